What follows belongs to an exercise in optimizing a design on an open flow for small area; a production flow would make more cautious choices.
Function was checked by simulation only, so behaviour that the tests miss may differ from the original.
Runs are listed by start time; runs that overlapped did not see each other's results, and the first one shown may already differ from the original design.
Not every run is shown, and edits may drop behaviour that the tests do not exercise.
Power figures rest on the tool's default switching activity, not on a simulated workload.

$ cat flow/design.v
module oled_fsm(
    input        clk_50m,
    input        rst_n,
    input        init_finish,
    input        clear_finish,
    output       init_req,
    output       clear_req,
    output       is_run
);
    localparam S_INIT  = 2'd0;
    localparam S_CLEAR = 2'd1;
    localparam S_RUN   = 2'd2;
    reg [1:0] state, next_state;
    always @(posedge clk_50m or negedge rst_n)
        if(!rst_n) state <= S_INIT;
        else       state <= next_state;
    always @(*) begin
        case(state)
            S_INIT : next_state = init_finish  ? S_CLEAR : S_INIT;
            S_CLEAR: next_state = clear_finish ? S_RUN   : S_CLEAR;
            S_RUN  : next_state = S_RUN;
            default: next_state = S_INIT;
        endcase
    end
    assign init_req  = (state == S_INIT);
    assign clear_req = (state == S_CLEAR);
    assign is_run    = (state == S_RUN);
endmodule
module oled_draw_engine_3fx3dy(
    input         clk_50m,
    input         rst_n,
    input         is_run,
    input  [63:0] fixed_char0,
    input  [6:0]  fixed_x0,
    input  [5:0]  fixed_y0,
    input  [63:0] fixed_char1,
    input  [6:0]  fixed_x1,
    input  [5:0]  fixed_y1,
    input  [63:0] fixed_char2,
    input  [6:0]  fixed_x2,
    input  [5:0]  fixed_y2,
    input  [15:0] dy_value0,
    input  [6:0]  dy_x0,
    input  [5:0]  dy_y0,
    input  [15:0] dy_value1,
    input  [6:0]  dy_x1,
    input  [5:0]  dy_y1,
    input  [15:0] dy_value2,
    input  [6:0]  dy_x2,
    input  [5:0]  dy_y2,
    output reg        start,
    output reg [7:0]  ascii,
    output reg [6:0]  x,
    output reg [3:0]  y,
    input             char_busy,
    input             char_done,
    output reg        engine_busy
);
    localparam ST_IDLE      = 3'd0;
    localparam ST_PREP_CHAR = 3'd1;
    localparam ST_SEND_CHAR = 3'd2;
    localparam ST_WAIT_DONE = 3'd3;
    reg [2:0] state;
    reg [2:0] cur_group;
    reg       cur_is_dynamic;       
    reg [3:0] cur_char_total;       
    reg [3:0] char_index;           
    reg [63:0] cur_word;            
    reg [6:0]  base_x;
    reg [3:0]  base_y;
    reg [3:0] digit3;   
    reg [3:0] digit2;   
    reg [3:0] digit1;   
    reg [3:0] digit0;   
    reg fix_pending0, fix_pending1, fix_pending2;
    reg dy_pending0,  dy_pending1,  dy_pending2;
    reg [63:0] prev_fixed_char0, prev_fixed_char1, prev_fixed_char2;
    reg [6:0]  prev_fixed_x0,    prev_fixed_x1,    prev_fixed_x2;
    reg [5:0]  prev_fixed_y0,    prev_fixed_y1,    prev_fixed_y2;
    reg [15:0] prev_dy_value0, prev_dy_value1, prev_dy_value2;
    reg [6:0]  prev_dy_x0,     prev_dy_x1,     prev_dy_x2;
    reg [5:0]  prev_dy_y0,     prev_dy_y1,     prev_dy_y2;
    always @(posedge clk_50m or negedge rst_n) begin
        if(!rst_n) begin
            state         <= ST_IDLE;
            cur_group     <= 3'd0;
            cur_is_dynamic<= 1'b0;
            cur_char_total<= 4'd0;
            char_index    <= 4'd0;
            cur_word      <= 64'd0;
            base_x        <= 7'd0;
            base_y        <= 4'd0;
            digit3        <= 4'd0;
            digit2        <= 4'd0;
            digit1        <= 4'd0;
            digit0        <= 4'd0;
            ascii         <= 8'd0;
            x             <= 7'd0;
            y             <= 4'd0;
            start         <= 1'b0;
            engine_busy   <= 1'b0;
            fix_pending0 <= 1'b1;
            fix_pending1 <= 1'b1;
            fix_pending2 <= 1'b1;
            dy_pending0  <= 1'b1;
            dy_pending1  <= 1'b1;
            dy_pending2  <= 1'b1;
            prev_fixed_char0 <= 64'd0;
            prev_fixed_char1 <= 64'd0;
            prev_fixed_char2 <= 64'd0;
            prev_fixed_x0    <= 7'd0;
            prev_fixed_x1    <= 7'd0;
            prev_fixed_x2    <= 7'd0;
            prev_fixed_y0    <= 6'd0;
            prev_fixed_y1    <= 6'd0;
            prev_fixed_y2    <= 6'd0;
            prev_dy_value0 <= 16'd0;
            prev_dy_value1 <= 16'd0;
            prev_dy_value2 <= 16'd0;
            prev_dy_x0     <= 7'd0;
            prev_dy_x1     <= 7'd0;
            prev_dy_x2     <= 7'd0;
            prev_dy_y0     <= 6'd0;
            prev_dy_y1     <= 6'd0;
            prev_dy_y2     <= 6'd0;
        end else begin
            start <= 1'b0;
            case(state)
                ST_IDLE: begin
                    char_index <= 4'd0;
                    if(is_run) begin
                        if(fix_pending0) begin
                            cur_group      <= 3'd0;
                            cur_is_dynamic <= 1'b0;
                            cur_char_total <= 4'd8;
                            cur_word       <= fixed_char0;
                            base_x         <= fixed_x0;
                            base_y         <= fixed_y0[3:0];
                            engine_busy    <= 1'b1;
                            state          <= ST_PREP_CHAR;
                        end else if(fix_pending1) begin
                            cur_group      <= 3'd1;
                            cur_is_dynamic <= 1'b0;
                            cur_char_total <= 4'd8;
                            cur_word       <= fixed_char1;
                            base_x         <= fixed_x1;
                            base_y         <= fixed_y1[3:0];
                            engine_busy    <= 1'b1;
                            state          <= ST_PREP_CHAR;
                        end else if(fix_pending2) begin
                            cur_group      <= 3'd2;
                            cur_is_dynamic <= 1'b0;
                            cur_char_total <= 4'd8;
                            cur_word       <= fixed_char2;
                            base_x         <= fixed_x2;
                            base_y         <= fixed_y2[3:0];
                            engine_busy    <= 1'b1;
                            state          <= ST_PREP_CHAR;
                        end else if(dy_pending0) begin
                            cur_group      <= 3'd3;
                            cur_is_dynamic <= 1'b1;
                            cur_char_total <= 4'd4;
                            base_x         <= dy_x0;
                            base_y         <= dy_y0[3:0];
                            digit3         <= (dy_value0 / 1000) % 10;
                            digit2         <= (dy_value0 / 100)  % 10;
                            digit1         <= (dy_value0 / 10)   % 10;
                            digit0         <=  dy_value0 % 10;
                            engine_busy    <= 1'b1;
                            state          <= ST_PREP_CHAR;
                        end else if(dy_pending1) begin
                            cur_group      <= 3'd4;
                            cur_is_dynamic <= 1'b1;
                            cur_char_total <= 4'd4;
                            base_x         <= dy_x1;
                            base_y         <= dy_y1[3:0];
                            digit3         <= (dy_value1 / 1000) % 10;
                            digit2         <= (dy_value1 / 100)  % 10;
                            digit1         <= (dy_value1 / 10)   % 10;
                            digit0         <=  dy_value1 % 10;
                            engine_busy    <= 1'b1;
                            state          <= ST_PREP_CHAR;
                        end else if(dy_pending2) begin
                            cur_group      <= 3'd5;
                            cur_is_dynamic <= 1'b1;
                            cur_char_total <= 4'd4;
                            base_x         <= dy_x2;
                            base_y         <= dy_y2[3:0];
                            digit3         <= (dy_value2 / 1000) % 10;
                            digit2         <= (dy_value2 / 100)  % 10;
                            digit1         <= (dy_value2 / 10)   % 10;
                            digit0         <=  dy_value2 % 10;
                            engine_busy    <= 1'b1;
                            state          <= ST_PREP_CHAR;
                        end else begin
                            engine_busy <= 1'b0;
                        end
                    end else begin
                        engine_busy <= 1'b0;
                    end
                end
                ST_PREP_CHAR: begin
                    if(!cur_is_dynamic) begin
                        case(char_index)
                            4'd0: ascii <= cur_word[63:56];
                            4'd1: ascii <= cur_word[55:48];
                            4'd2: ascii <= cur_word[47:40];
                            4'd3: ascii <= cur_word[39:32];
                            4'd4: ascii <= cur_word[31:24];
                            4'd5: ascii <= cur_word[23:16];
                            4'd6: ascii <= cur_word[15:8];
                            4'd7: ascii <= cur_word[7:0];
                            default: ascii <= 8'h20;
                        endcase
                    end else begin
                        case(char_index)
                            4'd0: ascii <= 8'd48 + digit3;
                            4'd1: ascii <= 8'd48 + digit2;
                            4'd2: ascii <= 8'd48 + digit1;
                            4'd3: ascii <= 8'd48 + digit0;
                            default: ascii <= 8'h20;
                        endcase
                    end
                    x <= base_x + (char_index << 3);
                    y <= base_y;
                    state <= ST_SEND_CHAR;
                end
                ST_SEND_CHAR: begin
                    if(!char_busy) begin
                        start <= 1'b1;
                        state <= ST_WAIT_DONE;
                    end
                end
                ST_WAIT_DONE: begin
                    if(char_done) begin
                        if(char_index == (cur_char_total - 1)) begin
                            case(cur_group)
                                3'd0: fix_pending0 <= 1'b0;
                                3'd1: fix_pending1 <= 1'b0;
                                3'd2: fix_pending2 <= 1'b0;
                                3'd3: dy_pending0  <= 1'b0;
                                3'd4: dy_pending1  <= 1'b0;
                                3'd5: dy_pending2  <= 1'b0;
                                default: ;
                            endcase
                            state <= ST_IDLE;
                        end else begin
                            char_index <= char_index + 1'b1;
                            state      <= ST_PREP_CHAR;
                        end
                    end
                end
                default: begin
                    state <= ST_IDLE;
                end
            endcase
            if( (fixed_char0 != prev_fixed_char0) ||
                (fixed_x0    != prev_fixed_x0)    ||
                (fixed_y0    != prev_fixed_y0) ) begin
                prev_fixed_char0 <= fixed_char0;
                prev_fixed_x0    <= fixed_x0;
                prev_fixed_y0    <= fixed_y0;
                fix_pending0     <= 1'b1;
            end
            if( (fixed_char1 != prev_fixed_char1) ||
                (fixed_x1    != prev_fixed_x1)    ||
                (fixed_y1    != prev_fixed_y1) ) begin
                prev_fixed_char1 <= fixed_char1;
                prev_fixed_x1    <= fixed_x1;
                prev_fixed_y1    <= fixed_y1;
                fix_pending1     <= 1'b1;
            end
            if( (fixed_char2 != prev_fixed_char2) ||
                (fixed_x2    != prev_fixed_x2)    ||
                (fixed_y2    != prev_fixed_y2) ) begin
                prev_fixed_char2 <= fixed_char2;
                prev_fixed_x2    <= fixed_x2;
                prev_fixed_y2    <= fixed_y2;
                fix_pending2     <= 1'b1;
            end
            if( (dy_value0 != prev_dy_value0) ||
                (dy_x0     != prev_dy_x0)     ||
                (dy_y0     != prev_dy_y0) ) begin
                prev_dy_value0 <= dy_value0;
                prev_dy_x0     <= dy_x0;
                prev_dy_y0     <= dy_y0;
                dy_pending0    <= 1'b1;
            end
            if( (dy_value1 != prev_dy_value1) ||
                (dy_x1     != prev_dy_x1)     ||
                (dy_y1     != prev_dy_y1) ) begin
                prev_dy_value1 <= dy_value1;
                prev_dy_x1     <= dy_x1;
                prev_dy_y1     <= dy_y1;
                dy_pending1    <= 1'b1;
            end
            if( (dy_value2 != prev_dy_value2) ||
                (dy_x2     != prev_dy_x2)     ||
                (dy_y2     != prev_dy_y2) ) begin
                prev_dy_value2 <= dy_value2;
                prev_dy_x2     <= dy_x2;
                prev_dy_y2     <= dy_y2;
                dy_pending2    <= 1'b1;
            end
        end
    end
endmodule
module font_data(
    input           clk_50m,
    input           rst_n,
    input           font_row,
    input [7:0]     ascii,
    input [4:0]     index, 
    output reg [7:0] data             
);
wire [4:0] rom_addr = index + (font_row ? 5'd8 : 5'd0);
reg  [3:0] rom_char;
reg        rom_hit;
reg  [7:0] rom_q;
always @(*) begin
    rom_hit  = 1'b1;
    rom_char = 4'd0;
    if      (ascii == "0") rom_char = 4'd0;
    else if (ascii == "1") rom_char = 4'd1;
    else if (ascii == "2") rom_char = 4'd2;
    else if (ascii == "3") rom_char = 4'd3;
    else if (ascii == "4") rom_char = 4'd4;
    else if (ascii == "5") rom_char = 4'd5;
    else if (ascii == "6") rom_char = 4'd6;
    else if (ascii == "7") rom_char = 4'd7;
    else if (ascii == "8") rom_char = 4'd8;
    else if (ascii == "9") rom_char = 4'd9;
    else                   rom_hit  = 1'b0;
end
always @(*) begin
    rom_q = 8'h00;
    if (!rom_addr[4]) begin
        case ({rom_char, rom_addr[3:0]})
            8'h00: rom_q = 8'h00;
            8'h01: rom_q = 8'hE0;
            8'h02: rom_q = 8'h10;
            8'h03: rom_q = 8'h08;
            8'h04: rom_q = 8'h08;
            8'h05: rom_q = 8'h10;
            8'h06: rom_q = 8'hE0;
            8'h07: rom_q = 8'h00;
            8'h08: rom_q = 8'h00;
            8'h09: rom_q = 8'h0F;
            8'h0A: rom_q = 8'h10;
            8'h0B: rom_q = 8'h20;
            8'h0C: rom_q = 8'h20;
            8'h0D: rom_q = 8'h10;
            8'h0E: rom_q = 8'h0F;
            8'h0F: rom_q = 8'h00;
            8'h10: rom_q = 8'h00;
            8'h11: rom_q = 8'h00;
            8'h12: rom_q = 8'h10;
            8'h13: rom_q = 8'h10;
            8'h14: rom_q = 8'hF8;
            8'h15: rom_q = 8'h00;
            8'h16: rom_q = 8'h00;
            8'h17: rom_q = 8'h00;
            8'h18: rom_q = 8'h00;
            8'h19: rom_q = 8'h00;
            8'h1A: rom_q = 8'h20;
            8'h1B: rom_q = 8'h20;
            8'h1C: rom_q = 8'h3F;
            8'h1D: rom_q = 8'h20;
            8'h1E: rom_q = 8'h20;
            8'h1F: rom_q = 8'h00;
            8'h20: rom_q = 8'h00;
            8'h21: rom_q = 8'h70;
            8'h22: rom_q = 8'h08;
            8'h23: rom_q = 8'h08;
            8'h24: rom_q = 8'h08;
            8'h25: rom_q = 8'h08;
            8'h26: rom_q = 8'hF0;
            8'h27: rom_q = 8'h00;
            8'h28: rom_q = 8'h00;
            8'h29: rom_q = 8'h30;
            8'h2A: rom_q = 8'h28;
            8'h2B: rom_q = 8'h24;
            8'h2C: rom_q = 8'h22;
            8'h2D: rom_q = 8'h21;
            8'h2E: rom_q = 8'h30;
            8'h2F: rom_q = 8'h00;
            8'h30: rom_q = 8'h00;
            8'h31: rom_q = 8'h30;
            8'h32: rom_q = 8'h08;
            8'h33: rom_q = 8'h08;
            8'h34: rom_q = 8'h08;
            8'h35: rom_q = 8'h88;
            8'h36: rom_q = 8'h70;
            8'h37: rom_q = 8'h00;
            8'h38: rom_q = 8'h00;
            8'h39: rom_q = 8'h18;
            8'h3A: rom_q = 8'h20;
            8'h3B: rom_q = 8'h21;
            8'h3C: rom_q = 8'h21;
            8'h3D: rom_q = 8'h22;
            8'h3E: rom_q = 8'h1C;
            8'h3F: rom_q = 8'h00;
            8'h40: rom_q = 8'h00;
            8'h41: rom_q = 8'h00;
            8'h42: rom_q = 8'h80;
            8'h43: rom_q = 8'h40;
            8'h44: rom_q = 8'h30;
            8'h45: rom_q = 8'hF8;
            8'h46: rom_q = 8'h00;
            8'h47: rom_q = 8'h00;
            8'h48: rom_q = 8'h00;
            8'h49: rom_q = 8'h06;
            8'h4A: rom_q = 8'h05;
            8'h4B: rom_q = 8'h24;
            8'h4C: rom_q = 8'h24;
            8'h4D: rom_q = 8'h3F;
            8'h4E: rom_q = 8'h24;
            8'h4F: rom_q = 8'h24;
            8'h50: rom_q = 8'h00;
            8'h51: rom_q = 8'hF8;
            8'h52: rom_q = 8'h88;
            8'h53: rom_q = 8'h88;
            8'h54: rom_q = 8'h88;
            8'h55: rom_q = 8'h08;
            8'h56: rom_q = 8'h08;
            8'h57: rom_q = 8'h00;
            8'h58: rom_q = 8'h00;
            8'h59: rom_q = 8'h19;
            8'h5A: rom_q = 8'h20;
            8'h5B: rom_q = 8'h20;
            8'h5C: rom_q = 8'h20;
            8'h5D: rom_q = 8'h11;
            8'h5E: rom_q = 8'h0E;
            8'h5F: rom_q = 8'h00;
            8'h60: rom_q = 8'h00;
            8'h61: rom_q = 8'hE0;
            8'h62: rom_q = 8'h10;
            8'h63: rom_q = 8'h88;
            8'h64: rom_q = 8'h88;
            8'h65: rom_q = 8'h90;
            8'h66: rom_q = 8'h00;
            8'h67: rom_q = 8'h00;
            8'h68: rom_q = 8'h00;
            8'h69: rom_q = 8'h0F;
            8'h6A: rom_q = 8'h11;
            8'h6B: rom_q = 8'h20;
            8'h6C: rom_q = 8'h20;
            8'h6D: rom_q = 8'h20;
            8'h6E: rom_q = 8'h1F;
            8'h6F: rom_q = 8'h00;
            8'h70: rom_q = 8'h00;
            8'h71: rom_q = 8'h18;
            8'h72: rom_q = 8'h08;
            8'h73: rom_q = 8'h08;
            8'h74: rom_q = 8'h88;
            8'h75: rom_q = 8'h68;
            8'h76: rom_q = 8'h18;
            8'h77: rom_q = 8'h00;
            8'h78: rom_q = 8'h00;
            8'h79: rom_q = 8'h00;
            8'h7A: rom_q = 8'h00;
            8'h7B: rom_q = 8'h3E;
            8'h7C: rom_q = 8'h01;
            8'h7D: rom_q = 8'h00;
            8'h7E: rom_q = 8'h00;
            8'h7F: rom_q = 8'h00;
            8'h80: rom_q = 8'h00;
            8'h81: rom_q = 8'h70;
            8'h82: rom_q = 8'h88;
            8'h83: rom_q = 8'h08;
            8'h84: rom_q = 8'h08;
            8'h85: rom_q = 8'h88;
            8'h86: rom_q = 8'h70;
            8'h87: rom_q = 8'h00;
            8'h88: rom_q = 8'h00;
            8'h89: rom_q = 8'h1C;
            8'h8A: rom_q = 8'h22;
            8'h8B: rom_q = 8'h21;
            8'h8C: rom_q = 8'h21;
            8'h8D: rom_q = 8'h22;
            8'h8E: rom_q = 8'h1C;
            8'h8F: rom_q = 8'h00;
            8'h90: rom_q = 8'h00;
            8'h91: rom_q = 8'hF0;
            8'h92: rom_q = 8'h08;
            8'h93: rom_q = 8'h08;
            8'h94: rom_q = 8'h08;
            8'h95: rom_q = 8'h10;
            8'h96: rom_q = 8'hE0;
            8'h97: rom_q = 8'h00;
            8'h98: rom_q = 8'h00;
            8'h99: rom_q = 8'h01;
            8'h9A: rom_q = 8'h12;
            8'h9B: rom_q = 8'h22;
            8'h9C: rom_q = 8'h22;
            8'h9D: rom_q = 8'h11;
            8'h9E: rom_q = 8'h0F;
            8'h9F: rom_q = 8'h00;
            default: rom_q = 8'h00;
        endcase
    end
end
always @(posedge clk_50m or negedge rst_n) begin
    if(!rst_n)
        data <= 8'h00;
    else if (rom_hit)
        data <= rom_q;
    else
        data <= 8'h00;    
end
endmodule
module oled_char_gen(
    input           clk_50m,       
    input           rst_n,         
    input           start,         
    input  [7:0]    ascii,         
    input  [6:0]    x,             
    input  [3:0]    y,             
    output reg      busy,          
    output reg      done,          
    output          iic_wr_req,    
    output [23:0]   iic_wr_data,   
    input           iic_wr_done    
);
    reg [4:0] font_index;          
    reg       font_row;            
    reg [3:0] digit;
    reg [7:0] show_x;              
    reg [3:0] show_y;              
    wire [7:0] fontdata;           
    font_data u_font (
        .clk_50m   (clk_50m),
        .rst_n     (rst_n),
        .font_row  (font_row),             
        .ascii     (ascii_latched),        
        .index     (font_index - 5'd3),    
        .data      (fontdata)
    );
    localparam IDLE   = 2'd0;      
    localparam RUN    = 2'd1;      
    localparam FINISH = 2'd2;      
    reg [1:0] state, next_state;
    always @(posedge clk_50m or negedge rst_n) begin
        if(!rst_n)
            state <= IDLE;
        else
            state <= next_state;
    end
    wire onefont_finish =
            (font_row   == 1'b1)  &&      
            (font_index == 5'd10) &&
            (iic_wr_done == 1'b1);
    always @(*) begin
        case(state)
            IDLE:   next_state = start ? RUN : IDLE;
            RUN:    next_state = onefont_finish ? FINISH : RUN;
            FINISH: next_state = IDLE;
            default:next_state = IDLE;
        endcase
    end
    always @(posedge clk_50m or negedge rst_n) begin
        if(!rst_n) begin
            busy <= 1'b0;
            done <= 1'b0;
        end else begin
            case(state)
                IDLE:   begin busy <= 1'b0; done <= 1'b0; end
                RUN:    begin busy <= 1'b1; done <= 1'b0; end
                FINISH: begin busy <= 1'b0; done <= 1'b1; end
            endcase
        end
    end
    reg [7:0] ascii_latched;
    always @(posedge clk_50m or negedge rst_n) begin
        if(!rst_n) begin
            ascii_latched <= 8'd0;
            show_x <= 8'd0;
            show_y <= 4'd0;
        end
        else if(state == IDLE && start) begin
            ascii_latched <= ascii;        
            show_x <= {1'b0, x};           
            show_y <= y;                   
        end
    end
    always @(posedge clk_50m or negedge rst_n) begin
        if(!rst_n)
            font_index <= 5'd0;
        else if(state == IDLE)
            font_index <= 5'd0;
        else if(state == RUN && iic_wr_done) begin
            if(font_index == 5'd10)
                font_index <= 5'd0;             
            else
                font_index <= font_index + 1'b1;
        end
    end
    always @(posedge clk_50m or negedge rst_n) begin
        if(!rst_n)
            font_row <= 1'b0;
        else if(state == IDLE)
            font_row <= 1'b0;                  
        else if(state == RUN && onefont_finish)
            font_row <= 1'b0;                  
        else if(state == RUN && iic_wr_done && font_index == 5'd10)
            font_row <= 1'b1;                  
    end
    reg [23:0] reg_data;
    always @(*) begin
        case(font_index)
            5'd0:
                reg_data = {8'h78, 8'h00, 8'hB0 + show_y + font_row};
            5'd1:
                reg_data = {8'h78, 8'h00, 8'h00 + show_x[3:0]};
            5'd2:
                reg_data = {8'h78, 8'h00, 8'h10 + show_x[7:4]};
            default:
                reg_data = {8'h78, 8'h40, fontdata};
        endcase
    end
    assign iic_wr_data = reg_data;
    assign iic_wr_req = (state == RUN);
endmodule  
module oled_init(
    input               clk_50m,
    input               rst_n,
    input               i_req,
    input               i_write_done,
    output              o_init_done,
    output [23:0]       o_data
);
    reg [4:0]   r_idx;
    reg [23:0]  r_data;
    assign o_data      = r_data;
    assign o_init_done = (r_idx == 5'd26 && i_write_done);
    always @(posedge clk_50m or negedge rst_n) begin
        if (!rst_n)
            r_idx <= 5'd0;
        else if (o_init_done)
            r_idx <= 5'd0;
        else if (i_write_done && i_req)
            r_idx <= r_idx + 1'b1;
    end
    always @(*) begin
        case (r_idx)
            5'd0 :  r_data = {8'h78, 8'h00, 8'hAE};
            5'd1 :  r_data = {8'h78, 8'h00, 8'h00};
            5'd2 :  r_data = {8'h78, 8'h00, 8'h10};
            5'd3 :  r_data = {8'h78, 8'h00, 8'h40};
            5'd4 :  r_data = {8'h78, 8'h00, 8'hB0};
            5'd5 :  r_data = {8'h78, 8'h00, 8'h81};
            5'd6 :  r_data = {8'h78, 8'h00, 8'hFF};
            5'd7 :  r_data = {8'h78, 8'h00, 8'hA1};
            5'd8 :  r_data = {8'h78, 8'h00, 8'hA6};
            5'd9 :  r_data = {8'h78, 8'h00, 8'hA8};
            5'd10:  r_data = {8'h78, 8'h00, 8'h3F};
            5'd11:  r_data = {8'h78, 8'h00, 8'hC8};
            5'd12:  r_data = {8'h78, 8'h00, 8'hD3};
            5'd13:  r_data = {8'h78, 8'h00, 8'h00};
            5'd14:  r_data = {8'h78, 8'h00, 8'hD5};
            5'd15:  r_data = {8'h78, 8'h00, 8'h80};
            5'd16:  r_data = {8'h78, 8'h00, 8'hD8};
            5'd17:  r_data = {8'h78, 8'h00, 8'h05};
            5'd18:  r_data = {8'h78, 8'h00, 8'hD9};
            5'd19:  r_data = {8'h78, 8'h00, 8'hF1};
            5'd20:  r_data = {8'h78, 8'h00, 8'hDA};
            5'd21:  r_data = {8'h78, 8'h00, 8'h12};
            5'd22:  r_data = {8'h78, 8'h00, 8'hDB};
            5'd23:  r_data = {8'h78, 8'h00, 8'h30};
            5'd24:  r_data = {8'h78, 8'h00, 8'h8D};
            5'd25:  r_data = {8'h78, 8'h00, 8'h14};
            5'd26:  r_data = {8'h78, 8'h00, 8'hAF};
            default:
                r_data = {8'h78, 8'h00, 8'hAE};
        endcase
    end
endmodule
module oled_clear(
    input               clk_50m,          
    input               rst_n,            
    input               refresh_req,      
    input               write_done,       
    output              refresh_finish,   
    output [23:0]       refresh_data      
);
reg [23:00]            refresh_data_reg;  
reg [10:0]             refresh_index;     
reg [2:0]              page;              
assign refresh_data = refresh_data_reg;
assign refresh_finish =
    (page == 'd7 && refresh_index == 'd130 && write_done == 1'b1) ? 1'b1 : 1'b0;
always @(posedge clk_50m or negedge rst_n) begin
    if (!rst_n)
        refresh_index <= 'd0;
    else if (refresh_index == 'd130 && write_done == 1'b1)
        refresh_index <= 'd0;               
    else if (write_done == 1'b1)
        refresh_index <= refresh_index + 1'b1;  
    else
        refresh_index <= refresh_index;
end
always @(posedge clk_50m or negedge rst_n) begin
    if (!rst_n)
        page <= 'd0;
    else if (refresh_index == 'd130 && write_done == 1'b1)
        page <= page + 1'b1;                
    else
        page <= page;
end
always @(*) begin
    case (refresh_index)
        'd0:
            refresh_data_reg <= {8'h78, 8'h00, 8'hB0 + page};
        'd1:
            refresh_data_reg <= {8'h78, 8'h00, 8'h00};
        'd2:
            refresh_data_reg <= {8'h78, 8'h00, 8'h10};
        default:
            refresh_data_reg <= {8'h78, 8'h40, 8'h00};
    endcase
end
endmodule
module oled_sel(
    input               clk_50m,
    input               rst_n,
    input               i_init_req,
    input   [23:0]      i_init_data,
    input               i_clear_req,
    input   [23:0]      i_clear_data,
    input               i_char_req,
    input   [23:0]      i_char_data,
    output              o_iic_req,
    output  [23:0]      o_iic_data
);
    reg         r_req;
    reg [23:0]  r_data;
    always @(*) begin
        r_req  = 1'b0;        
        r_data = 24'd0;       
        if (i_init_req) begin
            r_req  = 1'b1;
            r_data = i_init_data;
        end
        else if (i_clear_req) begin
            r_req  = 1'b1;
            r_data = i_clear_data;
        end
        else if (i_char_req) begin
            r_req  = 1'b1;
            r_data = i_char_data;
        end
    end
    assign o_iic_req  = r_req;
    assign o_iic_data = r_data;
endmodule
module oled_iic_driver(
    input           clk_50m,             
    input           rst_n,               
    output          iic_scl,             
    output          iic_sda,             
    output          iic_sda_oe,          
    input           iic_sda_i,           
    input  [15:0]   iic_slave,           
    input           iic_wr_req,          
    output          iic_wr_done,         
    input  [7:0]    iic_wr_data,         
    input           iic_rd_req,          
    output          iic_rd_done,         
    output [7:0]    iic_rd_data          
);
    localparam IDLE   = 6'b000_001;      
    localparam START  = 6'b000_010;      
    localparam WRDATA = 6'b000_100;      
    localparam RDDATA = 6'b001_000;      
    localparam ACK    = 6'b010_000;      
    localparam DONE   = 6'b100_000;      
    localparam WAIT_TIME = 'd100;        
    reg [5:0]   state, next_state;       
    reg [21:0]  iic_cnt;                 
    reg [3:0]   iic_bit_cnt;             
    reg [1:0]   iic_ack_done_cnt;        
    reg [2:0]   iic_send_bytes;          
    reg [15:0]  r_iic_slave;             
    reg [7:0]   r_iic_rd_data;           
    reg         r_iic_wr_req;            
    reg         iic_tx;                  
    reg         iic_clk;                 
    assign iic_sda    = iic_tx;
    assign iic_sda_oe = (state == RDDATA || (state == ACK)) ? 1'b0 : 1'b1;
    assign iic_scl = iic_clk;
    assign iic_rd_data = r_iic_rd_data;
    assign iic_rd_done = (state != next_state && state == DONE) ? 1'b1 : 1'b0;
    assign iic_wr_done = (state != next_state && state == DONE) ? 1'b1 : 1'b0;
    always @(posedge clk_50m or negedge rst_n) begin
        if (!rst_n)
            r_iic_wr_req <= 1'b0;
        else if (iic_wr_done)
            r_iic_wr_req <= 1'b0;
        else if (iic_wr_req)
            r_iic_wr_req <= 1'b1;         
        else
            r_iic_wr_req <= r_iic_wr_req;
    end
    always @(posedge clk_50m or negedge rst_n) begin
        if (!rst_n)
            state <= IDLE;
        else
            state <= next_state;
    end
    always @(*) begin
        case (state)
            IDLE:
                if (iic_wr_req || iic_rd_req)
                    next_state <= START;      
                else
                    next_state <= IDLE;
            START:
                if (iic_cnt == (WAIT_TIME * 2))
                    next_state <= WRDATA;     
                else
                    next_state <= START;
            WRDATA:
                if (iic_bit_cnt == 8 && iic_clk == 1'b0)
                    next_state <= ACK;        
                else
                    next_state <= WRDATA;
            RDDATA:
                if (iic_bit_cnt == 8 && iic_cnt == WAIT_TIME/4 && iic_clk == 1'b0)
                    next_state <= ACK;
                else
                    next_state <= RDDATA;
            ACK:
                if (iic_ack_done_cnt == 1 && iic_clk == 1'b0) begin
                    if (iic_send_bytes == 2) begin
                        if (r_iic_wr_req)
                            next_state <= DONE;      
                        else
                            next_state <= RDDATA;    
                    end
                    else if (iic_send_bytes == 2 && iic_rd_req)
                        next_state <= START;         
                    else if (iic_send_bytes == 4)
                        next_state <= DONE;          
                    else
                        next_state <= WRDATA;        
                end
                else
                    next_state <= ACK;
            DONE:
                if (iic_ack_done_cnt == 1 && iic_cnt == WAIT_TIME/4 && iic_clk == 1'b1)
                    next_state <= IDLE;              
                else
                    next_state <= DONE;
            default:
                next_state <= IDLE;
        endcase
    end
    always @(posedge clk_50m or negedge rst_n) begin
        if (!rst_n)
            iic_send_bytes <= 0;
        else if (state == IDLE)
            iic_send_bytes <= 0;
        else if (state == ACK && next_state != state)
            iic_send_bytes <= iic_send_bytes + 1'b1;
    end
    always @(posedge clk_50m or negedge rst_n) begin
        if (!rst_n)
            iic_cnt <= 0;
        else if ((iic_cnt == WAIT_TIME) && state != START)
            iic_cnt <= 0;
        else if ((iic_cnt == WAIT_TIME * 2) && state != START)
            iic_cnt <= 0;
        else if (state != next_state)
            iic_cnt <= 0;
        else
            iic_cnt <= iic_cnt + 1'b1;
    end
    always @(posedge clk_50m or negedge rst_n) begin
        if (!rst_n)
            iic_bit_cnt <= 0;
        else if (state == IDLE || state == ACK)
            iic_bit_cnt <= 0;
        else if (state == WRDATA && iic_cnt == WAIT_TIME/2 && iic_clk == 1'b1)
            iic_bit_cnt <= iic_bit_cnt + 1'b1;
        else if (state == RDDATA && iic_cnt == WAIT_TIME/2 && iic_clk == 1'b1)
            iic_bit_cnt <= iic_bit_cnt + 1'b1;
    end
    always @(posedge clk_50m or negedge rst_n) begin
        if (!rst_n)
            iic_ack_done_cnt <= 0;
        else if (state != next_state)
            iic_ack_done_cnt <= 0;
        else if ((state == ACK || state == DONE) && iic_cnt == WAIT_TIME/2 && iic_clk == 1'b1)
            iic_ack_done_cnt <= iic_ack_done_cnt + 1'b1;
    end
    always @(posedge clk_50m or negedge rst_n) begin
        if (!rst_n)
            r_iic_slave <= 0;
        else if ((iic_wr_req || iic_rd_req) && state == IDLE)
            r_iic_slave <= iic_slave;                    
        else if (state == ACK && state != next_state) begin
            if (iic_send_bytes == 2)
                r_iic_slave <= {r_iic_slave[7:0], r_iic_slave[15:8]} + 1'b1;
            else
                r_iic_slave <= {r_iic_slave[7:0], r_iic_slave[15:8]};
        end
    end
    always @(posedge clk_50m or negedge rst_n) begin
        if (!rst_n)
            iic_clk <= 1'b1;
        else if (state == START && iic_cnt == WAIT_TIME*2)
            iic_clk <= 1'b0;
        else if (state == START && iic_cnt > WAIT_TIME)
            iic_clk <= 1'b1;
        else if (state == WRDATA && iic_cnt == WAIT_TIME)
            iic_clk <= ~iic_clk;
        else if (state == RDDATA && iic_cnt == WAIT_TIME)
            iic_clk <= ~iic_clk;
        else if (state == ACK && iic_cnt == WAIT_TIME)
            iic_clk <= ~iic_clk;
        else if (state == DONE && iic_cnt == WAIT_TIME)
            iic_clk <= 1'b1;
    end
    always @(posedge clk_50m or negedge rst_n) begin
        if (!rst_n)
            iic_tx <= 1'b1;
        else if (state == START && iic_cnt == WAIT_TIME/2)
            iic_tx <= 1'b0;
        else if (state == START && iic_cnt == WAIT_TIME/4)
            iic_tx <= 1'b1;
        else if (state == WRDATA && iic_cnt == WAIT_TIME/2) begin
            if (iic_clk == 1'b0 && iic_send_bytes == 2 && (iic_wr_req || r_iic_wr_req))
                iic_tx <= iic_wr_data[7 - iic_bit_cnt];
            else if (iic_clk == 1'b0)
                iic_tx <= r_iic_slave[7 - iic_bit_cnt];
        end
        else if (state == ACK)
            iic_tx <= 1'b0;
        else if (state == DONE && iic_cnt == WAIT_TIME && iic_clk == 1'b1)
            iic_tx <= 1'b1;
        else if (state == IDLE)
            iic_tx <= 1'b1;
    end
    always @(posedge clk_50m or negedge rst_n) begin
        if (!rst_n)
            r_iic_rd_data <= 0;
        else if (state == RDDATA && iic_cnt == WAIT_TIME/2 && iic_clk == 1'b1)
            r_iic_rd_data <= {r_iic_rd_data[6:0], iic_sda_i};
    end
endmodule
module top_oled_driver(
    input           clk_50m,
    input           rst_n,
    input  [63:0]   fixed_char,
    input  [6:0]    fixed_x,
    input  [5:0]    fixed_y,
    input  [63:0]   fixed_char1,
    input  [6:0]    fixed_x1,
    input  [5:0]    fixed_y1,
    input  [63:0]   fixed_char2,
    input  [6:0]    fixed_x2,
    input  [5:0]    fixed_y2,
    input  [15:0]   dy_value,
    input  [6:0]    dy_x,
    input  [5:0]    dy_y,
    input  [15:0]   dy_value1,
    input  [6:0]    dy_x1,
    input  [5:0]    dy_y1,
    input  [15:0]   dy_value2,
    input  [6:0]    dy_x2,
    input  [5:0]    dy_y2,
    output          busy,
    output          iic_scl,
    output          iic_sda,       
    output          iic_sda_oe     
);
    wire init_finish;
    wire clear_finish;
    wire init_req;
    wire clear_req;
    wire is_run;
    oled_fsm u_oled_fsm(
        .clk_50m      (clk_50m),
        .rst_n        (rst_n),
        .init_finish  (init_finish),
        .clear_finish (clear_finish),
        .init_req     (init_req),
        .clear_req    (clear_req),
        .is_run       (is_run)
    );
    wire        draw_start;
    wire [7:0]  draw_ascii;
    wire [6:0]  draw_x;
    wire [3:0]  draw_y;
    wire        draw_busy;
    wire        draw_done;
    wire        engine_busy;
    oled_draw_engine_3fx3dy u_draw_engine(
        .clk_50m   (clk_50m),
        .rst_n     (rst_n),
        .is_run    (is_run),
        .fixed_char0 (fixed_char),
        .fixed_x0    (fixed_x),
        .fixed_y0    (fixed_y[3:0]),    
        .fixed_char1 (fixed_char1),
        .fixed_x1    (fixed_x1),
        .fixed_y1    (fixed_y1[3:0]),
        .fixed_char2 (fixed_char2),
        .fixed_x2    (fixed_x2),
        .fixed_y2    (fixed_y2[3:0]),
        .dy_value0   (dy_value),
        .dy_x0       (dy_x),
        .dy_y0       (dy_y[3:0]),
        .dy_value1   (dy_value1),
        .dy_x1       (dy_x1),
        .dy_y1       (dy_y1[3:0]),
        .dy_value2   (dy_value2),
        .dy_x2       (dy_x2),
        .dy_y2       (dy_y2[3:0]),
        .start       (draw_start),
        .ascii       (draw_ascii),
        .x           (draw_x),
        .y           (draw_y),
        .char_busy   (draw_busy),
        .char_done   (draw_done),
        .engine_busy (engine_busy)
    );
    wire [23:0] IICWriteData_char;
    wire        IICWriteReq_char;
    wire        IICWriteDone;
    oled_char_gen u_char_gen(
        .clk_50m     (clk_50m),
        .rst_n       (rst_n),
        .start       (draw_start),
        .ascii       (draw_ascii),
        .x           (draw_x),
        .y           (draw_y),
        .busy        (draw_busy),
        .done        (draw_done),
        .iic_wr_req  (IICWriteReq_char),
        .iic_wr_data (IICWriteData_char),
        .iic_wr_done (IICWriteDone)
    );
    wire [23:0] Init_data;
    wire [23:0] clear_data;
    wire        IICWriteReq;
    wire [23:0] IICWriteData;
    oled_init u_init(
        .clk_50m      (clk_50m),
        .rst_n        (rst_n),
        .i_req        (init_req),
        .i_write_done (IICWriteDone),
        .o_init_done  (init_finish),
        .o_data       (Init_data)
    );
    oled_clear u_clear(
        .clk_50m        (clk_50m),
        .rst_n          (rst_n),
        .refresh_req    (1'b0),
        .write_done     (IICWriteDone),
        .refresh_finish (clear_finish),
        .refresh_data   (clear_data)
    );
    oled_sel u_sel(
        .clk_50m      (clk_50m),
        .rst_n        (rst_n),
        .i_init_req   (init_req),
        .i_init_data  (Init_data),
        .i_clear_req  (clear_req),
        .i_clear_data (clear_data),
        .i_char_req   (IICWriteReq_char),
        .i_char_data  (IICWriteData_char),
        .o_iic_req    (IICWriteReq),
        .o_iic_data   (IICWriteData)
    );
    oled_iic_driver u_iic(
        .clk_50m      (clk_50m),
        .rst_n        (rst_n),
        .iic_scl      (iic_scl),
        .iic_sda      (iic_sda),
        .iic_sda_oe   (iic_sda_oe),
        .iic_sda_i    (1'b1),
        .iic_slave    ({IICWriteData[15:8], IICWriteData[23:16]}),
        .iic_wr_req   (IICWriteReq),
        .iic_wr_done  (IICWriteDone),
        .iic_wr_data  (IICWriteData[7:0]),
        .iic_rd_req   (1'b0)
    );
    assign busy = !is_run || engine_busy;
endmodule
$ cat flow/run.sh
#!/bin/bash
# synth_recipe.tcl (not shown) runs the flow's synth.tcl, then flattens the netlist and writes it again
# the make line also repeats each setting of config.mk as NAME=value (left out here)
make -C /OpenROAD-flow-scripts/flow DESIGN_CONFIG=/design/flow/config.mk WORK_HOME=/design/flow/orfs CLKGATE_MAP_FILE= SYNTH_SCRIPT=/design/flow/synth_recipe.tcl finish
$ cat flow/config.mk
export PLATFORM = sky130hd
export DESIGN_NAME = top_oled_driver
export DESIGN_NICKNAME = top_oled_driver
export VERILOG_FILES = /design/flow/design.v
export SDC_FILE = /design/flow/constraint.sdc
export NUM_CORES = 4
export LEC_CHECK = 0
export CAP_MARGIN = 20
export CORE_MARGIN = 2
export CORE_UTILIZATION = 40
export SLEW_MARGIN = 20
$ cat flow/constraint.sdc
create_clock -name core_clock -period 20.0 [get_ports {clk_50m}]
set_input_delay 4.0000 -clock core_clock [delete_from_list [all_inputs] [get_ports {clk_50m}]]
set_output_delay 4.0000 -clock core_clock [all_outputs]
set_load 0.01 [all_outputs]
==> impl_metrics.csv, run 1 <==
group,metric,value,unit
global_route,grt_pass1_wl,207.4,mm
worst_setup_path,critPathLaunch,"dy_value1[15]",
timing,rsz0062_at_grt,"false",
worst_setup_path,worstPathArrival,17.54,ns
power_and_ir_drop,design_power_total,4.066,mW
flow_run,drv_cap,0,
timing,fin_crit_sh,0.8520,
global_route,grt_pass1_vias,33910,
synth,synthAdderAreaFrac,0.02669,
detailed_routing,drt_first_pass_iters,5,
floorplan,die_h,318.3,um
global_route,grt_use_total,0.2600,
clock_tree,htreeDepth,2,
worst_setup_path,worstSetupStartpointType,"input port",
detailed_routing,ant_nets,0,
timing,max_freq,58.69,MHz
synth,synthMuxAreaShare,0.04892,
synth,synth_area,0.03952,mm^2
timing,worst_slew_pin_slew,1.141,ns
timing,setup_viol,0,
clock_tree,clk_pin_slew_worst_paths,0.06,ns
clock_tree,cts_resized,0,
detailed_routing,vias,35900,
power_and_ir_drop,powerDensity,90.90,mW/mm^2
cells_and_area,fin_nets,5050,
timing,slew_viol_final,0,
clock_tree,holdBufCountCts,0,
worst_setup_path,critPathMaxStageDelay,0.81,ns
synth,yosys.area_share.simple,0.1869,
synth,ys_seq_elements,549,
global_route,grt_start_max_net_pins,131,
cells_and_area,register_area,0.01376,mm^2
clock_tree,clock-sinks,549,
clock_tree,post_cts_buffers,0,
clock_tree,cts_root_buf,"clkbuf_16",
global_route,antenna_found_initial,24,
floorplan,fp.coreArea,0.09813,mm^2
synth,synth-compound-area-share,0.2262,
worst_setup_path,critical_path_class,"input port to flop",
synth,synthXorXnorAreaFrac,0.09973,
clock_tree,cts_tree,"built",
worst_setup_path,critPathMaxFanout,29,
detailed_routing,viasPerCell,5.973,
timing,finalCriticalPeriod,17.04,ns
power_and_ir_drop,ir_drop,0.00006849,V
timing,finalHoldViolCount,0,
floorplan,die_w,318.3,um
floorplan,start_util,0.4027,
power_and_ir_drop,leakage,18.15,nW
placement,port_buffers,311,
floorplan,fp.dieArea,0.1013,mm^2
cells_and_area,fillCellCount,9619,
detailed_routing,drc,0,
detailed_routing,drt-total-wl,135.6,mm
worst_setup_path,worstSetupEndpointType,"flop",
timing,relSlewSlack,0.2293,
cells_and_area,mostFrequentLayoutCells,"dfrtp_1, nor2_1, nand2_1",
synth,syn_avg_cell_area,8.249,um^2
synth,syn-num-nets,5177,
placement,hpwl,104.2,mm
cells_and_area,area_delta_synth_final,13.18,%
worst_setup_path,r2r-start,"u_draw_engine.dy_pending1$_DFFE_PN1P_",
worst_hold_path,hold_path_class,"flop to flop",
timing,setup_tns,0,ns
synth,synth_edf_count,0,
worst_setup_path,worstPathRequired,20.50,ns
worst_setup_path,cp_slowest_cell,"nor2_1",
status,status,"timing/DRC/antenna clean",
cells_and_area,layout_commonest_cell,"dfrtp_1",
synth,synth_flop_cell,"dfrtp_1",
cells_and_area,layout-drive-gt1-share,0.06872,
detailed_routing,drt_first_iter_violations,3482,
placement,gp_congestion,0.9436,
synth,synthArstFlopShare,1.000,
floorplan,io_pins,324,
clock_tree,clock_path_buffers,3,
synth,netlist_instances,4791,
worst_hold_path,holdCritStartpoint,"u_char_gen.busy$_DFFE_PN0P_",
detailed_routing,routedWlPerCell,22.56,um
synth,yosysSeqAreaShare,0.3479,
clock_tree,cts_buffers,61,
synth,synth_cell_types,125,
worst_setup_path,r2r_slack,5.95,ns
synth,yosys_warnings,14,
synth,synth_top_family_by_area,"compound AO/OA/AOI/OAI gates",
timing,finClkSkew,0.05193,ns
clock_tree,insertion_delay,0.66,ns
cells_and_area,multiInputGateArea,0.02331,mm^2
global_route,grt-ovfl-total,0,
floorplan,rows,115,
-- sequential cells by signal, summed over array words and instances (netlist names), 11 cells and up --
| name | count |
|---|---|
| u_draw_engine.prev_dy_value2 | 16 |
| u_draw_engine.prev_fixed_char1 | 64 |
| u_iic.iic_cnt | 22 |
| u_draw_engine.prev_fixed_char0 | 64 |
| u_clear.refresh_index | 11 |
| u_iic.r_iic_slave | 16 |
| u_draw_engine.prev_fixed_char2 | 64 |
| u_draw_engine.prev_dy_value0 | 16 |
| u_draw_engine.prev_dy_value1 | 16 |
| u_draw_engine.cur_word | 64 |
-- cells in the mapped netlist (13+ instances only) --
cell type | count | area share
a221oi_1 | 30 | 0.0066
xnor2_1 | 274 | 0.061
ha_1 | 65 | 0.021
o21ai_1 | 33 | 0.0042
nor2_1 | 435 | 0.041
nand4_1 | 95 | 0.015
a221o_1 | 13 | 0.0033
and3_1 | 39 | 0.0062
o211ai_1 | 66 | 0.013
nand2_1 | 418 | 0.040
o21ai_0 | 275 | 0.035
o41ai_1 | 17 | 0.0038
buf_1 | 22 | 0.0021
o2111ai_1 | 14 | 0.0031
xor2_1 | 176 | 0.039
nand3_1 | 142 | 0.018
a22oi_1 | 34 | 0.0065
maj3_1 | 21 | 0.0053
a21boi_0 | 14 | 0.0027
o31ai_1 | 31 | 0.0059
nor3_1 | 129 | 0.016
o221ai_1 | 21 | 0.0047
o211a_1 | 14 | 0.0035
and2_1 | 33 | 0.0052
a21o_1 | 26 | 0.0049
dfrtp_1 | 540 | 0.34
inv_1 | 88 | 0.0084
nor4_1 | 86 | 0.014
nand2b_1 | 31 | 0.0049
clkbuf_1 | 491 | 0.047
a31oi_1 | 73 | 0.012
or2_2 | 16 | 0.0025
or3_1 | 27 | 0.0043
buf_2 | 42 | 0.0053
a211o_1 | 21 | 0.0047
o21a_1 | 37 | 0.0070
mux2i_1 | 126 | 0.032
nor2b_1 | 21 | 0.0033
o22ai_1 | 39 | 0.0062
o31a_1 | 13 | 0.0029
a21oi_1 | 313 | 0.040
a32oi_1 | 13 | 0.0029
a211oi_1 | 59 | 0.011
mux2_2 | 48 | 0.014
a2111oi_0 | 15 | 0.0033
-- stage by stage --
| step | hold slack [ns] | cells | util | setup slack [ns] | area [um^2] |
|---|---|---|---|---|---|
| finish | 0.4719 | 6010 | 0.4558 | 2.960 | 44730 |
| global route | 0.4836 | 6007 | 0.4557 | 2.000 | 44720 |
| CTS | 0.4767 | 6001 | 0.4553 | 3.269 | 44680 |
| detailed placement | 0.4574 | 5887 | 0.4338 | 2.648 | 42570 |
| global placement | 0.4384 | 5887 | 0.4338 | 2.827 | 42570 |
| floorplan | 0.4253 | 4791 | - | 6.429 | 39520 |
-- per-layer routing --
metal  wire length [um]  part of all wire  GRT usage
met5                187            0.0014          0
met4               3400             0.025    0.06772
met3               9225             0.068    0.04903
met2              63520              0.47     0.4242
met1              59260              0.44     0.3535
-- power breakdown --
| part | leakage [nW] | internal, mW | switching (mW) |
|---|---|---|---|
| clock network | 1.03 | 0.682 | 0.491 |
| registers | 6.42 | 1.14 | 0.0158 |
| logic | 10.7 | 0.636 | 1.10 |
| total | 18.1 | 2.46 | 1.60 |
-- critical path, delay by kind of cell --
kind,cells,cell delay [ns]
simple gates,13,6.13
compound gates,16,4.48
buf+inv,4,1.44
fa+ha+maj,2,0.95
mux,2,0.47
-- final timing paths --
path | to | cells after the start
setup / recovery | u_draw_engine.digit1[2]$_DFFE_PN0P_ | 37
hold / removal | u_draw_engine.start$_DFF_PN0_ | 1
setup reg to reg | u_draw_engine.digit1[2]$_DFFE_PN0P_ | 36
hold reg to reg | u_draw_engine.start$_DFF_PN0_ | 1
max in group asynchronous | u_draw_engine.prev_fixed_char1[8]$_DFFE_PN0P_ | 4
min in group asynchronous | u_iic.iic_cnt[20]$_DFF_PN0_ | 1
-- kinds of logic (layout without fill, tap and decap cells) --
logic type | after synthesis | count (layout)
compound gates | 1327 | 1327
xor+xnor | 450 | 450
fa+ha+maj | 88 | 88
buf+inv | 652 | 576
flops | 549 | 549
mux | 181 | 181
other cells | 0 | 8
simple gates | 1544 | 1544
-- cell type report --
type                       instances  share of cell area
multi-input combinational       3590              0.5211
sequential                       549              0.3076
timing repair buffer             370             0.07997
tap                             1287             0.03600
clock inverter                    31            0.008056
clock buffer                      83             0.03913
inverter                          92            0.007720
antenna                            8           0.0004476
==> run 2: changes to the inputs <==
==> flow/design.v (replaced) <==
module top_oled_driver(
    input           clk_50m,
    input           rst_n,
    input  [63:0]   fixed_char,
    input  [6:0]    fixed_x,
    input  [5:0]    fixed_y,
    input  [63:0]   fixed_char1,
    input  [6:0]    fixed_x1,
    input  [5:0]    fixed_y1,
    input  [63:0]   fixed_char2,
    input  [6:0]    fixed_x2,
    input  [5:0]    fixed_y2,
    input  [15:0]   dy_value,
    input  [6:0]    dy_x,
    input  [5:0]    dy_y,
    input  [15:0]   dy_value1,
    input  [6:0]    dy_x1,
    input  [5:0]    dy_y1,
    input  [15:0]   dy_value2,
    input  [6:0]    dy_x2,
    input  [5:0]    dy_y2,
    output          busy,
    output          iic_scl,
    output          iic_sda,
    output          iic_sda_oe
);
    localparam P_INIT = 2'd0, P_CLEAR = 2'd1, P_RUN = 2'd2;
    reg [1:0] phase;
    wire is_init  = (phase == P_INIT);
    wire is_clear = (phase == P_CLEAR);
    wire is_run   = (phase == P_RUN);
    localparam E_IDLE0 = 3'd0,   
               E_IDLE1 = 3'd1,   
               E_PREP  = 3'd2,
               E_SEND  = 3'd3,
               E_W1    = 3'd4,   
               E_RUN   = 3'd5,   
               E_FIN   = 3'd6,
               E_DN    = 3'd7;   
    reg [2:0] es;
    wire wr_done;
    reg [7:0] wc;
    reg [2:0] pg;
    wire ch_active = (es == E_RUN) || (es == E_FIN);
    wire wc_wrap   = is_run ? (wc[3:0] == 4'd15) : (wc == 8'd130);
    always @(posedge clk_50m or negedge rst_n) begin
        if (!rst_n) begin
            wc <= 8'd0;
            pg <= 3'd0;
        end else if (is_run && !ch_active) begin
            wc <= 8'd5;
            pg <= 3'd0;
        end else if (wr_done) begin
            if (wc_wrap) begin
                wc <= is_run ? 8'd5 : 8'd0;
                pg <= pg + 1'b1;
            end else
                wc <= wc + 1'b1;
        end
    end
    wire init_done  = (wc == 8'd26) && wr_done;
    wire clear_done = (pg == 3'd7) && (wc == 8'd130) && wr_done;
    always @(posedge clk_50m or negedge rst_n) begin
        if (!rst_n)
            phase <= P_INIT;
        else if (is_init && init_done)
            phase <= P_CLEAR;
        else if (is_clear && clear_done)
            phase <= P_RUN;
    end
    reg [74:0] pf0, pf1, pf2;
    reg [26:0] pd0, pd1, pd2;
    wire [74:0] nf0 = {fixed_char,  fixed_x,  fixed_y[3:0]};
    wire [74:0] nf1 = {fixed_char1, fixed_x1, fixed_y1[3:0]};
    wire [74:0] nf2 = {fixed_char2, fixed_x2, fixed_y2[3:0]};
    wire [26:0] nd0 = {dy_value,  dy_x,  dy_y[3:0]};
    wire [26:0] nd1 = {dy_value1, dy_x1, dy_y1[3:0]};
    wire [26:0] nd2 = {dy_value2, dy_x2, dy_y2[3:0]};
    always @(posedge clk_50m) begin
        pf0 <= nf0; pf1 <= nf1; pf2 <= nf2;
        pd0 <= nd0; pd1 <= nd1; pd2 <= nd2;
    end
    wire [5:0] chg = { |(nd2 ^ pd2), |(nd1 ^ pd1), |(nd0 ^ pd0),
                       |(nf2 ^ pf2), |(nf1 ^ pf1), |(nf0 ^ pf0) };
    reg  [5:0] pend;
    reg  [2:0] cg;       
    reg  [2:0] ci;       
    reg  [31:0] R;       
    reg  [6:0] cx;       
    reg  [3:0] cy;       
    wire pick = (es == E_IDLE0 || es == E_IDLE1) && is_run && (|pend);
    wire last = (ci[1:0] == 2'd3) && (cg[2] || ci[2]);
    wire [2:0] sel = pend[0] ? 3'd0 : pend[1] ? 3'd1 : pend[2] ? 3'd2 :
                     pend[3] ? 3'd4 : pend[4] ? 3'd5 : 3'd6;
    always @(posedge clk_50m or negedge rst_n) begin
        if (!rst_n)
            pend <= 6'b111111;
        else begin
            if (es == E_DN && last) begin
                case (cg)
                    3'd0: pend[0] <= 1'b0;
                    3'd1: pend[1] <= 1'b0;
                    3'd2: pend[2] <= 1'b0;
                    3'd4: pend[3] <= 1'b0;
                    3'd5: pend[4] <= 1'b0;
                    default: pend[5] <= 1'b0;
                endcase
            end
            if (chg[0]) pend[0] <= 1'b1;
            if (chg[1]) pend[1] <= 1'b1;
            if (chg[2]) pend[2] <= 1'b1;
            if (chg[3]) pend[3] <= 1'b1;
            if (chg[4]) pend[4] <= 1'b1;
            if (chg[5]) pend[5] <= 1'b1;
        end
    end
    always @(posedge clk_50m or negedge rst_n) begin
        if (!rst_n)
            es <= E_IDLE0;
        else case (es)
            E_IDLE0, E_IDLE1: es <= pick ? E_PREP : E_IDLE0;
            E_PREP:  es <= E_SEND;
            E_SEND:  es <= E_W1;
            E_W1:    es <= E_RUN;
            E_RUN:   es <= (pg[0] && wc[3:0] == 4'd15 && wr_done) ? E_FIN : E_RUN;
            E_FIN:   es <= E_DN;
            default: es <= last ? E_IDLE1 : E_PREP;
        endcase
    end
    function [3:0] cc;
        input [7:0] a;
        cc = (a[7:4] == 4'h3 && a[3:0] <= 4'd9) ? a[3:0] : 4'hF;
    endfunction
    reg [63:0] ltxt;
    reg [15:0] lval;
    reg [6:0]  lx;
    reg [3:0]  ly;
    always @(*) begin
        case (sel)
            3'd0: begin ltxt = fixed_char;  lx = fixed_x;  ly = fixed_y[3:0];  end
            3'd1: begin ltxt = fixed_char1; lx = fixed_x1; ly = fixed_y1[3:0]; end
            3'd2: begin ltxt = fixed_char2; lx = fixed_x2; ly = fixed_y2[3:0]; end
            3'd4: begin ltxt = fixed_char2; lx = dy_x;     ly = dy_y[3:0];     end
            3'd5: begin ltxt = fixed_char2; lx = dy_x1;    ly = dy_y1[3:0];    end
            default: begin ltxt = fixed_char2; lx = dy_x2; ly = dy_y2[3:0];    end
        endcase
        case (sel)
            3'd4: lval = dy_value;
            3'd5: lval = dy_value1;
            default: lval = dy_value2;
        endcase
    end
    wire [31:0] ltxt_c = {cc(ltxt[63:56]), cc(ltxt[55:48]), cc(ltxt[47:40]), cc(ltxt[39:32]),
                          cc(ltxt[31:24]), cc(ltxt[23:16]), cc(ltxt[15:8]),  cc(ltxt[7:0])};
    wire [31:0] lval_c = {15'd0, lval, 1'b1};
    function [3:0] ad3;
        input [3:0] d;
        ad3 = (d >= 4'd5) ? d + 4'd3 : d;
    endfunction
    wire [15:0] bcd_adj = {ad3(R[31:28]), ad3(R[27:24]), ad3(R[23:20]), ad3(R[19:16])};
    wire dd_step = cg[2] && (|R[14:0]);
    always @(posedge clk_50m) begin
        if (pick) begin
            cg <= sel;
            ci <= 3'd0;
            R  <= sel[2] ? lval_c : ltxt_c;
            cx <= lx;
            cy <= ly;
        end else if (es == E_DN && !last) begin
            ci <= ci + 1'b1;
            R  <= {R[27:0], 4'd0};
            cx[6:3] <= cx[6:3] + 1'b1;
        end else if (dd_step) begin
            R <= {bcd_adj[14:0], R[15:0], 1'b0};
        end
    end
    wire [7:0] rom_key = {R[31:28], pg[0], wc[2:0]};
    reg  [7:0] rom_q;
    always @(*) begin
        case (rom_key)
            8'h00: rom_q = 8'h00;
            8'h01: rom_q = 8'hE0;
            8'h02: rom_q = 8'h10;
            8'h03: rom_q = 8'h08;
            8'h04: rom_q = 8'h08;
            8'h05: rom_q = 8'h10;
            8'h06: rom_q = 8'hE0;
            8'h07: rom_q = 8'h00;
            8'h08: rom_q = 8'h00;
            8'h09: rom_q = 8'h0F;
            8'h0A: rom_q = 8'h10;
            8'h0B: rom_q = 8'h20;
            8'h0C: rom_q = 8'h20;
            8'h0D: rom_q = 8'h10;
            8'h0E: rom_q = 8'h0F;
            8'h0F: rom_q = 8'h00;
            8'h10: rom_q = 8'h00;
            8'h11: rom_q = 8'h00;
            8'h12: rom_q = 8'h10;
            8'h13: rom_q = 8'h10;
            8'h14: rom_q = 8'hF8;
            8'h15: rom_q = 8'h00;
            8'h16: rom_q = 8'h00;
            8'h17: rom_q = 8'h00;
            8'h18: rom_q = 8'h00;
            8'h19: rom_q = 8'h00;
            8'h1A: rom_q = 8'h20;
            8'h1B: rom_q = 8'h20;
            8'h1C: rom_q = 8'h3F;
            8'h1D: rom_q = 8'h20;
            8'h1E: rom_q = 8'h20;
            8'h1F: rom_q = 8'h00;
            8'h20: rom_q = 8'h00;
            8'h21: rom_q = 8'h70;
            8'h22: rom_q = 8'h08;
            8'h23: rom_q = 8'h08;
            8'h24: rom_q = 8'h08;
            8'h25: rom_q = 8'h08;
            8'h26: rom_q = 8'hF0;
            8'h27: rom_q = 8'h00;
            8'h28: rom_q = 8'h00;
            8'h29: rom_q = 8'h30;
            8'h2A: rom_q = 8'h28;
            8'h2B: rom_q = 8'h24;
            8'h2C: rom_q = 8'h22;
            8'h2D: rom_q = 8'h21;
            8'h2E: rom_q = 8'h30;
            8'h2F: rom_q = 8'h00;
            8'h30: rom_q = 8'h00;
            8'h31: rom_q = 8'h30;
            8'h32: rom_q = 8'h08;
            8'h33: rom_q = 8'h08;
            8'h34: rom_q = 8'h08;
            8'h35: rom_q = 8'h88;
            8'h36: rom_q = 8'h70;
            8'h37: rom_q = 8'h00;
            8'h38: rom_q = 8'h00;
            8'h39: rom_q = 8'h18;
            8'h3A: rom_q = 8'h20;
            8'h3B: rom_q = 8'h21;
            8'h3C: rom_q = 8'h21;
            8'h3D: rom_q = 8'h22;
            8'h3E: rom_q = 8'h1C;
            8'h3F: rom_q = 8'h00;
            8'h40: rom_q = 8'h00;
            8'h41: rom_q = 8'h00;
            8'h42: rom_q = 8'h80;
            8'h43: rom_q = 8'h40;
            8'h44: rom_q = 8'h30;
            8'h45: rom_q = 8'hF8;
            8'h46: rom_q = 8'h00;
            8'h47: rom_q = 8'h00;
            8'h48: rom_q = 8'h00;
            8'h49: rom_q = 8'h06;
            8'h4A: rom_q = 8'h05;
            8'h4B: rom_q = 8'h24;
            8'h4C: rom_q = 8'h24;
            8'h4D: rom_q = 8'h3F;
            8'h4E: rom_q = 8'h24;
            8'h4F: rom_q = 8'h24;
            8'h50: rom_q = 8'h00;
            8'h51: rom_q = 8'hF8;
            8'h52: rom_q = 8'h88;
            8'h53: rom_q = 8'h88;
            8'h54: rom_q = 8'h88;
            8'h55: rom_q = 8'h08;
            8'h56: rom_q = 8'h08;
            8'h57: rom_q = 8'h00;
            8'h58: rom_q = 8'h00;
            8'h59: rom_q = 8'h19;
            8'h5A: rom_q = 8'h20;
            8'h5B: rom_q = 8'h20;
            8'h5C: rom_q = 8'h20;
            8'h5D: rom_q = 8'h11;
            8'h5E: rom_q = 8'h0E;
            8'h5F: rom_q = 8'h00;
            8'h60: rom_q = 8'h00;
            8'h61: rom_q = 8'hE0;
            8'h62: rom_q = 8'h10;
            8'h63: rom_q = 8'h88;
            8'h64: rom_q = 8'h88;
            8'h65: rom_q = 8'h90;
            8'h66: rom_q = 8'h00;
            8'h67: rom_q = 8'h00;
            8'h68: rom_q = 8'h00;
            8'h69: rom_q = 8'h0F;
            8'h6A: rom_q = 8'h11;
            8'h6B: rom_q = 8'h20;
            8'h6C: rom_q = 8'h20;
            8'h6D: rom_q = 8'h20;
            8'h6E: rom_q = 8'h1F;
            8'h6F: rom_q = 8'h00;
            8'h70: rom_q = 8'h00;
            8'h71: rom_q = 8'h18;
            8'h72: rom_q = 8'h08;
            8'h73: rom_q = 8'h08;
            8'h74: rom_q = 8'h88;
            8'h75: rom_q = 8'h68;
            8'h76: rom_q = 8'h18;
            8'h77: rom_q = 8'h00;
            8'h78: rom_q = 8'h00;
            8'h79: rom_q = 8'h00;
            8'h7A: rom_q = 8'h00;
            8'h7B: rom_q = 8'h3E;
            8'h7C: rom_q = 8'h01;
            8'h7D: rom_q = 8'h00;
            8'h7E: rom_q = 8'h00;
            8'h7F: rom_q = 8'h00;
            8'h80: rom_q = 8'h00;
            8'h81: rom_q = 8'h70;
            8'h82: rom_q = 8'h88;
            8'h83: rom_q = 8'h08;
            8'h84: rom_q = 8'h08;
            8'h85: rom_q = 8'h88;
            8'h86: rom_q = 8'h70;
            8'h87: rom_q = 8'h00;
            8'h88: rom_q = 8'h00;
            8'h89: rom_q = 8'h1C;
            8'h8A: rom_q = 8'h22;
            8'h8B: rom_q = 8'h21;
            8'h8C: rom_q = 8'h21;
            8'h8D: rom_q = 8'h22;
            8'h8E: rom_q = 8'h1C;
            8'h8F: rom_q = 8'h00;
            8'h90: rom_q = 8'h00;
            8'h91: rom_q = 8'hF0;
            8'h92: rom_q = 8'h08;
            8'h93: rom_q = 8'h08;
            8'h94: rom_q = 8'h08;
            8'h95: rom_q = 8'h10;
            8'h96: rom_q = 8'hE0;
            8'h97: rom_q = 8'h00;
            8'h98: rom_q = 8'h00;
            8'h99: rom_q = 8'h01;
            8'h9A: rom_q = 8'h12;
            8'h9B: rom_q = 8'h22;
            8'h9C: rom_q = 8'h22;
            8'h9D: rom_q = 8'h11;
            8'h9E: rom_q = 8'h0F;
            8'h9F: rom_q = 8'h00;
            default: rom_q = 8'h00;
        endcase
    end
    reg [7:0] init_b;
    always @(*) begin
        case (wc[4:0])
            5'd0 :  init_b = 8'hAE;
            5'd1 :  init_b = 8'h00;
            5'd2 :  init_b = 8'h10;
            5'd3 :  init_b = 8'h40;
            5'd4 :  init_b = 8'hB0;
            5'd5 :  init_b = 8'h81;
            5'd6 :  init_b = 8'hFF;
            5'd7 :  init_b = 8'hA1;
            5'd8 :  init_b = 8'hA6;
            5'd9 :  init_b = 8'hA8;
            5'd10:  init_b = 8'h3F;
            5'd11:  init_b = 8'hC8;
            5'd12:  init_b = 8'hD3;
            5'd13:  init_b = 8'h00;
            5'd14:  init_b = 8'hD5;
            5'd15:  init_b = 8'h80;
            5'd16:  init_b = 8'hD8;
            5'd17:  init_b = 8'h05;
            5'd18:  init_b = 8'hD9;
            5'd19:  init_b = 8'hF1;
            5'd20:  init_b = 8'hDA;
            5'd21:  init_b = 8'h12;
            5'd22:  init_b = 8'hDB;
            5'd23:  init_b = 8'h30;
            5'd24:  init_b = 8'h8D;
            5'd25:  init_b = 8'h14;
            5'd26:  init_b = 8'hAF;
            default: init_b = 8'hAE;
        endcase
    end
    reg [7:0] data_b;
    reg       is_data;
    always @(*) begin
        if (is_init) begin
            data_b  = init_b;
            is_data = 1'b0;
        end else if (is_clear) begin
            is_data = (wc >= 8'd3);
            case (wc)
                8'd0:    data_b = 8'hB0 + pg;
                8'd2:    data_b = 8'h10;
                default: data_b = 8'h00;
            endcase
        end else begin
            is_data = wc[3];
            case (wc[3:0])
                4'd5:    data_b = 8'hB0 + cy + pg[0];
                4'd6:    data_b = {4'h0, cx[3:0]};
                4'd7:    data_b = {5'h02, cx[6:4]};
                default: data_b = rom_q;
            endcase
        end
    end
    wire wr_req = !is_run || (es == E_RUN);
    localparam S_IDLE = 3'd0, S_START = 3'd1, S_WR = 3'd2, S_ACK = 3'd3, S_DONE = 3'd4;
    reg [2:0] st, st_n;
    reg [7:0] cnt;
    reg [3:0] bitc;
    reg       ackc;
    reg [1:0] nbytes;
    reg       scl_r, sda_r;
    always @(*) begin
        case (st)
            S_IDLE:  st_n = wr_req ? S_START : S_IDLE;
            S_START: st_n = (cnt == 8'd200) ? S_WR : S_START;
            S_WR:    st_n = (bitc == 4'd8 && !scl_r) ? S_ACK : S_WR;
            S_ACK:   st_n = (ackc && !scl_r) ? ((nbytes == 2'd2) ? S_DONE : S_WR) : S_ACK;
            S_DONE:  st_n = (ackc && cnt == 8'd25 && scl_r) ? S_IDLE : S_DONE;
            default: st_n = S_IDLE;
        endcase
    end
    wire st_chg = (st != st_n);
    assign wr_done = (st == S_DONE) && st_chg;
    always @(posedge clk_50m or negedge rst_n) begin
        if (!rst_n)
            st <= S_IDLE;
        else
            st <= st_n;
    end
    always @(posedge clk_50m or negedge rst_n) begin
        if (!rst_n)
            cnt <= 8'd0;
        else if (st_chg || (cnt == 8'd100 && st != S_START))
            cnt <= 8'd0;
        else
            cnt <= cnt + 1'b1;
    end
    wire mid_hi = (cnt == 8'd50) && scl_r;
    always @(posedge clk_50m or negedge rst_n) begin
        if (!rst_n)
            nbytes <= 2'd0;
        else if (st == S_IDLE)
            nbytes <= 2'd0;
        else if (st == S_ACK && st_chg)
            nbytes <= nbytes + 1'b1;
    end
    always @(posedge clk_50m or negedge rst_n) begin
        if (!rst_n)
            bitc <= 4'd0;
        else if (st == S_IDLE || st == S_ACK)
            bitc <= 4'd0;
        else if (st == S_WR && mid_hi)
            bitc <= bitc + 1'b1;
    end
    always @(posedge clk_50m or negedge rst_n) begin
        if (!rst_n)
            ackc <= 1'b0;
        else if (st_chg)
            ackc <= 1'b0;
        else if ((st == S_ACK || st == S_DONE) && mid_hi)
            ackc <= 1'b1;
    end
    always @(posedge clk_50m or negedge rst_n) begin
        if (!rst_n)
            scl_r <= 1'b1;
        else if (st == S_START && cnt == 8'd200)
            scl_r <= 1'b0;
        else if ((st == S_WR || st == S_ACK) && cnt == 8'd100)
            scl_r <= ~scl_r;
        else if (st == S_DONE && cnt == 8'd100)
            scl_r <= 1'b1;
    end
    reg [7:0] tx_byte;
    always @(*) begin
        case (nbytes)
            2'd0:    tx_byte = 8'h78;
            2'd1:    tx_byte = {1'b0, is_data, 6'd0};
            default: tx_byte = data_b;
        endcase
    end
    always @(posedge clk_50m or negedge rst_n) begin
        if (!rst_n)
            sda_r <= 1'b1;
        else if (st == S_START && cnt == 8'd50)
            sda_r <= 1'b0;
        else if (st == S_WR && cnt == 8'd50) begin
            if (!scl_r)
                sda_r <= tx_byte[~bitc[2:0]];
        end
        else if (st == S_ACK)
            sda_r <= 1'b0;
        else if (st == S_DONE && cnt == 8'd100 && scl_r)
            sda_r <= 1'b1;
        else if (st == S_IDLE)
            sda_r <= 1'b1;
    end
    assign iic_scl    = scl_r;
    assign iic_sda    = sda_r;
    assign iic_sda_oe = (st != S_ACK);
    assign busy       = !is_run || (es != E_IDLE0);
endmodule
==> run 2 against run 1 <==
Net effect: still clean; sequential cell count fell by 152; register-to-register slack improved by 9.2 ns; first-iteration DRC count fell by 59%; largest power group is now sequential cells.
==> impl_metrics.csv, run 2 <==
group,metric,value,unit
synth,synth_flop_cell,"dfxtp_1",
clock_tree,clock-sinks,397,
synth,syn-num-nets,2285,
status,status,"timing/DRC/antenna clean",
timing,fin_crit_sh,0.3343,
clock_tree,post_cts_buffers,0,
synth,synthTopCellsByCount,"dfxtp_1, xnor2_1, nor2_1, xor2_1, nand2_1",
clock_tree,insertion_delay,0.58,ns
worst_setup_path,worstSetupStartpointType,"flop",
synth,ys_seq_elements,397,
cells_and_area,layout_commonest_cell,"clkdlybuf4s50_1",
worst_hold_path,holdCritStartpoint,"ci[1]$_SDFFE_PP0P_",
floorplan,rows,78,
detailed_routing,drt_first_pass_iters,5,
worst_setup_path,worstSetupEndpointType,"output pin",
synth,yosys_warnings,1,
floorplan,die_w,219.3,um
clock_tree,cts_resized,0,
clock_tree,clk_pin_slew_worst_paths,0.06,ns
placement,hpwl,51.93,mm
synth,synth_cell_types,76,
detailed_routing,viasPerCell,5.533,
floorplan,die_h,219.3,um
cells_and_area,fin_nets,2562,
cells_and_area,layout-drive-gt1-share,0.05226,
global_route,grt_start_max_net_pins,71,
clock_tree,cts_tree,"built",
clock_tree,clock_path_buffers,3,
cells_and_area,area_delta_synth_final,27.25,%
timing,max_freq,149.6,MHz
worst_hold_path,hold_path_class,"flop to flop",
global_route,grt-ovfl-total,0,
synth,syn_avg_cell_area,9.620,um^2
synth,synth.most_common_cell,"dfxtp_1",
timing,finClkSkew,0.02824,ns
floorplan,fp.coreArea,0.04558,mm^2
synth,netlist_instances,1928,
detailed_routing,drt-total-wl,65.82,mm
cells_and_area,largestRegisters,"pf0 x75, pf1 x75, pf2 x75",
timing,slew_viol_final,0,
synth,synth-compound-area-share,0.1344,
synth,synth_top_family_by_area,"XOR/XNOR gates",
placement,port_buffers,311,
detailed_routing,routedWlPerCell,23.07,um
detailed_routing,ant_nets,0,
worst_setup_path,r2r-start,"pend[1]$_DFFE_PN1P_",
cells_and_area,mostFrequentLayoutCells,"clkdlybuf4s50_1, dfxtp_1, xnor2_1",
detailed_routing,drt_first_iter_violations,1421,
timing,worst_slew_pin_slew,1.049,ns
flow_run,drv_cap,0,
synth,yosysSeqAreaShare,0.4652,
timing,setup_viol,0,
synth,yosys.area_share.simple,0.1501,
synth,synth_area,0.01855,mm^2
floorplan,start_util,0.4070,
placement,dp_cells,2761,
detailed_routing,vias,15790,
synth,synthAdderAreaFrac,0.02496,
global_route,grt_use_total,0.2717,
synth,synthXorXnorAreaFrac,0.1544,
worst_setup_path,worstPathArrival,2.69,ns
timing,relSlewSlack,0.2945,
worst_setup_path,worstPathRequired,16.00,ns
worst_setup_path,r2r_slack,15.14,ns
worst_setup_path,critPathLaunch,"phase[1]$_DFFE_PN0P_",
worst_setup_path,critPathMaxFanout,12,
clock_tree,htreeDepth,2,
power_and_ir_drop,powerDensity,77.01,mW/mm^2
worst_setup_path,critical_path_class,"flop to output pin",
worst_setup_path,timing.rr.end,"es[1]$_DFF_PN0_",
synth,synthArstFlopShare,0.1058,
worst_setup_path,r2r.worst_path.cells,8,
floorplan,io_pins,324,
clock_tree,cts_root_buf,"clkbuf_16",
synth,synth_edf_count,46,
global_route,antenna_found_initial,21,
synth,synth_top_area_frac,0.3335,
power_and_ir_drop,leakage,9.009,nW
detailed_routing,drc,0,
timing,rsz0062_at_grt,"false",
global_route,grt_pass1_vias,15580,
timing,finalCriticalPeriod,6.685,ns
global_route,grt_pass1_wl,96.76,mm
timing,holdWs,0.4674,ns
clock_tree,holdBufCountCts,0,
timing,setup_tns,0,ns
floorplan,fp.dieArea,0.04811,mm^2
synth,synth.largest_area_cell,"dfxtp_1",
cells_and_area,layoutNonFillerInstCount,2853,
synth,synthTopCellsByArea,"dfxtp_1, xnor2_1, xor2_1",
worst_hold_path,hold_depth,2,
worst_hold_path,hold-path-endpoint,"ci[1]$_SDFFE_PP0P_",
power_and_ir_drop,design_power_total,1.818,mW
placement,gp_congestion,0.9083,
power_and_ir_drop,ir_drop,0.00006025,V
cells_and_area,fin_util,0.5178,
clock_tree,cts_buffers,42,
timing,finalHoldViolCount,0,
synth,synthMuxAreaShare,0.04115,
[run 2: changes by cell type in the layout (fill, tap and decap cells not counted), moves of 198 or more]
cell	before	now
nor2_1	435	158
a21oi_1	312	114
dfrtp_1	540	34
dfxtp_1	0	309
nand2_1	418	126
o21ai_0	274	67
[run 2: report_power, final]
part	switching (mW)	internal [mW]	total, mW
clock	0.330	0.459	0.789
sequential	0.0135	0.839	0.852
combinational	0.0801	0.0961	0.176
total	0.424	1.39	1.82
[run 2: cell families (layout without fill, tap and decap cells)]
family / Yosys count / after routing
and+or+nand+nor: 575 / 575
DFF: 397 / 397
AOI/OAI and AO/OA: 380 / 380
xor gates and xnor gates: 327 / 327
buffers and inverters: 138 / 449
muxes: 74 / 74
adders and majority gates: 37 / 37
other: 0 / 14
[run 2: metrics by stage]
stage | setup slack (ns) | area [um^2]
after floorplan | 14.44 | 18550
after detailed placement | 12.86 | 22150
final | 13.31 | 23600
after CTS | 13.30 | 23570
after global routing | 13.15 | 23600
after global placement | 12.83 | 22150
[run 2: worst max path at each step]
stage,to,slack (ns),depth (start not counted)
final,busy,13.31,4
after global routing,busy,13.15,4
after CTS,busy,13.30,4
after detailed placement,R[13]$_DFFE_PP_,12.86,7
after global placement,R[13]$_DFFE_PP_,12.83,7
after floorplan,R[10]$_DFFE_PP_,14.44,8
[run 2: critical path, cell delays in order (launching register included)]
cell and delay, ns:
dfrtp_1 0.58, nand2b_1 0.21, nor3_1 0.63, nand2b_1 0.20
clkdlybuf4s50_1 0.52
[run 2: metal layers]
layer | vias to the layer above | share of wire | track usage
li1 | 7502 | - | -
met1 | 7534 | 0.44 | 0.3662
met2 | 617 | 0.44 | 0.4181
met3 | 122 | 0.081 | 0.07013
met4 | 10 | 0.034 | 0.1005
met5 | - | 0.00087 | 0
[run 2: area by class of cell]
cell class / count / area, um^2
diodes: 14 / 35.03
clock buffers: 63 / 1284
clock inverters: 15 / 128.9
fillers: 4169 / 21970
inverters: 45 / 168.9
multi-input cells: 1393 / 9382
flip-flops and latches: 397 / 8632
well taps: 600 / 750.7
repair buffers: 326 / 3221
==> run 3: changes to the inputs <==
--- a/flow/design.v
+++ b/flow/design.v
@@ -131,3 +131,7 @@
         input [7:0] a;
-        cc = (a[7:4] == 4'h3 && a[3:0] <= 4'd9) ? a[3:0] : 4'hF;
+        reg nh;
+        begin
+            nh = (a[7:4] != 4'h3);
+            cc = {a[3] | nh, a[2], a[1] | nh, a[0]};
+        end
     endfunction
@@ -160,3 +164,6 @@
     wire [15:0] bcd_adj = {ad3(R[31:28]), ad3(R[27:24]), ad3(R[23:20]), ad3(R[19:16])};
-    wire dd_step = cg[2] && (|R[14:0]);
+    wire dd_act  = cg[2] && (|R[14:0]);
+    wire adv     = (es == E_FIN) || (es == E_DN) ||
+                   ((es == E_PREP || es == E_SEND) && (ci != 3'd0));
+    wire [15:0] rtop = dd_act ? bcd_adj : R[31:16];
     always @(posedge clk_50m) begin
@@ -168,8 +175,9 @@
             cy <= ly;
-        end else if (es == E_DN && !last) begin
-            ci <= ci + 1'b1;
-            R  <= {R[27:0], 4'd0};
-            cx[6:3] <= cx[6:3] + 1'b1;
-        end else if (dd_step) begin
-            R <= {bcd_adj[14:0], R[15:0], 1'b0};
+        end else begin
+            if (es == E_DN && !last) begin
+                ci <= ci + 1'b1;
+                cx[6:3] <= cx[6:3] + 1'b1;
+            end
+            if (dd_act || adv)
+                R <= {rtop[14:0], R[15:0], 1'b0};
         end
@@ -402,5 +410,5 @@
     reg [2:0] st, st_n;
-    reg [7:0] cnt;
-    reg [3:0] bitc;
-    reg       ackc;
+    reg [7:0] cnt;       
+    localparam [7:0] T25 = 8'hAF, T50 = 8'hAC, T100 = 8'hA2, T200 = 8'h41;
+    reg [3:0] bitc;      
     reg [1:0] nbytes;
@@ -410,6 +418,6 @@
             S_IDLE:  st_n = wr_req ? S_START : S_IDLE;
-            S_START: st_n = (cnt == 8'd200) ? S_WR : S_START;
+            S_START: st_n = (cnt == T200) ? S_WR : S_START;
             S_WR:    st_n = (bitc == 4'd8 && !scl_r) ? S_ACK : S_WR;
-            S_ACK:   st_n = (ackc && !scl_r) ? ((nbytes == 2'd2) ? S_DONE : S_WR) : S_ACK;
-            S_DONE:  st_n = (ackc && cnt == 8'd25 && scl_r) ? S_IDLE : S_DONE;
+            S_ACK:   st_n = (bitc[0] && !scl_r) ? ((nbytes == 2'd2) ? S_DONE : S_WR) : S_ACK;
+            S_DONE:  st_n = (bitc[0] && cnt == T25 && scl_r) ? S_IDLE : S_DONE;
             default: st_n = S_IDLE;
@@ -425,15 +433,11 @@
     end
-    always @(posedge clk_50m or negedge rst_n) begin
-        if (!rst_n)
-            cnt <= 8'd0;
-        else if (st_chg || (cnt == 8'd100 && st != S_START))
+    always @(posedge clk_50m) begin
+        if (st_chg || (cnt == T100 && st != S_START))
             cnt <= 8'd0;
         else
-            cnt <= cnt + 1'b1;
+            cnt <= {cnt[6:0], ~(cnt[7] ^ cnt[2])};
     end
-    wire mid_hi = (cnt == 8'd50) && scl_r;
-    always @(posedge clk_50m or negedge rst_n) begin
-        if (!rst_n)
-            nbytes <= 2'd0;
-        else if (st == S_IDLE)
+    wire mid_hi = (cnt == T50) && scl_r;
+    always @(posedge clk_50m) begin
+        if (st == S_IDLE)
             nbytes <= 2'd0;
@@ -442,8 +446,6 @@
     end
-    always @(posedge clk_50m or negedge rst_n) begin
-        if (!rst_n)
-            bitc <= 4'd0;
-        else if (st == S_IDLE || st == S_ACK)
+    always @(posedge clk_50m) begin
+        if (st == S_IDLE || st_chg)
             bitc <= 4'd0;
-        else if (st == S_WR && mid_hi)
+        else if (st != S_START && mid_hi)
             bitc <= bitc + 1'b1;
@@ -452,16 +454,8 @@
         if (!rst_n)
-            ackc <= 1'b0;
-        else if (st_chg)
-            ackc <= 1'b0;
-        else if ((st == S_ACK || st == S_DONE) && mid_hi)
-            ackc <= 1'b1;
-    end
-    always @(posedge clk_50m or negedge rst_n) begin
-        if (!rst_n)
             scl_r <= 1'b1;
-        else if (st == S_START && cnt == 8'd200)
+        else if (st == S_START && cnt == T200)
             scl_r <= 1'b0;
-        else if ((st == S_WR || st == S_ACK) && cnt == 8'd100)
+        else if ((st == S_WR || st == S_ACK) && cnt == T100)
             scl_r <= ~scl_r;
-        else if (st == S_DONE && cnt == 8'd100)
+        else if (st == S_DONE && cnt == T100)
             scl_r <= 1'b1;
@@ -479,5 +473,5 @@
             sda_r <= 1'b1;
-        else if (st == S_START && cnt == 8'd50)
+        else if (st == S_START && cnt == T50)
             sda_r <= 1'b0;
-        else if (st == S_WR && cnt == 8'd50) begin
+        else if (st == S_WR && cnt == T50) begin
             if (!scl_r)
@@ -487,3 +481,3 @@
             sda_r <= 1'b0;
-        else if (st == S_DONE && cnt == 8'd100 && scl_r)
+        else if (st == S_DONE && cnt == T100 && scl_r)
             sda_r <= 1'b1;
==> flow/flow/run.sh (new file) <==
#!/bin/bash
set -euo pipefail
cat >> config.mk <<'EOC'
export BUFFER_PORTS_ARGS = -buffer_cell sky130_fd_sc_hd__buf_1
export CTS_ARGS = -sink_clustering_enable -repair_clock_nets -buf_list {sky130_fd_sc_hd__clkbuf_16} -sink_clustering_size 24 -sink_clustering_max_diameter 100 -dont_use_dummy_load
EOC

# 1. standard synthesis
bash standard.sh synth > synth.log 2>&1
RES=orfs/results/${FLOW_PLATFORM}/top_oled_driver/base
LOGD=orfs/logs/${FLOW_PLATFORM}/top_oled_driver/base
cp $RES/1_2_yosys.v $RES/1_2_yosys_std.v

# re-map combinational logic
YOSYS=yosys
if [ -x "$FLOW_HOME/../tools/install/yosys/bin/yosys" ]; then YOSYS="$FLOW_HOME/../tools/install/yosys/bin/yosys"; fi
export REMAP_LIB="$FLOW_HOME/platforms/sky130hd/lib/sky130_fd_sc_hd__tt_025C_1v80.lib"
export REMAP_IN="$RES/1_2_yosys_std.v"
export REMAP_OUT="$RES/1_2_yosys_remap.v"
export REMAP_ABC="$PWD/flow/remap.abc"
export REMAP_TOP="$FLOW_TOP"
export REMAP_DONT_USE="$(grep -o -- '-dont_use [^ ]*' $LOGD/1_2_yosys.log | sort -u | awk '{print $2}' | tr '\n' ' ')"
$YOSYS -c flow/remap.tcl > remap.log 2>&1
cp $REMAP_OUT $RES/1_2_yosys.v
rm -f $RES/1_synth.odb
bash standard.sh synth > synth_odb.log 2>&1

# 2./3. rest of the standard flow
bash standard.sh > standard.log 2>&1
==> flow/flow/remap.abc (new file) <==
strash
dch
map -a
topo
dnsize
==> flow/flow/remap.tcl (new file) <==
# Re-map the combinational logic of the standard synthesis netlist for area.
# Registers (and every other sequential cell) are kept as they are: same
# instances, names, cell types and connections.
set lib $::env(REMAP_LIB)
set in  $::env(REMAP_IN)
set out $::env(REMAP_OUT)
set abc_script $::env(REMAP_ABC)
set dont_use $::env(REMAP_DONT_USE)

yosys read_liberty -ignore_miss_func $lib
yosys blackbox sky130_fd_sc_hd__df* sky130_fd_sc_hd__edf* sky130_fd_sc_hd__sdf* sky130_fd_sc_hd__sedf* sky130_fd_sc_hd__dl*
yosys read_verilog $in
yosys hierarchy -top $::env(REMAP_TOP)
yosys tee -o remap_before.txt stat -liberty $lib
yosys flatten
# define every library cell again (as blackboxes) so the new cells have port directions
yosys read_liberty -lib -overwrite $lib
yosys opt -purge
yosys setundef -zero
set du {}
foreach c $dont_use { lappend du -dont_use $c }
yosys abc -script $abc_script -liberty $lib {*}$du
yosys splitnets
yosys opt_clean -purge
yosys hilomap -singleton -hicell sky130_fd_sc_hd__conb_1 HI -locell sky130_fd_sc_hd__conb_1 LO
yosys insbuf -buf sky130_fd_sc_hd__buf_4 A X
yosys check -assert -mapped
yosys tee -o remap_after.txt stat -liberty $lib
yosys write_verilog -noattr -nohex -nodec $out
==> flow/standard.sh (new file) <==
#!/bin/bash
# synth_recipe.tcl (not shown) runs the flow's synth.tcl, then flattens the netlist and writes it again
# the make line also repeats each setting of config.mk as NAME=value (left out here)
make -C /OpenROAD-flow-scripts/flow DESIGN_CONFIG=/design/flow/config.mk WORK_HOME=/design/flow/orfs CLKGATE_MAP_FILE= SYNTH_SCRIPT=/design/flow/synth_recipe.tcl "${@:-finish}"
--- a/flow/config.mk
+++ b/flow/config.mk
@@ -7,5 +7,8 @@
 export LEC_CHECK = 0
+export ABC_AREA = 1
 export CAP_MARGIN = 20
 export CORE_MARGIN = 2
-export CORE_UTILIZATION = 40
+export CORE_UTILIZATION = 60
 export SLEW_MARGIN = 20
+export BUFFER_PORTS_ARGS = -buffer_cell sky130_fd_sc_hd__buf_1
+export CTS_ARGS = -sink_clustering_enable -repair_clock_nets -buf_list {sky130_fd_sc_hd__clkbuf_16} -sink_clustering_size 24 -sink_clustering_max_diameter 100 -dont_use_dummy_load
removed: flow/run.sh
==> run 3 against run 2 <==
Net effect: still clean; sequential power is essentially flat; clock skew increased by 0.017 ns; count of clock-buffer cells in the layout fell by 43; hold slack got worse by 0.022 ns; largest cell class is now sequential cells; cell area is 20% lower; die area decreased by 40%; non-clock buffer count is 2 lower.
==> impl_metrics.csv, run 3 <==
group,metric,value,unit
timing,finalHoldViolCount,0,
worst_setup_path,timing.rr.end,"R[16]$_DFFE_PP_",
placement,hpwl,39.83,mm
worst_hold_path,hold-path-endpoint,"cnt[7]$_SDFF_PP0_",
worst_hold_path,hold_depth,2,
detailed_routing,drt_first_pass_iters,6,
worst_setup_path,worstSetupStartpointType,"input port",
clock_tree,post_cts_buffers,0,
floorplan,rows,60,
synth,synth_area,0.01659,mm^2
timing,worst_slew_pin_slew,1.037,ns
clock_tree,cts_root_buf,"clkbuf_16",
cells_and_area,layout-drive-gt1-share,0.02658,
worst_setup_path,worstPathRequired,20.44,ns
global_route,grt-ovfl-total,0,
synth,syn-num-nets,2083,
cells_and_area,final_area,0.01882,mm^2
clock_tree,insertion_delay,0.54,ns
floorplan,die_h,170.3,um
detailed_routing,viasPerCell,5.965,
cells_and_area,area_delta_synth_final,13.43,%
placement,place_area,0.01831,mm^2
placement,dp_slack,13.41,ns
worst_setup_path,worstSetupEndpointType,"flop",
global_route,grt_pass1_vias,14180,
flow_run,drv_cap,0,
floorplan,io_pins,324,
timing,rsz0062_at_grt,"false",
power_and_ir_drop,powerDensity,74.32,mW/mm^2
global_route,use_met3,0.06977,
timing,setup_tns,0,ns
worst_setup_path,r2r_slack,15.21,ns
detailed_routing,drc,0,
placement,port_buffers,311,
clock_tree,clk_pin_slew_worst_paths,0.09,ns
floorplan,die_w,170.3,um
worst_setup_path,r2r-start,"pend[1]$_DFFE_PN1P_",
global_route,grt_start_max_net_pins,44,
global_route,met2_usage,0.5840,
timing,fin_crit_sh,0.3067,
synth,syn_avg_cell_area,9.410,um^2
detailed_routing,ant_nets,0,
power_and_ir_drop,leakage,6.519,nW
clock_tree,clock-sinks,396,
worst_setup_path,path_delay_family,"simple AND/OR/NAND/NOR gates",
worst_setup_path,cp_slowest_cell,"nor4_1",
detailed_routing,routedWlPerCell,20.72,um
cells_and_area,layout_commonest_cell,"dfxtp_1",
clock_tree,cts_buffers,20,
clock_tree,holdBufCountCts,0,
power_and_ir_drop,ir_drop,0.00008471,V
global_route,use_met1,0.4338,
timing,setup_ws,13.87,ns
worst_hold_path,hold_path_class,"flop to flop",
worst_hold_path,holdCritStartpoint,"cnt[6]$_SDFF_PP0_",
worst_setup_path,cp_num_buf_inv,1,
global_route,grt_pass1_wl,77.20,mm
cells_and_area,mostFrequentLayoutCells,"dfxtp_1, buf_1, xnor2_1",
timing,finClkSkew,0.04545,ns
floorplan,start_util,0.6138,
worst_setup_path,crit_chain,"buf_1, xnor2_1, nand4_1, nor4_1, nand4_1, nor4_1, o21ai_0",
worst_setup_path,critPathMaxFanout,3,
timing,relSlewSlack,0.3061,
clock_tree,htreeDepth,1,
synth,netlist_instances,1763,
cells_and_area,largestRegisters,"pf0 x75, pf1 x75, pf2 x75",
global_route,top_usage_layer,"met2",
timing,max_freq,163.0,MHz
worst_setup_path,critical_path_class,"input port to flop",
worst_setup_path,critPathMaxStageDelay,0.82,ns
worst_setup_path,worstPathArrival,6.57,ns
floorplan,fp.dieArea,0.02900,mm^2
timing,setup_viol,0,
synth,yosys_warnings,1,
clock_tree,clock_path_buffers,3,
detailed_routing,drt-total-wl,50.83,mm
worst_setup_path,r2r.worst_path.cells,13,
floorplan,fp.coreArea,0.02703,mm^2
global_route,antenna_found_initial,7,
placement,gp_congestion,0.9614,
global_route,grt_use_total,0.3451,
timing,finalCriticalPeriod,6.134,ns
detailed_routing,vias,14630,
cells_and_area,fin_nets,2429,
clock_tree,cts_tree,"built",
timing,slew_viol_final,0,
status,status,"timing/DRC/antenna clean",
cells_and_area,fin_util,0.6963,
clock_tree,cts_resized,0,
detailed_routing,drt_first_iter_violations,1370,
==> run 3: cell types whose count changed in the layout (fill, tap and decap cells not counted), moves of 37 or more <==
cell             change
buf_1              +310
xnor2_1             +38
xor2_1              -64
a21oi_1             -37
mux2i_1             -65
nand2_1             +38
inv_1               -40
clkinv_1           +145
ha_1                -37
clkdlybuf4s50_1    -310
==> run 3: how the worst max path moves through the flow <==
| stage | slack (ns) | cells after the start | start | to |
|---|---|---|---|---|
| 2_1_floorplan | 14.42 | 12 | pend[0]$_DFFE_PN1P_ | es[1]$_DFF_PN0_ |
| 3_3_place_gp | 13.44 | 7 | fixed_y1[3] | pend[1]$_DFFE_PN1P_ |
| 3_5_place_dp | 13.41 | 7 | fixed_char1[4] | pend[1]$_DFFE_PN1P_ |
| 4_1_cts | 13.94 | 7 | fixed_char1[4] | pend[1]$_DFFE_PN1P_ |
| 5_1_grt | 13.81 | 4 | phase[1]$_DFFE_PN0P_ | busy |
| 6_report | 13.87 | 7 | fixed_char1[4] | pend[1]$_DFFE_PN1P_ |
==> run 3: worst reg2reg max path, stage by stage, from the launching register on <==
cell and delay, ns:
dfstp_2 0.43, nor2_4 0.08, buf_4 0.42, clkinv_1 0.48
nor2_1 0.53, clkinv_1 0.48, nor2_1 0.27, clkinv_1 0.24
nor2_1 0.66, buf_4 0.36, a22oi_1 0.14, nand3_1 0.21
o211ai_1 0.14, a21oi_1 0.18
==> run 3: through the flow <==
stage	std cells	total power, mW	hold slack (ns)
2_1_floorplan	1763	0.9264	0.4163
3_3_place_gp	2428	0.9818	0.4261
3_5_place_dp	2428	0.9872	0.4333
4_1_cts	2448	1.399	0.4492
5_1_grt	2451	1.441	0.4783
6_report	2453	1.399	0.4459
==> run 3: metal layers <==
layer	vias up	wire (um)
met4	2	2025
li1	6877	-
met3	119	4602
met5	-	11
met1	6911	19940
met2	723	24250
==> run 3: cell type report <==
| type | instances | area [um^2] |
|---|---|---|
| fill | 2214 | 8208 |
| sequential | 396 | 8533 |
| clock buffer | 20 | 500.5 |
| timing repair buffer | 324 | 1266 |
| tap | 341 | 426.7 |
| multi-input combinational | 1217 | 7516 |
| inverter | 150 | 563.0 |
| antenna | 5 | 12.51 |
==> run 3: where the power goes <==
part / switching [mW] / internal (mW) / leakage (nW) / total, mW
Combinational: 0.0658 / 0.0560 / 2.79 / 0.122
Sequential: 0.0141 / 0.835 / 3.48 / 0.849
Clock: 0.248 / 0.180 / 0.246 / 0.428
Total: 0.328 / 1.07 / 6.52 / 1.40
==> run 4: changes to the inputs <==
--- a/flow/flow/run.sh
+++ b/flow/flow/run.sh
@@ -4,3 +4,3 @@
 export BUFFER_PORTS_ARGS = -buffer_cell sky130_fd_sc_hd__buf_1
-export CTS_ARGS = -sink_clustering_enable -repair_clock_nets -buf_list {sky130_fd_sc_hd__clkbuf_16} -sink_clustering_size 24 -sink_clustering_max_diameter 100 -dont_use_dummy_load
+export CTS_ARGS = -sink_clustering_enable -repair_clock_nets -buf_list {sky130_fd_sc_hd__clkbuf_16} -sink_clustering_size 28 -sink_clustering_max_diameter 100 -dont_use_dummy_load
 EOC
==> flow/flow/remap.abc (replaced) <==
strash
&get -n
&dch -f
&nf -R 1000
&put
--- a/flow/config.mk
+++ b/flow/config.mk
@@ -10,5 +10,5 @@
 export CORE_MARGIN = 2
-export CORE_UTILIZATION = 60
+export CORE_UTILIZATION = 55
 export SLEW_MARGIN = 20
 export BUFFER_PORTS_ARGS = -buffer_cell sky130_fd_sc_hd__buf_1
-export CTS_ARGS = -sink_clustering_enable -repair_clock_nets -buf_list {sky130_fd_sc_hd__clkbuf_16} -sink_clustering_size 24 -sink_clustering_max_diameter 100 -dont_use_dummy_load
+export CTS_ARGS = -sink_clustering_enable -repair_clock_nets -buf_list {sky130_fd_sc_hd__clkbuf_16} -sink_clustering_size 28 -sink_clustering_max_diameter 100 -dont_use_dummy_load
==> run 4 against run 3 <==
Net effect: still clean on timing, DRC and antenna; register-to-register slack gained 0.38 ns; die area up 7.5%; non-clock buffer count is 2 higher; wire length is 2.8% lower; hold slack improved by 0.041 ns; critical endpoint is now busy.
==> impl_metrics.csv, run 4 <==
group,metric,value,unit
status,status,"timing/DRC/antenna clean",
cells_and_area,register_area,0.008533,mm^2
timing,finalCriticalPeriod,6.058,ns
timing,relSlewSlack,0.3741,
power_and_ir_drop,ir_drop,0.00007541,V
worst_hold_path,hold_path_class,"flop to flop",
placement,port_buffers,311,
power_and_ir_drop,power.internal,1.054,mW
cells_and_area,largestRegisters,"pf0 x75, pf1 x75, pf2 x75",
clock_tree,htreeDepth,1,
detailed_routing,drt-total-wl,49.41,mm
detailed_routing,vias,13720,
power_and_ir_drop,p_sw_frac,0.2341,
synth,syn-num-nets,1932,
synth,yosys_warnings,1,
placement,hpwl,38.31,mm
timing,fin_crit_sh,0.3029,
timing,max_freq,165.1,MHz
floorplan,die_h,176.5,um
detailed_routing,drt_first_iter_violations,1098,
worst_setup_path,timing.rr.end,"sda_r$_DFFE_PN1P_",
timing,setup_tns,0,ns
power_and_ir_drop,p_clk_frac,0.295,
worst_setup_path,worstPathArrival,2.06,ns
worst_setup_path,critPathMaxFanout,10,
floorplan,fp.dieArea,0.03116,mm^2
floorplan,fp.coreArea,0.02948,mm^2
power_and_ir_drop,powerDensity,73.85,mW/mm^2
timing,slew_viol_final,0,
clock_tree,clk_pin_slew_worst_paths,0.10,ns
cells_and_area,mostFrequentLayoutCells,"dfxtp_1, buf_1, xnor2_1",
detailed_routing,viasPerCell,5.835,
global_route,grt_use_total,0.3134,
global_route,grt_start_max_net_pins,46,
worst_hold_path,holdCritStartpoint,"cnt[0]$_SDFF_PP0_",
worst_setup_path,r2r-start,"wc[1]$_DFFE_PN0P_",
floorplan,rows,63,
global_route,grt_pass1_vias,13250,
global_route,antenna_found_initial,5,
power_and_ir_drop,p_switching,0.3223,mW
timing,finalHoldViolCount,0,
timing,setup_ws,13.94,ns
worst_setup_path,worstSetupEndpointType,"output pin",
placement,dp_slack,13.61,ns
cells_and_area,multiInputGateArea,0.007779,mm^2
worst_setup_path,r2r.worst_path.cells,17,
floorplan,start_util,0.5553,
detailed_routing,routedWlPerCell,21.02,um
detailed_routing,ant_nets,0,
worst_setup_path,r2r_slack,15.59,ns
synth,syn_avg_cell_area,10.16,um^2
timing,finClkSkew,0.08733,ns
cells_and_area,fin_nets,2278,
worst_hold_path,hold_depth,1,
worst_hold_path,hold-path-endpoint,"cnt[1]$_SDFF_PP0_",
cells_and_area,area_delta_synth_final,13.85,%
timing,rsz0062_at_grt,"false",
global_route,grt_pass1_wl,75.17,mm
clock_tree,insertion_delay,0.55,ns
synth,synth_area,0.01637,mm^2
placement,gp_congestion,0.9211,
clock_tree,cts_resized,0,
cells_and_area,layout_commonest_cell,"dfxtp_1",
detailed_routing,drc,0,
clock_tree,holdBufCountCts,0,
worst_setup_path,critical_path_class,"flop to output pin",
worst_setup_path,worstPathRequired,16.00,ns
floorplan,die_w,176.5,um
clock_tree,cts_buffers,18,
floorplan,io_pins,324,
cells_and_area,fillCellCount,2603,
power_and_ir_drop,pwr-share-seq,0.617,
clock_tree,clock-sinks,396,
global_route,grt-ovfl-total,0,
clock_tree,post_cts_buffers,0,
clock_tree,cts_root_buf,"clkbuf_16",
detailed_routing,drt_first_pass_iters,6,
clock_tree,cts_tree,"built",
flow_run,drv_cap,0,
power_and_ir_drop,leakage,6.567,nW
synth,netlist_instances,1612,
worst_setup_path,worstSetupStartpointType,"flop",
timing,setup_viol,0,
cells_and_area,layout-drive-gt1-share,0.02505,
clock_tree,clock_path_buffers,3,
power_and_ir_drop,pwr-share-comb,0.088,
timing,worst_slew_pin_slew,0.9366,ns
[run 4: layer usage]
metal  vias up  GRT usage  share of wire  routed length, um
li1       6590          -              -                  -
met1      6545     0.4386           0.44              21940
met2       518     0.5049           0.46              22500
met3        63    0.05814          0.077               3800
met4         2    0.07266          0.023               1156
met5         -          0        0.00028                 14
[run 4: metrics by stage]
step	instances	total power, mW	util	area [um^2]	hold WS, ns
finish	2351	1.376	0.6322	18640	0.4867
global route	2348	1.420	0.6320	18630	0.4976
CTS	2346	1.382	0.6316	18620	0.4745
detailed placement	2328	0.9871	0.6163	18170	0.4702
global placement	2328	0.9835	0.6163	18170	0.4676
floorplan	1612	0.9255	-	16370	0.4540
[run 4: worst max-delay path, stage by stage, from the launching register on]
cell and delay [ns]:
dfrtp_1 0.56, nand2b_1 0.18, nor3_1 0.48, nand2b_1 0.17, buf_1 0.16
[run 4: worst max-delay path by stage]
stage / start / to / slack [ns] / depth (start not counted)
floorplan: pend[0]$_DFFE_PN1P_ / es[1]$_DFF_PN0_ / 14.59 / 7
global placement: fixed_char[4] / pend[0]$_DFFE_PN1P_ / 13.63 / 7
detailed placement: fixed_char[4] / pend[0]$_DFFE_PN1P_ / 13.61 / 7
CTS: phase[1]$_DFFE_PN0P_ / busy / 13.89 / 4
global route: phase[1]$_DFFE_PN0P_ / busy / 13.78 / 4
finish: phase[1]$_DFFE_PN0P_ / busy / 13.94 / 4
[run 4: final cells by class]
cell class	instances	area share
inverters	25	0.005035
clock buffers	18	0.02417
diodes	5	0.0006713
multi-input cells	1191	0.4174
well taps	390	0.02618
repair buffers	326	0.06874
flip-flops and latches	396	0.4578
[run 4: power by group through the flow]
stage / clock network [mW] / registers [mW] / logic (mW)
after floorplan: 0 / 0.865 / 0.0604
after CTS: 0.412 / 0.849 / 0.121
after global routing: 0.434 / 0.852 / 0.133
final: 0.406 / 0.849 / 0.122
after detailed placement: 0 / 0.867 / 0.120
after global placement: 0 / 0.866 / 0.118
==> run 5: changes to the inputs <==
--- a/flow/design.v
+++ b/flow/design.v
@@ -1 +1,408 @@
+module font_rom_bit(code, row, col, b, o);
+  input [3:0] code;
+  wire [3:0] code;
+  input row;
+  wire row;
+  input [2:0] col;
+  wire [2:0] col;
+  input [2:0] b;
+  wire [2:0] b;
+  output o;
+  wire o;
+  wire _000_;
+  wire _001_;
+  wire _002_;
+  wire _003_;
+  wire _004_;
+  wire _005_;
+  wire _006_;
+  wire _007_;
+  wire _008_;
+  wire _009_;
+  wire _010_;
+  wire _011_;
+  wire _012_;
+  wire _013_;
+  wire _014_;
+  wire _015_;
+  wire _016_;
+  wire _017_;
+  wire _018_;
+  wire _019_;
+  wire _020_;
+  wire _021_;
+  wire _022_;
+  wire _023_;
+  wire _024_;
+  wire _025_;
+  wire _026_;
+  wire _027_;
+  wire _028_;
+  wire _029_;
+  wire _030_;
+  wire _031_;
+  wire _032_;
+  wire _033_;
+  wire _034_;
+  wire _035_;
+  wire _036_;
+  wire _037_;
+  wire _038_;
+  wire _039_;
+  wire _040_;
+  wire _041_;
+  wire _042_;
+  wire _043_;
+  wire _044_;
+  wire _045_;
+  wire _046_;
+  wire _047_;
+  wire _048_;
+  wire _049_;
+  wire _050_;
+  wire _051_;
+  wire _052_;
+  wire _053_;
+  wire _054_;
+  wire _055_;
+  wire _056_;
+  wire _057_;
+  wire _058_;
+  wire _059_;
+  wire _060_;
+  wire _061_;
+  wire _062_;
+  wire _063_;
+  wire _064_;
+  wire _065_;
+  wire _066_;
+  wire _067_;
+  wire _068_;
+  wire _069_;
+  wire _070_;
+  wire _071_;
+  wire _072_;
+  wire _073_;
+  wire _074_;
+  wire _075_;
+  wire _076_;
+  wire _077_;
+  wire _078_;
+  wire _079_;
+  wire _080_;
+  wire _081_;
+  wire _082_;
+  wire _083_;
+  wire _084_;
+  wire _085_;
+  wire _086_;
+  wire _087_;
+  wire _088_;
+  wire _089_;
+  wire _090_;
+  wire _091_;
+  wire _092_;
+  wire _093_;
+  wire _094_;
+  wire _095_;
+  wire _096_;
+  wire _097_;
+  wire _098_;
+  wire _099_;
+  wire _100_;
+  wire _101_;
+  wire _102_;
+  wire _103_;
+  wire _104_;
+  wire _105_;
+  wire _106_;
+  wire _107_;
+  wire _108_;
+  wire _109_;
+  wire _110_;
+  wire _111_;
+  wire _112_;
+  wire _113_;
+  wire _114_;
+  wire _115_;
+  wire _116_;
+  wire _117_;
+  wire _118_;
+  wire _119_;
+  wire _120_;
+  wire _121_;
+  wire _122_;
+  wire _123_;
+  wire _124_;
+  wire _125_;
+  wire _126_;
+  wire _127_;
+  wire _128_;
+  wire _129_;
+  wire _130_;
+  wire _131_;
+  wire _132_;
+  wire _133_;
+  wire _134_;
+  wire _135_;
+  wire _136_;
+  wire _137_;
+  wire _138_;
+  wire _139_;
+  wire _140_;
+  wire _141_;
+  wire _142_;
+  wire _143_;
+  wire _144_;
+  wire _145_;
+  wire _146_;
+  wire _147_;
+  wire _148_;
+  wire _149_;
+  wire _150_;
+  wire _151_;
+  wire _152_;
+  wire _153_;
+  wire _154_;
+  wire _155_;
+  wire _156_;
+  wire _157_;
+  wire _158_;
+  wire _159_;
+  wire _160_;
+  wire _161_;
+  wire _162_;
+  wire _163_;
+  wire _164_;
+  wire _165_;
+  wire _166_;
+  wire _167_;
+  wire _168_;
+  wire _169_;
+  wire _170_;
+  wire _171_;
+  wire _172_;
+  wire _173_;
+  wire _174_;
+  wire _175_;
+  wire _176_;
+  wire _177_;
+  wire _178_;
+  wire _179_;
+  wire _180_;
+  wire _181_;
+  wire _182_;
+  wire _183_;
+  wire _184_;
+  wire _185_;
+  wire _186_;
+  wire _187_;
+  wire _188_;
+  wire _189_;
+  wire _190_;
+  wire _191_;
+  wire _192_;
+  wire _193_;
+  wire _194_;
+  wire _195_;
+  wire _196_;
+  assign _030_ = 4'h2 >> { code[1], col[2] };
+  assign _041_ = 4'h2 >> { col[1], col[2] };
+  assign _052_ = 4'h4 >> { _041_, col[0] };
+  assign _063_ = 4'h8 >> { _052_, code[0] };
+  assign _074_ = 4'h2 >> { col[0], col[1] };
+  assign _085_ = 4'h4 >> { _074_, code[0] };
+  assign _096_ = 4'h1 >> { _085_, _063_ };
+  assign _107_ = 4'h1 >> { _096_, _030_ };
+  assign _118_ = 4'h4 >> { col[0], col[1] };
+  assign _119_ = 4'h8 >> { _118_, code[0] };
+  assign _120_ = 4'h4 >> { _119_, code[1] };
+  assign _121_ = 4'h1 >> { _120_, _107_ };
+  assign _122_ = 4'h2 >> { _121_, b[0] };
+  assign _123_ = 4'h4 >> { code[1], col[2] };
+  assign _124_ = 4'h1 >> { _123_, _030_ };
+  assign _125_ = 4'h2 >> { _124_, _119_ };
+  assign _126_ = 4'h4 >> code[1:0];
+  assign _127_ = 4'h2 >> { _126_, _118_ };
+  assign _128_ = 4'h4 >> { col[0], col[2] };
+  assign _129_ = 4'h4 >> { _128_, code[0] };
+  assign _130_ = 4'h8 >> { code[1], col[1] };
+  assign _131_ = 4'h2 >> { _130_, _129_ };
+  assign _132_ = 4'h2 >> { _131_, _127_ };
+  assign _133_ = 4'h4 >> { _131_, _127_ };
+  assign _134_ = 4'h2 >> { _133_, code[2] };
+  assign _135_ = 4'h4 >> { _134_, _132_ };
+  assign _136_ = 4'h1 >> { _135_, _125_ };
+  assign _137_ = 4'h2 >> { _136_, b[0] };
+  assign _138_ = 4'h1 >> { _119_, _085_ };
+  assign _139_ = 4'h1 >> { _138_, col[2] };
+  assign _140_ = 4'h4 >> { col[1], col[2] };
+  assign _141_ = 4'h4 >> { col[0], code[0] };
+  assign _142_ = 4'h2 >> { _141_, _140_ };
+  assign _143_ = 4'h1 >> { _142_, code[1] };
+  assign _144_ = 4'h4 >> { _143_, _139_ };
+  assign _145_ = 4'h2 >> { _129_, code[1] };
+  assign _146_ = 4'h4 >> { _145_, _052_ };
+  assign _147_ = 4'h1 >> { _146_, _144_ };
+  assign _148_ = 4'h1 >> { _118_, _074_ };
+  assign _149_ = 4'h1 >> { _140_, _041_ };
+  assign _150_ = 4'h1 >> { _149_, code[0] };
+  assign _151_ = 4'h8 >> { _150_, _148_ };
+  assign _152_ = 4'h1 >> { _151_, _119_ };
+  assign _153_ = 4'h8 >> { _152_, _041_ };
+  assign _154_ = 4'h2 >> { _153_, code[2] };
+  assign _155_ = 4'h4 >> { _154_, _147_ };
+  assign _156_ = 4'h1 >> { _155_, _134_ };
+  assign _157_ = 4'h4 >> { _149_, _148_ };
+  assign _158_ = 4'h4 >> { _157_, code[0] };
+  assign _159_ = 4'h8 >> { _130_, _128_ };
+  assign _160_ = 4'h1 >> { _159_, _158_ };
+  assign _161_ = 4'h2 >> { _160_, _145_ };
+  assign _162_ = 4'h2 >> { _148_, _138_ };
+  assign _163_ = 4'h8 >> { _162_, _143_ };
+  assign _164_ = 4'h1 >> { _163_, _161_ };
+  assign _165_ = 4'h4 >> { _164_, _156_ };
+  assign _166_ = 4'h1 >> { _165_, _137_ };
+  assign _167_ = 4'h1 >> { _166_, _122_ };
+  assign _168_ = 4'h1 >> { _167_, code[3] };
+  assign _169_ = 4'h1 >> { _149_, b[0] };
+  assign _170_ = 4'h8 >> { _169_, _152_ };
+  assign _171_ = 4'h8 >> { col[2], code[0] };
+  assign _172_ = 4'h8 >> { _171_, _074_ };
+  assign _173_ = 4'h2 >> { _152_, b[0] };
+  assign _174_ = 4'h1 >> { _173_, _172_ };
+  assign _175_ = 4'h4 >> { _174_, _170_ };
+  assign _176_ = 4'h1 >> { _175_, code[2] };
+  assign _177_ = 4'h1 >> { _176_, _168_ };
+  assign _178_ = 4'h2 >> code[2:1];
+  assign _179_ = 4'h1 >> { _149_, _074_ };
+  assign _180_ = 4'h8 >> { _179_, _175_ };
+  assign _181_ = 4'h2 >> { _180_, _178_ };
+  assign _182_ = 4'h1 >> code[2:1];
+  assign _183_ = 4'h4 >> { _182_, _063_ };
+  assign _184_ = 4'h4 >> { _183_, _158_ };
+  assign _185_ = 4'h4 >> { _184_, code[3] };
+  assign _186_ = 4'h8 >> { _141_, _130_ };
+  assign _187_ = 4'h8 >> { b[1], row };
+  assign _188_ = 4'h4 >> { _187_, _186_ };
+  assign _189_ = 4'h4 >> { _188_, _185_ };
+  assign _190_ = 4'h4 >> { _189_, _181_ };
+  assign _191_ = 4'h4 >> { _190_, _177_ };
+  assign _192_ = 4'h1 >> code[1:0];
+  assign _193_ = 4'h1 >> { col[1], col[2] };
+  assign _194_ = 4'h2 >> { _193_, _192_ };
+  assign _195_ = 4'h2 >> { _194_, _165_ };
+  assign _196_ = 4'h2 >> { _158_, _149_ };
+  assign _000_ = 4'h4 >> { _196_, _163_ };
+  assign _001_ = 4'h2 >> { _192_, row };
+  assign _002_ = 4'h4 >> { _001_, _000_ };
+  assign _003_ = 4'h8 >> { _002_, code[3] };
+  assign _004_ = 4'h4 >> { _178_, _172_ };
+  assign _005_ = 4'h8 >> { _129_, col[1] };
+  assign _006_ = 4'h2 >> { _005_, _004_ };
+  assign _007_ = 4'h8 >> { b[0], row };
+  assign _008_ = 4'h4 >> { _007_, _006_ };
+  assign _009_ = 4'h4 >> { _008_, _184_ };
+  assign _010_ = 4'h1 >> { _009_, _003_ };
+  assign _011_ = 4'h1 >> { _010_, _195_ };
+  assign _012_ = 4'h1 >> { _171_, row };
+  assign _013_ = 4'h8 >> { _121_, row };
+  assign _014_ = 4'h2 >> { _194_, _149_ };
+  assign _015_ = 4'h2 >> { _014_, _013_ };
+  assign _016_ = 4'h8 >> { _192_, _041_ };
+  assign _017_ = 4'h2 >> { _016_, code[2] };
+  assign _018_ = 4'h4 >> { _017_, _015_ };
+  assign _019_ = 4'h2 >> { row, col[2] };
+  assign _020_ = 4'h2 >> { _019_, _119_ };
+  assign _021_ = 4'h8 >> { _074_, code[1] };
+  assign _022_ = 4'h4 >> { _021_, _012_ };
+  assign _023_ = 4'h1 >> { _022_, _020_ };
+  assign _024_ = 4'h4 >> { _150_, _148_ };
+  assign _025_ = 4'h8 >> { _024_, code[1] };
+  assign _026_ = 4'h2 >> { _025_, _023_ };
+  assign _027_ = 4'h8 >> { _026_, _018_ };
+  assign _028_ = 4'h2 >> { _148_, code[3] };
+  assign _029_ = 4'h2 >> { _002_, _142_ };
+  assign _031_ = 4'h4 >> { _182_, _153_ };
+  assign _032_ = 4'h4 >> { _031_, _029_ };
+  assign _033_ = 4'h4 >> { _032_, _028_ };
+  assign _034_ = 4'h2 >> { _032_, code[3] };
+  assign _035_ = 4'h1 >> { _034_, _033_ };
+  assign _036_ = 4'h4 >> { _035_, _027_ };
+  assign _037_ = 4'h2 >> { _036_, _012_ };
+  assign _038_ = 4'h8 >> { _004_, row };
+  assign _039_ = 4'h4 >> { _038_, _139_ };
+  assign _040_ = 4'h1 >> { _039_, _184_ };
+  assign _042_ = 4'h1 >> { _040_, _037_ };
+  assign _043_ = 4'h2 >> { _023_, code[2] };
+  assign _044_ = 4'h1 >> { _043_, _018_ };
+  assign _045_ = 4'h8 >> { code[1], row };
+  assign _046_ = 4'h1 >> { _045_, _044_ };
+  assign _047_ = 4'h2 >> { _046_, _165_ };
+  assign _048_ = 4'h1 >> { _119_, _052_ };
+  assign _049_ = 4'h1 >> { _048_, row };
+  assign _050_ = 4'h1 >> { _128_, _074_ };
+  assign _051_ = 4'h2 >> { _050_, code[0] };
+  assign _053_ = 4'h1 >> { _051_, _159_ };
+  assign _054_ = 4'h4 >> { _053_, _049_ };
+  assign _055_ = 4'h8 >> { _054_, _046_ };
+  assign _056_ = 4'h1 >> { _055_, b[0] };
+  assign _057_ = 4'h4 >> { _056_, _047_ };
+  assign _058_ = 4'h4 >> { _057_, _042_ };
+  assign _059_ = 4'h1 >> { _058_, _011_ };
+  assign _060_ = 4'h2 >> { _149_, row };
+  assign _061_ = 4'h2 >> { _060_, _182_ };
+  assign _062_ = 4'h2 >> { _061_, code[3] };
+  assign _064_ = 4'h1 >> { code[2], row };
+  assign _065_ = 4'h8 >> { _064_, _149_ };
+  assign _066_ = 4'h1 >> { _065_, b[1] };
+  assign _067_ = 4'h4 >> { _066_, _062_ };
+  assign _068_ = 4'h4 >> { _067_, _059_ };
+  assign _069_ = 4'h1 >> { _068_, _191_ };
+  assign _070_ = 4'h2 >> { _069_, b[2] };
+  assign _071_ = 4'h4 >> { _178_, _157_ };
+  assign _072_ = 4'h2 >> { code[2], row };
+  assign _073_ = 4'h1 >> { _072_, _071_ };
+  assign _075_ = 4'h4 >> { _073_, _184_ };
+  assign _076_ = 4'h1 >> { _075_, _002_ };
+  assign _077_ = 4'h1 >> { _076_, code[3] };
+  assign _078_ = 4'h8 >> { _065_, _028_ };
+  assign _079_ = 4'h8 >> { _078_, _061_ };
+  assign _080_ = 4'h1 >> { _079_, _077_ };
+  assign _081_ = 4'h1 >> { row, col[1] };
+  assign _082_ = 4'h8 >> { _081_, _136_ };
+  assign _083_ = 4'h1 >> { _082_, _044_ };
+  assign _084_ = 4'h1 >> { _083_, _080_ };
+  assign _086_ = 4'h8 >> { code[3], code[0] };
+  assign _087_ = 4'h4 >> { _086_, _081_ };
+  assign _088_ = 4'h8 >> { _087_, _149_ };
+  assign _089_ = 4'h8 >> { _013_, _165_ };
+  assign _090_ = 4'h1 >> { _089_, _088_ };
+  assign _091_ = 4'h8 >> { _090_, _036_ };
+  assign _092_ = 4'h8 >> { _060_, _182_ };
+  assign _093_ = 4'h4 >> { _092_, _091_ };
+  assign _094_ = 4'h1 >> { _093_, _084_ };
+  assign _095_ = 4'h1 >> { _094_, b[0] };
+  assign _097_ = 4'h2 >> { _071_, b[0] };
+  assign _098_ = 4'h8 >> { _097_, _091_ };
+  assign _099_ = 4'h2 >> { _098_, b[1] };
+  assign _100_ = 4'h4 >> { _099_, _095_ };
+  assign _101_ = 4'h8 >> { _136_, b[0] };
+  assign _102_ = 4'h2 >> { _101_, _040_ };
+  assign _103_ = 4'h1 >> { _102_, _080_ };
+  assign _104_ = 4'h4 >> { _024_, code[2] };
+  assign _105_ = 4'h2 >> { _104_, code[3] };
+  assign _106_ = 4'h2 >> { _138_, col[2] };
+  assign _108_ = 4'h2 >> { _106_, _178_ };
+  assign _109_ = 4'h1 >> { _108_, b[0] };
+  assign _110_ = 4'h4 >> { _109_, _185_ };
+  assign _111_ = 4'h4 >> { _110_, _105_ };
+  assign _112_ = 4'h4 >> { _111_, _155_ };
+  assign _113_ = 4'h1 >> { _112_, _103_ };
+  assign _114_ = 4'h1 >> { _113_, row };
+  assign _115_ = 4'h1 >> { _114_, b[1] };
+  assign _116_ = 4'h1 >> { _115_, b[2] };
+  assign _117_ = 4'h4 >> { _116_, _100_ };
+  assign o = 4'he >> { _117_, _070_ };
+endmodule
 module top_oled_driver(
@@ -184,169 +591,10 @@
     end
-    wire [7:0] rom_key = {R[31:28], pg[0], wc[2:0]};
-    reg  [7:0] rom_q;
-    always @(*) begin
-        case (rom_key)
-            8'h00: rom_q = 8'h00;
-            8'h01: rom_q = 8'hE0;
-            8'h02: rom_q = 8'h10;
-            8'h03: rom_q = 8'h08;
-            8'h04: rom_q = 8'h08;
-            8'h05: rom_q = 8'h10;
-            8'h06: rom_q = 8'hE0;
-            8'h07: rom_q = 8'h00;
-            8'h08: rom_q = 8'h00;
-            8'h09: rom_q = 8'h0F;
-            8'h0A: rom_q = 8'h10;
-            8'h0B: rom_q = 8'h20;
-            8'h0C: rom_q = 8'h20;
-            8'h0D: rom_q = 8'h10;
-            8'h0E: rom_q = 8'h0F;
-            8'h0F: rom_q = 8'h00;
-            8'h10: rom_q = 8'h00;
-            8'h11: rom_q = 8'h00;
-            8'h12: rom_q = 8'h10;
-            8'h13: rom_q = 8'h10;
-            8'h14: rom_q = 8'hF8;
-            8'h15: rom_q = 8'h00;
-            8'h16: rom_q = 8'h00;
-            8'h17: rom_q = 8'h00;
-            8'h18: rom_q = 8'h00;
-            8'h19: rom_q = 8'h00;
-            8'h1A: rom_q = 8'h20;
-            8'h1B: rom_q = 8'h20;
-            8'h1C: rom_q = 8'h3F;
-            8'h1D: rom_q = 8'h20;
-            8'h1E: rom_q = 8'h20;
-            8'h1F: rom_q = 8'h00;
-            8'h20: rom_q = 8'h00;
-            8'h21: rom_q = 8'h70;
-            8'h22: rom_q = 8'h08;
-            8'h23: rom_q = 8'h08;
-            8'h24: rom_q = 8'h08;
-            8'h25: rom_q = 8'h08;
-            8'h26: rom_q = 8'hF0;
-            8'h27: rom_q = 8'h00;
-            8'h28: rom_q = 8'h00;
-            8'h29: rom_q = 8'h30;
-            8'h2A: rom_q = 8'h28;
-            8'h2B: rom_q = 8'h24;
-            8'h2C: rom_q = 8'h22;
-            8'h2D: rom_q = 8'h21;
-            8'h2E: rom_q = 8'h30;
-            8'h2F: rom_q = 8'h00;
-            8'h30: rom_q = 8'h00;
-            8'h31: rom_q = 8'h30;
-            8'h32: rom_q = 8'h08;
-            8'h33: rom_q = 8'h08;
-            8'h34: rom_q = 8'h08;
-            8'h35: rom_q = 8'h88;
-            8'h36: rom_q = 8'h70;
-            8'h37: rom_q = 8'h00;
-            8'h38: rom_q = 8'h00;
-            8'h39: rom_q = 8'h18;
-            8'h3A: rom_q = 8'h20;
-            8'h3B: rom_q = 8'h21;
-            8'h3C: rom_q = 8'h21;
-            8'h3D: rom_q = 8'h22;
-            8'h3E: rom_q = 8'h1C;
-            8'h3F: rom_q = 8'h00;
-            8'h40: rom_q = 8'h00;
-            8'h41: rom_q = 8'h00;
-            8'h42: rom_q = 8'h80;
-            8'h43: rom_q = 8'h40;
-            8'h44: rom_q = 8'h30;
-            8'h45: rom_q = 8'hF8;
-            8'h46: rom_q = 8'h00;
-            8'h47: rom_q = 8'h00;
-            8'h48: rom_q = 8'h00;
-            8'h49: rom_q = 8'h06;
-            8'h4A: rom_q = 8'h05;
-            8'h4B: rom_q = 8'h24;
-            8'h4C: rom_q = 8'h24;
-            8'h4D: rom_q = 8'h3F;
-            8'h4E: rom_q = 8'h24;
-            8'h4F: rom_q = 8'h24;
-            8'h50: rom_q = 8'h00;
-            8'h51: rom_q = 8'hF8;
-            8'h52: rom_q = 8'h88;
-            8'h53: rom_q = 8'h88;
-            8'h54: rom_q = 8'h88;
-            8'h55: rom_q = 8'h08;
-            8'h56: rom_q = 8'h08;
-            8'h57: rom_q = 8'h00;
-            8'h58: rom_q = 8'h00;
-            8'h59: rom_q = 8'h19;
-            8'h5A: rom_q = 8'h20;
-            8'h5B: rom_q = 8'h20;
-            8'h5C: rom_q = 8'h20;
-            8'h5D: rom_q = 8'h11;
-            8'h5E: rom_q = 8'h0E;
-            8'h5F: rom_q = 8'h00;
-            8'h60: rom_q = 8'h00;
-            8'h61: rom_q = 8'hE0;
-            8'h62: rom_q = 8'h10;
-            8'h63: rom_q = 8'h88;
-            8'h64: rom_q = 8'h88;
-            8'h65: rom_q = 8'h90;
-            8'h66: rom_q = 8'h00;
-            8'h67: rom_q = 8'h00;
-            8'h68: rom_q = 8'h00;
-            8'h69: rom_q = 8'h0F;
-            8'h6A: rom_q = 8'h11;
-            8'h6B: rom_q = 8'h20;
-            8'h6C: rom_q = 8'h20;
-            8'h6D: rom_q = 8'h20;
-            8'h6E: rom_q = 8'h1F;
-            8'h6F: rom_q = 8'h00;
-            8'h70: rom_q = 8'h00;
-            8'h71: rom_q = 8'h18;
-            8'h72: rom_q = 8'h08;
-            8'h73: rom_q = 8'h08;
-            8'h74: rom_q = 8'h88;
-            8'h75: rom_q = 8'h68;
-            8'h76: rom_q = 8'h18;
-            8'h77: rom_q = 8'h00;
-            8'h78: rom_q = 8'h00;
-            8'h79: rom_q = 8'h00;
-            8'h7A: rom_q = 8'h00;
-            8'h7B: rom_q = 8'h3E;
-            8'h7C: rom_q = 8'h01;
-            8'h7D: rom_q = 8'h00;
-            8'h7E: rom_q = 8'h00;
-            8'h7F: rom_q = 8'h00;
-            8'h80: rom_q = 8'h00;
-            8'h81: rom_q = 8'h70;
-            8'h82: rom_q = 8'h88;
-            8'h83: rom_q = 8'h08;
-            8'h84: rom_q = 8'h08;
-            8'h85: rom_q = 8'h88;
-            8'h86: rom_q = 8'h70;
-            8'h87: rom_q = 8'h00;
-            8'h88: rom_q = 8'h00;
-            8'h89: rom_q = 8'h1C;
-            8'h8A: rom_q = 8'h22;
-            8'h8B: rom_q = 8'h21;
-            8'h8C: rom_q = 8'h21;
-            8'h8D: rom_q = 8'h22;
-            8'h8E: rom_q = 8'h1C;
-            8'h8F: rom_q = 8'h00;
-            8'h90: rom_q = 8'h00;
-            8'h91: rom_q = 8'hF0;
-            8'h92: rom_q = 8'h08;
-            8'h93: rom_q = 8'h08;
-            8'h94: rom_q = 8'h08;
-            8'h95: rom_q = 8'h10;
-            8'h96: rom_q = 8'hE0;
-            8'h97: rom_q = 8'h00;
-            8'h98: rom_q = 8'h00;
-            8'h99: rom_q = 8'h01;
-            8'h9A: rom_q = 8'h12;
-            8'h9B: rom_q = 8'h22;
-            8'h9C: rom_q = 8'h22;
-            8'h9D: rom_q = 8'h11;
-            8'h9E: rom_q = 8'h0F;
-            8'h9F: rom_q = 8'h00;
-            default: rom_q = 8'h00;
-        endcase
-    end
+    wire rom_bit;
+    font_rom_bit u_font (
+        .code (R[31:28]),
+        .row  (pg[0]),
+        .col  (wc[2:0]),
+        .b    (bitc[2:0]),
+        .o    (rom_bit)
+    );
     reg [7:0] init_b;
@@ -403,3 +651,3 @@
                 4'd7:    data_b = {5'h02, cx[6:4]};
-                default: data_b = rom_q;
+                default: data_b = 8'h00;
             endcase
@@ -470,2 +718,4 @@
     end
+    wire rom_sel = is_run && wc[3] && (nbytes == 2'd2);
+    wire tx_bit  = rom_sel ? rom_bit : tx_byte[~bitc[2:0]];
     always @(posedge clk_50m or negedge rst_n) begin
@@ -477,3 +727,3 @@
             if (!scl_r)
-                sda_r <= tx_byte[~bitc[2:0]];
+                sda_r <= tx_bit;
         end
==> run 5 against run 4 <==
Net effect: still clean on timing, DRC and antenna; sequential cell count stayed put; hold slack better by 0.0058 ns; die area is 1.4% lower; sequential share of layout area is 0.71 points higher; cell area is 1.5% lower; register-to-register slack worse by 0.44 ns; critical path type unchanged; highest routed layer unchanged.
==> impl_metrics.csv, run 5 <==
group,metric,value,unit
worst_setup_path,r2r.worst_path.cells,15,
worst_setup_path,worstSetupEndpointType,"output pin",
detailed_routing,drc,0,
clock_tree,clock-sinks,396,
timing,slew_viol_final,0,
clock_tree,clk_pin_slew_worst_paths,0.10,ns
clock_tree,cts_resized,0,
worst_setup_path,worstSetupStartpointType,"flop",
flow_run,drv_cap,0,
worst_setup_path,worstPathRequired,16.00,ns
synth,syn_avg_cell_area,10.39,um^2
clock_tree,post_cts_buffers,0,
detailed_routing,drt-total-wl,47.99,mm
global_route,grt_use_total,0.3080,
worst_setup_path,worstPathArrival,2.13,ns
synth,synth_area,0.01614,mm^2
synth,netlist_instances,1553,
worst_hold_path,hold_depth,2,
global_route,grt-ovfl-total,0,
cells_and_area,fin_util,0.6377,
cells_and_area,mostFrequentLayoutCells,"dfxtp_1, buf_1, xnor2_1",
worst_hold_path,hold-path-endpoint,"sda_r$_DFFE_PN1P_",
clock_tree,cts_root_buf,"clkbuf_16",
global_route,grt_start_max_net_pins,39,
power_and_ir_drop,leakage,6.588,nW
timing,relSlewSlack,0.3765,
detailed_routing,routedWlPerCell,21.05,um
cells_and_area,largestRegisters,"pf0 x75, pf1 x75, pf2 x75",
timing,finalHoldViolCount,0,
power_and_ir_drop,p_clk_frac,0.295,
power_and_ir_drop,p_sw_frac,0.2339,
cells_and_area,area_delta_synth_final,13.74,%
detailed_routing,drt_first_iter_violations,1296,
worst_setup_path,critical_path_class,"flop to output pin",
clock_tree,holdBufCountCts,0,
global_route,antenna_found_initial,3,
worst_setup_path,critPathMaxStageDelay,0.60,ns
global_route,grt_pass1_vias,12970,
detailed_routing,ant_nets,0,
timing,worst_slew_pin_slew,0.9352,ns
clock_tree,insertion_delay,0.53,ns
timing,setup_tns,0,ns
floorplan,rows,62,
power_and_ir_drop,pwr-share-comb,0.087,
power_and_ir_drop,p_switching,0.3213,mW
detailed_routing,vias,13440,
clock_tree,htreeDepth,1,
worst_hold_path,hold_path_class,"flop to flop",
status,status,"timing/DRC/antenna clean",
clock_tree,cts_tree,"built",
timing,max_freq,163.2,MHz
clock_tree,clock_path_buffers,3,
floorplan,io_pins,324,
detailed_routing,drt_first_pass_iters,6,
power_and_ir_drop,ir_drop,0.00007696,V
detailed_routing,viasPerCell,5.893,
floorplan,fp.coreArea,0.02878,mm^2
power_and_ir_drop,powerDensity,74.87,mW/mm^2
worst_setup_path,timing.rr.end,"sda_r$_DFFE_PN1P_",
power_and_ir_drop,design_power_total,1.374,mW
worst_setup_path,path_common_cell,"nand2b_1",
worst_setup_path,crit_chain,"nand2b_1, nor3_1, nand2b_1, buf_1",
timing,finalCriticalPeriod,6.128,ns
worst_setup_path,r2r-start,"wc[2]$_DFFE_PN0P_",
placement,place_area,0.01790,mm^2
timing,holdWs,0.4924,ns
cells_and_area,final_area,0.01835,mm^2
power_and_ir_drop,power.internal,1.053,mW
worst_setup_path,cp_slowest_cell,"dfrtp_1",
floorplan,die_h,175.3,um
timing,setup_viol,0,
power_and_ir_drop,pwr-share-seq,0.618,
timing,finClkSkew,0.03688,ns
timing,rsz0062_at_grt,"false",
synth,yosys_warnings,1,
worst_setup_path,critPathMaxFanout,12,
placement,hpwl,36.92,mm
clock_tree,cts_buffers,18,
synth,syn-num-nets,1873,
cells_and_area,layout-drive-gt1-share,0.02270,
placement,port_buffers,311,
placement,gp_congestion,0.8967,
cells_and_area,fin_nets,2216,
global_route,grt_pass1_wl,73.22,mm
timing,fin_crit_sh,0.3064,
floorplan,fp.dieArea,0.03072,mm^2
worst_setup_path,r2r_slack,15.15,ns
worst_hold_path,holdCritStartpoint,"sda_r$_DFFE_PN1P_",
floorplan,start_util,0.5606,
floorplan,die_w,175.3,um
cells_and_area,layout_commonest_cell,"dfxtp_1",
run 5: final cells by class:
cell class | count | area (um^2)
clock buffer | 18 | 450.4
inverter | 14 | 52.55
tap | 384 | 480.5
timing repair buffer | 323 | 1257
multi-input combinational | 1143 | 7574
sequential | 396 | 8533
antenna | 2 | 5.005
fill | 2494 | 10430
run 5: power groups by stage:
stage                     logic, mW  clock network [mW]  registers [mW]
final                         0.120               0.405           0.849
after global routing          0.132               0.437           0.852
after CTS                     0.120               0.410           0.849
after detailed placement      0.119                   0           0.867
after global placement        0.117                   0           0.866
after floorplan              0.0586                   0           0.865
run 5: routing by layer:
| metal | GRT usage | vias up | wire length [um] |
|---|---|---|---|
| met5 | 0 | - | 14 |
| met4 | 0.08993 | 2 | 1462 |
| met3 | 0.07944 | 85 | 4616 |
| met2 | 0.4806 | 621 | 21110 |
| met1 | 0.4235 | 6344 | 20790 |
| li1 | - | 6384 | - |
run 5: metrics by stage:
| stage | setup WS [ns] | std cells |
|---|---|---|
| floorplan | 14.53 | 1553 |
| global placement | 13.71 | 2260 |
| CTS | 13.90 | 2278 |
| global route | 13.80 | 2279 |
| finish | 13.87 | 2280 |
| detailed placement | 13.65 | 2260 |
run 5: worst max-delay path by stage:
stage / startpoint / to / cells after the start
6_report: phase[1]$_DFFE_PN0P_ / busy / 4
5_1_grt: phase[1]$_DFFE_PN0P_ / busy / 4
4_1_cts: phase[1]$_DFFE_PN0P_ / busy / 4
3_5_place_dp: fixed_x2[3] / pend[2]$_DFFE_PN1P_ / 7
3_3_place_gp: fixed_x2[3] / pend[2]$_DFFE_PN1P_ / 7
2_1_floorplan: fixed_char2[56] / pend[2]$_DFFE_PN1P_ / 7
run 5: critical path, delay by kind of cell, from the launching register on:
family | cells | cell delay (ns)
AND/OR/NAND/NOR | 3 | 0.81
flip-flops | 1 | 0.60
buffers and inverters | 1 | 0.19
==> run 6: changes to the inputs <==
--- a/flow/flow/run.sh
+++ b/flow/flow/run.sh
@@ -4,3 +4,3 @@
 export BUFFER_PORTS_ARGS = -buffer_cell sky130_fd_sc_hd__buf_1
-export CTS_ARGS = -sink_clustering_enable -repair_clock_nets -buf_list {sky130_fd_sc_hd__clkbuf_16} -sink_clustering_size 28 -sink_clustering_max_diameter 100 -dont_use_dummy_load
+export CTS_ARGS = -sink_clustering_enable -repair_clock_nets -buf_list {sky130_fd_sc_hd__clkbuf_16} -sink_clustering_size 34 -sink_clustering_max_diameter 70 -dont_use_dummy_load
 EOC
--- a/flow/config.mk
+++ b/flow/config.mk
@@ -13,2 +13,2 @@
 export BUFFER_PORTS_ARGS = -buffer_cell sky130_fd_sc_hd__buf_1
-export CTS_ARGS = -sink_clustering_enable -repair_clock_nets -buf_list {sky130_fd_sc_hd__clkbuf_16} -sink_clustering_size 28 -sink_clustering_max_diameter 100 -dont_use_dummy_load
+export CTS_ARGS = -sink_clustering_enable -repair_clock_nets -buf_list {sky130_fd_sc_hd__clkbuf_16} -sink_clustering_size 34 -sink_clustering_max_diameter 70 -dont_use_dummy_load
==> run 6 against run 5 <==
Net effect: still clean; synthesized cell count did not move; clock skew up 0.030 ns; core utilization rose by 0.52 points; sequential share of layout area is 0.38 points lower; setup slack better by 0.076 ns; total power is 4.1% higher; sequential cell count is the same; critical endpoint unchanged; largest cell class unchanged.
==> impl_metrics.csv, run 6 <==
group,metric,value,unit
floorplan,fp.coreArea,0.02878,mm^2
placement,dp_cells,2260,
worst_setup_path,critPathMaxStageDelay,0.57,ns
worst_setup_path,worstSetupEndpointType,"output pin",
global_route,grt_use_total,0.3097,
synth,synth_area,0.01614,mm^2
clock_tree,cts_tree,"built",
power_and_ir_drop,power.internal,1.102,mW
clock_tree,clock_path_buffers,3,
power_and_ir_drop,powerDensity,77.32,mW/mm^2
detailed_routing,drc,0,
cells_and_area,fin_nets,2222,
power_and_ir_drop,p_clk_frac,0.323,
clock_tree,post_cts_buffers,0,
worst_setup_path,critical_path_class,"flop to output pin",
worst_setup_path,path_depth,4,
worst_setup_path,cp_slowest_cell,"dfrtp_1",
worst_setup_path,r2r_slack,15.14,ns
timing,finalCriticalPeriod,6.052,ns
detailed_routing,routedWlPerCell,21.13,um
cells_and_area,area_delta_synth_final,14.67,%
cells_and_area,largestRegisters,"pf0 x75, pf1 x75, pf2 x75",
worst_setup_path,crit_chain,"nand2b_1, nor3_1, nand2b_1, buf_1",
timing,setup_ws,13.95,ns
cells_and_area,layout_commonest_cell,"dfxtp_1",
synth,syn_avg_cell_area,10.39,um^2
floorplan,die_w,175.3,um
clock_tree,cts_buffers,24,
worst_setup_path,r2r.worst_path.cells,15,
worst_setup_path,critPathMaxFanout,12,
detailed_routing,vias,13450,
flow_run,drv_cap,0,
global_route,grt_pass1_wl,73.67,mm
placement,gp_congestion,0.8967,
placement,hpwl,36.92,mm
cells_and_area,layout-drive-gt1-share,0.02579,
clock_tree,htreeDepth,1,
placement,dp_slack,13.65,ns
synth,yosys_warnings,1,
timing,fin_crit_sh,0.3026,
worst_setup_path,worstPathRequired,16.00,ns
floorplan,rows,62,
timing,worst_slew_pin_slew,0.9095,ns
power_and_ir_drop,p_sw_frac,0.2294,
timing,rsz0062_at_grt,"false",
worst_setup_path,timing.rr.end,"sda_r$_DFFE_PN1P_",
clock_tree,clk_pin_slew_worst_paths,0.06,ns
floorplan,fp.dieArea,0.03072,mm^2
detailed_routing,drt-total-wl,48.30,mm
detailed_routing,viasPerCell,5.885,
timing,setup_tns,0,ns
synth,syn-num-nets,1873,
worst_setup_path,cp_num_buf_inv,1,
timing,finClkSkew,0.06693,ns
worst_setup_path,worstPathArrival,2.05,ns
power_and_ir_drop,p_switching,0.3282,mW
power_and_ir_drop,ir_drop,0.00006870,V
global_route,grt-ovfl-total,0,
floorplan,start_util,0.5606,
detailed_routing,drt_first_pass_iters,7,
detailed_routing,ant_nets,0,
power_and_ir_drop,pwr-share-seq,0.593,
clock_tree,insertion_delay,0.57,ns
clock_tree,cts_resized,0,
worst_hold_path,holdCritStartpoint,"sda_r$_DFFE_PN1P_",
timing,slew_viol_final,0,
cells_and_area,layoutNonFillerInstCount,2286,
worst_setup_path,critPathLaunch,"phase[1]$_DFFE_PN0P_",
global_route,antenna_found_initial,4,
power_and_ir_drop,design_power_total,1.431,mW
power_and_ir_drop,leakage,6.662,nW
worst_hold_path,hold-path-endpoint,"sda_r$_DFFE_PN1P_",
worst_setup_path,r2r-start,"wc[2]$_DFFE_PN0P_",
worst_setup_path,path_delay_family,"simple AND/OR/NAND/NOR gates",
power_and_ir_drop,pwr-share-comb,0.084,
synth,netlist_instances,1553,
timing,setup_viol,0,
worst_setup_path,path_common_cell,"nand2b_1",
placement,port_buffers,311,
floorplan,die_h,175.3,um
cells_and_area,mostFrequentLayoutCells,"dfxtp_1, buf_1, xnor2_1",
worst_hold_path,hold_path_class,"flop to flop",
clock_tree,holdBufCountCts,0,
floorplan,io_pins,324,
detailed_routing,drt_first_iter_violations,1162,
worst_hold_path,hold_depth,2,
status,status,"timing/DRC/antenna clean",
global_route,grt_start_max_net_pins,39,
worst_setup_path,worstSetupStartpointType,"flop",
clock_tree,cts_root_buf,"clkbuf_16",
timing,max_freq,165.2,MHz
global_route,grt_pass1_vias,13090,
timing,finalHoldViolCount,0,
timing,relSlewSlack,0.3937,
clock_tree,clock-sinks,396,
-- run 6: layout make-up --
cell class                      instances  area [um^2]
Fill cell                            2472        10280
Sequential cell                       396         8533
Multi-Input combinational cell       1143         7574
Timing Repair Buffer                  323         1257
Clock buffer                           24        600.6
Tap cell                              384        480.5
Inverter                               14        52.55
Antenna cell                            2        5.005
-- run 6: worst max-delay path by stage --
| stage | end | slack (ns) |
|---|---|---|
| 2_1_floorplan | pend[2]$_DFFE_PN1P_ | 14.53 |
| 3_3_place_gp | pend[2]$_DFFE_PN1P_ | 13.71 |
| 3_5_place_dp | pend[2]$_DFFE_PN1P_ | 13.65 |
| 4_1_cts | busy | 13.94 |
| 5_1_grt | busy | 13.81 |
| 6_report | busy | 13.95 |
-- run 6: through the flow --
stage               hold WS, ns  cell area (um^2)    util
floorplan                0.4548             16140       -
global placement         0.4657             17900  0.6219
detailed placement       0.4810             17900  0.6219
CTS                      0.4917             18500  0.6427
global route             0.5098             18500  0.6428
finish                   0.4869             18500  0.6429
-- run 6: worst reg2reg max path, stage by stage, from the launching register on --
cell and delay, ns:
dfrtp_1 0.87, clkinv_1 0.56, nand2_1 0.35, nand2_1 0.28
o311a_1 0.48, o311ai_0 0.45, a221oi_1 0.23, nand2b_1 0.19
a211oi_1 0.24, nor2_1 0.11, a2111oi_0 0.37, o21ai_0 0.15
o311a_1 0.12, o21ai_0 0.17, nand3b_1 0.09, o21ai_0 0.08
-- run 6: metal layers --
layer  up-vias  wire, um  GRT usage
met1      6379     20600     0.4176
met4         4      1402    0.08924
li1       6396         -          -
met3        85      4767    0.08874
met2       590     21510     0.4869
met5         -        23          0
-- run 6: power by group through the flow --
stage	logic, mW	registers (mW)	clock network, mW
after floorplan	0.0586	0.865	0
after global placement	0.117	0.866	0
after detailed placement	0.119	0.867	0
after CTS	0.120	0.849	0.470
after global routing	0.132	0.852	0.497
final	0.120	0.849	0.462
==> run 7: changes to the inputs <==
--- a/flow/flow/run.sh
+++ b/flow/flow/run.sh
@@ -4,3 +4,3 @@
 export BUFFER_PORTS_ARGS = -buffer_cell sky130_fd_sc_hd__buf_1
-export CTS_ARGS = -sink_clustering_enable -repair_clock_nets -buf_list {sky130_fd_sc_hd__clkbuf_16} -sink_clustering_size 34 -sink_clustering_max_diameter 70 -dont_use_dummy_load
+export CTS_ARGS = -sink_clustering_enable -repair_clock_nets -buf_list {sky130_fd_sc_hd__clkbuf_16} -sink_clustering_size 28 -sink_clustering_max_diameter 100 -dont_use_dummy_load
 EOC
==> flow/config.mk (replaced) <==
export PLATFORM = sky130hd
export DESIGN_NAME = top_oled_driver
export DESIGN_NICKNAME = top_oled_driver
export VERILOG_FILES = /design/flow/design.v
export SDC_FILE = /design/flow/constraint.sdc
export NUM_CORES = 4
export LEC_CHECK = 0
export ABC_AREA = 1
export CAP_MARGIN = 5
export CORE_MARGIN = 2
export CORE_UTILIZATION = 55
export SLEW_MARGIN = 5
export BUFFER_PORTS_ARGS = -buffer_cell sky130_fd_sc_hd__buf_1
export CTS_ARGS = -sink_clustering_enable -repair_clock_nets -buf_list {sky130_fd_sc_hd__clkbuf_16} -sink_clustering_size 28 -sink_clustering_max_diameter 100 -dont_use_dummy_load
==> run 7 against run 6 <==
Net effect: sequential power barely moved; critical endpoint unchanged; core utilization fell by 0.52 points; cell area fell by 0.81%; area after synthesis did not move; via count fell by 0.13%; critical path type unchanged; hold slack improved by 0.0055 ns; fmax fell by 1.2%; setup slack got worse by 0.076 ns; non-clock buffer count did not move; clock skew fell by 0.030 ns; largest cell class unchanged.
==> impl_metrics.csv, run 7 <==
group,metric,value,unit
status,status,"timing/DRC/antenna clean",
clock_tree,cts_tree,"built",
detailed_routing,routed-wl-met3,4.616,mm
global_route,grt-ovfl-total,0,
clock_tree,clk_pin_slew_worst_paths,0.10,ns
timing,finalCriticalPeriod,6.128,ns
detailed_routing,drt_first_pass_iters,6,
timing,relSlewSlack,0.3765,
floorplan,fp.coreArea,0.02878,mm^2
cells_and_area,fin_util,0.6377,
timing,finClkSkew,0.03688,ns
floorplan,rows,62,
clock_tree,holdBufCountCts,0,
detailed_routing,top_layer_used,"met5",
cells_and_area,layout_commonest_cell,"dfxtp_1",
cells_and_area,largestRegisters,"pf0 x75, pf1 x75, pf2 x75",
synth,syn_avg_cell_area,10.39,um^2
cells_and_area,fin_nets,2216,
worst_setup_path,critPathMaxFanout,12,
clock_tree,htreeDepth,1,
timing,finalHoldViolCount,0,
power_and_ir_drop,leakage,6.588,nW
clock_tree,cts_buffers,18,
worst_hold_path,hold-path-endpoint,"sda_r$_DFFE_PN1P_",
clock_tree,post_cts_buffers,0,
detailed_routing,viasPerCell,5.893,
synth,yosys_warnings,1,
clock_tree,clock-sinks,396,
timing,max_freq,163.2,MHz
power_and_ir_drop,design_power_total,1.374,mW
worst_hold_path,holdCritStartpoint,"sda_r$_DFFE_PN1P_",
timing,fin_crit_sh,0.3064,
clock_tree,clock_path_buffers,3,
timing,worst_slew_pin_slew,0.9352,ns
worst_setup_path,cp_slowest_cell,"dfrtp_1",
global_route,grt_pass1_wl,73.22,mm
floorplan,die_h,175.3,um
placement,dp_cells,2260,
timing,slew_viol_final,0,
placement,dp_slack,13.65,ns
placement,port_buffers,311,
clock_tree,cts_resized,0,
worst_setup_path,timing.rr.end,"sda_r$_DFFE_PN1P_",
detailed_routing,met2_length,21.11,mm
timing,rsz0062_at_grt,"false",
worst_setup_path,crit_chain,"nand2b_1, nor3_1, nand2b_1, buf_1",
placement,gp_congestion,0.8967,
worst_setup_path,path_common_cell,"nand2b_1",
cells_and_area,layout-drive-gt1-share,0.02270,
detailed_routing,wl_met1,20.79,mm
placement,place_area,0.01790,mm^2
worst_hold_path,hold_path_class,"flop to flop",
clock_tree,cts_root_buf,"clkbuf_16",
timing,setup_tns,0,ns
worst_setup_path,worstSetupStartpointType,"flop",
global_route,antenna_found_initial,3,
cells_and_area,area_delta_synth_final,13.74,%
synth,synth_area,0.01614,mm^2
floorplan,io_pins,324,
worst_hold_path,hold_depth,2,
global_route,grt_start_max_net_pins,39,
worst_setup_path,cp_num_buf_inv,1,
worst_setup_path,r2r_slack,15.15,ns
worst_setup_path,path_delay_family,"simple AND/OR/NAND/NOR gates",
cells_and_area,mostFrequentLayoutCells,"dfxtp_1, buf_1, xnor2_1",
power_and_ir_drop,powerDensity,74.87,mW/mm^2
clock_tree,insertion_delay,0.53,ns
power_and_ir_drop,ir_drop,0.00007696,V
worst_setup_path,critical_path_class,"flop to output pin",
synth,syn-num-nets,1873,
detailed_routing,drc,0,
timing,setup_viol,0,
flow_run,drv_cap,0,
floorplan,fp.dieArea,0.03072,mm^2
detailed_routing,routedWlPerCell,21.05,um
worst_setup_path,worstSetupEndpointType,"output pin",
worst_setup_path,r2r.worst_path.cells,15,
worst_setup_path,worstPathArrival,2.13,ns
global_route,grt_pass1_vias,12970,
detailed_routing,drt_first_iter_violations,1296,
worst_setup_path,worstPathRequired,16.00,ns
cells_and_area,layoutNonFillerInstCount,2280,
placement,hpwl,36.92,mm
floorplan,die_w,175.3,um
floorplan,start_util,0.5606,
timing,setup_ws,13.87,ns
global_route,grt_use_total,0.3080,
synth,netlist_instances,1553,
cells_and_area,final_area,0.01835,mm^2
timing,holdWs,0.4924,ns
detailed_routing,ant_nets,0,
detailed_routing,vias,13440,
worst_setup_path,critPathMaxStageDelay,0.60,ns
detailed_routing,drt-total-wl,47.99,mm
worst_setup_path,r2r-start,"wc[2]$_DFFE_PN0P_",
==> run 7: per-layer routing <==
layer | vias up | track usage
li1 | 6384 | -
met1 | 6344 | 0.4235
met2 | 621 | 0.4806
met3 | 85 | 0.07944
met4 | 2 | 0.08993
met5 | - | 0
==> run 7: how the worst max path moves through the flow <==
stage | startpoint | endpoint | slack [ns] | cells past startpoint
floorplan | fixed_char2[56] | pend[2]$_DFFE_PN1P_ | 14.53 | 7
global placement | fixed_x2[3] | pend[2]$_DFFE_PN1P_ | 13.71 | 7
detailed placement | fixed_x2[3] | pend[2]$_DFFE_PN1P_ | 13.65 | 7
CTS | phase[1]$_DFFE_PN0P_ | busy | 13.90 | 4
global route | phase[1]$_DFFE_PN0P_ | busy | 13.80 | 4
finish | phase[1]$_DFFE_PN0P_ | busy | 13.87 | 4
==> run 7: worst reg2reg max path: stages, from the launching register on <==
cell and delay [ns]:
dfrtp_1 0.90, clkinv_1 0.58, nand2_1 0.35, nand2_1 0.28
o311a_1 0.48, o311ai_0 0.46, a221oi_1 0.22, nand2b_1 0.19
a211oi_1 0.25, nor2_1 0.12, a2111oi_0 0.38, o21ai_0 0.15
o311a_1 0.12, o21ai_0 0.17, nand3b_1 0.09, o21ai_0 0.08
==> run 7: layout make-up <==
type,instances,area [um^2]
antenna,2,5.005
clock buffer,18,450.4
fill,2494,10430
inverter,14,52.55
multi-input combinational,1143,7574
sequential,396,8533
tap,384,480.5
timing repair buffer,323,1257
==> run 7: report_power, final <==
part	switching, mW	leakage [nW]	internal, mW
Combinational	0.0654	2.82	0.0546
Clock	0.243	0.222	0.163
Sequential	0.0134	3.54	0.835
Total	0.321	6.59	1.05
==> run 8: changes to the inputs <==
--- a/flow/flow/run.sh
+++ b/flow/flow/run.sh
@@ -4,3 +4,3 @@
 export BUFFER_PORTS_ARGS = -buffer_cell sky130_fd_sc_hd__buf_1
-export CTS_ARGS = -sink_clustering_enable -repair_clock_nets -buf_list {sky130_fd_sc_hd__clkbuf_16} -sink_clustering_size 28 -sink_clustering_max_diameter 100 -dont_use_dummy_load
+export CTS_ARGS = -sink_clustering_enable -repair_clock_nets -buf_list {sky130_fd_sc_hd__clkbuf_16} -sink_clustering_size 30 -sink_clustering_max_diameter 120 -dont_use_dummy_load
 EOC
==> flow/config.mk (replaced) <==
export PLATFORM = sky130hd
export DESIGN_NAME = top_oled_driver
export DESIGN_NICKNAME = top_oled_driver
export VERILOG_FILES = /design/flow/design.v
export SDC_FILE = /design/flow/constraint.sdc
export NUM_CORES = 4
export LEC_CHECK = 0
export ABC_AREA = 1
export CAP_MARGIN = 20
export CORE_MARGIN = 2
export CORE_UTILIZATION = 55
export SLEW_MARGIN = 20
export BUFFER_PORTS_ARGS = -buffer_cell sky130_fd_sc_hd__buf_1
export CTS_ARGS = -sink_clustering_enable -repair_clock_nets -buf_list {sky130_fd_sc_hd__clkbuf_16} -sink_clustering_size 30 -sink_clustering_max_diameter 120 -dont_use_dummy_load
==> run 8 against run 7 <==
Net effect: final cell count about the same; still clean; largest cell class unchanged; die area stayed put; first-iteration DRC count is 5.4% lower; critical path depth stayed put; hold slack lost 0.0021 ns; total power fell by 0.86%; clock skew up 0.017 ns; sequential power barely moved.
==> impl_metrics.csv, run 8 <==
group,metric,value,unit
cells_and_area,largestRegisters,"pf0 x75, pf1 x75, pf2 x75",
timing,finalHoldViolCount,0,
power_and_ir_drop,p_sw_frac,0.2335,
placement,dp_slack,13.65,ns
cells_and_area,final_area,0.01833,mm^2
clock_tree,clk_pin_slew_worst_paths,0.11,ns
power_and_ir_drop,leakage,6.576,nW
cells_and_area,layout-drive-gt1-share,0.02219,
floorplan,start_util,0.5606,
clock_tree,cts_resized,0,
placement,port_buffers,311,
worst_setup_path,cp_slowest_cell,"dfrtp_1",
power_and_ir_drop,ir_drop,0.00006587,V
worst_setup_path,critPathMaxFanout,12,
global_route,grt-ovfl-total,0,
clock_tree,clock-sinks,396,
power_and_ir_drop,power.internal,1.044,mW
clock_tree,cts_buffers,17,
power_and_ir_drop,pwr-share-comb,0.088,
timing,setup_tns,0,ns
detailed_routing,vias,13400,
status,status,"timing/DRC/antenna clean",
placement,gp_congestion,0.8967,
cells_and_area,multiInputGateArea,0.007574,mm^2
timing,max_freq,163.7,MHz
timing,worst_slew_pin_slew,0.9383,ns
global_route,grt_pass1_wl,72.91,mm
worst_setup_path,path_common_cell,"nand2b_1",
power_and_ir_drop,powerDensity,74.33,mW/mm^2
floorplan,fp.dieArea,0.03072,mm^2
worst_setup_path,r2r-start,"wc[2]$_DFFE_PN0P_",
detailed_routing,drt_first_iter_violations,1226,
clock_tree,clock_path_buffers,3,
global_route,grt_pass1_vias,12960,
worst_setup_path,critical_path_class,"flop to output pin",
detailed_routing,drt-total-wl,48.00,mm
floorplan,rows,62,
floorplan,io_pins,324,
synth,yosys_warnings,1,
timing,finalCriticalPeriod,6.109,ns
cells_and_area,fillCellCount,2485,
global_route,grt_start_max_net_pins,39,
worst_setup_path,timing.rr.end,"sda_r$_DFFE_PN1P_",
synth,syn-num-nets,1873,
worst_setup_path,worstPathRequired,16.00,ns
cells_and_area,area_delta_synth_final,13.59,%
global_route,grt_use_total,0.3065,
timing,rsz0062_at_grt,"false",
worst_setup_path,r2r.worst_path.cells,15,
worst_hold_path,hold_path_class,"flop to flop",
timing,holdWs,0.4903,ns
worst_setup_path,crit_chain,"nand2b_1, nor3_1, nand2b_1, buf_1",
placement,dp_cells,2260,
placement,hpwl,36.92,mm
cells_and_area,fin_nets,2215,
floorplan,fp.coreArea,0.02878,mm^2
worst_setup_path,critPathLaunch,"phase[1]$_DFFE_PN0P_",
timing,slew_viol_final,0,
clock_tree,post_cts_buffers,0,
floorplan,die_h,175.3,um
clock_tree,cts_tree,"built",
worst_setup_path,worstSetupStartpointType,"flop",
clock_tree,holdBufCountCts,0,
worst_setup_path,critPathMaxStageDelay,0.59,ns
timing,setup_viol,0,
clock_tree,insertion_delay,0.54,ns
detailed_routing,routedWlPerCell,21.06,um
power_and_ir_drop,p_switching,0.3181,mW
power_and_ir_drop,design_power_total,1.362,mW
timing,relSlewSlack,0.3744,
cells_and_area,layoutNonFillerInstCount,2279,
timing,setup_ws,13.89,ns
clock_tree,htreeDepth,1,
floorplan,die_w,175.3,um
worst_setup_path,crit_path_end,"busy",
worst_setup_path,r2r_slack,15.19,ns
cells_and_area,register_area,0.008533,mm^2
detailed_routing,viasPerCell,5.881,
timing,finClkSkew,0.05387,ns
worst_setup_path,worstSetupEndpointType,"output pin",
global_route,antenna_found_initial,4,
detailed_routing,drc,0,
cells_and_area,mostFrequentLayoutCells,"dfxtp_1, buf_1, xnor2_1",
timing,fin_crit_sh,0.3055,
synth,synth_area,0.01614,mm^2
detailed_routing,ant_nets,0,
worst_setup_path,worstPathArrival,2.11,ns
detailed_routing,drt_first_pass_iters,8,
placement,place_area,0.01790,mm^2
power_and_ir_drop,pwr-share-seq,0.623,
synth,netlist_instances,1553,
synth,syn_avg_cell_area,10.39,um^2
power_and_ir_drop,p_clk_frac,0.289,
flow_run,drv_cap,0,
cells_and_area,fin_util,0.6368,
clock_tree,cts_root_buf,"clkbuf_16",
cells_and_area,layout_commonest_cell,"dfxtp_1",
==> run 8: cell count changes in the layout (fill, tap and decap cells not counted) <==
cell and change:
clkbuf_16 -1
==> run 8: worst min-delay path by stage <==
stage | cells after the start | startpoint | endpoint | slack (ns)
5_1_grt | 1 | cnt[5]$_SDFF_PP0_ | cnt[6]$_SDFF_PP0_ | 0.52
6_report | 2 | sda_r$_DFFE_PN1P_ | sda_r$_DFFE_PN1P_ | 0.49
2_1_floorplan | 1 | cnt[6]$_SDFF_PP0_ | cnt[7]$_SDFF_PP0_ | 0.45
3_3_place_gp | 1 | cnt[5]$_SDFF_PP0_ | cnt[6]$_SDFF_PP0_ | 0.47
4_1_cts | 2 | sda_r$_DFFE_PN1P_ | sda_r$_DFFE_PN1P_ | 0.50
3_5_place_dp | 2 | sda_r$_DFFE_PN1P_ | sda_r$_DFFE_PN1P_ | 0.48
==> run 8: critical path: cells and delay by family (launching register included) <==
family | cells | cell delay [ns]
buf+inv | 1 | 0.19
flops | 1 | 0.59
simple gates | 3 | 0.81
==> run 8: power by group through the flow <==
stage	combinational, mW	clock [mW]	sequential (mW)
after floorplan	0.0586	0	0.865
after global placement	0.117	0	0.866
after detailed placement	0.119	0	0.867
after CTS	0.120	0.399	0.849
after global routing	0.132	0.422	0.852
final	0.120	0.393	0.849
==> run 8: layer usage <==
layer,up-vias,share of wire,wire length (um),track usage
li1,6376,-,-,-
met3,85,0.098,4710,0.07987
met4,4,0.031,1502,0.09097
met1,6351,0.43,20510,0.4179
met2,587,0.44,21250,0.4811
met5,-,0.00050,24,0
==> run 8: layout make-up <==
cell class | instances | share of cell area
Clock buffer | 17 | 0.02321
Timing Repair Buffer | 323 | 0.06861
Sequential cell | 396 | 0.4656
Antenna cell | 2 | 0.0002731
Inverter | 14 | 0.002867
Tap cell | 384 | 0.02622
Multi-Input combinational cell | 1143 | 0.4132

afterwards: timing with drivers on the ports:
How much do the figures lean on ideal ports? The routed layouts below were timed once more, with nothing changed but the port constraints. Step 1 assumes that a clkbuf_16 drives the clock port and a buf_2 every other input. Step 2 moves the port delays by t, midway between the first and last clock arrival at a register: inputs arrive t later, outputs are due t later. That takes back most of the time a late clock gives input paths. Slacks: no drivers / after step 1 / after step 2; pairs: no drivers / after step 1.
run | t (ns) | setup slack, ns | worst setup path at the end | worst register clock-pin slew, ns | worst slew at a driven data input, ns
run 1 | 0.703 | 2.960 / 2.998 / 2.296 | input to register | 0.07 / 0.07 | 0.14
run 2 | 0.619 | 13.315 / 13.260 / 12.781 | input to register | 0.06 / 0.06 | 0.10
run 3 | 0.572 | 13.867 / 13.894 / 13.323 | input to register | 0.10 / 0.10 | 0.08
run 4 | 0.560 | 13.942 / 13.887 / 13.927 | input to register | 0.11 / 0.11 | 0.11
run 5 | 0.564 | 13.872 / 13.822 / 13.583 | input to register | 0.11 / 0.11 | 0.08
run 6 | 0.577 | 13.948 / 13.897 / 13.468 | input to register | 0.11 / 0.11 | 0.08
run 7 | 0.564 | 13.872 / 13.822 / 13.583 | input to register | 0.11 / 0.11 | 0.08
run 8 | 0.566 | 13.891 / 13.838 / 13.548 | input to register | 0.11 / 0.11 | 0.09
After both steps every run listed still meets setup and hold. For run 1, which loses most, drivers alone change the setup slack by +0.038 ns; drivers and shift together by -0.664 ns.
